Context: an optimization exercise on an open-source flow, tuned for small area. The choices shown serve that exercise and are no tape-out recipe. Where RTL was checked, it was by simulation tests only, not by an equivalence proof against the original. The runs stand in the order in which they began. Some may have run side by side, so a run need not build on the results above it, and the first need not be the original design. Some runs may be left out. An edit can pass the tests and still lose a function that they never use. For runs 4 and 5, only the layout was checked, not whether the RTL still works. The clock cells of runs 15 to 17 come from the design's own scripts or RTL, not from TritonCTS. No driver is modelled on the clock port, so clock power and skew are understated where the tree is cut down; a real chip needs a root buffer or a tree. No activity file was given, so power comes from the tool's default toggle rates.

**flow/design.v**
```verilog
module top (
  input clk,
  input rst,
  input echo,
  input respSeguidorLinea1,
  input respSeguidorLinea2,
  output VCC_respSeguidorLinea1,
  output GND_respSeguidorLinea1,
  output VCC_respSeguidorLinea2,
  output GND_respSeguidorLinea2,
  output trig,
  output D8,
  output D7,
  output D6,
  output D5,
  output D4,
  output D3,
  output D2,
  output D1,
  output A,
  output B,
  output C,
  output D,
  output E,
  output F,
  output G,
  output H,
  output VCC,
  output GND,
  output GND_motor_iz,
  output GND_motor_de,
  output m_izquierdo,
  output m_derecho
);
  top_inicial top_inicial_i0 (
    .clk( clk ),
    .rst( rst ),
    .echo( echo ),
    .trig( trig ),
    .D8( D8 ),
    .D7( D7 ),
    .D6( D6 ),
    .D5( D5 ),
    .D4( D4 ),
    .D3( D3 ),
    .D2( D2 ),
    .D1( D1 ),
    .A( A ),
    .B( B ),
    .C( C ),
    .D( D ),
    .E( E ),
    .F( F ),
    .G( G ),
    .H( H ),
    .VCC( VCC ),
    .GND( GND ),
    .GND_motor_iz(GND_motor_iz),
    .GND_motor_de(GND_motor_de),
    .respSeguidorLinea1(respSeguidorLinea1),
    .respSeguidorLinea2(respSeguidorLinea2),
    .m_izquierdo(m_izquierdo),
    .m_derecho(m_derecho),
    .VCC_respSeguidorLinea1(VCC_respSeguidorLinea1),
    .GND_respSeguidorLinea1(GND_respSeguidorLinea1),
    .VCC_respSeguidorLinea2(VCC_respSeguidorLinea2),
    .GND_respSeguidorLinea2(GND_respSeguidorLinea2)
  );
endmodule
module top_inicial (
  input clk,
  input rst,
  input echo,
  input respSeguidorLinea1,
  input respSeguidorLinea2,
  output VCC_respSeguidorLinea1,
  output GND_respSeguidorLinea1,
  output VCC_respSeguidorLinea2,
  output GND_respSeguidorLinea2,
  output trig,
  output D8,
  output D7,
  output D6,
  output D5,
  output D4,
  output D3,
  output D2,
  output D1,
  output A,
  output B,
  output C,
  output D,
  output E,
  output F,
  output G,
  output H,
  output VCC,
  output GND,
  output GND_motor_iz,
  output GND_motor_de,
  output m_izquierdo,
  output m_derecho
);
  wire s6;
  wire [19:0] s7;
  wire [3:0] s8;
  wire s9;
  wire [3:0] s10;
  wire [3:0] s11;
  wire [3:0] s12;
  wire [15:0] s13;
  wire [15:0] s14;
  wire [15:0] s15;
  wire [3:0] s16;
  wire [3:0] s17;
  wire s18;
  wire [1:0] s19;
  wire centenas;
  wire decenas;
  wire unidades;
  wire decimal;
  wire [6:0] s25;
  wire [8:0] valorDistancia;
  wire s18_en;
  reg echo_q;
  wire echo_cae;
  always @(posedge clk) begin
    if (rst)
      echo_q <= 1'b0;
    else
      echo_q <= echo;
  end
  assign echo_cae = echo_q & ~echo;
  assign s13 = 16'b1010101111001101;
  assign VCC = 1'b1;
  assign GND = 1'b0;
  assign D8 = 1'b1;
  assign D7 = 1'b1;
  assign D6 = 1'b1;
  assign D5 = 1'b1;  
  assign GND_motor_iz = 1'b0;
  assign GND_motor_de = 1'b0;
  assign VCC_respSeguidorLinea1 = 1'b1;
  assign GND_respSeguidorLinea1 = 1'b0;
  assign VCC_respSeguidorLinea2 = 1'b1;
  assign GND_respSeguidorLinea2 = 1'b0;
  divFreq divFreq_i4 (
    .cl( clk ),
    .rst( rst ),
    .dvcl( s18 ),
    .dvcl_sube( s18_en )
  );
  senalTriger senalTriger_i6 (
    .clk( clk ),
    .rst( rst ),
    .pulso( trig  )
  );
  contadorSeleccionarDisplay contadorSD1 (
    .C( clk ),
    .rst( rst ),
    .en( s18_en ),
    .out( s19 )
  ); 
  obtener_D_U_D_C_Distancia obtener_D_U_D_C_Distancia_io(
    .echo( echo ),
    .clk( clk ),
    .rst( rst ),
    .distancia_calculada( s15 ),
    .distanciaEnElRango( s6 ),
    .distancia_temporal(valorDistancia)
  );
  controlMotor controlMotor_1(
	  .distancia(valorDistancia),
	  .clk( clk ),
	  .rst( rst ),
	  .respSeguidorLinea1(respSeguidorLinea1),
	  .respSeguidorLinea2(respSeguidorLinea2),
	  .m_izquierdo(m_izquierdo),
	  .m_derecho(m_derecho)
	);
  mostrarDisplay mostrarDisplay_io(
    .clk( clk ),
    .rst( rst ),
    .echo_cae( echo_cae ),
    .distancia_calculada( s15 ),
    .displaySeleccionado( s19 ),
    .centenas( centenas ),
    .decenas( decenas ),
    .unidades( unidades ),
    .decimal( decimal ),
    .valorNumericoDisplay( s25 )
  );
  assign D4 = ~ centenas;
  assign D3 = ~ decenas;
  assign D2 = ~ unidades;
  assign D1 = ~ decimal;
  assign A = s25[0];
  assign B = s25[1];
  assign C = s25[2];
  assign D = s25[3];
  assign E = s25[4];
  assign F = s25[5];
  assign G = s25[6];
  colocarPunto colocarPunto_1(
	  .clk(clk),
	  .rst(rst),
	  .echo_cae(echo_cae),
	  .transmitido(s6),
	  .centenas(centenas),
	  .unidades(unidades),
	  .H(H)
	); 
endmodule
module DIG_Counter_20bit
(
    output [(20-1):0] out,
    output ovf,
    input C,
    input en,
    input clr
);
    reg [(20-1):0] count;
    always @ (posedge C) begin
        if (clr)
          count <= 'h0;
        else if (en)
          count <= count + 1'b1;
    end
    assign out = count;
    assign ovf = en? &count : 1'b0;
endmodule
module contadorSeleccionarDisplay
(
    output [(2-1):0] out,
    output ovf,
    input C,
    input rst,
    input en
);
    reg [(2-1):0] count;
    always @ (posedge C) begin
        if (rst)
          count <= 'h0;
        else if (en)
          count <= count + 1'b1;
    end
    assign out = count;
    assign ovf = &count;
endmodule
module DIG_D_FF_1bit
(
   input D,
   input C,
   input rst,
   input en,
   output Q,
   output \~Q
);
    reg state;
    assign Q = state;
    assign \~Q = ~state;
    always @ (posedge C) begin
        if (rst)
          state <= 1'b0;
        else if (en)
          state <= D;
    end
endmodule
module divFreq(
  input cl,
  input rst,
  output reg dvcl,
  output dvcl_sube
);
parameter SIZE = 11; 
parameter LIMIT = 11'b11111111111; 
reg [SIZE-1:0] count;
assign dvcl_sube = (count == LIMIT) & ~dvcl;
always@(posedge cl)
begin
  if(rst)
  begin
    count <= 0;
    dvcl <= 1'b0;
  end
  else if(count == LIMIT)
  begin
    count <= 0;
    dvcl <= ~dvcl;
  end
  else
  begin
    count <= count + 1;
  end
end
endmodule
module senalTriger (
  input clk,
  input rst,
  output pulso
);  
  wire[19:0] ctd;
  DIG_Counter_20bit DIG_Counter_20bit_i0 (
    .en( 1'b1 ),
    .C( clk ),
    .clr( rst ),
    .out( ctd )
  );
  assign pulso =  ctd <= 20'b100010011;
endmodule
module colocarPunto(
  input clk,
  input rst,
  input echo_cae,
  input transmitido,
  input centenas,
  input unidades,
  output H
);  
  wire distanciaCorrecta;
  DIG_D_FF_1bit DIG_D_FF_1bit_i12 (
    .D( transmitido ),
    .C( clk ),
    .rst( rst ),
    .en( echo_cae ),
    .Q( distanciaCorrecta )
  );
  assign H = ((~ centenas & ~ distanciaCorrecta ) | (distanciaCorrecta  & ~ unidades));
endmodule
module controlMotor (
  input [8:0] distancia,
  input clk,
  input rst,
  input respSeguidorLinea1,
  input respSeguidorLinea2,
  output m_izquierdo,
  output m_derecho
);
  wire [8:0] s0;
  wire s1;
  DIG_D_FF_9bit DIG_D_FF_Nbit_i0 (
    .D( distancia ),
    .C( clk ),
    .rst( rst ),
    .Q( s0 )
  );
  assign s1 = s0 >= 9'b1111;
  assign m_izquierdo = s1 & respSeguidorLinea1;
  assign m_derecho = respSeguidorLinea2 | ~s1;
endmodule
module DIG_D_FF_9bit
(
   input [(9-1):0] D,
   input C,
   input rst,
   output [(9-1):0] Q,
   output [(9-1):0] \~Q
);
    reg [(9-1):0] state;
    assign Q = state;
    assign \~Q = ~state;
    always @ (posedge C) begin
        if (rst)
          state <= 0;
        else
          state <= D;
    end
endmodule
module obtener_D_U_D_C_Distancia (
  input echo,
  input clk,
  input rst,
  output [15:0] distancia_calculada,
  output distanciaEnElRango,
  output [8:0] distancia_temporal
);
  wire [19:0] s0;
  wire [3:0] s1;
  wire [3:0] s2;
  wire [3:0] s3;
  wire [3:0] s4;
  wire [3:0] s5;
  wire [15:0] s13;
  assign s13 = 16'b1010101111001101;   
  contadorTiempoEcho contadorTiempoEcho_i0 (
    .echo( echo ),
    .C( clk ),
    .rst( rst ),
    .out( s0 )
  );
  medicion_distancia medicion_distancia_i5 (
    .cn( s0 ),
    .l( distancia_temporal ),
    .ld( s1 )
  );
  bitsToBcd  bitsToBcd_i8 (
    .l( distancia_temporal ),
    .c( s2 ),
    .d( s3 ),
    .u( s4 )
  );
  assign s5 = (s1 < 4'b1010)? s1 : s1-4'b1010; 
  assign distanciaEnElRango = distancia_temporal <= 9'b10001100;  
  assign distancia_calculada = distanciaEnElRango ? {s2,s3,s4,s5} : s13;
endmodule
module medicion_distancia (
  input [19:0] cn,
  output [8:0] l,
  output [3:0] ld
);
  wire [28:0] s0;
  assign s0 = ( 9'b101100111 ) * cn;
  assign l = s0[28:20];
  assign ld = s0[19:16];
endmodule
module bitsToBcd  (
  input [8:0] l,
  output [3:0] c,
  output [3:0] d,
  output [3:0] u
);
assign c = (l <= 9'b111111111)? l/100 : 1'b0;  
assign d = (l <= 9'b111111111)? l/10-c*10 : 1'b0;
assign u = (l <= 9'b111111111)? l-c*100-d*10 : 1'b0;
endmodule
module contadorTiempoEcho
(
    output [(20-1):0] out,
    output ovf,
    input C,
    input rst,
    input echo
);
    reg [(20-1):0] count;
    always @ (posedge C) begin
        if (rst | ~ echo)
          count <= 'h0;
        else if (echo)
          count <= count + 1'b1;
    end
    assign out = count;
    assign ovf = echo? &count : 1'b0;
endmodule
module mostrarDisplay (
  input clk,
  input rst,
  input echo_cae,
  input [15:0] distancia_calculada,
  input [1:0] displaySeleccionado,
  output centenas,
  output decenas,
  output unidades,
  output decimal,
  output [6:0] valorNumericoDisplay
);
  wire [3:0] s8;
  wire [3:0] s10;
  wire [3:0] s11;
  wire [3:0] s12;
  wire [3:0] s16;
  wire [3:0] s17;
  wire [3:0] s22;
  wire [3:0] s23;
  wire [3:0] s24;
  wire [3:0] s26;
  wire s27;
  wire [3:0] s28;
  wire s30;
  wire s31;
  wire [3:0] s32;
  assign s11 = distancia_calculada[3:0];
  assign s8 = distancia_calculada[7:4];
  assign s16 = distancia_calculada[11:8];
  assign s17 = distancia_calculada[15:12];
  assign s32 = 4'b1110;
DIG_D_FF_Nbit DIG_D_FF_Nbit_i15 (
    .D( s8 ),
    .C( clk ),
    .rst( rst ),
    .en( echo_cae ),
    .Q( s10 )
  );
  DIG_D_FF_Nbit DIG_D_FF_Nbit_i16 (
    .D( s11 ),
    .C( clk ),
    .rst( rst ),
    .en( echo_cae ),
    .Q( s12 )
  );
  DIG_D_FF_Nbit DIG_D_FF_Nbit_i17 (
    .D( s17 ),
    .C( clk ),
    .rst( rst ),
    .en( echo_cae ),
    .Q( s28 )
  );
  DIG_D_FF_Nbit DIG_D_FF_Nbit_i18 (
    .D( s16 ),
    .C( clk ),
    .rst( rst ),
    .en( echo_cae ),
    .Q( s26 )
  );
  assign s31 = (s26 != 4'b0 || s28 != 4'b0);
  assign s30 = s28 != 4'b0;
  assign s22 = s30 ? s28 : s32;
  assign s23 = s31 ? s26 : s32;
  Mux_4x1_NBits Mux_4x1_NBits_i24 (
    .sel( displaySeleccionado ),
    .in_0( s22 ),
    .in_1( s23 ),
    .in_2( s10 ),
    .in_3( s12 ),
    .out( s24 )
  );
seg7 seg7_i25 (
.e( s24 ),
.s( valorNumericoDisplay )
);
visualizarDisplay visualizarDisplay_i11 (
    .sel( displaySeleccionado ),
    .in( 1'b1 ),
    .out_0( centenas ),
    .out_1( decenas ),
    .out_2( unidades ),
    .out_3( decimal )
  );
endmodule
module seg7 (
  input [3:0] e,
  output [6:0] s
);
  wire e_0;
  wire e_1;
  wire e_2;
  wire s0;
  wire s1;
  wire s2;
  wire e_3;
  wire s3;
  assign e_0 = e[0];
  assign e_1 = e[1];
  assign e_2 = e[2];
  assign e_3 = e[3];
  assign s2 = ~ e_3;
  assign s1 = ~ e_2;
  assign s0 = ~ e_1;
  assign s3 = ~ e_0;
  assign s[0] = ((e_0 & s0 & s1 & s2) | (s3 & s0 & e_2) | (s3 & e_2 & e_3));
  assign s[1] = ((e_0 & s0 & e_2) | (s3 & e_1 & e_2) | (s3 & e_1 & e_3) | (s3 & e_2 & e_3));
  assign s[2] = ((s3 & e_1 & s1) | (s3 & e_1 & e_3) | (s0 & e_2 & e_3));
  assign s[3] = ((e_0 & s0 & s1) | (s3 & s0 & e_2 & s2) | (e_0 & e_1 & e_2 & s2) | (s3 & e_1 & e_3) | (e_0 & s1 & e_3));
  assign s[4] = ((e_0 & s2) | (e_0 & s0 & s1) | (s3 & e_1 & e_2 & e_3) | (s0 & e_2 & s2));
  assign s[5] = ((e_0 & s1 & s2) | (e_0 & e_1 & s2) | (s3 & e_1 & e_2 & e_3) | (e_1 & s1 & s2));
  assign s[6] = ((e_0 & e_1 & e_2) | (s0 & s1 & s2) | (e_2 & e_3));
endmodule
module Mux_4x1_NBits 
(
    input [1:0] sel,
    input [(4 - 1):0] in_0,
    input [(4 - 1):0] in_1,
    input [(4 - 1):0] in_2,
    input [(4 - 1):0] in_3,
    output reg [(4 - 1):0] out
);
    always @ (*) begin
        case (sel)
            2'h0: out = in_0;
            2'h1: out = in_1;
            2'h2: out = in_2;
            2'h3: out = in_3;
            default:
                out = 'h0;
        endcase
    end
endmodule
module visualizarDisplay
(
    output out_0,
    output out_1,
    output out_2,
    output out_3,
    input [1:0] sel,
    input in
);
    assign out_0 = (sel == 2'h0)? in : 0;
    assign out_1 = (sel == 2'h1)? in : 0;
    assign out_2 = (sel == 2'h2)? in : 0;
    assign out_3 = (sel == 2'h3)? in : 0;
endmodule
module DIG_D_FF_Nbit
(
   input [(4-1):0] D,
   input C,
   input rst,
   input en,
   output [(4-1):0] Q
);
    reg [(4-1):0] state;
    assign Q = state;
    always @ (posedge C) begin
        if (rst)
          state <= 0;
        else if (en)
          state <= D;
    end
endmodule
```
**flow/run.sh**
```bash
#!/bin/bash
# synth_recipe.tcl (not shown) runs the flow's synth.tcl, then flattens the netlist and writes it again
# the make line also repeats each setting of config.mk as NAME=value (left out here)
make -C /OpenROAD-flow-scripts/flow DESIGN_CONFIG=/design/flow/config.mk WORK_HOME=/design/flow/orfs CLKGATE_MAP_FILE= SYNTH_SCRIPT=/design/flow/synth_recipe.tcl finish
```
**flow/config.mk**
```make
export PLATFORM = sky130hd
export DESIGN_NAME = top
export DESIGN_NICKNAME = top
export VERILOG_FILES = /design/flow/design.v
export SDC_FILE = /design/flow/constraint.sdc
export NUM_CORES = 4
export LEC_CHECK = 0
export CAP_MARGIN = 20
export CORE_MARGIN = 2
export CORE_UTILIZATION = 40
export SLEW_MARGIN = 20
```
**flow/constraint.sdc**
```tcl
create_clock -name core_clock -period 20.0 [get_ports {clk}]
set_input_delay 4.0000 -clock core_clock [delete_from_list [all_inputs] [get_ports {clk}]]
set_output_delay 4.0000 -clock core_clock [all_outputs]
set_load 0.01 [all_outputs]
```
==> metrics.cfg, run 1 <==
[timing]
final_period_minus_worst_setup_slack_ns=10.46
setup-tns-final_ns=0
slew_viol_final=0
slew_headroom_pct=33.7
worst_clock_skew_ns=0.0128
worstMarginPinSlew_ns=0.987
unrepaired_setup_endpoints_after_global_routing=false
peak_freq_ghz=0.0956
final_min_period_over_clock_period_pct=52.3
setup_slack_ns=9.54
final_setup_violation_count=0
final-hold-violation-count=0

[clock_network]
worst_setup_hold_path_clk_slew_ns=0.07
worst_skew_pair_latency_ns=0.35
cts_hold_buf=0
cts-buffers-inserted=9
cts_tree=yes
ctsRootBufferMaster=sky130_fd_sc_hd__clkbuf_16
post_cts_resize_count=0
h-tree-depth=3
cts_setup_buffers=0
clock_path_buffers=2
cts_sinks=81

[detailed_routing]
wl_mm=18.8
wire_per_inst_um=13.9
route.detailed.vias_per_inst=5.26
route.vias.total=7101
drt.antenna.violating_nets=0
drt_first_iter_violations=488
number_of_optimization_iterations_in_the_first_detailed_route_pass=5
residual_drc_count=0

[place]
placer_s_final_routability_congestion_estimate=0.863
dpl_worst_slack_ns=9.70
portBuffers=19
detailedPlacementHpwl_mm=14.5
detailed_place.area_um2=9270

[cells_and_area]
ff_latch_area_um2=1620
fin_nets=1255
fin_util_pct=44.0
post_route_cells_drive_above_1_share_pct=4.20
layout.cell_area.non_filler_um2=9600
fillCellCount=2164
multi_input_comb_area_um2=6550
area_growth_syn_to_layout_pct=7.84
diodes=0

[outcome]
run_status=finished clean

[critical_path]
timing.critical_path.slowest_stage_cell=sky130_fd_sc_hd__dfxtp_1
cp_data_required_time_ns=20.29
worst_setup_path_end_kind=flip-flop
worst_path_most_repeated_cell=sky130_fd_sc_hd__ha_1
cp_data_arrival_time_ns=10.75
r2r_slack_ns=9.54
worstSetupPathType=reg -> reg
r2r_cells=38
crit_path_start_kind=flip-flop
critical_path_peak_fanout=20
max_stage_delay_ns=0.63

[synthesis]
commonest_cells_post_synth=sky130_fd_sc_hd__inv_1 (136), sky130_fd_sc_hd__nor2_1 (124), sky130_fd_sc_hd__ha_1 (114)
synth.most_common_cell=sky130_fd_sc_hd__inv_1
synth.avg_cell_area_um2=8.34
synth_sequential_area_ratio_pct=18.2
syn-instance-count=1067
ys_types=78
ys_ff_latch=81
synth_enable_flop_cells=0
synth.top_cells.by_area=sky130_fd_sc_hd__dfxtp_1 (18%), sky130_fd_sc_hd__ha_1 (16%), sky130_fd_sc_hd__fa_1 (16%), sky130_fd_sc_hd__inv_1 (5.7%), sky130_fd_sc_hd__nor2_1 (5.2%)
synth.top_cell.area_share_pct=18.2
synth-main-ff-cell=sky130_fd_sc_hd__dfxtp_1
async_flop_share_pct=0
cell_type_with_the_highest_aggregate_area_in_the_netlist=sky130_fd_sc_hd__dfxtp_1
yosysWarningCount=9
mappedNetlistArea_um2=8900

[global_route]
first_global_vias=6826
grt_overflow=0
antenna_found_initial=0
grt_first_pass_wirelength_mm=33.2
groute.usage.overall_pct=16.8
grt_start_max_net_pins=54

[pwr]
power_density_nw_per_um2=39.3
cellLeakagePower_nw=4.66
ir_worst_vdd_uv=37.4

[min_path]
hp-class=reg -> reg

[die]
die_width_um=153
start_util_pct=40.8
floorplan.core_area_um2=21800
num_rows=54
floorplan.die_area_um2=23500
io-pin-count=32
dieHeight_um=153

[job]
max_cap_viol_count=0

-- layout by cell type (no fill, tap or decap), drive strengths merged, types with 4 or more instances in the layout --
master and count:
inv 142, nor2 124, ha 114, dfxtp 81, fa 70, nand2 66
a21oi 50, o21ai 47, xnor2 40, nand3 36, xor2 27, nor3 25
clkdlybuf4s50 18, nand4 15, nand2b 13, and3 12, conb 12, a31oi 11
a21o 10, and2 10, or3 10, a211oi 9, clkbuf 9, o211ai 8
a221oi 8, mux2i 7, nor2b 6, and4 6, buf 6, or4 5
o21a 5, o211a 5, nor4 5, a31o 4, o311ai 4
-- worst min path at each step --
stage               startpoint   endpoint  depth (start not counted)
floorplan            flip-flop  flip-flop                          1
global placement     flip-flop  flip-flop                          1
detailed placement   flip-flop  flip-flop                          1
CTS                  flip-flop  flip-flop                          1
global route         flip-flop  flip-flop                          1
finish               flip-flop  flip-flop                          1
-- where the power goes --
part	leakage [nW]	internal [W]	switching, W	total (W)
Clock	0.160	0.000112	0.0000767	0.000189
Combinational	3.84	0.00000974	0.0000129	0.0000226
Sequential	0.655	0.000164	0.00000229	0.000166
-- final cells by class --
cell class	count	area share, %
multi-input combinational	812	68.3
sequential	81	16.9
tap	280	3.65
clock buffer	9	2.35
clock inverter	7	1.12
timing repair buffer	24	2.32
inverter	138	5.40
-- cells by family (layout without fill, tap and decap cells) --
kind of cell,after synthesis,in the layout,share of synthesized area [%]
AOI/OAI and AO/OA,200,200,15.4
xor gates and xnor gates,67,67,6.59
adders and majority gates,184,184,31.8
buffers and inverters,184,178,8.58
DFF,81,81,18.2
muxes,9,9,1.04
other,2,12,0.0844
and+or+nand+nor,340,340,18.3
-- metrics by stage --
| step | hold slack [ns] | total power, W | cells |
|---|---|---|---|
| floorplan | 0.413 | 0.000186 | 1077 |
| global placement | 0.424 | 0.000192 | 1335 |
| detailed placement | 0.433 | 0.000192 | 1335 |
| CTS | 0.445 | 0.000382 | 1351 |
| global route | 0.474 | 0.000391 | 1351 |
| finish | 0.438 | 0.000377 | 1351 |
-- routing by layer --
metal  track usage [%]  wire length [um]
met1              24.2              9730
met2              26.6              8320
met3              2.35               563
met4              4.14               232
met5                 0                 0
-- critical path: cells and delay by family (launching register included) --
family          cells  cell delay (ns)
fa+ha+maj           9             3.54
simple gates       14             3.36
compound gates      8             1.72
flops               1             0.63
xor+xnor            3             0.56
buf+inv             3             0.41
mux                 1             0.14
==> run 2: changes to the inputs <==
==> flow/design.v (replaced) <==
module top (
  input clk,
  input rst,
  input echo,
  input respSeguidorLinea1,
  input respSeguidorLinea2,
  output VCC_respSeguidorLinea1,
  output GND_respSeguidorLinea1,
  output VCC_respSeguidorLinea2,
  output GND_respSeguidorLinea2,
  output trig,
  output D8,
  output D7,
  output D6,
  output D5,
  output D4,
  output D3,
  output D2,
  output D1,
  output A,
  output B,
  output C,
  output D,
  output E,
  output F,
  output G,
  output H,
  output VCC,
  output GND,
  output GND_motor_iz,
  output GND_motor_de,
  output m_izquierdo,
  output m_derecho
);
  assign VCC = 1'b1;
  assign GND = 1'b0;
  assign D8 = 1'b1;
  assign D7 = 1'b1;
  assign D6 = 1'b1;
  assign D5 = 1'b1;
  assign GND_motor_iz = 1'b0;
  assign GND_motor_de = 1'b0;
  assign VCC_respSeguidorLinea1 = 1'b1;
  assign GND_respSeguidorLinea1 = 1'b0;
  assign VCC_respSeguidorLinea2 = 1'b1;
  assign GND_respSeguidorLinea2 = 1'b0;
  reg [19:0] tc;
  always @(posedge clk) begin
    if (rst)
      tc <= 20'h00800;
    else
      tc <= tc + 1'b1;
  end
  wire [1:0] sel = tc[13:12];
  assign trig = (tc[19:11] == 9'b000000001) && (tc[10:0] <= 11'd275);
  reg echo_q;
  reg [19:0] acc;
  reg [1:0] lh;
  reg [3:0] lt, lu;
  wire [20:0] acc_n = {1'b0, acc} + 21'd359;
  wire inc = acc_n[20];
  wire lu9 = lu[3] & lu[0];
  wire lt9 = lt[3] & lt[0];
  wire l358 = lh[1] & lh[0] & lt[2] & lt[0] & lu[3];
  always @(posedge clk) begin
    if (rst)
      echo_q <= 1'b0;
    else
      echo_q <= echo;
  end
  always @(posedge clk) begin
    if (rst | ~echo) begin
      acc <= 20'd0;
      lh <= 2'd0;
      lt <= 4'd0;
      lu <= 4'd0;
    end else begin
      acc <= acc_n[19:0];
      if (inc) begin
        if (l358) begin
          lh <= 2'd0;
          lt <= 4'd0;
          lu <= 4'd0;
        end else if (lu9) begin
          lu <= 4'd0;
          if (lt9) begin
            lt <= 4'd0;
            lh <= lh + 1'b1;
          end else
            lt <= lt + 1'b1;
        end else
          lu <= lu + 1'b1;
      end
    end
  end
  wire in_range = ~lh[1] & (~lh[0] | ~(lt[3] | lt[2]) |
                  (lt[2] & ~lt[1] & ~lt[0] & ~lu[3] & ~lu[2] & ~lu[1] & ~lu[0]));
  wire far_n = lh[1] | lh[0] | lt[3] | lt[2] | lt[1] |
               (lt[0] & (lu[3] | (lu[2] & (lu[1] | lu[0]))));
  wire [3:0] fr = acc[19:16];
  wire [3:0] fd = (fr < 4'd10) ? fr : fr - 4'd10;
  reg far;
  always @(posedge clk) begin
    if (rst)
      far <= 1'b0;
    else
      far <= far_n;
  end
  assign m_izquierdo = far & respSeguidorLinea1;
  assign m_derecho = respSeguidorLinea2 | ~far;
  reg dp, wh;
  reg [3:0] wt, wu, wf;
  wire cap = echo_q & ~echo;
  always @(posedge clk) begin
    if (rst) begin
      dp <= 1'b0;
      wh <= 1'b0;
      wt <= 4'd0;
      wu <= 4'd0;
      wf <= 4'd0;
    end else if (cap) begin
      dp <= in_range;
      wh <= in_range ? lh[0] : 1'b1;
      wt <= in_range ? lt : 4'hB;
      wu <= in_range ? lu : 4'hC;
      wf <= in_range ? fd : 4'hD;
    end
  end
  wire [3:0] wc = {wh & ~dp, 1'b0, wh & ~dp, wh & dp};
  reg [3:0] v;
  always @(*) begin
    case (sel)
      2'd0: v = wh ? wc : 4'd14;
      2'd1: v = (wh | (wt != 4'd0)) ? wt : 4'd14;
      2'd2: v = wu;
      default: v = wf;
    endcase
  end
  reg [6:0] s;
  always @(*) begin
    case (v)
      4'd0: s = 7'h40;
      4'd1: s = 7'h79;
      4'd2: s = 7'h24;
      4'd3: s = 7'h30;
      4'd4: s = 7'h19;
      4'd5: s = 7'h12;
      4'd6: s = 7'h02;
      4'd7: s = 7'h78;
      4'd8: s = 7'h00;
      4'd9: s = 7'h18;
      4'd10: s = 7'h0e;
      4'd11: s = 7'h08;
      4'd12: s = 7'h47;
      4'd13: s = 7'h46;
      4'd14: s = 7'h7f;
      default: s = 7'h40;
    endcase
  end
  assign {G, F, E, D, C, B, A} = s;
  assign D4 = (sel != 2'd0);
  assign D3 = (sel != 2'd1);
  assign D2 = (sel != 2'd2);
  assign D1 = (sel != 2'd3);
  assign H = ((sel != 2'd0) & ~dp) | (dp & (sel != 2'd2));
endmodule
==> metrics.cfg, run 2 <==
[timing]
peak_freq_ghz=0.110  ; +15%
finalHoldWorstSlack_ns=0.478  ; +0.0403 ns
setup_slack_ns=10.89  ; +1.35 ns
final-hold-violation-count=0  ; unchanged
slew_headroom_pct=52.4  ; +19 points
unrepaired_setup_endpoints_after_global_routing=false
setup-tns-final_ns=0  ; unchanged
worstMarginPinSlew_ns=0.712  ; -0.275 ns
final_min_period_over_clock_period_pct=45.6  ; -6.8 points
slew_viol_final=0  ; unchanged
final_setup_violation_count=0  ; unchanged
final_period_minus_worst_setup_slack_ns=9.11  ; -1.35 ns
worst_clock_skew_ns=0.0118  ; -0.000980 ns

[detailed_routing]
drt.antenna.violating_nets=0  ; unchanged
route.detailed.vias_per_inst=5.15  ; -1.9%
residual_drc_count=0  ; unchanged
number_of_optimization_iterations_in_the_first_detailed_route_pass=6  ; +1
wire_per_inst_um=12.1  ; -13%
wl_mm=6.49  ; -66%
drt_first_iter_violations=109  ; -78%
route.vias.total=2773  ; -61%

[critical_path]
worstSetupPathType=in -> out
regToRegEndpoint=lu[2]$_SDFFE_PP0P_
path_cells=clkdlybuf4s50_1 > and2_1 > clkdlybuf4s50_1
crit_path_start_kind=input port
timing.rr.start=acc[0]$_SDFF_PP0_
worst_setup_path_end_kind=primary output
cp_data_required_time_ns=16.00  ; -4.29 ns
crit_family=buffers and inverters
max_stage_delay_ns=0.53  ; -0.10 ns
r2r_cells=7  ; -82%
cp_data_arrival_time_ns=5.11  ; -5.64 ns
timing.critical_path.slowest_stage_cell=sky130_fd_sc_hd__clkdlybuf4s50_1
worst_path_most_repeated_cell=sky130_fd_sc_hd__clkdlybuf4s50_1
critical_path_peak_fanout=1  ; -95%
r2r_slack_ns=17.99  ; +8.45 ns
crit_buf_inv=2  ; -1

[outcome]
run_status=finished clean

[pwr]
cellLeakagePower_nw=1.39  ; -70%
ir_worst_vdd_uv=35.1  ; -6.0%
power_density_nw_per_um2=68.5  ; +74%

[clock_network]
cts_setup_buffers=0  ; unchanged
clock_path_buffers=2  ; unchanged
cts_tree=yes
cts-buffers-inserted=9  ; unchanged
worst_setup_hold_path_clk_slew_ns=0.08  ; about the same
worst_skew_pair_latency_ns=0.33  ; -0.02 ns
cts_hold_buf=0  ; unchanged
h-tree-depth=3  ; unchanged
post_cts_resize_count=0  ; unchanged
cts_sinks=66  ; -19%
ctsRootBufferMaster=sky130_fd_sc_hd__clkbuf_8

[synthesis]
synth.avg_cell_area_um2=8.53  ; +2.2%
cell_type_with_the_highest_aggregate_area_in_the_netlist=sky130_fd_sc_hd__dfxtp_1
synth.top_cells.by_area=sky130_fd_sc_hd__dfxtp_1 (37%), sky130_fd_sc_hd__nor2_1 (6.2%), sky130_fd_sc_hd__ha_1 (5.3%), sky130_fd_sc_hd__xor2_1 (3.7%), sky130_fd_sc_hd__xnor2_1 (3.5%)
commonest_cells_post_synth=sky130_fd_sc_hd__dfxtp_1 (66), sky130_fd_sc_hd__nor2_1 (58), sky130_fd_sc_hd__inv_1 (21)
mappedNetlistArea_um2=3540  ; -60%
synth_enable_flop_cells=0  ; unchanged
yosysWarningCount=1  ; -8
syn-instance-count=415  ; -61%
async_flop_share_pct=0  ; unchanged
synth.most_common_cell=sky130_fd_sc_hd__dfxtp_1
ys_types=67  ; -14%
synth_sequential_area_ratio_pct=37.3  ; +19 points
ys_ff_latch=66  ; -19%
synth-main-ff-cell=sky130_fd_sc_hd__dfxtp_1
synth.top_cell.area_share_pct=37.3  ; +19 points

[global_route]
first_global_vias=2555  ; -63%
grt_overflow=0  ; unchanged
grt_first_pass_wirelength_mm=11.5  ; -65%
grt_start_max_net_pins=37  ; -31%
groute.usage.overall_pct=14.1  ; -2.7 points
antenna_found_initial=0  ; unchanged

[cells_and_area]
fin_nets=445  ; -65%
fin_util_pct=45.4  ; +1.4 points
registers_with_the_most_flip_flops=acc x20, tc x20
area_growth_syn_to_layout_pct=10.8
post_route_cells_drive_above_1_share_pct=8.14  ; +3.9 points
diodes=0  ; unchanged
most_common_cell_after_layout_fill_and_taps_aside=sky130_fd_sc_hd__dfxtp_1
filler_free_cell_count_of_the_finished_design=538  ; -60%
fillCellCount=873  ; -60%
layout.cells.most_common_list=sky130_fd_sc_hd__dfxtp_1 (66), sky130_fd_sc_hd__nor2_1 (58), sky130_fd_sc_hd__inv_1 (21), sky130_fd_sc_hd__clkdlybuf4s50_1 (19)

[place]
dp_cells=522  ; -61%
dpl_worst_slack_ns=10.87  ; +1.18 ns
portBuffers=19  ; unchanged
placer_s_final_routability_congestion_estimate=0.785  ; -9.0%
detailedPlacementHpwl_mm=4.56  ; -69%

[min_path]
capture_endpoint_of_the_worst_hold_path=acc[0]$_SDFF_PP0_
hp-class=reg -> reg
hp-start=acc[0]$_SDFF_PP0_
whs_path_cells=1  ; unchanged

[die]
die_width_um=98.1  ; -36%
floorplan.core_area_um2=8640  ; -60%
dieHeight_um=98.1  ; -36%
io-pin-count=32  ; unchanged
num_rows=34  ; -37%
floorplan.die_area_um2=9610  ; -59%
start_util_pct=41.0  ; +0.19 points

[job]
max_cap_viol_count=0  ; unchanged

-- run 2: how the worst max path moves through the flow --
stage | start | end | slack (ns) | depth (start not counted)
4_1_cts | respSeguidorLinea1 | m_izquierdo | 10.87 | 3
5_1_grt | respSeguidorLinea1 | m_izquierdo | 10.84 | 3
2_1_floorplan | respSeguidorLinea1 | m_izquierdo | 11.84 | 1
6_report | respSeguidorLinea1 | m_izquierdo | 10.89 | 3
3_3_place_gp | respSeguidorLinea1 | m_izquierdo | 10.88 | 3
3_5_place_dp | respSeguidorLinea1 | m_izquierdo | 10.87 | 3
-- run 2: per-stage QoR --
stage / power [W] / area [um2]
after floorplan: 0.000154 / 3580
after global placement: 0.000156 / 3710
after global routing: 0.000280 / 3920
after detailed placement: 0.000157 / 3720
after CTS: 0.000272 / 3920
final: 0.000269 / 3920
-- run 2: layout make-up --
class / instances / area [um2] / share of cell area [%]
clock inverters: 4 / 50.0 / 1.28
repair buffers: 21 / 205 / 5.23
multi-input cells: 306 / 1980 / 50.4
flip-flops and latches: 66 / 1320 / 33.7
well taps: 108 / 135 / 3.45
clock buffers: 12 / 155 / 3.96
inverters: 21 / 78.8 / 2.01
-- run 2: cells by family after synthesis --
group,after synthesis,share of synthesized area [%]
other cells,2,0.212
compound gates,74,14.0
simple gates,164,24.5
xor+xnor,29,7.18
buf+inv,53,8.03
fa+ha+maj,15,5.30
flops,66,37.3
mux,12,3.43
-- run 2: per-layer routing --
metal | up-vias | routed length [um] | track usage, %
met4 | 0 | 50 | 5.13
met5 | - | 0 | 0
met1 | 1288 | 3320 | 19.1
li1 | 1435 | - | -
met2 | 45 | 2890 | 22.4
met3 | 5 | 242 | 2.86
-- run 2: power by group --
part	leakage (nW)	switching (W)	internal (W)
clock	0.0986	0.0000508	0.0000643
sequential	0.535	0.00000303	0.000134
combinational	0.760	0.00000966	0.00000669
total	1.39	0.0000635	0.000205
==> run 3: changes to the inputs <==
--- a/flow/config.mk
+++ b/flow/config.mk
@@ -9,3 +9,6 @@
 export CORE_MARGIN = 2
-export CORE_UTILIZATION = 40
+export CORE_UTILIZATION = 60
+export CTS_BUF_LIST = sky130_fd_sc_hd__clkbuf_4
+export CTS_CLUSTER_DIAMETER = 200
+export CTS_CLUSTER_SIZE = 33
 export SLEW_MARGIN = 20
==> metrics.cfg, run 3 <==
[outcome]
run_status=finished clean

[timing]
setup-tns-final_ns=0  ; unchanged
final_period_minus_worst_setup_slack_ns=9.08  ; -0.0324 ns
final_min_period_over_clock_period_pct=45.4  ; -0.16 points
final_setup_violation_count=0  ; unchanged
peak_freq_ghz=0.110  ; +0.36%
final-hold-violation-count=0  ; unchanged
slew_viol_final=0  ; unchanged
unrepaired_setup_endpoints_after_global_routing=false
worst_clock_skew_ns=0.00932  ; -0.00249 ns
slew_headroom_pct=52.6  ; +0.20 points
worstMarginPinSlew_ns=0.709  ; -0.00304 ns

[clock_network]
cts_setup_buffers=0  ; unchanged
cts-buffers-inserted=9  ; unchanged
worst_setup_hold_path_clk_slew_ns=0.10  ; +0.02 ns
ctsRootBufferMaster=sky130_fd_sc_hd__clkbuf_4
worst_skew_pair_latency_ns=0.42  ; +0.09 ns
post_cts_resize_count=0  ; unchanged
h-tree-depth=3  ; unchanged
clock_path_buffers=2  ; unchanged
cts_sinks=66  ; unchanged
cts_tree=yes
cts_hold_buf=0  ; unchanged

[synthesis]
synth.top_cell.area_share_pct=37.3  ; unchanged
synth-adder-area-share_pct=5.30  ; unchanged
synth_compound_gate_area_share_pct=14.0  ; unchanged
yosys-mux-area-fraction_pct=3.43  ; unchanged
syn-instance-count=415  ; unchanged
synth-main-ff-cell=sky130_fd_sc_hd__dfxtp_1
yosysWarningCount=1  ; unchanged
synth.most_common_cell=sky130_fd_sc_hd__dfxtp_1
post_synth_and_or_nand_nor_area_fraction_pct=24.5  ; unchanged
mappedNetlistArea_um2=3540  ; unchanged
synth_sequential_area_ratio_pct=37.3  ; unchanged
synth.top_cells.by_area=sky130_fd_sc_hd__dfxtp_1 (37%), sky130_fd_sc_hd__nor2_1 (6.2%), sky130_fd_sc_hd__ha_1 (5.3%), sky130_fd_sc_hd__xor2_1 (3.7%), sky130_fd_sc_hd__xnor2_1 (3.5%)
async_flop_share_pct=0  ; unchanged
xor_and_xnor_area_share_after_synthesis_pct=7.18  ; unchanged
synth.avg_cell_area_um2=8.53  ; unchanged
cell_type_with_the_highest_aggregate_area_in_the_netlist=sky130_fd_sc_hd__dfxtp_1
synth_enable_flop_cells=0  ; unchanged
commonest_cells_post_synth=sky130_fd_sc_hd__dfxtp_1 (66), sky130_fd_sc_hd__nor2_1 (58), sky130_fd_sc_hd__inv_1 (21)
ys_ff_latch=66  ; unchanged
synth_top_family_by_area=simple AND/OR/NAND/NOR gates
ys_types=67  ; unchanged

[critical_path]
crit_path_start_kind=input port
worstSetupPathType=in -> out
max_stage_delay_ns=0.52  ; about the same
timing.critical_path.slowest_stage_cell=sky130_fd_sc_hd__clkdlybuf4s50_1
cp_data_required_time_ns=16.00  ; about the same
cp_data_arrival_time_ns=5.08  ; -0.03 ns
path_cells=clkdlybuf4s50_1 > and2_1 > clkdlybuf4s50_1
worst_path_most_repeated_cell=sky130_fd_sc_hd__clkdlybuf4s50_1
worst_setup_path_end_kind=primary output
critical_path_peak_fanout=1  ; unchanged

[pwr]
p_total_w=0.000253  ; -5.6%
power.switching_fraction_pct=24.6  ; +0.93 points
power_report.internal_total_w=0.000191  ; -6.8%
power_density_nw_per_um2=66.1  ; -3.4%
power_switching_w=0.0000623  ; -1.9%
share_comb_of_total_power_pct=6.5  ; +0.4 points
pwr-share-clk_pct=39.4  ; -3.4 points
ir_worst_vdd_uv=62.9  ; +79%
power.share.sequential_pct=54.2  ; +3.1 points
cellLeakagePower_nw=1.38  ; -1.2%

[cells_and_area]
fin_nets=445  ; unchanged
post_route_cells_drive_above_1_share_pct=8.37  ; +0.23 points
area_growth_syn_to_layout_pct=8.31
layout.cells.most_common_list=sky130_fd_sc_hd__dfxtp_1 (66), sky130_fd_sc_hd__nor2_1 (58), sky130_fd_sc_hd__inv_1 (21), sky130_fd_sc_hd__clkdlybuf4s50_1 (19)
most_common_cell_after_layout_fill_and_taps_aside=sky130_fd_sc_hd__dfxtp_1
multi_input_comb_area_um2=1980  ; unchanged
diodes=0  ; unchanged
ff_latch_area_um2=1320  ; unchanged
registers_with_the_most_flip_flops=acc x20, tc x20
fillCellCount=492  ; -44%
layout.cell_area.non_filler_um2=3830  ; -2.3%

[place]
portBuffers=19  ; unchanged
detailedPlacementHpwl_mm=4.69  ; +2.9%
placer_s_final_routability_congestion_estimate=0.777  ; -1.1%
detailed_place.area_um2=3670  ; -1.3%

[die]
num_rows=27  ; -21%
floorplan.core_area_um2=5610  ; -35%
start_util_pct=63.1  ; +22 points
floorplan.die_area_um2=6530  ; -32%
dieHeight_um=80.8  ; -18%
io-pin-count=32  ; unchanged
die_width_um=80.8  ; -18%

[detailed_routing]
route.detailed.vias_per_inst=5.56  ; +7.9%
wl_mm=6.58  ; +1.4%
route.vias.total=2793  ; +0.72%
number_of_optimization_iterations_in_the_first_detailed_route_pass=4  ; -2
drt_first_iter_violations=109  ; unchanged
residual_drc_count=0  ; unchanged
drt.antenna.violating_nets=0  ; unchanged
wire_per_inst_um=13.1  ; +8.6%

[global_route]
groute.usage.overall_pct=22.1  ; +8.0 points
grt_start_max_net_pins=37  ; unchanged
grt_first_pass_wirelength_mm=11.3  ; -2.0%
first_global_vias=2534  ; -0.82%
grt_overflow=0  ; unchanged
antenna_found_initial=0  ; unchanged

[min_path]
hp-class=reg -> reg

[job]
max_cap_viol_count=0  ; unchanged

[run 3: changes by cell type in the layout (fill, tap and decap cells not counted), sizes merged]
cell,before,now
clkbuf,12,9
clkinv,1,3
bufinv,1,2
[run 3: power groups by stage]
stage	sequential [W]	combinational, W	clock [W]
3_5_place_dp	0.000140	0.0000163	0
5_1_grt	0.000138	0.0000184	0.000108
6_report	0.000137	0.0000164	0.0000998
2_1_floorplan	0.000139	0.0000145	0
4_1_cts	0.000137	0.0000164	0.000102
3_3_place_gp	0.000140	0.0000160	0
[run 3: layer usage]
layer  share of wire [%]  GRT usage [%]  wire, um  up-vias
met5                   0              0         0        -
li1                    -              -         -     1437
met4                 1.5           8.31        99        0
met3                 3.4           5.00       222       10
met1                  50           29.6      3270     1305
met2                  45           34.9      2990       41
[run 3: cells by family (layout without fill, tap and decap cells)]
| kind of cell | Yosys count | count (layout) |
|---|---|---|
| xor gates and xnor gates | 29 | 29 |
| AOI/OAI and AO/OA | 74 | 74 |
| DFF | 66 | 66 |
| buffers and inverters | 53 | 58 |
| adders and majority gates | 15 | 15 |
| and+or+nand+nor | 164 | 164 |
| muxes | 12 | 12 |
| other | 2 | 12 |
[run 3: critical path, delay by kind of cell]
| kind | cells | cell delay, ns |
|---|---|---|
| AND/OR/NAND/NOR | 1 | 0.11 |
| buffers and inverters | 2 | 0.96 |
[run 3: worst paths after layout]
check,start,to,slack (ns),cells after the start
max,respSeguidorLinea1,m_izquierdo,10.92,3
min,acc[0]$_SDFF_PP0_,acc[0]$_SDFF_PP0_,0.49,1
max reg2reg,acc[0]$_SDFF_PP0_,lu[2]$_SDFFE_PP0P_,17.99,7
min reg2reg,acc[0]$_SDFF_PP0_,acc[0]$_SDFF_PP0_,0.49,1
[run 3: final cells by class]
type                    instances  area share [%]
clock buffers                   9            1.76
clock inverters                 7            2.45
inverters                      21            2.06
multi-input cells             306            51.6
flip-flops and latches         66            34.5
well taps                      72            2.35
repair buffers                 21            5.35
[run 3: stage by stage]
stage | hold WS, ns | utilization (%) | setup slack [ns] | std cells
3_3_place_gp | 0.449 | 65.4 | 10.92 | 486
4_1_cts | 0.494 | 68.3 | 10.92 | 502
5_1_grt | 0.518 | 68.3 | 10.88 | 502
6_report | 0.494 | 68.3 | 10.92 | 502
2_1_floorplan | 0.435 | - | 11.84 | 425
3_5_place_dp | 0.469 | 65.4 | 10.92 | 486
==> run 4: changes to the inputs <==
--- a/flow/design.v
+++ b/flow/design.v
@@ -47,8 +47,19 @@
   reg [19:0] tc;
-  always @(posedge clk) begin
-    if (rst)
-      tc <= 20'h00800;
-    else
-      tc <= tc + 1'b1;
-  end
+  wire [19:0] tc_d;
+  wire [20:0] tc_c;   
+  assign tc_d[0] = ~(rst | tc[0]);
+  assign tc_c[1] = tc[0];
+  genvar i;
+  generate
+    for (i = 1; i < 20; i = i + 1) begin : g_tc
+      if (i == 11)
+        cbit_p1 u (.q(tc[i]), .c(tc_c[i]), .r(rst), .d(tc_d[i]), .cn(tc_c[i+1]));
+      else if (i % 2 == 1)
+        cbit_p u (.q(tc[i]), .c(tc_c[i]), .r(rst), .d(tc_d[i]), .cn(tc_c[i+1]));
+      else
+        cbit_n u (.q(tc[i]), .cn(tc_c[i]), .r(rst), .d(tc_d[i]), .c(tc_c[i+1]));
+    end
+  endgenerate
+  always @(posedge clk)
+    tc <= tc_d;
   wire [1:0] sel = tc[13:12];
@@ -59,4 +70,23 @@
   reg [3:0] lt, lu;
-  wire [20:0] acc_n = {1'b0, acc} + 21'd359;
-  wire inc = acc_n[20];
+  wire clr = rst | ~echo;
+  wire [19:0] acc_d;
+  wire [20:0] acc_c;   
+  assign acc_d[0] = ~(clr | acc[0]);
+  assign acc_c[1] = acc[0];
+  generate
+    for (i = 1; i < 20; i = i + 1) begin : g_acc
+      if (i == 1 || i == 5 || i == 8 || i == 2 || i == 6) begin : k1
+        if (i % 2 == 1)
+          add1_p u (.q(acc[i]), .c(acc_c[i]), .r(clr), .d(acc_d[i]), .cn(acc_c[i+1]));
+        else
+          add1_n u (.q(acc[i]), .cn(acc_c[i]), .r(clr), .d(acc_d[i]), .c(acc_c[i+1]));
+      end else begin : k0
+        if (i % 2 == 1)
+          cbit_p u (.q(acc[i]), .c(acc_c[i]), .r(clr), .d(acc_d[i]), .cn(acc_c[i+1]));
+        else
+          cbit_n u (.q(acc[i]), .cn(acc_c[i]), .r(clr), .d(acc_d[i]), .c(acc_c[i+1]));
+      end
+    end
+  endgenerate
+  wire inc = ~acc_c[20];
   wire lu9 = lu[3] & lu[0];
@@ -70,5 +100,6 @@
   end
-  always @(posedge clk) begin
-    if (rst | ~echo) begin
-      acc <= 20'd0;
+  always @(posedge clk)
+    acc <= acc_d;
+  always @(posedge clk) begin
+    if (clr) begin
       lh <= 2'd0;
@@ -77,3 +108,2 @@
     end else begin
-      acc <= acc_n[19:0];
       if (inc) begin
@@ -166 +196,21 @@
 endmodule
+module cbit_p (input q, input c, input r, output d, output cn);
+  assign d = ~r & (q ^ c);
+  assign cn = ~(q & c);
+endmodule
+module cbit_n (input q, input cn, input r, output d, output c);
+  assign d = ~r & ~(q ^ cn);
+  assign c = q & ~cn;
+endmodule
+module cbit_p1 (input q, input c, input r, output d, output cn);
+  assign d = r | (q ^ c);
+  assign cn = ~(q & c);
+endmodule
+module add1_p (input q, input c, input r, output d, output cn);
+  assign d = ~r & ~(q ^ c);
+  assign cn = ~(q | c);
+endmodule
+module add1_n (input q, input cn, input r, output d, output c);
+  assign d = ~r & (q ^ cn);
+  assign c = q | ~cn;
+endmodule
==> flow/flow/run.sh (new file) <==
#!/bin/bash
# Layout flow: the standard ORFS flow (standard.sh, unchanged synthesis),
# with area-saving hooks:
#  - after floorplan, every logic cell is swapped to the smallest drive
#    strength of the same cell (downsize.tcl); timing repair later in the
#    flow may size them up again where needed
#  - tie cells are not duplicated per port
#  - ports are buffered with buf_1
#  - CTS with small clock buffers and no dummy loads
# Each tool's output stays in the ORFS logs under orfs/logs; make's output
# goes to flow.log.
set -euo pipefail
HERE=$(pwd)
export POST_FLOORPLAN_TCL=$HERE/flow/downsize.tcl
export SKIP_REPAIR_TIE_FANOUT=1
export BUFFER_PORTS_ARGS="-buffer_cell sky130_fd_sc_hd__buf_1"
export CTS_ARGS="-sink_clustering_enable -repair_clock_nets -dont_use_dummy_load -buf_list sky130_fd_sc_hd__clkbuf_4 -sink_clustering_size 24 -sink_clustering_max_diameter 120"
bash standard.sh > flow.log 2>&1
==> flow/flow/downsize.tcl (new file) <==
# Swap each instance to the smallest-area master of the same cell family
# (same name up to the drive-strength suffix), skipping DONT_USE cells.
set block [ord::get_db_block]
set db [ord::get_db]
set dont_use $::env(DONT_USE_CELLS)
proc is_dont_use { name } {
  foreach pat $::dont_use {
    if { [string match $pat $name] } { return 1 }
  }
  return 0
}
set best [dict create]
foreach lib [$db getLibs] {
  foreach m [$lib getMasters] {
    set n [$m getName]
    if { ![regexp {^sky130_fd_sc_hd__.*_[0-9]+$} $n] } { continue }
    set base [regsub {_[0-9]+$} $n ""]
    if { [is_dont_use $n] } { continue }
    set a [expr { [$m getWidth] * [$m getHeight] }]
    if { ![dict exists $best $base] || $a < [lindex [dict get $best $base] 1] } {
      dict set best $base [list $m $a]
    }
  }
}
set swapped 0
foreach inst [$block getInsts] {
  set m [$inst getMaster]
  set n [$m getName]
  if { ![regexp {^sky130_fd_sc_hd__.*_[0-9]+$} $n] } { continue }
  set base [regsub {_[0-9]+$} $n ""]
  if { ![dict exists $best $base] } { continue }
  set nm [lindex [dict get $best $base] 0]
  if { [$nm getName] eq $n } { continue }
  set a0 [expr { [$m getWidth] * [$m getHeight] }]
  if { [lindex [dict get $best $base] 1] >= $a0 } { continue }
  if { [$inst swapMaster $nm] } {
    puts "downsize: [$inst getName] $n -> [$nm getName]"
    incr swapped
  }
}
puts "downsize: swapped $swapped instances"
==> flow/standard.sh (new file) <==
#!/bin/bash
# synth_recipe.tcl (not shown) runs the flow's synth.tcl, then flattens the netlist and writes it again
# the make line also repeats each setting of config.mk as NAME=value (left out here)
make -C /OpenROAD-flow-scripts/flow DESIGN_CONFIG=/design/flow/config.mk WORK_HOME=/design/flow/orfs CLKGATE_MAP_FILE= SYNTH_SCRIPT=/design/flow/synth_recipe.tcl "${@:-finish}"
--- a/flow/config.mk
+++ b/flow/config.mk
@@ -9,6 +9,3 @@
 export CORE_MARGIN = 2
-export CORE_UTILIZATION = 60
-export CTS_BUF_LIST = sky130_fd_sc_hd__clkbuf_4
-export CTS_CLUSTER_DIAMETER = 200
-export CTS_CLUSTER_SIZE = 33
+export CORE_UTILIZATION = 40
 export SLEW_MARGIN = 20
removed: flow/run.sh
==> metrics.cfg, run 4 <==
[synthesis]
synth.top_cell.area_share_pct=39.6  ; +2.3 points
cell_type_with_the_highest_aggregate_area_in_the_netlist=sky130_fd_sc_hd__dfxtp_1
synth_enable_flop_cells=0  ; unchanged
synth_top_family_by_area=simple AND/OR/NAND/NOR gates
mappedNetlistArea_um2=3340  ; -5.7%
synth.avg_cell_area_um2=9.61  ; +13%
yosys-mux-area-fraction_pct=2.78  ; -0.65 points
synth_sequential_area_ratio_pct=39.6  ; +2.3 points
post_synth_and_or_nand_nor_area_fraction_pct=18.5  ; -6.0 points
ys_ff_latch=66  ; unchanged
async_flop_share_pct=0  ; unchanged
xor_and_xnor_area_share_after_synthesis_pct=1.31  ; -5.9 points
synth.top_cells.by_area=sky130_fd_sc_hd__dfxtp_1 (40%), sky130_fd_sc_hd__ha_1 (18%), sky130_fd_sc_hd__nor2_1 (3.7%), sky130_fd_sc_hd__nor2b_1 (3.6%), sky130_fd_sc_hd__inv_1 (3.4%)
synth_compound_gate_area_share_pct=11.2  ; -2.9 points
commonest_cells_post_synth=sky130_fd_sc_hd__dfxtp_1 (66), sky130_fd_sc_hd__ha_1 (49), sky130_fd_sc_hd__nor2_1 (33)
ys_types=51  ; -24%
synth.most_common_cell=sky130_fd_sc_hd__dfxtp_1
synth-adder-area-share_pct=18.4  ; +13 points
yosysWarningCount=1  ; unchanged
syn-instance-count=347  ; -16%
synth-main-ff-cell=sky130_fd_sc_hd__dfxtp_1

[outcome]
stop_stage=floorplan (2_1_floorplan)
run_status=stopped before the end
firstError=Error: floorplan.tcl, 161 can't read "::dont_use": no such variable

[die]
start_util_pct=41.0  ; -22 points
die_width_um=95.3  ; +18%
num_rows=33  ; +22%
dieHeight_um=95.3  ; +18%

run 4: cell types whose count changed after synthesis, moves of 9 or more:
cell                      before  now
sky130_fd_sc_hd__ha_1         15   49
sky130_fd_sc_hd__nor2_1       58   33
sky130_fd_sc_hd__nor2b_1       3   19
sky130_fd_sc_hd__xor2_1       15    1
sky130_fd_sc_hd__and2_1        4   15
sky130_fd_sc_hd__nor3_1       17    7
sky130_fd_sc_hd__xnor2_1      14    4
sky130_fd_sc_hd__inv_1        21   30
run 4: logic make-up after synthesis:
| family | count (synthesis) |
|---|---|
| other | 2 |
| adders and majority gates | 49 |
| and+or+nand+nor | 114 |
| buffers and inverters | 54 |
| xor gates and xnor gates | 5 |
| muxes | 7 |
| DFF | 66 |
| AOI/OAI and AO/OA | 50 |
==> run 5: changes to the inputs <==
--- a/flow/flow/downsize.tcl
+++ b/flow/flow/downsize.tcl
@@ -4,5 +4,5 @@
 set db [ord::get_db]
-set dont_use $::env(DONT_USE_CELLS)
+set ::ds_dont_use $::env(DONT_USE_CELLS)
 proc is_dont_use { name } {
-  foreach pat $::dont_use {
+  foreach pat $::ds_dont_use {
     if { [string match $pat $name] } { return 1 }
==> metrics.cfg, run 5 <==
[critical_path]
worst_setup_path_end_kind=primary output
timing.critical_path.slowest_stage_cell=sky130_fd_sc_hd__buf_1
crit_path_start=respSeguidorLinea1
critical_path_peak_fanout=1
path_cells=buf_1 > and2_1 > buf_1
crit_buf_inv=2
max_stage_delay_ns=0.14
worst_path_most_repeated_cell=sky130_fd_sc_hd__buf_1
cp_data_arrival_time_ns=4.31
crit_family=buffers and inverters
crit_path_start_kind=input port
timing.rr.start=acc[0]$_DFF_P_
worstSetupPathType=in -> out
cp_data_required_time_ns=16.00

[clock_network]
cts_setup_buffers=0
clock_path_buffers=2
worst_skew_pair_latency_ns=0.39
post_cts_resize_count=0
cts-buffers-inserted=9
ctsRootBufferMaster=sky130_fd_sc_hd__clkbuf_4
cts_hold_buf=0
cts_sinks=66
h-tree-depth=3
cts_tree=yes
worst_setup_hold_path_clk_slew_ns=0.08

[pwr]
ir_worst_vdd_uv=45.7
cellLeakagePower_nw=1.49
power_report.internal_total_w=0.000160
p_total_w=0.000209
power_switching_w=0.0000486
power.switching_fraction_pct=23.3
pwr-share-clk_pct=28.6
share_comb_of_total_power_pct=6.4
power.share.sequential_pct=65.0
power_density_nw_per_um2=61.3

[min_path]
hp-class=reg -> reg
hp-start=acc[0]$_DFF_P_

[die]
io-pin-count=32
die_width_um=95.3  ; unchanged
floorplan.die_area_um2=9090
dieHeight_um=95.3  ; unchanged
num_rows=33  ; unchanged
start_util_pct=41.0  ; unchanged
floorplan.core_area_um2=8130

[timing]
final_setup_violation_count=0
final_min_period_over_clock_period_pct=41.6
peak_freq_ghz=0.120
unrepaired_setup_endpoints_after_global_routing=false
finalHoldWorstSlack_ns=0.420
slew_headroom_pct=55.3
setup-tns-final_ns=0
slew_viol_final=0
setup_slack_ns=11.69
final_period_minus_worst_setup_slack_ns=8.31
worst_clock_skew_ns=0.0319
worstMarginPinSlew_ns=0.670
final-hold-violation-count=0

[synthesis]
yosysWarningCount=1  ; unchanged
syn-instance-count=347  ; unchanged
synth-main-ff-cell=sky130_fd_sc_hd__dfxtp_1
ys_ff_latch=66  ; unchanged
mappedNetlistArea_um2=3340  ; unchanged
synth_enable_flop_cells=0  ; unchanged
synth.most_common_cell=sky130_fd_sc_hd__dfxtp_1
ys_types=51  ; unchanged
synth_sequential_area_ratio_pct=39.6  ; unchanged
cell_type_with_the_highest_aggregate_area_in_the_netlist=sky130_fd_sc_hd__dfxtp_1
commonest_cells_post_synth=sky130_fd_sc_hd__dfxtp_1 (66), sky130_fd_sc_hd__ha_1 (49), sky130_fd_sc_hd__nor2_1 (33)
synth.top_cell.area_share_pct=39.6  ; unchanged
synth.avg_cell_area_um2=9.61  ; unchanged
synth.top_cells.by_area=sky130_fd_sc_hd__dfxtp_1 (40%), sky130_fd_sc_hd__ha_1 (18%), sky130_fd_sc_hd__nor2_1 (3.7%), sky130_fd_sc_hd__nor2b_1 (3.6%), sky130_fd_sc_hd__inv_1 (3.4%)
async_flop_share_pct=0  ; unchanged

[place]
placer_s_final_routability_congestion_estimate=0.754
detailed_place.area_um2=3340
portBuffers=19
detailedPlacementHpwl_mm=3.78
dpl_worst_slack_ns=11.68

[cells_and_area]
registers_with_the_most_flip_flops=acc x20, tc x20
layout.cells.most_common_list=sky130_fd_sc_hd__dfxtp_1 (66), sky130_fd_sc_hd__ha_1 (49), sky130_fd_sc_hd__nor2_1 (33), sky130_fd_sc_hd__inv_1 (30)
most_common_cell_after_layout_fill_and_taps_aside=sky130_fd_sc_hd__dfxtp_1
diodes=0
post_route_cells_drive_above_1_share_pct=3.97
fin_nets=409
layout.cell_area.non_filler_um2=3400
area_growth_syn_to_layout_pct=2.03
fillCellCount=830

[global_route]
antenna_found_initial=0
grt_first_pass_wirelength_mm=9.18
grt_overflow=0
groute.usage.overall_pct=12.8
grt_start_max_net_pins=37
first_global_vias=2175

[detailed_routing]
residual_drc_count=0
drt_first_iter_violations=75
drt.antenna.violating_nets=0
route.vias.total=2209
wire_per_inst_um=11.4
route.detailed.vias_per_inst=4.82
number_of_optimization_iterations_in_the_first_detailed_route_pass=4
wl_mm=5.23

[outcome]
run_status=finished clean

[job]
max_cap_viol_count=0

-- run 5: final timing paths --
kind,cells after the start,to,slack [ns]
max,3,m_izquierdo,11.69
min,1,acc[0]$_DFF_P_,0.42
max reg2reg,30,lh[0]$_SDFFE_PN0P_,15.25
min reg2reg,1,acc[0]$_DFF_P_,0.42
-- run 5: final cells by class --
cell class / instances / area [um2] / share of cell area (%)
repair buffers: 21 / 86.3 / 2.54
well taps: 105 / 131 / 3.86
multi-input cells: 227 / 1680 / 49.5
clock buffers: 9 / 67.6 / 1.99
flip-flops and latches: 66 / 1320 / 38.8
inverters: 30 / 113 / 3.31
-- run 5: metrics by stage --
stage	utilization, %	std cells
floorplan	-	347
global placement	41.0	449
detailed placement	41.0	449
CTS	41.8	458
global route	41.8	458
finish	41.8	458
-- run 5: cell families after synthesis --
| kind of cell | after synthesis | synth area share, % |
|---|---|---|
| flops | 66 | 39.6 |
| buf+inv | 54 | 8.06 |
| xor+xnor | 5 | 1.31 |
| other cells | 2 | 0.225 |
| fa+ha+maj | 49 | 18.4 |
| mux | 7 | 2.78 |
| compound gates | 50 | 11.2 |
| simple gates | 114 | 18.5 |
-- run 5: per-layer routing --
layer	share of wire [%]	GRT usage, %	vias to the layer above	routed length, um
met4	0.71	3.99	0	37
met2	45	21.2	34	2380
li1	-	-	1168	-
met1	49	15.3	1002	2580
met3	4.5	4.90	5	233
met5	0	0	-	0
-- run 5: power by group through the flow --
stage | sequential, W | clock, W | combinational, W
CTS | 0.000136 | 0.0000634 | 0.0000136
detailed placement | 0.000139 | 0 | 0.0000135
global placement | 0.000139 | 0 | 0.0000131
finish | 0.000136 | 0.0000596 | 0.0000134
global route | 0.000136 | 0.0000688 | 0.0000160
floorplan | 0.000138 | 0 | 0.0000128
==> run 6: changes to the inputs <==
==> flow/design.v (replaced) <==
module top (
  input clk,
  input rst,
  input echo,
  input respSeguidorLinea1,
  input respSeguidorLinea2,
  output VCC_respSeguidorLinea1,
  output GND_respSeguidorLinea1,
  output VCC_respSeguidorLinea2,
  output GND_respSeguidorLinea2,
  output trig,
  output D8,
  output D7,
  output D6,
  output D5,
  output D4,
  output D3,
  output D2,
  output D1,
  output A,
  output B,
  output C,
  output D,
  output E,
  output F,
  output G,
  output H,
  output VCC,
  output GND,
  output GND_motor_iz,
  output GND_motor_de,
  output m_izquierdo,
  output m_derecho
);
  assign VCC = 1'b1;
  assign GND = 1'b0;
  assign D8 = 1'b1;
  assign D7 = 1'b1;
  assign D6 = 1'b1;
  assign D5 = 1'b1;
  assign GND_motor_iz = 1'b0;
  assign GND_motor_de = 1'b0;
  assign VCC_respSeguidorLinea1 = 1'b1;
  assign GND_respSeguidorLinea1 = 1'b0;
  assign VCC_respSeguidorLinea2 = 1'b1;
  assign GND_respSeguidorLinea2 = 1'b0;
  genvar i;
  wire rst_n = ~rst;
  reg [19:0] tc_s;
  wire [19:0] tc_d;
  wire [20:0] tc_c;
  assign tc_d[0] = ~(rst | tc_s[0]);
  assign tc_c[1] = tc_s[0];
  generate
    for (i = 1; i < 20; i = i + 1) begin : g_tc
      if (i == 11)
        rbit_a1 u (.q(tc_s[i]), .c(tc_c[i]), .rn(rst_n), .d(tc_d[i]), .cn(tc_c[i+1]));
      else if (i % 2 == 1)
        rbit_a0 u (.q(tc_s[i]), .c(tc_c[i]), .r(rst), .d(tc_d[i]), .cn(tc_c[i+1]));
      else
        rbit_b0 u (.qn(tc_s[i]), .cn(tc_c[i]), .rn(rst_n), .d(tc_d[i]), .c(tc_c[i+1]));
    end
  endgenerate
  always @(posedge clk)
    tc_s <= tc_d;
  wire [19:0] tc = tc_s ^ 20'h55554;
  wire [1:0] sel = tc[13:12];
  assign trig = (tc[19:11] == 9'b000000001) && (tc[10:0] <= 11'd275);
  reg echo_q;
  always @(posedge clk) begin
    if (rst)
      echo_q <= 1'b0;
    else
      echo_q <= echo;
  end
  wire clr = rst | ~echo;
  wire clr_n = ~clr;
  reg [19:0] acc_s;
  wire [19:0] acc_d;
  wire [20:0] acc_c;
  assign acc_d[0] = ~(clr | acc_s[0]);
  assign acc_c[1] = acc_s[0];
  generate
    for (i = 1; i < 20; i = i + 1) begin : g_acc
      if (i == 1 || i == 5)
        rbit_a1k u (.q(acc_s[i]), .c(acc_c[i]), .r(clr), .d(acc_d[i]), .cn(acc_c[i+1]));
      else if (i == 2 || i == 6 || i == 8)
        rbit_b1k u (.qn(acc_s[i]), .cn(acc_c[i]), .rn(clr_n), .d(acc_d[i]), .c(acc_c[i+1]));
      else if (i % 2 == 1)
        rbit_a0 u (.q(acc_s[i]), .c(acc_c[i]), .r(clr), .d(acc_d[i]), .cn(acc_c[i+1]));
      else
        rbit_b0 u (.qn(acc_s[i]), .cn(acc_c[i]), .rn(clr_n), .d(acc_d[i]), .c(acc_c[i+1]));
    end
  endgenerate
  always @(posedge clk)
    acc_s <= acc_d;
  wire inc = ~acc_c[20];
  wire [3:0] fr = acc_s[19:16] ^ 4'b0101;
  reg [1:0] lh;
  reg [3:0] lt, lu;
  wire l358 = lh[1] & lh[0] & lt[2] & lt[0] & lu[3];
  wire kill = clr | (inc & l358);
  wire [3:0] lu_d, lt_d;
  wire cu, ct;
  bcd_digit u_lu (.q(lu), .e(inc), .k(kill), .d(lu_d), .co(cu));
  bcd_digit u_lt (.q(lt), .e(cu), .k(kill), .d(lt_d), .co(ct));
  wire [1:0] lh_d;
  tbit u_lh0 (.q(lh[0]), .t(ct), .k(kill), .d(lh_d[0]));
  tbit u_lh1 (.q(lh[1]), .t(ct & lh[0]), .k(kill), .d(lh_d[1]));
  always @(posedge clk) begin
    lu <= lu_d;
    lt <= lt_d;
    lh <= lh_d;
  end
  wire in_range = ~lh[1] & (~lh[0] | ~(lt[3] | lt[2]) |
                  (lt[2] & ~lt[1] & ~lt[0] & ~lu[3] & ~lu[2] & ~lu[1] & ~lu[0]));
  wire far_n = lh[1] | lh[0] | lt[3] | lt[2] | lt[1] |
               (lt[0] & (lu[3] | (lu[2] & (lu[1] | lu[0]))));
  wire [3:0] fd = (fr < 4'd10) ? fr : fr - 4'd10;
  reg far;
  always @(posedge clk) begin
    if (rst)
      far <= 1'b0;
    else
      far <= far_n;
  end
  assign m_izquierdo = far & respSeguidorLinea1;
  assign m_derecho = respSeguidorLinea2 | ~far;
  reg dp, wh;
  reg [3:0] wt, wu, wf;
  wire cap = echo_q & ~echo;
  always @(posedge clk) begin
    if (rst) begin
      dp <= 1'b0;
      wh <= 1'b0;
      wt <= 4'd0;
      wu <= 4'd0;
      wf <= 4'd0;
    end else if (cap) begin
      dp <= in_range;
      wh <= ~in_range | lh[0];
      wt <= lt;
      wu <= lu;
      wf <= fd;
    end
  end
  reg [3:0] q;
  always @(*) begin
    case (sel)
      2'd0: q = 4'd1;
      2'd1: q = wt;
      2'd2: q = wu;
      default: q = wf;
    endcase
  end
  wire [6:0] sg;
  assign sg[0] = ~(q[1] | (~q[2] & ~q[0]) | (q[2] & q[0]) | q[3]);
  assign sg[1] = ~((~q[1] & ~q[0]) | (q[1] & q[0]) | ~q[2]);
  assign sg[2] = ~q[2] & q[1] & ~q[0];
  assign sg[3] = (~q[2] & ~q[1] & q[0]) | (q[2] & ~q[1] & ~q[0]) | (q[2] & q[1] & q[0]);
  assign sg[4] = q[0] | (q[2] & ~q[1]);
  assign sg[5] = (q[1] & q[0]) | (~q[2] & q[1]) | (~q[3] & ~q[2] & q[0]);
  assign sg[6] = (q[2] & q[1] & q[0]) | (~q[3] & ~q[2] & ~q[1]);
  wire oor = wh & ~dp;
  wire blank = ~wh & (sel == 2'd0 || (sel == 2'd1 && wt == 4'd0));
  reg [6:0] letter;
  always @(*) begin
    case (sel)
      2'd0: letter = 7'h0e;   
      2'd1: letter = 7'h08;   
      2'd2: letter = 7'h47;   
      default: letter = 7'h46;   
    endcase
  end
  assign {G, F, E, D, C, B, A} = oor ? letter : blank ? 7'h7f : sg;
  assign D4 = (sel != 2'd0);
  assign D3 = (sel != 2'd1);
  assign D2 = (sel != 2'd2);
  assign D1 = (sel != 2'd3);
  assign H = ((sel != 2'd0) & ~dp) | (dp & (sel != 2'd2));
endmodule
module rbit_a0 (input q, input c, input r, output d, output cn);
  assign d = (q & ~c & ~r) | (~q & c & ~r);
  assign cn = ~(q & c);
endmodule
module rbit_a1 (input q, input c, input rn, output d, output cn);
  assign d = ~rn | (q & ~c) | (~q & c);
  assign cn = ~(q & c);
endmodule
module rbit_b0 (input qn, input cn, input rn, output d, output c);
  assign d = ~rn | (qn & cn) | (~qn & ~cn);
  assign c = ~(qn | cn);
endmodule
module rbit_a1k (input q, input c, input r, output d, output cn);
  assign d = (q & c & ~r) | (~q & ~c & ~r);
  assign cn = ~(q | c);
endmodule
module rbit_b1k (input qn, input cn, input rn, output d, output c);
  assign d = ~rn | (qn & ~cn) | (~qn & cn);
  assign c = ~(qn & cn);
endmodule
module bcd_digit (input [3:0] q, input e, input k, output [3:0] d, output co);
  wire n0 = ~(e & q[0]);
  wire [3:0] t;
  assign t[0] = e;
  assign t[1] = ~(n0 | q[3]);
  assign t[2] = ~(n0 | ~q[1]);
  assign t[3] = ~(n0 | ~(q[3] | (q[1] & q[2])));
  assign co = ~(n0 | ~q[3]);
  tbit u0 (.q(q[0]), .t(t[0]), .k(k), .d(d[0]));
  tbit u1 (.q(q[1]), .t(t[1]), .k(k), .d(d[1]));
  tbit u2 (.q(q[2]), .t(t[2]), .k(k), .d(d[2]));
  tbit u3 (.q(q[3]), .t(t[3]), .k(k), .d(d[3]));
endmodule
module tbit (input q, input t, input k, output d);
  assign d = (q & ~t & ~k) | (~q & t & ~k);
endmodule
--- a/flow/flow/run.sh
+++ b/flow/flow/run.sh
@@ -16,3 +16,3 @@
 export BUFFER_PORTS_ARGS="-buffer_cell sky130_fd_sc_hd__buf_1"
-export CTS_ARGS="-sink_clustering_enable -repair_clock_nets -dont_use_dummy_load -buf_list sky130_fd_sc_hd__clkbuf_4 -sink_clustering_size 24 -sink_clustering_max_diameter 120"
+export CTS_ARGS="-sink_clustering_enable -repair_clock_nets -dont_use_dummy_load -buf_list sky130_fd_sc_hd__clkbuf_8 -sink_clustering_size 33 -sink_clustering_max_diameter 250"
 bash standard.sh > flow.log 2>&1
--- a/flow/config.mk
+++ b/flow/config.mk
@@ -11 +11,3 @@
 export SLEW_MARGIN = 20
+export SYNTH_HIERARCHICAL = 1
+export SYNTH_MINIMUM_KEEP_SIZE = 0
==> metrics.cfg, run 6 <==
[outcome]
run_status=finished clean

[detailed_routing]
drt.antenna.violating_nets=0  ; unchanged
route.detailed.vias_per_inst=4.75  ; -1.6%
residual_drc_count=0  ; unchanged
wire_per_inst_um=11.2  ; -2.4%
route.vias.total=2212  ; +0.14%
number_of_optimization_iterations_in_the_first_detailed_route_pass=4  ; unchanged
drt_first_iter_violations=98  ; +31%
wl_mm=5.20  ; -0.65%

[critical_path]
worstSetupPathType=in -> out
cp_data_required_time_ns=16.00  ; about the same
critical_path_peak_fanout=1  ; unchanged
timing.critical_path.slowest_stage_cell=sky130_fd_sc_hd__buf_1
worst_path_most_repeated_cell=sky130_fd_sc_hd__buf_1
max_stage_delay_ns=0.15  ; about the same
path_cells=buf_1 > and2_1 > buf_1
crit_path_start_kind=input port
worst_setup_path_end_kind=primary output
cp_data_arrival_time_ns=4.31  ; about the same

[timing]
setup-tns-final_ns=0  ; unchanged
slew_viol_final=0  ; unchanged
unrepaired_setup_endpoints_after_global_routing=false
final_min_period_over_clock_period_pct=41.6  ; about the same
slew_headroom_pct=43.6  ; -12 points
final-hold-violation-count=0  ; unchanged
worst_clock_skew_ns=0.0235  ; -0.00839 ns
final_period_minus_worst_setup_slack_ns=8.31  ; +0.00130 ns
peak_freq_ghz=0.120  ; about the same
final_setup_violation_count=0  ; unchanged
worstMarginPinSlew_ns=0.844  ; +0.174 ns

[global_route]
grt_overflow=0  ; unchanged
groute.usage.overall_pct=13.7  ; +0.89 points
grt_first_pass_wirelength_mm=9.06  ; -1.3%
antenna_found_initial=0  ; unchanged
first_global_vias=2069  ; -4.9%
grt_start_max_net_pins=27  ; -27%

[synthesis]
synth.avg_cell_area_um2=8.39  ; -13%
syn-instance-count=357  ; +2.9%
mappedNetlistArea_um2=3000  ; -10%
yosysWarningCount=7  ; +6

[die]
floorplan.die_area_um2=8200  ; -9.7%
die_width_um=90.6  ; -5.0%
floorplan.core_area_um2=7250  ; -11%
start_util_pct=41.3  ; +0.31 points
dieHeight_um=90.6  ; -5.0%
io-pin-count=32  ; unchanged
num_rows=31  ; -6.1%

[pwr]
ir_worst_vdd_uv=35.1  ; -23%
power_density_nw_per_um2=71.7  ; +17%
cellLeakagePower_nw=1.09  ; -27%

[cells_and_area]
multi_input_comb_area_um2=1490  ; -11%
area_growth_syn_to_layout_pct=5.80
registers_with_the_most_flip_flops=acc_s x20, tc_s x20
diodes=0  ; unchanged
fillCellCount=755  ; -9.0%
fin_util_pct=43.7  ; +1.9 points
post_route_cells_drive_above_1_share_pct=3.54  ; -0.42 points
layout.cells.most_common_list=sky130_fd_sc_hd__nor2_1 (66), sky130_fd_sc_hd__dfxtp_1 (66), sky130_fd_sc_hd__nand2_1 (65), sky130_fd_sc_hd__xnor2_1 (34), sky130_fd_sc_hd__a21oi_1 (21)
fin_nets=376  ; -8.1%
ff_latch_area_um2=1320  ; unchanged

[place]
detailedPlacementHpwl_mm=3.52  ; -7.1%
portBuffers=19  ; unchanged
placer_s_final_routability_congestion_estimate=0.761  ; +0.90%

[min_path]
hp-class=reg -> reg

[clock_network]
cts_setup_buffers=0  ; unchanged
worst_setup_hold_path_clk_slew_ns=0.05  ; -0.03 ns
cts_hold_buf=0  ; unchanged
ctsRootBufferMaster=sky130_fd_sc_hd__clkbuf_8
cts_tree=yes
h-tree-depth=3  ; unchanged
cts_sinks=66  ; unchanged
clock_path_buffers=2  ; unchanged
worst_skew_pair_latency_ns=0.34  ; -0.05 ns
post_cts_resize_count=0  ; unchanged
cts-buffers-inserted=9  ; unchanged

[job]
max_cap_viol_count=0  ; unchanged

-- run 6: critical path, delay by kind of cell --
family	cells	cell delay, ns
buffers and inverters	2	0.21
and+or+nand+nor	1	0.10
-- run 6: metal layers --
metal	vias to the layer above	track usage, %	part of all wire [%]
li1	1171	-	-
met4	0	7.69	1.8
met1	1008	16.7	50
met3	6	4.26	3.8
met2	27	21.4	44
met5	-	0	0
-- run 6: worst paths after layout --
| kind | cells past startpoint | startpoint | end | slack (ns) |
|---|---|---|---|---|
| min | 2 | wu[3]$_SDFFE_PP0P_ | wu[3]$_SDFFE_PP0P_ | 0.45 |
| min reg2reg | 2 | wu[3]$_SDFFE_PP0P_ | wu[3]$_SDFFE_PP0P_ | 0.45 |
| max reg2reg | 23 | acc_s[0]$_DFF_P_ | lu[3]$_DFF_P_ | 16.26 |
| max | 3 | respSeguidorLinea1 | m_izquierdo | 11.69 |
-- run 6: through the flow --
stage / hold WS [ns] / cell area, um2 / power, W / worst slack (ns) / instances
finish: 0.454 / 3170 / 0.000227 / 11.69 / 466
detailed placement: 0.444 / 3050 / 0.000149 / 11.68 / 457
global route: 0.477 / 3170 / 0.000238 / 11.65 / 466
floorplan: 0.425 / 3000 / 0.000148 / 11.84 / 357
CTS: 0.455 / 3170 / 0.000232 / 11.68 / 466
global placement: 0.436 / 3050 / 0.000149 / 11.69 / 457
-- run 6: layout make-up --
type | instances | area share, %
inverters | 8 | 0.947
flip-flops and latches | 66 | 41.7
well taps | 99 | 3.91
repair buffers | 20 | 2.49
multi-input cells | 264 | 47.1
clock buffers | 9 | 3.91
-- run 6: power by group --
| part | internal, W | switching [W] |
|---|---|---|
| Combinational | 0.00000381 | 0.00000702 |
| Sequential | 0.000134 | 0.00000161 |
| Clock | 0.0000399 | 0.0000413 |
| Total | 0.000178 | 0.0000500 |
==> run 7: changes to the inputs <==
--- a/flow/flow/run.sh
+++ b/flow/flow/run.sh
@@ -16,3 +16,3 @@
 export BUFFER_PORTS_ARGS="-buffer_cell sky130_fd_sc_hd__buf_1"
-export CTS_ARGS="-sink_clustering_enable -repair_clock_nets -dont_use_dummy_load -buf_list sky130_fd_sc_hd__clkbuf_8 -sink_clustering_size 33 -sink_clustering_max_diameter 250"
+export CTS_ARGS="-sink_clustering_enable -repair_clock_nets -dont_use_dummy_load -buf_list sky130_fd_sc_hd__clkbuf_4 -sink_clustering_size 24 -sink_clustering_max_diameter 120"
 bash standard.sh > flow.log 2>&1
==> metrics.cfg, run 7 <==
[die]
floorplan.core_area_um2=7250  ; unchanged
die_width_um=90.6  ; unchanged
start_util_pct=41.3  ; unchanged
io-pin-count=32  ; unchanged
num_rows=31  ; unchanged
floorplan.die_area_um2=8200  ; unchanged
dieHeight_um=90.6  ; unchanged

[synthesis]
synth.avg_cell_area_um2=8.39  ; unchanged
syn-instance-count=357  ; unchanged
yosysWarningCount=7  ; unchanged
mappedNetlistArea_um2=3000  ; unchanged

[clock_network]
cts_setup_buffers=0  ; unchanged
worst_setup_hold_path_clk_slew_ns=0.07  ; +0.02 ns
clock_path_buffers=2  ; unchanged
cts_hold_buf=0  ; unchanged
cts_tree=yes
h-tree-depth=3  ; unchanged
cts_sinks=66  ; unchanged
ctsRootBufferMaster=sky130_fd_sc_hd__clkbuf_4
worst_skew_pair_latency_ns=0.40  ; +0.06 ns
post_cts_resize_count=0  ; unchanged
cts-buffers-inserted=9  ; unchanged

[cells_and_area]
fin_nets=376  ; unchanged
post_route_cells_drive_above_1_share_pct=3.54  ; unchanged
area_growth_syn_to_layout_pct=3.92
multi_input_comb_area_um2=1490  ; unchanged
fin_util_pct=42.9  ; -0.78 points
registers_with_the_most_flip_flops=acc_s x20, tc_s x20
ff_latch_area_um2=1320  ; unchanged
diodes=0  ; unchanged
filler_free_cell_count_of_the_finished_design=466  ; unchanged
fillCellCount=752  ; -0.40%
layout.cells.most_common_list=sky130_fd_sc_hd__nor2_1 (66), sky130_fd_sc_hd__dfxtp_1 (66), sky130_fd_sc_hd__nand2_1 (65), sky130_fd_sc_hd__xnor2_1 (34), sky130_fd_sc_hd__a21oi_1 (21)

[critical_path]
cp_data_arrival_time_ns=4.31  ; about the same
worst_setup_path_end_kind=primary output
path_cells=buf_1 > and2_1 > buf_1
worstSetupPathType=in -> out
crit_buf_inv=2  ; unchanged
timing.critical_path.slowest_stage_cell=sky130_fd_sc_hd__buf_1
worst_path_most_repeated_cell=sky130_fd_sc_hd__buf_1
crit_family=buffers and inverters
critical_path_peak_fanout=1  ; unchanged
cp_data_required_time_ns=16.00  ; about the same
crit_path_start_kind=input port
max_stage_delay_ns=0.15  ; about the same

[timing]
final_min_period_over_clock_period_pct=41.6  ; about the same
unrepaired_setup_endpoints_after_global_routing=false
final_period_minus_worst_setup_slack_ns=8.31  ; -0.00100 ns
worst_clock_skew_ns=0.0353  ; +0.0118 ns
slew_viol_final=0  ; unchanged
setup-tns-final_ns=0  ; unchanged
worstMarginPinSlew_ns=0.865  ; +0.0218 ns
final-hold-violation-count=0  ; unchanged
setup_slack_ns=11.69  ; +0.00100 ns
final_setup_violation_count=0  ; unchanged
peak_freq_ghz=0.120  ; about the same
slew_headroom_pct=42.2  ; -1.5 points

[global_route]
groute.usage.overall_pct=13.7  ; unchanged
grt_overflow=0  ; unchanged
antenna_found_initial=0  ; unchanged
first_global_vias=2081  ; +0.58%
grt_first_pass_wirelength_mm=9.08  ; +0.23%
grt_start_max_net_pins=27  ; unchanged

[detailed_routing]
route.detailed.vias_per_inst=4.74  ; about the same
drt.antenna.violating_nets=0  ; unchanged
wire_per_inst_um=11.1  ; -0.35%
drt_first_iter_violations=102  ; +4.1%
wl_mm=5.18  ; -0.35%
residual_drc_count=0  ; unchanged
route.vias.total=2211  ; -0.045%
number_of_optimization_iterations_in_the_first_detailed_route_pass=4  ; unchanged

[job]
max_cap_viol_count=0  ; unchanged

[place]
dpl_worst_slack_ns=11.68  ; unchanged
placer_s_final_routability_congestion_estimate=0.761  ; unchanged
dp_cells=457  ; unchanged
portBuffers=19  ; unchanged
detailedPlacementHpwl_mm=3.52  ; unchanged

[pwr]
ir_worst_vdd_uv=33.9  ; -3.3%
p_total_w=0.000206  ; -9.5%
cellLeakagePower_nw=1.06  ; -2.1%
power_density_nw_per_um2=66.1  ; -7.9%

[min_path]
hp-class=reg -> reg

[outcome]
run_status=finished clean

## run 7: report_power, final
group	switching, W	internal (W)
registers	0.00000160	0.000134
clock network	0.0000390	0.0000209
logic	0.00000705	0.00000381
total	0.0000476	0.000158
## run 7: stage by stage
stage | hold WS [ns] | instance area [um2]
3_3_place_gp | 0.436 | 3050
4_1_cts | 0.459 | 3110
6_report | 0.456 | 3110
3_5_place_dp | 0.444 | 3050
2_1_floorplan | 0.425 | 3000
5_1_grt | 0.485 | 3110
## run 7: routing by layer
metal,vias to the layer above,GRT usage [%],routed length [um]
met5,-,0,0
met4,0,5.77,97
met3,11,5.26,249
met2,30,21.6,2240
met1,1000,16.7,2600
li1,1170,-,-
## run 7: final timing paths
path,start,to,slack (ns),cells after the start
setup reg to reg,acc_s[0]$_DFF_P_,lu[3]$_DFF_P_,16.23,23
hold / removal,wu[3]$_SDFFE_PP0P_,wu[3]$_SDFFE_PP0P_,0.46,2
hold reg to reg,wu[3]$_SDFFE_PP0P_,wu[3]$_SDFFE_PP0P_,0.46,2
setup / recovery,respSeguidorLinea1,m_izquierdo,11.69,3
## run 7: worst register-to-register path: cells and delay by family (launching register included)
kind	cells	cell delay, ns
AOI/OAI and AO/OA	1	0.58
buffers and inverters	1	0.15
DFF	1	0.37
and+or+nand+nor	21	2.53
## run 7: layout make-up
cell class,count,area share [%]
clock buffers,9,2.17
inverters,8,0.964
multi-input cells,264,47.9
flip-flops and latches,66,42.4
well taps,99,3.98
repair buffers,20,2.53
==> run 8: changes to the inputs <==
==> flow/flow/run.sh (replaced) <==
#!/bin/bash
# Layout flow: the standard ORFS flow (standard.sh) with area-saving
# changes:
#  - synthesis: synth_recipe.tcl with an area-oriented abc script
#    (synth_area.tcl, area.abc); registers are the same as the standard
#    synthesis's
#  - after floorplan, every logic cell is swapped to the smallest drive
#    strength of the same cell (downsize.tcl); timing repair later in the
#    flow may size cells up again where needed
#  - tie cells are not duplicated per port
#  - ports are buffered with buf_1
#  - CTS with clkbuf_4 and no dummy loads; a leaf clock buffer with a
#    slow edge at its flip-flops is then swapped for clkbuf_8 (clkfix.tcl)
# Each ORFS step writes its full log under orfs/logs/; make's output goes
# to flow.log.
set -euo pipefail
HERE=$(pwd)
export FLOW_SYNTH_TCL=$HERE/synth_recipe.tcl
export AREA_ABC_SCRIPT=$HERE/flow/area.abc
export POST_FLOORPLAN_TCL=$HERE/flow/downsize.tcl
export POST_CTS_TCL=$HERE/flow/clkfix.tcl
export SKIP_REPAIR_TIE_FANOUT=1
export BUFFER_PORTS_ARGS="-buffer_cell sky130_fd_sc_hd__buf_1"
export CTS_ARGS="-sink_clustering_enable -repair_clock_nets -dont_use_dummy_load -buf_list sky130_fd_sc_hd__clkbuf_4 -sink_clustering_size 24 -sink_clustering_max_diameter 120"
sed "s#SYNTH_SCRIPT=[^ ]*#SYNTH_SCRIPT=$HERE/flow/synth_area.tcl#" standard.sh > standard_area.sh
grep -q "SYNTH_SCRIPT=$HERE/flow/synth_area.tcl" standard_area.sh
bash standard_area.sh > flow.log 2>&1
==> flow/flow/area.abc (new file) <==
&get -n
&st
&dch -f
&nf -R 1000 -p -E 50
&put
strash
&get -n
&st
&dch -f
&nf -R 1000 -p -E 50
&put
topo
==> flow/flow/clkfix.tcl (new file) <==
estimate_parasitics -placement
set ::cf_big [[ord::get_db] findMaster sky130_fd_sc_hd__clkbuf_8]
set ::cf_changed 0
foreach inst [[ord::get_db_block] getInsts] {
  set mname [[$inst getMaster] getName]
  if { ![string match "sky130_fd_sc_hd__clkbuf_*" $mname] } { continue }
  if { $mname eq "sky130_fd_sc_hd__clkbuf_8" || $mname eq "sky130_fd_sc_hd__clkbuf_16" } { continue }
  set out [$inst findITerm X]
  if { $out eq "NULL" || [$out getNet] eq "NULL" } { continue }
  if { [[$out getNet] getSigType] ne "CLOCK" } { continue }
  set drives_ff 0
  foreach it [[$out getNet] getITerms] {
    if { [string match "sky130_fd_sc_hd__df*" [[[$it getInst] getMaster] getName]] } { set drives_ff 1 }
  }
  if { !$drives_ff } { continue }
  set slew [get_property [get_pins [$inst getName]/X] slew_max]
  if { $slew > 0.110 } {
    puts "clkfix: [$inst getName] $mname slew $slew -> clkbuf_8"
    $inst swapMaster $::cf_big
    incr ::cf_changed
  }
}
if { $::cf_changed > 0 } {
  detailed_placement
  check_placement -verbose
  estimate_parasitics -placement
}
puts "clkfix: resized $::cf_changed clock buffers"
==> flow/flow/synth_area.tcl (new file) <==
# The standard flow's synthesis script (synth_recipe.tcl, which sources ORFS's
# synth.tcl), with one change: abc maps the logic with an area-oriented
# script (flow/area.abc) instead of ORFS's delay-oriented one. Registers,
# their names and cells are untouched: abc runs after dfflibmap and
# does not see the flip-flops.
proc abc {args} {
  set i [lsearch -exact $args -script]
  if { $i >= 0 } {
    lset args [expr { $i + 1 }] $::env(AREA_ABC_SCRIPT)
  }
  yosys abc {*}$args
}
source $::env(FLOW_SYNTH_TCL)
--- a/flow/config.mk
+++ b/flow/config.mk
@@ -11,3 +11 @@
 export SLEW_MARGIN = 20
-export SYNTH_HIERARCHICAL = 1
-export SYNTH_MINIMUM_KEEP_SIZE = 0
==> metrics.cfg, run 8 <==
[outcome]
run_status=finished clean

[timing]
final_setup_violation_count=0  ; unchanged
slew_headroom_pct=33.4  ; -8.8 points
worst_clock_skew_ns=0.0277  ; -0.00758 ns
unrepaired_setup_endpoints_after_global_routing=false
final-hold-violation-count=0  ; unchanged
slew_viol_final=0  ; unchanged
final_period_minus_worst_setup_slack_ns=8.31  ; +0.00230 ns
final_min_period_over_clock_period_pct=41.6  ; about the same
peak_freq_ghz=0.120  ; about the same
setup-tns-final_ns=0  ; unchanged
worstMarginPinSlew_ns=0.997  ; +0.131 ns

[critical_path]
critical_path_peak_fanout=1  ; unchanged
timing.rr.start=acc_s[0]$_DFF_P_
r2r_cells=23  ; unchanged
worst_path_most_repeated_cell=sky130_fd_sc_hd__buf_1
max_stage_delay_ns=0.15  ; about the same
path_cells=buf_1 > and2_0 > buf_1
timing.critical_path.slowest_stage_cell=sky130_fd_sc_hd__buf_1
crit_family=buffers and inverters
crit_buf_inv=2  ; unchanged
cp_data_arrival_time_ns=4.31  ; about the same
cp_data_required_time_ns=16.00  ; about the same
regToRegEndpoint=lh[1]$_DFF_P_
worst_setup_path_end_kind=primary output
worstSetupPathType=in -> out
crit_path_start_kind=input port
r2r_slack_ns=16.48  ; +0.25 ns

[die]
num_rows=30  ; -3.2%
floorplan.core_area_um2=6720  ; -7.4%
dieHeight_um=87.0  ; -3.9%
floorplan.die_area_um2=7570  ; -7.7%
die_width_um=87.0  ; -3.9%
io-pin-count=32  ; unchanged
start_util_pct=41.0  ; -0.31 points

[global_route]
grt_first_pass_wirelength_mm=8.37  ; -7.8%
grt_start_max_net_pins=37  ; +37%
grt_overflow=0  ; unchanged
groute.usage.overall_pct=14.0  ; +0.32 points
antenna_found_initial=0  ; unchanged
first_global_vias=1935  ; -7.0%

[detailed_routing]
residual_drc_count=0  ; unchanged
route.detailed.vias_per_inst=5.03  ; +6.1%
number_of_optimization_iterations_in_the_first_detailed_route_pass=4  ; unchanged
wl_mm=4.74  ; -8.5%
route.vias.total=2195  ; -0.72%
met3WireLength_um=176  ; -29%
drt.antenna.violating_nets=0  ; unchanged
wl_met2_mm=1.96  ; -12%
topRoutingLayerUsed=met4
drt_first_iter_violations=110  ; +7.8%
met1Wirelength_mm=2.50  ; -3.6%
wire_per_inst_um=10.9  ; -2.2%

[clock_network]
cts_tree=yes
worst_setup_hold_path_clk_slew_ns=0.06  ; about the same
cts_sinks=66  ; unchanged
worst_skew_pair_latency_ns=0.40  ; about the same

[synthesis]
ys_types=39
synth.top_cells.by_area=sky130_fd_sc_hd__dfxtp_1 (48%), sky130_fd_sc_hd__a21oi_1 (8.0%), sky130_fd_sc_hd__nor2_1 (6.9%), sky130_fd_sc_hd__nand2_1 (6.3%), sky130_fd_sc_hd__o21ai_0 (5.3%)
synth_enable_flop_cells=0
cell_type_with_the_highest_aggregate_area_in_the_netlist=sky130_fd_sc_hd__dfxtp_1
mappedNetlistArea_um2=2760  ; -8.1%
ys_ff_latch=66
yosysWarningCount=1  ; -6
syn-instance-count=339  ; -5.0%
synth.avg_cell_area_um2=8.13  ; -3.2%
synth-main-ff-cell=sky130_fd_sc_hd__dfxtp_1
async_flop_share_pct=0
synth.top_cell.area_share_pct=48.0
commonest_cells_post_synth=sky130_fd_sc_hd__dfxtp_1 (66), sky130_fd_sc_hd__nor2_1 (51), sky130_fd_sc_hd__nand2_1 (46)
synth_sequential_area_ratio_pct=48.0
synth.most_common_cell=sky130_fd_sc_hd__dfxtp_1

[job]
max_cap_viol_count=0  ; unchanged

[cells_and_area]
registers_with_the_most_flip_flops=acc_s x20, tc_s x20
fin_util_pct=43.4  ; +0.49 points
layout.cells.most_common_list=sky130_fd_sc_hd__dfxtp_1 (66), sky130_fd_sc_hd__nor2_1 (51), sky130_fd_sc_hd__nand2_1 (46), sky130_fd_sc_hd__a21oi_1 (44), sky130_fd_sc_hd__o21ai_0 (29)
fin_nets=365  ; -2.9%
diodes=0  ; unchanged
filler_free_cell_count_of_the_finished_design=436  ; -6.4%
fillCellCount=694  ; -7.7%
most_common_cell_after_layout_fill_and_taps_aside=sky130_fd_sc_hd__dfxtp_1
post_route_cells_drive_above_1_share_pct=2.81  ; -0.73 points
area_growth_syn_to_layout_pct=5.90

[place]
dp_cells=427  ; -6.6%
placer_s_final_routability_congestion_estimate=0.787  ; +3.4%
detailedPlacementHpwl_mm=3.34  ; -5.1%
portBuffers=19  ; unchanged

[min_path]
capture_endpoint_of_the_worst_hold_path=tc_s[0]$_DFF_P_
hp-start=tc_s[0]$_DFF_P_
whs_path_cells=1  ; -1
hp-class=reg -> reg

[pwr]
power_density_nw_per_um2=70.8  ; +7.1%
cellLeakagePower_nw=0.974  ; -8.4%
ir_worst_vdd_uv=40.8  ; +20%

## run 8: cell count changes in the layout (fill, tap and decap cells not counted), sizes merged, moves of 10 or more
cell	previous run	this run
a21oi	21	44
o21ai	1	29
nor2	66	51
xnor2	34	6
xor2	17	1
clkinv	0	10
nand2	65	46
## run 8: metal layers
layer | up-vias | track usage, %
met1 | 954 | 18.4
li1 | 1202 | -
met2 | 28 | 20.7
met5 | - | 0
met3 | 11 | 4.64
met4 | 0 | 6.53
## run 8: cell families (layout without fill, tap and decap cells)
group | Yosys count | count (layout) | synth area share, %
mux | 1 | 1 | 0.409
simple gates | 146 | 146 | 24.5
flops | 66 | 66 | 48.0
fa+ha+maj | 2 | 2 | 0.908
compound gates | 93 | 93 | 19.1
xor+xnor | 7 | 7 | 2.23
other cells | 2 | 2 | 0.273
buf+inv | 22 | 39 | 4.63
## run 8: cell type report
cell class / count / area (um2) / area share, %
multi-input combinational: 251 / 1310 / 44.8
clock buffer: 9 / 73.8 / 2.53
sequential: 66 / 1320 / 45.3
timing repair buffer: 20 / 78.8 / 2.70
inverter: 10 / 37.5 / 1.29
tap: 80 / 100 / 3.43
## run 8: report_power, final
group,internal (W),switching (W)
Sequential,0.000134,0.00000140
Combinational,0.00000304,0.00000697
Clock,0.0000230,0.0000385
## run 8: how the worst max path moves through the flow
stage	cells past startpoint	startpoint	to	slack (ns)
5_1_grt	3	respSeguidorLinea1	m_izquierdo	11.63
6_report	3	respSeguidorLinea1	m_izquierdo	11.69
3_3_place_gp	3	respSeguidorLinea1	m_izquierdo	11.69
2_1_floorplan	1	respSeguidorLinea1	m_izquierdo	11.83
3_5_place_dp	3	respSeguidorLinea1	m_izquierdo	11.68
## run 8: through the flow
step / power, W / hold slack [ns] / worst slack (ns) / cell area, um2
final: 0.000207 / 0.431 / 11.69 / 2920
after global placement: 0.000148 / 0.410 / 11.69 / 2840
after floorplan: 0.000146 / 0.398 / 11.83 / 2760
after detailed placement: 0.000148 / 0.420 / 11.68 / 2840
after global routing: 0.000216 / 0.449 / 11.63 / 2920
## run 8: worst reg2reg max path, cell delays in order (launching register included)
cell and delay [ns]:
sky130_fd_sc_hd__dfxtp_1 0.35, sky130_fd_sc_hd__nor2_1 0.09, sky130_fd_sc_hd__nand2_1 0.10, sky130_fd_sc_hd__nand2_1 0.08
sky130_fd_sc_hd__nor2_1 0.13, sky130_fd_sc_hd__nor2_1 0.09, sky130_fd_sc_hd__nand2_1 0.10, sky130_fd_sc_hd__nand2_1 0.09
sky130_fd_sc_hd__nand2_1 0.10, sky130_fd_sc_hd__nand2_1 0.09, sky130_fd_sc_hd__nor2_1 0.16, sky130_fd_sc_hd__nand2_1 0.11
sky130_fd_sc_hd__nor2_1 0.15, sky130_fd_sc_hd__nand2_1 0.10, sky130_fd_sc_hd__nor2_1 0.16, sky130_fd_sc_hd__nand2_1 0.10
sky130_fd_sc_hd__nor2_1 0.17, sky130_fd_sc_hd__nand2_1 0.10, sky130_fd_sc_hd__nor2_1 0.17, sky130_fd_sc_hd__and3_1 0.31
sky130_fd_sc_hd__and3_1 0.31, sky130_fd_sc_hd__nand3_1 0.14, sky130_fd_sc_hd__xor2_1 0.15, sky130_fd_sc_hd__nor2_1 0.05
==> run 9: changes to the inputs <==
--- a/flow/config.mk
+++ b/flow/config.mk
@@ -7,5 +7,6 @@
 export LEC_CHECK = 0
-export CAP_MARGIN = 20
+export CAP_MARGIN = 0
 export CORE_MARGIN = 2
 export CORE_UTILIZATION = 40
-export SLEW_MARGIN = 20
+export GPL_TIMING_DRIVEN = 0
+export SLEW_MARGIN = 0
==> metrics.cfg, run 9 <==
[cells_and_area]
layout.cell_area.non_filler_um2=2960  ; +1.5%
registers_with_the_most_flip_flops=acc_s x20, tc_s x20
layout.cells.most_common_list=sky130_fd_sc_hd__dfxtp_1 (66), sky130_fd_sc_hd__nor2_1 (51), sky130_fd_sc_hd__nand2_1 (46), sky130_fd_sc_hd__a21oi_1 (44), sky130_fd_sc_hd__buf_1 (30)
diodes=0  ; unchanged
post_route_cells_drive_above_1_share_pct=2.72  ; -0.084 points
area_growth_syn_to_layout_pct=7.54
fin_nets=376  ; +3.0%
most_common_cell_after_layout_fill_and_taps_aside=sky130_fd_sc_hd__dfxtp_1

[synthesis]
ys_types=39  ; unchanged
synth_enable_flop_cells=0  ; unchanged
synth.top_cells.by_area=sky130_fd_sc_hd__dfxtp_1 (48%), sky130_fd_sc_hd__a21oi_1 (8.0%), sky130_fd_sc_hd__nor2_1 (6.9%), sky130_fd_sc_hd__nand2_1 (6.3%), sky130_fd_sc_hd__o21ai_0 (5.3%)
yosysWarningCount=1  ; unchanged
syn-instance-count=339  ; unchanged
synth.most_common_cell=sky130_fd_sc_hd__dfxtp_1
async_flop_share_pct=0  ; unchanged
synth.top_cell.area_share_pct=48.0  ; unchanged
synth.avg_cell_area_um2=8.13  ; unchanged
synth_sequential_area_ratio_pct=48.0  ; unchanged
ys_ff_latch=66  ; unchanged
cell_type_with_the_highest_aggregate_area_in_the_netlist=sky130_fd_sc_hd__dfxtp_1
commonest_cells_post_synth=sky130_fd_sc_hd__dfxtp_1 (66), sky130_fd_sc_hd__nor2_1 (51), sky130_fd_sc_hd__nand2_1 (46)
synth-main-ff-cell=sky130_fd_sc_hd__dfxtp_1
mappedNetlistArea_um2=2760  ; unchanged

[critical_path]
cp_data_arrival_time_ns=4.31  ; about the same
critical_path_peak_fanout=1  ; unchanged
crit_family=buffers and inverters
worst_setup_path_end_kind=primary output
r2r_cells=23  ; unchanged
worstSetupPathType=in -> out
path_cells=buf_1 > and2_0 > buf_1
crit_path_start_kind=input port
cp.depth=3  ; unchanged
cp_data_required_time_ns=16.00  ; about the same
max_stage_delay_ns=0.14  ; about the same
timing.critical_path.slowest_stage_cell=sky130_fd_sc_hd__buf_1
worst_path_most_repeated_cell=sky130_fd_sc_hd__buf_1
crit_buf_inv=2  ; unchanged

[timing]
final-hold-violation-count=0  ; unchanged
setup-tns-final_ns=0  ; unchanged
final_setup_violation_count=0  ; unchanged
unrepaired_setup_endpoints_after_global_routing=false
peak_freq_ghz=0.120  ; about the same
slew_headroom_pct=36.3  ; +2.9 points
final_period_minus_worst_setup_slack_ns=8.31  ; -0.00430 ns
finalHoldWorstSlack_ns=0.432  ; +0.000179 ns
worstMarginPinSlew_ns=0.954  ; -0.0427 ns
final_min_period_over_clock_period_pct=41.5  ; about the same
worst_clock_skew_ns=0.0252  ; -0.00249 ns
slew_viol_final=0  ; unchanged

[place]
portBuffers=19  ; unchanged
detailedPlacementHpwl_mm=3.52  ; +5.4%
placer_s_final_routability_congestion_estimate=0.779  ; -0.90%
detailed_place.area_um2=2880  ; +1.4%

[die]
floorplan.die_area_um2=7570  ; unchanged
io-pin-count=32  ; unchanged
start_util_pct=41.0  ; unchanged
num_rows=30  ; unchanged
die_width_um=87.0  ; unchanged
dieHeight_um=87.0  ; unchanged
floorplan.core_area_um2=6720  ; unchanged

[global_route]
grt_first_pass_wirelength_mm=8.27  ; -1.1%
antenna_found_initial=0  ; unchanged
groute.usage.overall_pct=14.0  ; -0.046 points
grt_start_max_net_pins=37  ; unchanged
first_global_vias=1892  ; -2.2%
grt_overflow=0  ; unchanged

[detailed_routing]
drt.antenna.violating_nets=0  ; unchanged
topRoutingLayerUsed=met4
wl_mm=5.05  ; +6.5%
wire_per_inst_um=11.3  ; +3.9%
drt_first_iter_violations=127  ; +15%
route.vias.total=2277  ; +3.7%
route.detailed.vias_per_inst=5.09  ; +1.2%
number_of_optimization_iterations_in_the_first_detailed_route_pass=4  ; unchanged
met1Wirelength_mm=2.67  ; +6.5%
wl_met2_mm=2.07  ; +5.5%
residual_drc_count=0  ; unchanged
met3WireLength_um=220  ; +25%

[outcome]
run_status=finished clean

[clock_network]
cts_tree=yes
cts_sinks=66  ; unchanged
worst_setup_hold_path_clk_slew_ns=0.08  ; +0.02 ns
worst_skew_pair_latency_ns=0.41  ; about the same

[pwr]
ir_worst_vdd_uv=31.8  ; -22%
power_density_nw_per_um2=71.4  ; +0.85%
cellLeakagePower_nw=0.989  ; +1.5%

[min_path]
hp-class=reg -> reg
whs_path_cells=1  ; unchanged

[job]
max_cap_viol_count=0  ; unchanged

[run 9: cell families after synthesis]
kind of cell	count (synthesis)	share of synthesized area [%]
AOI/OAI and AO/OA	93	19.1
xor gates and xnor gates	7	2.23
adders and majority gates	2	0.908
buffers and inverters	22	4.63
DFF	66	48.0
muxes	1	0.409
other	2	0.273
and+or+nand+nor	146	24.5
[run 9: path summary, 6_finish.rpt]
path / slack (ns) / from / end
setup / recovery: 11.69 / respSeguidorLinea1 / m_izquierdo
hold / removal: 0.43 / tc_s[0]$_DFF_P_ / tc_s[0]$_DFF_P_
setup reg to reg: 16.44 / acc_s[0]$_DFF_P_ / lt[1]$_DFF_P_
hold reg to reg: 0.43 / tc_s[0]$_DFF_P_ / tc_s[0]$_DFF_P_
[run 9: power breakdown]
part | leakage [nW] | switching [W] | internal, W
Clock | 0.0466 | 0.0000407 | 0.0000251
Sequential | 0.536 | 0.00000143 | 0.000134
Combinational | 0.407 | 0.00000726 | 0.00000345
Total | 0.989 | 0.0000494 | 0.000162
[run 9: layout make-up]
cell class	count	area [um2]
fill	690	3760
sequential	66	1320
multi-input combinational	251	1310
tap	80	100
clock buffer	9	80.1
timing repair buffer	19	72.6
buffer	12	45.0
inverter	10	37.5
[run 9: routing by layer]
layer	GRT usage (%)	vias to the layer above
met5	0	-
met4	6.39	0
met3	4.93	10
met2	21.0	34
met1	17.9	1001
li1	-	1232
[run 9: stage by stage]
step / setup slack [ns] / util, % / power [W] / instances
2_1_floorplan: 11.83 / - / 0.000146 / 339
3_3_place_gp: 11.68 / 42.9 / 0.000149 / 438
3_5_place_dp: 11.68 / 42.9 / 0.000149 / 438
5_1_grt: 11.65 / 44.1 / 0.000221 / 447
6_report: 11.69 / 44.1 / 0.000212 / 447
==> run 10: changes to the inputs <==
--- a/flow/config.mk
+++ b/flow/config.mk
@@ -7,3 +7,3 @@
 export LEC_CHECK = 0
-export CAP_MARGIN = 0
+export CAP_MARGIN = 20
 export CORE_MARGIN = 2
@@ -11,2 +11,2 @@
 export GPL_TIMING_DRIVEN = 0
-export SLEW_MARGIN = 0
+export SLEW_MARGIN = 20
==> metrics.cfg, run 10 <==
[place]
portBuffers=19  ; unchanged
detailed_place.area_um2=2880  ; unchanged
placer_s_final_routability_congestion_estimate=0.779  ; unchanged
detailedPlacementHpwl_mm=3.52  ; unchanged

[global_route]
grt_overflow=0  ; unchanged
grt_first_pass_wirelength_mm=8.27  ; unchanged
first_global_vias=1892  ; unchanged
groute.usage.overall_pct=14.0  ; unchanged
antenna_found_initial=0  ; unchanged
grt_start_max_net_pins=37  ; unchanged

[outcome]
run_status=finished clean

[critical_path]
max_stage_delay_ns=0.14  ; about the same
worstSetupPathType=in -> out
path_cells=buf_1 > and2_0 > buf_1
timing.critical_path.slowest_stage_cell=sky130_fd_sc_hd__buf_1
worst_setup_path_end_kind=primary output
critical_path_peak_fanout=1  ; unchanged
cp_data_arrival_time_ns=4.31  ; about the same
crit_path_start_kind=input port
cp_data_required_time_ns=16.00  ; about the same
worst_path_most_repeated_cell=sky130_fd_sc_hd__buf_1

[pwr]
ir_worst_vdd_uv=31.8  ; unchanged
cellLeakagePower_nw=0.989  ; unchanged
p_total_w=0.000212  ; unchanged
power_density_nw_per_um2=71.4  ; unchanged

[cells_and_area]
diodes=0  ; unchanged
fin_nets=376  ; unchanged
post_route_cells_drive_above_1_share_pct=2.72  ; unchanged
fillCellCount=690  ; unchanged
ff_latch_area_um2=1320  ; unchanged
layout.cells.most_common_list=sky130_fd_sc_hd__dfxtp_1 (66), sky130_fd_sc_hd__nor2_1 (51), sky130_fd_sc_hd__nand2_1 (46), sky130_fd_sc_hd__a21oi_1 (44), sky130_fd_sc_hd__buf_1 (30)
area_growth_syn_to_layout_pct=7.54  ; unchanged
multi_input_comb_area_um2=1310  ; unchanged
most_common_cell_after_layout_fill_and_taps_aside=sky130_fd_sc_hd__dfxtp_1
registers_with_the_most_flip_flops=acc_s x20, tc_s x20
fin_util_pct=44.1  ; unchanged
layout.cell_area.non_filler_um2=2960  ; unchanged

[timing]
finalHoldWorstSlack_ns=0.432  ; unchanged
final-hold-violation-count=0  ; unchanged
unrepaired_setup_endpoints_after_global_routing=false
final_min_period_over_clock_period_pct=41.5  ; unchanged
setup-tns-final_ns=0  ; unchanged
final_period_minus_worst_setup_slack_ns=8.31  ; unchanged
slew_viol_final=0  ; unchanged
worstMarginPinSlew_ns=0.954  ; unchanged
final_setup_violation_count=0  ; unchanged
slew_headroom_pct=36.3  ; unchanged
peak_freq_ghz=0.120  ; unchanged
worst_clock_skew_ns=0.0252  ; unchanged

[die]
floorplan.core_area_um2=6720  ; unchanged
die_width_um=87.0  ; unchanged
io-pin-count=32  ; unchanged
start_util_pct=41.0  ; unchanged
num_rows=30  ; unchanged
dieHeight_um=87.0  ; unchanged
floorplan.die_area_um2=7570  ; unchanged

[synthesis]
synth_enable_flop_cells=0  ; unchanged
yosysWarningCount=1  ; unchanged
syn-instance-count=339  ; unchanged
mappedNetlistArea_um2=2760  ; unchanged
cell_type_with_the_highest_aggregate_area_in_the_netlist=sky130_fd_sc_hd__dfxtp_1
synth_sequential_area_ratio_pct=48.0  ; unchanged
synth-main-ff-cell=sky130_fd_sc_hd__dfxtp_1
synth.most_common_cell=sky130_fd_sc_hd__dfxtp_1
ys_types=39  ; unchanged
synth.top_cells.by_area=sky130_fd_sc_hd__dfxtp_1 (48%), sky130_fd_sc_hd__a21oi_1 (8.0%), sky130_fd_sc_hd__nor2_1 (6.9%), sky130_fd_sc_hd__nand2_1 (6.3%), sky130_fd_sc_hd__o21ai_0 (5.3%)
synth.top_cell.area_share_pct=48.0  ; unchanged
commonest_cells_post_synth=sky130_fd_sc_hd__dfxtp_1 (66), sky130_fd_sc_hd__nor2_1 (51), sky130_fd_sc_hd__nand2_1 (46)
ys_ff_latch=66  ; unchanged
async_flop_share_pct=0  ; unchanged
synth.avg_cell_area_um2=8.13  ; unchanged

[detailed_routing]
wire_per_inst_um=11.3  ; unchanged
route.detailed.vias_per_inst=5.09  ; unchanged
number_of_optimization_iterations_in_the_first_detailed_route_pass=4  ; unchanged
route.vias.total=2277  ; unchanged
drt_first_iter_violations=127  ; unchanged
residual_drc_count=0  ; unchanged
drt.antenna.violating_nets=0  ; unchanged
wl_mm=5.05  ; unchanged

[clock_network]
cts_tree=yes
worst_setup_hold_path_clk_slew_ns=0.08  ; about the same
cts_sinks=66  ; unchanged
worst_skew_pair_latency_ns=0.41  ; about the same

[min_path]
hp-class=reg -> reg

[job]
max_cap_viol_count=0  ; unchanged

run 10: power by group:
group	switching (W)	internal, W
Combinational	0.00000726	0.00000345
Sequential	0.00000143	0.000134
Clock	0.0000407	0.0000251
run 10: worst max-delay path, delay by kind of cell:
| kind | cells | cell delay (ns) |
|---|---|---|
| buffers and inverters | 2 | 0.20 |
| AND/OR/NAND/NOR | 1 | 0.11 |
run 10: logic make-up after synthesis:
logic type      share of synthesized area (%)
flops                                    48.0
fa+ha+maj                               0.908
other cells                             0.273
simple gates                             24.5
mux                                     0.409
xor+xnor                                 2.23
compound gates                           19.1
buf+inv                                  4.63
run 10: final cells by class:
cell class	count	area share, %
plain buffers	12	1.52
clock buffers	9	2.70
inverters	10	1.27
multi-input cells	251	44.1
flip-flops and latches	66	44.6
well taps	80	3.38
repair buffers	19	2.45
run 10: metrics by stage:
| stage | setup WS, ns | cells |
|---|---|---|
| 6_report | 11.69 | 447 |
| 5_1_grt | 11.65 | 447 |
| 3_5_place_dp | 11.68 | 438 |
| 3_3_place_gp | 11.68 | 438 |
| 2_1_floorplan | 11.83 | 339 |
run 10: routing by layer:
layer / up-vias / share of wire, % / track usage, %
met2: 34 / 41 / 21.0
met5: - / 0 / 0
li1: 1232 / - / -
met1: 1001 / 53 / 17.9
met4: 0 / 1.7 / 6.39
met3: 10 / 4.4 / 4.93
run 10: path summary, 6_finish.rpt:
path,start,endpoint,slack (ns),cells past startpoint
setup reg to reg,acc_s[0]$_DFF_P_,lt[1]$_DFF_P_,16.44,23
hold reg to reg,tc_s[0]$_DFF_P_,tc_s[0]$_DFF_P_,0.43,1
hold / removal,tc_s[0]$_DFF_P_,tc_s[0]$_DFF_P_,0.43,1
setup / recovery,respSeguidorLinea1,m_izquierdo,11.69,3
==> run 11: changes to the inputs <==
--- a/flow/config.mk
+++ b/flow/config.mk
@@ -9,4 +9,3 @@
 export CORE_MARGIN = 2
-export CORE_UTILIZATION = 40
-export GPL_TIMING_DRIVEN = 0
+export CORE_UTILIZATION = 60
 export SLEW_MARGIN = 20
==> metrics.cfg, run 11 <==
[clock_network]
cts_tree=yes
worst_skew_pair_latency_ns=0.39  ; -0.02 ns
worst_setup_hold_path_clk_slew_ns=0.09  ; about the same
cts_sinks=66  ; unchanged

[place]
portBuffers=19  ; unchanged
placer_s_final_routability_congestion_estimate=0.848  ; +8.8%
detailedPlacementHpwl_mm=3.33  ; -5.4%
dp_cells=399  ; -8.9%

[synthesis]
ys_ff_latch=66  ; unchanged
synth.most_common_cell=sky130_fd_sc_hd__dfxtp_1
synth-main-ff-cell=sky130_fd_sc_hd__dfxtp_1
ys_types=39  ; unchanged
synth.top_cell.area_share_pct=48.0  ; unchanged
mappedNetlistArea_um2=2760  ; unchanged
commonest_cells_post_synth=sky130_fd_sc_hd__dfxtp_1 (66), sky130_fd_sc_hd__nor2_1 (51), sky130_fd_sc_hd__nand2_1 (46)
synth.avg_cell_area_um2=8.13  ; unchanged
synth.top_cells.by_area=sky130_fd_sc_hd__dfxtp_1 (48%), sky130_fd_sc_hd__a21oi_1 (8.0%), sky130_fd_sc_hd__nor2_1 (6.9%), sky130_fd_sc_hd__nand2_1 (6.3%), sky130_fd_sc_hd__o21ai_0 (5.3%)
yosysWarningCount=1  ; unchanged
synth_sequential_area_ratio_pct=48.0  ; unchanged
async_flop_share_pct=0  ; unchanged
syn-instance-count=339  ; unchanged
cell_type_with_the_highest_aggregate_area_in_the_netlist=sky130_fd_sc_hd__dfxtp_1
synth_enable_flop_cells=0  ; unchanged

[global_route]
grt_first_pass_wirelength_mm=8.62  ; +4.2%
antenna_found_initial=0  ; unchanged
groute.usage.overall_pct=21.1  ; +7.2 points
grt_overflow=0  ; unchanged
grt_start_max_net_pins=37  ; unchanged
first_global_vias=2013  ; +6.4%

[cells_and_area]
layout.cells.most_common_list=sky130_fd_sc_hd__dfxtp_1 (66), sky130_fd_sc_hd__nor2_1 (51), sky130_fd_sc_hd__nand2_1 (46), sky130_fd_sc_hd__a21oi_1 (44), sky130_fd_sc_hd__o21ai_0 (29)
diodes=0  ; unchanged
filler_free_cell_count_of_the_finished_design=408  ; -8.7%
fin_nets=365  ; -2.9%
most_common_cell_after_layout_fill_and_taps_aside=sky130_fd_sc_hd__dfxtp_1
fin_util_pct=65.6  ; +22 points
area_growth_syn_to_layout_pct=4.41
registers_with_the_most_flip_flops=acc_s x20, tc_s x20
post_route_cells_drive_above_1_share_pct=2.81  ; +0.084 points

[detailed_routing]
wire_per_inst_um=11.6  ; +2.9%
wl_mm=4.74  ; -6.1%
drt_first_iter_violations=126  ; -0.79%
route.detailed.vias_per_inst=5.47  ; +7.3%
residual_drc_count=0  ; unchanged
route.vias.total=2230  ; -2.1%
drt.antenna.violating_nets=0  ; unchanged
number_of_optimization_iterations_in_the_first_detailed_route_pass=4  ; unchanged

[timing]
final_min_period_over_clock_period_pct=41.6  ; +0.044 points
peak_freq_ghz=0.120  ; -0.11%
unrepaired_setup_endpoints_after_global_routing=false
final_period_minus_worst_setup_slack_ns=8.32  ; +0.00880 ns
slew_headroom_pct=37.0  ; +0.75 points
final-hold-violation-count=0  ; unchanged
slew_viol_final=0  ; unchanged
worst_clock_skew_ns=0.0241  ; -0.00115 ns
final_setup_violation_count=0  ; unchanged
worstMarginPinSlew_ns=0.943  ; -0.0112 ns
setup-tns-final_ns=0  ; unchanged

[critical_path]
cp_data_arrival_time_ns=4.32  ; about the same
crit_path_start_kind=input port
cp_data_required_time_ns=16.00  ; about the same
critical_path_peak_fanout=1  ; unchanged
worst_setup_path_end_kind=primary output
worstSetupPathType=in -> out

[die]
die_width_um=71.8  ; -18%
io-pin-count=32  ; unchanged
start_util_pct=62.8  ; +22 points
floorplan.die_area_um2=5150  ; -32%
dieHeight_um=71.8  ; -18%
floorplan.core_area_um2=4380  ; -35%
num_rows=24  ; -20%

[pwr]
cellLeakagePower_nw=0.971  ; -1.7%
power_density_nw_per_um2=71.0  ; -0.53%
ir_worst_vdd_uv=43.5  ; +37%

[job]
max_cap_viol_count=0  ; unchanged

[min_path]
hp-class=reg -> reg

[outcome]
run_status=finished clean

## run 11: cell counts after synthesis
No cell type changed its count.
## run 11: path summary, 6_finish.rpt
kind	endpoint	cells past startpoint	startpoint	slack, ns
setup reg to reg	lt[1]$_DFF_P_	23	acc_s[0]$_DFF_P_	16.45
hold reg to reg	tc_s[0]$_DFF_P_	1	tc_s[0]$_DFF_P_	0.44
setup / recovery	m_izquierdo	3	respSeguidorLinea1	11.68
hold / removal	tc_s[0]$_DFF_P_	1	tc_s[0]$_DFF_P_	0.44
## run 11: logic make-up after synthesis
group	after synthesis	share of synthesized area (%)
and+or+nand+nor	146	24.5
AOI/OAI and AO/OA	93	19.1
DFF	66	48.0
buffers and inverters	22	4.63
xor gates and xnor gates	7	2.23
adders and majority gates	2	0.908
other	2	0.273
muxes	1	0.409
## run 11: final cells by class
| type | instances | area (um2) |
|---|---|---|
| multi-input cells | 251 | 1310 |
| well taps | 52 | 65.1 |
| fillers | 405 | 1510 |
| clock buffers | 9 | 67.6 |
| repair buffers | 20 | 78.8 |
| inverters | 10 | 37.5 |
| flip-flops and latches | 66 | 1320 |
## run 11: worst max-delay path, cell delays in order
cell and delay (ns):
sky130_fd_sc_hd__buf_1 0.07, sky130_fd_sc_hd__and2_0 0.11, sky130_fd_sc_hd__buf_1 0.14
## run 11: per-layer routing
| layer | share of wire (%) | GRT usage [%] | vias up |
|---|---|---|---|
| li1 | - | - | 1207 |
| met3 | 3.6 | 5.49 | 11 |
| met1 | 50 | 27.2 | 980 |
| met4 | 1.8 | 9.64 | 0 |
| met5 | 0 | 0 | - |
| met2 | 45 | 33.3 | 32 |
## run 11: through the flow
stage               total power, W  hold slack (ns)  cell area [um2]  setup WS (ns)
global placement          0.000148            0.411             2810          11.69
global route              0.000215            0.488             2880          11.63
floorplan                 0.000146            0.398             2760          11.83
finish                    0.000204            0.437             2880          11.68
detailed placement        0.000148            0.418             2810          11.67
## run 11: report_power, final
group	internal [W]	switching, W
combinational	0.00000303	0.00000684
sequential	0.000134	0.00000145
clock	0.0000209	0.0000384
total	0.000158	0.0000467
==> run 12: changes to the inputs <==
--- a/flow/flow/run.sh
+++ b/flow/flow/run.sh
@@ -9,3 +9,3 @@
 #    flow may size cells up again where needed
-#  - tie cells are not duplicated per port
+#  - one tie cell drives all constant outputs (tiemerge.tcl)
 #  - ports are buffered with buf_1
@@ -19,3 +19,4 @@
 export AREA_ABC_SCRIPT=$HERE/flow/area.abc
-export POST_FLOORPLAN_TCL=$HERE/flow/downsize.tcl
+export FLOW_DIR_OWN=$HERE/flow
+export POST_FLOORPLAN_TCL=$HERE/flow/post_floorplan.tcl
 export POST_CTS_TCL=$HERE/flow/clkfix.tcl
==> flow/flow/post_floorplan.tcl (new file) <==
# After floorplan: smallest drive strengths, then a single tie cell.
source [file join $::env(FLOW_DIR_OWN) downsize.tcl]
source [file join $::env(FLOW_DIR_OWN) tiemerge.tcl]
==> flow/flow/tiemerge.tcl (new file) <==
# One tie cell for all constant outputs: the HI and LO outputs of a single
# conb_1 drive every constant-1 and constant-0 net.
set ::tm_block [ord::get_db_block]
set ::tm_keep ""
foreach inst [$::tm_block getInsts] {
  if { [[$inst getMaster] getName] ne "sky130_fd_sc_hd__conb_1" } { continue }
  if { $::tm_keep eq "" } { set ::tm_keep $inst; continue }
  foreach pin {HI LO} {
    set it [$inst findITerm $pin]
    set net [$it getNet]
    if { $net eq "NULL" } { continue }
    $it disconnect
    set kit [$::tm_keep findITerm $pin]
    set knet [$kit getNet]
    if { $knet eq "NULL" } {
      $kit connect $net
    } else {
      foreach i2 [$net getITerms] { $i2 disconnect; $i2 connect $knet }
      foreach b2 [$net getBTerms] { $b2 connect $knet }
      odb::dbNet_destroy $net
    }
  }
  puts "tiemerge: removed [$inst getName]"
  odb::dbInst_destroy $inst
}
--- a/flow/config.mk
+++ b/flow/config.mk
@@ -9,3 +9,3 @@
 export CORE_MARGIN = 2
-export CORE_UTILIZATION = 60
+export CORE_UTILIZATION = 70
 export SLEW_MARGIN = 20
==> metrics.cfg, run 12 <==
[outcome]
run_status=finished clean

[timing]
final_min_period_over_clock_period_pct=41.6  ; about the same
slew_viol_final=0  ; unchanged
unrepaired_setup_endpoints_after_global_routing=false
finalHoldWorstSlack_ns=0.437  ; -0.000887 ns
peak_freq_ghz=0.120  ; about the same
worstMarginPinSlew_ns=0.892  ; -0.0511 ns
final_setup_violation_count=0  ; unchanged
final-hold-violation-count=0  ; unchanged
worst_clock_skew_ns=0.0222  ; -0.00187 ns
setup-tns-final_ns=0  ; unchanged
final_period_minus_worst_setup_slack_ns=8.31  ; -0.00630 ns
slew_headroom_pct=40.4  ; +3.4 points

[place]
detailedPlacementHpwl_mm=3.45  ; +3.6%
portBuffers=19  ; unchanged
placer_s_final_routability_congestion_estimate=0.867  ; +2.2%

[critical_path]
worstSetupPathType=in -> out
timing.rr.start=acc_s[0]$_DFF_P_
crit_path_start_kind=input port
cp_data_required_time_ns=16.00  ; about the same
worst_path_most_repeated_cell=sky130_fd_sc_hd__buf_1
r2r_cells=23  ; unchanged
r2r_slack_ns=16.38  ; -0.07 ns
critical_path_peak_fanout=1  ; unchanged
timing.critical_path.slowest_stage_cell=sky130_fd_sc_hd__nand2b_1
path_cells=buf_1 > nand2b_1 > buf_1
max_stage_delay_ns=0.13  ; about the same
crit_family=buffers and inverters
worst_setup_path_end_kind=primary output
crit_buf_inv=2  ; unchanged
cp_data_arrival_time_ns=4.31  ; about the same
regToRegEndpoint=lt[1]$_DFF_P_

[die]
die_width_um=66.7  ; -7.0%
start_util_pct=74.1  ; +11 points
dieHeight_um=66.7  ; -7.0%
floorplan.core_area_um2=3720  ; -15%
io-pin-count=32  ; unchanged
num_rows=22  ; -8.3%
floorplan.die_area_um2=4450  ; -14%

[cells_and_area]
fin_nets=365  ; unchanged
fillCellCount=307  ; -24%
area_growth_syn_to_layout_pct=4.09
most_common_cell_after_layout_fill_and_taps_aside=sky130_fd_sc_hd__dfxtp_1
post_route_cells_drive_above_1_share_pct=2.82  ; +0.0079 points
diodes=0  ; unchanged
registers_with_the_most_flip_flops=acc_s x20, tc_s x20
layout.cells.most_common_list=sky130_fd_sc_hd__dfxtp_1 (66), sky130_fd_sc_hd__nor2_1 (51), sky130_fd_sc_hd__nand2_1 (46), sky130_fd_sc_hd__a21oi_1 (44), sky130_fd_sc_hd__o21ai_0 (29)

[global_route]
grt_first_pass_wirelength_mm=8.66  ; +0.48%
first_global_vias=2071  ; +2.9%
busiest_layer=met2
grt_overflow=0  ; unchanged
antenna_found_initial=0  ; unchanged
grt_start_max_net_pins=37  ; unchanged
groute.usage.overall_pct=25.8  ; +4.7 points
met3_usage_pct=9.12  ; +3.6 points
grt_use_met2_pct=41.5  ; +8.2 points
groute.layer.met1.usage_pct=31.4  ; +4.2 points

[synthesis]
synth.top_cells.by_area=sky130_fd_sc_hd__dfxtp_1 (48%), sky130_fd_sc_hd__a21oi_1 (8.0%), sky130_fd_sc_hd__nor2_1 (6.9%), sky130_fd_sc_hd__nand2_1 (6.3%), sky130_fd_sc_hd__o21ai_0 (5.3%)
yosysWarningCount=1  ; unchanged
cell_type_with_the_highest_aggregate_area_in_the_netlist=sky130_fd_sc_hd__dfxtp_1
synth-main-ff-cell=sky130_fd_sc_hd__dfxtp_1
synth_enable_flop_cells=0  ; unchanged
commonest_cells_post_synth=sky130_fd_sc_hd__dfxtp_1 (66), sky130_fd_sc_hd__nor2_1 (51), sky130_fd_sc_hd__nand2_1 (46)
async_flop_share_pct=0  ; unchanged
synth.top_cell.area_share_pct=48.0  ; unchanged
syn-instance-count=339  ; unchanged
synth.avg_cell_area_um2=8.13  ; unchanged
synth_sequential_area_ratio_pct=48.0  ; unchanged
ys_types=39  ; unchanged
ys_ff_latch=66  ; unchanged
mappedNetlistArea_um2=2760  ; unchanged
synth.most_common_cell=sky130_fd_sc_hd__dfxtp_1

[pwr]
power_density_nw_per_um2=71.0  ; about the same
ir_worst_vdd_uv=50.1  ; +15%
cellLeakagePower_nw=0.968  ; -0.33%

[detailed_routing]
wl_mm=4.90  ; +3.4%
drt.antenna.violating_nets=0  ; unchanged
route.vias.total=2274  ; +2.0%
route.detailed.vias_per_inst=5.64  ; +3.2%
residual_drc_count=0  ; unchanged
drt_first_iter_violations=117  ; -7.1%
wire_per_inst_um=12.2  ; +4.7%
number_of_optimization_iterations_in_the_first_detailed_route_pass=4  ; unchanged

[clock_network]
worst_setup_hold_path_clk_slew_ns=0.08  ; about the same
cts_sinks=66  ; unchanged
cts_tree=yes
worst_skew_pair_latency_ns=0.39  ; about the same

[job]
max_cap_viol_count=0  ; unchanged

[min_path]
capture_endpoint_of_the_worst_hold_path=tc_s[0]$_DFF_P_
whs_path_cells=1  ; unchanged
hp-class=reg -> reg
hp-start=tc_s[0]$_DFF_P_

==> run 12: logic make-up after synthesis <==
group,after synthesis,synth area share [%]
simple gates,146,24.5
buf+inv,22,4.63
compound gates,93,19.1
other cells,2,0.273
xor+xnor,7,2.23
mux,1,0.409
fa+ha+maj,2,0.908
flops,66,48.0
==> run 12: worst max-delay path by stage <==
stage | to | start | cells past startpoint
2_1_floorplan | m_izquierdo | respSeguidorLinea1 | 1
3_3_place_gp | m_izquierdo | respSeguidorLinea1 | 3
3_5_place_dp | m_derecho | respSeguidorLinea2 | 3
5_1_grt | m_izquierdo | respSeguidorLinea1 | 3
6_report | m_derecho | respSeguidorLinea2 | 3
==> run 12: metal layers <==
layer	up-vias	part of all wire [%]
met4	0	1.5
met2	41	47
met3	10	3.6
li1	1204	-
met5	-	0
met1	1019	48
==> run 12: layout make-up <==
cell class,instances,area (um2),share of cell area [%]
Tap cell,48,60.1,2.09
Sequential cell,66,1320,46.1
Timing Repair Buffer,20,78.8,2.75
Inverter,10,37.5,1.31
Clock buffer,9,67.6,2.36
Multi-Input combinational cell,250,1300,45.4
==> run 12: power breakdown <==
group          switching [W]  internal [W]  leakage, nW   total [W]
clock              0.0000378     0.0000209       0.0414   0.0000587
combinational     0.00000693    0.00000303        0.391  0.00000996
sequential        0.00000147      0.000134        0.536    0.000135
==> run 12: per-stage QoR <==
stage	setup slack, ns	instance area, um2	cells	utilization, %	total power [W]
finish	11.69	2870	403	77.2	0.000204
global route	11.67	2870	403	77.2	0.000214
detailed placement	11.68	2800	394	75.4	0.000148
global placement	11.69	2800	394	75.4	0.000148
floorplan	11.83	2760	339	-	0.000146
==> run 13: changes to the inputs <==
--- a/flow/config.mk
+++ b/flow/config.mk
@@ -9,3 +9,3 @@
 export CORE_MARGIN = 2
-export CORE_UTILIZATION = 70
+export CORE_UTILIZATION = 60
 export SLEW_MARGIN = 20
==> metrics.cfg, run 13 <==
[synthesis]
yosysWarningCount=1  ; unchanged
synth.avg_cell_area_um2=8.13  ; unchanged
synth_enable_flop_cells=0  ; unchanged
synth_sequential_area_ratio_pct=48.0  ; unchanged
async_flop_share_pct=0  ; unchanged
commonest_cells_post_synth=sky130_fd_sc_hd__dfxtp_1 (66), sky130_fd_sc_hd__nor2_1 (51), sky130_fd_sc_hd__nand2_1 (46)
mappedNetlistArea_um2=2760  ; unchanged
synth.top_cells.by_area=sky130_fd_sc_hd__dfxtp_1 (48%), sky130_fd_sc_hd__a21oi_1 (8.0%), sky130_fd_sc_hd__nor2_1 (6.9%), sky130_fd_sc_hd__nand2_1 (6.3%), sky130_fd_sc_hd__o21ai_0 (5.3%)
synth.top_cell.area_share_pct=48.0  ; unchanged
syn-instance-count=339  ; unchanged
cell_type_with_the_highest_aggregate_area_in_the_netlist=sky130_fd_sc_hd__dfxtp_1
synth.most_common_cell=sky130_fd_sc_hd__dfxtp_1
ys_ff_latch=66  ; unchanged
ys_types=39  ; unchanged
synth-main-ff-cell=sky130_fd_sc_hd__dfxtp_1

[detailed_routing]
wl_mm=4.66  ; -5.0%
residual_drc_count=0  ; unchanged
number_of_optimization_iterations_in_the_first_detailed_route_pass=4  ; unchanged
route.detailed.vias_per_inst=5.44  ; -3.6%
drt_first_iter_violations=118  ; +0.85%
route.vias.total=2215  ; -2.6%
wire_per_inst_um=11.4  ; -6.0%
drt.antenna.violating_nets=0  ; unchanged

[cells_and_area]
diodes=0  ; unchanged
most_common_cell_after_layout_fill_and_taps_aside=sky130_fd_sc_hd__dfxtp_1
layout.cells.most_common_list=sky130_fd_sc_hd__dfxtp_1 (66), sky130_fd_sc_hd__nor2_1 (51), sky130_fd_sc_hd__nand2_1 (46), sky130_fd_sc_hd__a21oi_1 (44), sky130_fd_sc_hd__o21ai_0 (29)
fillCellCount=399  ; +30%
area_growth_syn_to_layout_pct=4.27
registers_with_the_most_flip_flops=acc_s x20, tc_s x20
fin_nets=365  ; unchanged
filler_free_cell_count_of_the_finished_design=407  ; +0.99%
fin_util_pct=65.5  ; -12 points
layout.cell_area.non_filler_um2=2870  ; +0.17%
post_route_cells_drive_above_1_share_pct=2.82  ; unchanged

[die]
floorplan.core_area_um2=4380  ; +18%
num_rows=24  ; +9.1%
floorplan.die_area_um2=5150  ; +16%
dieHeight_um=71.8  ; +7.5%
die_width_um=71.8  ; +7.5%
start_util_pct=62.8  ; -11 points
io-pin-count=32  ; unchanged

[timing]
peak_freq_ghz=0.120  ; about the same
slew_headroom_pct=41.0  ; +0.62 points
final_min_period_over_clock_period_pct=41.5  ; about the same
final_period_minus_worst_setup_slack_ns=8.31  ; -0.00190 ns
final-hold-violation-count=0  ; unchanged
final_setup_violation_count=0  ; unchanged
worstMarginPinSlew_ns=0.883  ; -0.00927 ns
setup-tns-final_ns=0  ; unchanged
finalHoldWorstSlack_ns=0.436  ; -0.000340 ns
unrepaired_setup_endpoints_after_global_routing=false
slew_viol_final=0  ; unchanged
worst_clock_skew_ns=0.0133  ; -0.00889 ns

[critical_path]
worst_setup_path_end_kind=primary output
crit_path_start_kind=input port
cp_data_required_time_ns=16.00  ; about the same
worstSetupPathType=in -> out
cp_data_arrival_time_ns=4.31  ; about the same
critical_path_peak_fanout=1  ; unchanged

[clock_network]
cts_sinks=66  ; unchanged
worst_skew_pair_latency_ns=0.38  ; about the same
worst_setup_hold_path_clk_slew_ns=0.09  ; about the same
cts_tree=yes

[global_route]
first_global_vias=2062  ; -0.43%
antenna_found_initial=0  ; unchanged
grt_start_max_net_pins=37  ; unchanged
groute.usage.overall_pct=21.6  ; -4.2 points
grt_first_pass_wirelength_mm=8.80  ; +1.6%
grt_overflow=0  ; unchanged

[place]
dp_cells=398  ; +1.0%
detailed_place.area_um2=2810  ; +0.18%
placer_s_final_routability_congestion_estimate=0.850  ; -2.0%
portBuffers=19  ; unchanged
detailedPlacementHpwl_mm=3.40  ; -1.5%

[pwr]
power_report.internal_total_w=0.000158  ; about the same
power.share.sequential_pct=66.7  ; +0.4 points
pwr-share-clk_pct=28.4  ; -0.4 points
power_switching_w=0.0000449  ; -2.7%
power.switching_fraction_pct=22.2  ; -0.47 points
cellLeakagePower_nw=0.968  ; unchanged
share_comb_of_total_power_pct=4.9  ; about the same
power_density_nw_per_um2=70.5  ; -0.77%
ir_worst_vdd_uv=45.9  ; -8.3%

[outcome]
run_status=finished clean

[job]
max_cap_viol_count=0  ; unchanged

[min_path]
hp-class=reg -> reg

## run 13: final cells by class
| type | instances | area [um2] | share of cell area [%] |
|---|---|---|---|
| flip-flops and latches | 66 | 1320 | 46.0 |
| multi-input cells | 250 | 1300 | 45.3 |
| repair buffers | 20 | 78.8 | 2.74 |
| inverters | 10 | 37.5 | 1.31 |
| clock buffers | 9 | 67.6 | 2.35 |
| well taps | 52 | 65.1 | 2.26 |
## run 13: final timing paths
check	startpoint	to	slack, ns	depth (start not counted)
setup / recovery	respSeguidorLinea2	m_derecho	11.69	3
hold / removal	tc_s[0]$_DFF_P_	tc_s[0]$_DFF_P_	0.44	1
setup reg to reg	acc_s[0]$_DFF_P_	lt[1]$_DFF_P_	16.45	23
hold reg to reg	tc_s[0]$_DFF_P_	tc_s[0]$_DFF_P_	0.44	1
## run 13: power by group through the flow
stage | sequential, W | clock (W) | combinational [W]
floorplan | 0.000138 | 0 | 0.00000866
global placement | 0.000138 | 0 | 0.00000982
detailed placement | 0.000138 | 0 | 0.0000100
global route | 0.000135 | 0.0000673 | 0.0000116
finish | 0.000135 | 0.0000574 | 0.00000998
## run 13: worst max-delay path, stage by stage
cell and delay (ns):
sky130_fd_sc_hd__buf_1 0.06, sky130_fd_sc_hd__nand2b_1 0.13, sky130_fd_sc_hd__buf_1 0.12
## run 13: metal layers
metal / vias to the layer above / GRT usage, % / wire, um
met2: 29 / 33.5 / 2080
met1: 976 / 28.1 / 2370
met4: 0 / 8.81 / 69
met5: - / 0 / 0
li1: 1204 / - / -
met3: 6 / 6.47 / 129
## run 13: per-stage QoR
stage                     setup slack [ns]  total power, W
after floorplan                      11.83        0.000146
after global placement               11.69        0.000148
after detailed placement             11.69        0.000148
after global routing                 11.65        0.000214
final                                11.69        0.000202
## run 13: logic make-up after synthesis
family	synth area share, %
XOR/XNOR	2.23
other	0.273
AO/OA/AOI/OAI	19.1
buffers and inverters	4.63
flip-flops	48.0
adder cells (fa/ha/maj)	0.908
AND/OR/NAND/NOR	24.5
multiplexers	0.409
==> run 14: changes to the inputs <==
--- a/flow/design.v
+++ b/flow/design.v
@@ -131,26 +131,17 @@
   wire cap = echo_q & ~echo;
-  always @(posedge clk) begin
-    if (rst) begin
-      dp <= 1'b0;
-      wh <= 1'b0;
-      wt <= 4'd0;
-      wu <= 4'd0;
-      wf <= 4'd0;
-    end else if (cap) begin
-      dp <= in_range;
-      wh <= ~in_range | lh[0];
-      wt <= lt;
-      wu <= lu;
-      wf <= fd;
+  wire [13:0] w_q = {dp, wh, wt, wu, wf};
+  wire [13:0] w_nv = {in_range, ~in_range | lh[0], lt, lu, fd};
+  wire [13:0] w_d;
+  generate
+    for (i = 0; i < 14; i = i + 1) begin : g_w
+      capbit u (.q(w_q[i]), .nv(w_nv[i]), .e(cap), .r(rst), .d(w_d[i]));
     end
-  end
-  reg [3:0] q;
-  always @(*) begin
-    case (sel)
-      2'd0: q = 4'd1;
-      2'd1: q = wt;
-      2'd2: q = wu;
-      default: q = wf;
-    endcase
-  end
+  endgenerate
+  always @(posedge clk)
+    {dp, wh, wt, wu, wf} <= w_d;
+  wire s0 = ~sel[1] & ~sel[0];
+  wire s1 = ~sel[1] & sel[0];
+  wire s2 = sel[1] & ~sel[0];
+  wire s3 = sel[1] & sel[0];
+  wire [3:0] q = ({4{s1}} & wt) | ({4{s2}} & wu) | ({4{s3}} & wf) | {3'b000, s0};
   wire [6:0] sg;
@@ -164,3 +155,3 @@
   wire oor = wh & ~dp;
-  wire blank = ~wh & (sel == 2'd0 || (sel == 2'd1 && wt == 4'd0));
+  wire blank = ~wh & (s0 | (s1 & (wt == 4'd0)));
   reg [6:0] letter;
@@ -175,7 +166,7 @@
   assign {G, F, E, D, C, B, A} = oor ? letter : blank ? 7'h7f : sg;
-  assign D4 = (sel != 2'd0);
-  assign D3 = (sel != 2'd1);
-  assign D2 = (sel != 2'd2);
-  assign D1 = (sel != 2'd3);
-  assign H = ((sel != 2'd0) & ~dp) | (dp & (sel != 2'd2));
+  assign D4 = ~s0;
+  assign D3 = ~s1;
+  assign D2 = ~s2;
+  assign D1 = ~s3;
+  assign H = dp ? ~s2 : ~s0;
 endmodule
@@ -217 +208,4 @@
 endmodule
+module capbit (input q, input nv, input e, input r, output d);
+  assign d = ~r & ((e & nv) | (~e & q));
+endmodule
==> metrics.cfg, run 14 <==
[die]
num_rows=24  ; unchanged
io-pin-count=32  ; unchanged
die_width_um=71.6  ; -0.28%
floorplan.core_area_um2=4380  ; unchanged
dieHeight_um=71.6  ; -0.28%
start_util_pct=62.5  ; -0.37 points
floorplan.die_area_um2=5120  ; -0.56%

[pwr]
power_density_nw_per_um2=71.3  ; +1.2%
ir_worst_vdd_uv=41.8  ; -8.9%
cellLeakagePower_nw=0.921  ; -4.9%

[timing]
slew_headroom_pct=43.1  ; +2.0 points
peak_freq_ghz=0.120  ; -0.18%
final_period_minus_worst_setup_slack_ns=8.32  ; +0.0150 ns
final_min_period_over_clock_period_pct=41.6  ; +0.075 points
final-hold-violation-count=0  ; unchanged
final_setup_violation_count=0  ; unchanged
unrepaired_setup_endpoints_after_global_routing=false
setup-tns-final_ns=0  ; unchanged
worst_clock_skew_ns=0.0190  ; +0.00566 ns
slew_viol_final=0  ; unchanged
worstMarginPinSlew_ns=0.854  ; -0.0289 ns

[min_path]
hp-class=reg -> reg

[cells_and_area]
post_route_cells_drive_above_1_share_pct=2.84  ; +0.024 points
diodes=0  ; unchanged
layout.cell_area.non_filler_um2=2860  ; -0.57%
fin_util_pct=65.2  ; -0.37 points
area_growth_syn_to_layout_pct=4.29  ; about the same
most_common_cell_after_layout_fill_and_taps_aside=sky130_fd_sc_hd__dfxtp_1
fillCellCount=409  ; +2.5%
registers_with_the_most_flip_flops=acc_s x20, tc_s x20
layout.cells.most_common_list=sky130_fd_sc_hd__dfxtp_1 (66), sky130_fd_sc_hd__a21oi_1 (52), sky130_fd_sc_hd__nand2_1 (43), sky130_fd_sc_hd__nor2_1 (42), sky130_fd_sc_hd__o21ai_0 (30)
fin_nets=362  ; -0.82%

[global_route]
grt_start_max_net_pins=37  ; unchanged
grt_overflow=0  ; unchanged
antenna_found_initial=0  ; unchanged
grt_first_pass_wirelength_mm=8.41  ; -4.4%
first_global_vias=1965  ; -4.7%
groute.usage.overall_pct=21.0  ; -0.62 points

[clock_network]
worst_setup_hold_path_clk_slew_ns=0.09  ; about the same
cts_sinks=66  ; unchanged
worst_skew_pair_latency_ns=0.40  ; +0.02 ns
cts_tree=yes

[synthesis]
synth-main-ff-cell=sky130_fd_sc_hd__dfxtp_1
synth.top_cells.by_area=sky130_fd_sc_hd__dfxtp_1 (48%), sky130_fd_sc_hd__a21oi_1 (9.5%), sky130_fd_sc_hd__nand2_1 (5.9%), sky130_fd_sc_hd__nor2_1 (5.8%), sky130_fd_sc_hd__o21ai_0 (5.5%)
synth_compound_gate_area_share_pct=21.6  ; +2.5 points
synth.most_common_cell=sky130_fd_sc_hd__dfxtp_1
ys_types=31  ; -21%
cell_type_with_the_highest_aggregate_area_in_the_netlist=sky130_fd_sc_hd__dfxtp_1
synth_top_family_by_area=simple AND/OR/NAND/NOR gates
ys_ff_latch=66  ; unchanged
syn-instance-count=336  ; -0.88%
post_synth_and_or_nand_nor_area_fraction_pct=22.6  ; -1.9 points
xor_and_xnor_area_share_after_synthesis_pct=1.60  ; -0.63 points
synth.avg_cell_area_um2=8.15  ; +0.30%
synth-adder-area-share_pct=0.914  ; +0.0054 points
mappedNetlistArea_um2=2740  ; -0.59%
synth_enable_flop_cells=0  ; unchanged
synth_sequential_area_ratio_pct=48.2  ; +0.28 points
yosysWarningCount=1  ; unchanged
commonest_cells_post_synth=sky130_fd_sc_hd__dfxtp_1 (66), sky130_fd_sc_hd__a21oi_1 (52), sky130_fd_sc_hd__nand2_1 (43)
async_flop_share_pct=0  ; unchanged
synth.top_cell.area_share_pct=48.2  ; +0.28 points
yosys-mux-area-fraction_pct=0  ; -0.41 points

[detailed_routing]
wire_per_inst_um=12.2  ; +6.7%
drt.antenna.violating_nets=0  ; unchanged
route.vias.total=2263  ; +2.2%
wl_mm=4.93  ; +5.9%
route.detailed.vias_per_inst=5.60  ; +2.9%
number_of_optimization_iterations_in_the_first_detailed_route_pass=4  ; unchanged
residual_drc_count=0  ; unchanged
drt_first_iter_violations=111  ; -5.9%

[place]
placer_s_final_routability_congestion_estimate=0.873  ; +2.8%
detailedPlacementHpwl_mm=3.40  ; about the same
portBuffers=19  ; unchanged
detailed_place.area_um2=2790  ; -0.58%

[outcome]
run_status=finished clean

[critical_path]
worst_setup_path_end_kind=primary output
cp_data_required_time_ns=16.00  ; about the same
crit_path_start_kind=input port
worstSetupPathType=in -> out
critical_path_peak_fanout=1  ; unchanged
cp_data_arrival_time_ns=4.32  ; about the same

[job]
max_cap_viol_count=0  ; unchanged

-- run 14: cell types whose count changed after synthesis, sizes merged, moves of 3 or more --
| cell | before | now |
|---|---|---|
| a211oi | 5 | 9 |
| a21oi | 44 | 52 |
| a31oi | 1 | 5 |
| nand2 | 46 | 43 |
| nor2 | 51 | 42 |
-- run 14: critical path, cell delays in order --
cell,delay (ns)
sky130_fd_sc_hd__buf_1,0.06
sky130_fd_sc_hd__and2_0,0.11
sky130_fd_sc_hd__buf_1,0.15
-- run 14: cell type report --
| type | instances | area [um2] | area share (%) |
|---|---|---|---|
| multi-input combinational | 246 | 1280 | 44.9 |
| tap | 52 | 65.1 | 2.28 |
| timing repair buffer | 20 | 78.8 | 2.76 |
| clock buffer | 9 | 67.6 | 2.37 |
| inverter | 11 | 41.3 | 1.45 |
| sequential | 66 | 1320 | 46.3 |
-- run 14: metrics by stage --
stage          hold slack (ns)  cells  setup slack [ns]  total power [W]
2_1_floorplan            0.398    336             11.83         0.000145
3_3_place_gp             0.416    395             11.69         0.000146
3_5_place_dp             0.428    395             11.68         0.000147
5_1_grt                  0.449    404             11.63         0.000214
6_report                 0.439    404             11.68         0.000204
-- run 14: final timing paths --
| check | cells past startpoint | slack, ns | startpoint | to |
|---|---|---|---|---|
| setup / recovery | 3 | 11.68 | respSeguidorLinea1 | m_izquierdo |
| hold / removal | 1 | 0.44 | tc_s[0]$_DFF_P_ | tc_s[0]$_DFF_P_ |
| setup reg to reg | 21 | 16.54 | acc_s[0]$_DFF_P_ | lh[1]$_DFF_P_ |
| hold reg to reg | 1 | 0.44 | tc_s[0]$_DFF_P_ | tc_s[0]$_DFF_P_ |
-- run 14: cells by family (layout without fill, tap and decap cells) --
logic type | Yosys count | in the layout
DFF | 66 | 66
AOI/OAI and AO/OA | 105 | 105
adders and majority gates | 2 | 2
buffers and inverters | 23 | 40
and+or+nand+nor | 133 | 133
xor gates and xnor gates | 5 | 5
other | 2 | 1
-- run 14: where the power goes --
part / total (W) / switching, W / internal [W]
logic: 0.00000854 / 0.00000600 / 0.00000253
clock network: 0.0000602 / 0.0000393 / 0.0000209
registers: 0.000135 / 0.00000148 / 0.000134
-- run 14: layer usage --
| layer | vias to the layer above | track usage, % | share of wire [%] |
|---|---|---|---|
| met5 | - | 0 | 0 |
| met4 | 0 | 9.43 | 1.0 |
| met3 | 5 | 6.61 | 3.9 |
| met2 | 32 | 33.0 | 45 |
| met1 | 1013 | 26.4 | 50 |
| li1 | 1213 | - | - |
==> run 15: changes to the inputs <==
--- a/flow/flow/run.sh
+++ b/flow/flow/run.sh
@@ -11,4 +11,7 @@
 #  - ports are buffered with buf_1
-#  - CTS with clkbuf_4 and no dummy loads; a leaf clock buffer with a
-#    slow edge at its flip-flops is then swapped for clkbuf_8 (clkfix.tcl)
+#  - clock tree: after CTS, its tree is replaced by a balanced two-level
+#    inverter tree (clktree.tcl): the clock port drives one inv_6, which
+#    drives four inverters (inv_6, sized up while their estimated slew is
+#    over 95 ps), each driving the flip-flops of one placement cluster
+#    (balanced k-means); every flip-flop is two inversions from the port
 # Each ORFS step writes its full log under orfs/logs/; make's output goes
@@ -21,3 +24,7 @@
 export POST_FLOORPLAN_TCL=$HERE/flow/post_floorplan.tcl
-export POST_CTS_TCL=$HERE/flow/clkfix.tcl
+export POST_CTS_TCL=$HERE/flow/clktree.tcl
+export CLKTREE_NBUF=4
+export CLKTREE_CELL=sky130_fd_sc_hd__inv_6
+export CLKTREE_ROOT=sky130_fd_sc_hd__inv_6
+export CLKTREE_MAX_SLEW=0.095
 export SKIP_REPAIR_TIE_FANOUT=1
==> flow/flow/clktree.tcl (new file) <==
set ::ct_db [ord::get_db]
set ::ct_block [ord::get_db_block]
set ::ct_nbuf [expr {[info exists ::env(CLKTREE_NBUF)] ? $::env(CLKTREE_NBUF) : 3}]
set ::ct_master [$::ct_db findMaster [expr {[info exists ::env(CLKTREE_CELL)] ? $::env(CLKTREE_CELL) : "sky130_fd_sc_hd__clkbuf_8"}]]
set ::ct_clk [$::ct_block findNet clk]
set ::ct_root [expr {[info exists ::env(CLKTREE_ROOT)] ? $::env(CLKTREE_ROOT) : ""}]

# collect the flip-flop clock pins under the clock port, through CTS's buffers
proc ct_collect { net } {
  set sinks {}
  foreach it [$net getITerms] {
    if { [$it isOutputSignal] } { continue }
    set inst [$it getInst]
    set m [[$inst getMaster] getName]
    if { [string match "sky130_fd_sc_hd__df*" $m] } {
      lappend sinks $it
    } else {
      set out [$inst findITerm X]
      if { $out eq "NULL" } { set out [$inst findITerm Y] }
      lappend ::ct_old $inst
      if { [$out getNet] ne "NULL" } {
        lappend ::ct_oldnets [$out getNet]
        set sinks [concat $sinks [ct_collect [$out getNet]]]
      }
    }
  }
  return $sinks
}
set ::ct_old {}
set ::ct_oldnets {}
set ::ct_sinks [ct_collect $::ct_clk]
foreach inst $::ct_old { odb::dbInst_destroy $inst }
foreach net $::ct_oldnets { odb::dbNet_destroy $net }

# optional root cell between the port and the leaves
set ::ct_src $::ct_clk
if { $::ct_root ne "" } {
  set rinst [odb::dbInst_create $::ct_block [$::ct_db findMaster $::ct_root] clkbuf_root]
  set rnet [odb::dbNet_create $::ct_block clknet_root]
  $rnet setSigType CLOCK
  set rin [$rinst findITerm A]
  set rout [$rinst findITerm X]
  if { $rout eq "NULL" } { set rout [$rinst findITerm Y] }
  $rin connect $::ct_clk
  $rout connect $rnet
  set ::ct_src $rnet
}
# k-means on the flip-flop locations
set pts {}
foreach it $::ct_sinks {
  set bb [[$it getInst] getBBox]
  lappend pts [list [expr {([$bb xMin] + [$bb xMax]) / 2.0}] [expr {([$bb yMin] + [$bb yMax]) / 2.0}]]
}
set n [llength $pts]
set k $::ct_nbuf
set sorted [lsort -real -index 0 $pts]
set cents {}
for {set c 0} {$c < $k} {incr c} {
  lappend cents [lindex $sorted [expr {int(($c + 0.5) * $n / $k)}]]
}
# balanced k-means: each cluster takes at most ceil(n / k) flip-flops
set cap [expr {($n + $k - 1) / $k}]
for {set iter 0} {$iter < 30} {incr iter} {
  set pairs {}
  set pi 0
  foreach p $pts {
    for {set c 0} {$c < $k} {incr c} {
      set q [lindex $cents $c]
      lappend pairs [list [expr {abs([lindex $p 0] - [lindex $q 0]) + abs([lindex $p 1] - [lindex $q 1])}] $pi $c]
    }
    incr pi
  }
  set pairs [lsort -real -index 0 $pairs]
  set assign [lrepeat $n -1]
  set fill [lrepeat $k 0]
  foreach pr $pairs {
    lassign $pr d pi c
    if { [lindex $assign $pi] >= 0 } { continue }
    if { [lindex $fill $c] >= $cap } { continue }
    lset assign $pi $c
    lset fill $c [expr {[lindex $fill $c] + 1}]
  }
  set newc {}
  for {set c 0} {$c < $k} {incr c} {
    set sx 0; set sy 0; set m 0
    foreach p $pts a $assign { if { $a == $c } { set sx [expr {$sx + [lindex $p 0]}]; set sy [expr {$sy + [lindex $p 1]}]; incr m } }
    if { $m > 0 } { lappend newc [list [expr {$sx / $m}] [expr {$sy / $m}]] } else { lappend newc [lindex $cents $c] }
  }
  set cents $newc
}
for {set c 0} {$c < $k} {incr c} {
  set buf [odb::dbInst_create $::ct_block $::ct_master "clkbuf_leaf_$c"]
  set net [odb::dbNet_create $::ct_block "clknet_leaf_$c"]
  $net setSigType CLOCK
  [$buf findITerm A] connect $::ct_src
  set bo [$buf findITerm X]
  if { $bo eq "NULL" } { set bo [$buf findITerm Y] }
  $bo connect $net
  set m 0
  foreach it $::ct_sinks a $assign {
    if { $a == $c } { $it disconnect; $it connect $net; incr m }
  }
  set q [lindex $cents $c]
  $buf setLocation [expr {int([lindex $q 0])}] [expr {int([lindex $q 1])}]
  $buf setPlacementStatus PLACED
  puts "clktree: clkbuf_leaf_$c [$::ct_master getName] drives $m flip-flops"
}
if { $::ct_root ne "" } {
  set sx 0; set sy 0
  foreach q $cents { set sx [expr {$sx + [lindex $q 0]}]; set sy [expr {$sy + [lindex $q 1]}] }
  $rinst setLocation [expr {int($sx / $k)}] [expr {int($sy / $k)}]
  $rinst setPlacementStatus PLACED
}
detailed_placement
check_placement -verbose
estimate_parasitics -placement
# a leaf whose estimated output slew is over CLKTREE_MAX_SLEW (ns) takes
# the next stronger cell of its kind
set ::ct_max [expr {[info exists ::env(CLKTREE_MAX_SLEW)] ? $::env(CLKTREE_MAX_SLEW) : 0.095}]
set ::ct_up {}
foreach c {inv_1 inv_2 inv_4 inv_6 inv_8 inv_12 inv_16 clkbuf_2 clkbuf_4 clkbuf_8 clkbuf_16} n {inv_2 inv_4 inv_6 inv_8 inv_12 inv_16 "" clkbuf_4 clkbuf_8 clkbuf_16 ""} {
  dict set ::ct_up sky130_fd_sc_hd__$c [expr {$n eq "" ? "" : "sky130_fd_sc_hd__$n"}]
}
for {set pass 0} {$pass < 4} {incr pass} {
  set changed 0
  for {set c 0} {$c < $k} {incr c} {
    set inst [$::ct_block findInst "clkbuf_leaf_$c"]
    set mn [[$inst getMaster] getName]
    set pin [expr {[$inst findITerm X] ne "NULL" ? "X" : "Y"}]
    set slew [get_property [get_pins clkbuf_leaf_$c/$pin] slew_max]
    if { $slew > $::ct_max && [dict exists $::ct_up $mn] && [dict get $::ct_up $mn] ne "" } {
      puts "clktree: clkbuf_leaf_$c slew $slew, $mn -> [dict get $::ct_up $mn]"
      $inst swapMaster [$::ct_db findMaster [dict get $::ct_up $mn]]
      incr changed
    }
  }
  if { $changed == 0 } { break }
  detailed_placement
  estimate_parasitics -placement
}
for {set c 0} {$c < $k} {incr c} {
  set pin [expr {[[$::ct_block findInst "clkbuf_leaf_$c"] findITerm X] ne "NULL" ? "X" : "Y"}]
  puts "clktree: clkbuf_leaf_$c [[[$::ct_block findInst clkbuf_leaf_$c] getMaster] getName] slew [get_property [get_pins clkbuf_leaf_$c/$pin] slew_max]"
}
check_placement -verbose
removed: flow/flow/clkfix.tcl
==> metrics.cfg, run 15 <==
[critical_path]
critical_path_peak_fanout=1  ; unchanged
timing.rr.start=acc_s[0]$_DFF_P_
crit_path_start=respSeguidorLinea1
worstSetupEndpoint=m_izquierdo
r2r_slack_ns=16.56  ; +0.02 ns
regToRegEndpoint=lh[1]$_DFF_P_
crit_path_start_kind=input port
r2r_cells=21  ; unchanged
cp_data_required_time_ns=16.00  ; about the same
worstSetupPathType=in -> out
cp_data_arrival_time_ns=4.33  ; about the same
worst_setup_path_end_kind=primary output

[global_route]
grt_first_pass_wirelength_mm=8.35  ; -0.74%
groute.layer.met1.usage_pct=26.0  ; -0.36 points
met3_usage_pct=2.95  ; -3.7 points
grt_overflow=0  ; unchanged
grt_use_met2_pct=33.5  ; +0.51 points
first_global_vias=1942  ; -1.2%
antenna_found_initial=0  ; unchanged
busiest_layer=met2
grt_start_max_net_pins=37  ; unchanged
groute.usage.overall_pct=19.5  ; -1.4 points

[timing]
unrepaired_setup_endpoints_after_global_routing=false
slew_headroom_pct=42.6  ; -0.52 points
worstMarginPinSlew_ns=0.861  ; +0.00774 ns
final_setup_violation_count=0  ; unchanged
setup-tns-final_ns=0  ; unchanged
peak_freq_ghz=0.120  ; about the same
worst_clock_skew_ns=0.0127  ; -0.00630 ns
final_min_period_over_clock_period_pct=41.6  ; about the same
final-hold-violation-count=0  ; unchanged
final_period_minus_worst_setup_slack_ns=8.33  ; +0.000200 ns
slew_viol_final=0  ; unchanged

[cells_and_area]
fillCellCount=406  ; -0.73%
post_route_cells_drive_above_1_share_pct=1.72  ; -1.1 points
registers_with_the_most_flip_flops=acc_s x20, tc_s x20
most_common_cell_after_layout_fill_and_taps_aside=sky130_fd_sc_hd__dfxtp_1
area_growth_syn_to_layout_pct=3.79
diodes=0  ; unchanged
filler_free_cell_count_of_the_finished_design=400  ; -0.99%
fin_nets=358  ; -1.1%
layout.cells.most_common_list=sky130_fd_sc_hd__dfxtp_1 (66), sky130_fd_sc_hd__a21oi_1 (52), sky130_fd_sc_hd__nand2_1 (43), sky130_fd_sc_hd__nor2_1 (42), sky130_fd_sc_hd__o21ai_0 (30)

[pwr]
power_report.internal_total_w=0.000145  ; -7.8%
p_total_w=0.000198  ; -2.6%
power_switching_w=0.0000537  ; +15%
power.switching_fraction_pct=27.1  ; +4.1 points
ir_worst_vdd_uv=56.4  ; +35%
power.share.sequential_pct=68.0  ; +1.7 points
cellLeakagePower_nw=0.909  ; -1.4%
power_density_nw_per_um2=69.8  ; -2.1%
share_comb_of_total_power_pct=4.3  ; about the same
pwr-share-clk_pct=27.7  ; -1.8 points

[detailed_routing]
drt_first_iter_violations=125  ; +13%
wl_mm=4.85  ; -1.6%
wire_per_inst_um=12.1  ; -0.58%
drt.antenna.violating_nets=0  ; unchanged
route.detailed.vias_per_inst=5.60  ; about the same
residual_drc_count=0  ; unchanged
number_of_optimization_iterations_in_the_first_detailed_route_pass=4  ; unchanged
route.vias.total=2240  ; -1.0%

[die]
floorplan.core_area_um2=4380  ; unchanged
die_width_um=71.6  ; unchanged
start_util_pct=62.5  ; unchanged
num_rows=24  ; unchanged
io-pin-count=32  ; unchanged
floorplan.die_area_um2=5120  ; unchanged
dieHeight_um=71.6  ; unchanged

[synthesis]
ys_types=31  ; unchanged
synth.top_cells.by_area=sky130_fd_sc_hd__dfxtp_1 (48%), sky130_fd_sc_hd__a21oi_1 (9.5%), sky130_fd_sc_hd__nand2_1 (5.9%), sky130_fd_sc_hd__nor2_1 (5.8%), sky130_fd_sc_hd__o21ai_0 (5.5%)
synth.most_common_cell=sky130_fd_sc_hd__dfxtp_1
mappedNetlistArea_um2=2740  ; unchanged
ys_ff_latch=66  ; unchanged
synth.avg_cell_area_um2=8.15  ; unchanged
commonest_cells_post_synth=sky130_fd_sc_hd__dfxtp_1 (66), sky130_fd_sc_hd__a21oi_1 (52), sky130_fd_sc_hd__nand2_1 (43)
yosysWarningCount=1  ; unchanged
synth.top_cell.area_share_pct=48.2  ; unchanged
synth_enable_flop_cells=0  ; unchanged
cell_type_with_the_highest_aggregate_area_in_the_netlist=sky130_fd_sc_hd__dfxtp_1
synth-main-ff-cell=sky130_fd_sc_hd__dfxtp_1
async_flop_share_pct=0  ; unchanged
synth_sequential_area_ratio_pct=48.2  ; unchanged
syn-instance-count=336  ; unchanged

[outcome]
run_status=finished clean

[place]
placer_s_final_routability_congestion_estimate=0.873  ; unchanged
portBuffers=19  ; unchanged
dp_cells=395  ; unchanged
detailedPlacementHpwl_mm=3.40  ; unchanged

[clock_network]
worst_skew_pair_latency_ns=0.16  ; -0.24 ns
cts_sinks=66  ; unchanged
worst_setup_hold_path_clk_slew_ns=0.07  ; -0.02 ns

[job]
max_cap_viol_count=0  ; unchanged

[min_path]
hp-class=reg -> reg

## run 15: cell counts after synthesis
Identical to the previous run, type by type.
## run 15: kinds of logic (layout without fill, tap and decap cells)
logic type               Yosys count  after routing  synth area share [%]
AO/OA/AOI/OAI                    105            105                  21.6
XOR/XNOR                           5              5                  1.60
adder cells (fa/ha/maj)            2              2                 0.914
buffers and inverters             23             36                  4.80
flip-flops                        66             66                  48.2
other                              2              1                 0.274
AND/OR/NAND/NOR                  133            133                  22.6
## run 15: how the worst min path moves through the flow
stage                       to             from  cells past startpoint
2_1_floorplan  tc_s[0]$_DFF_P_  tc_s[0]$_DFF_P_                      1
3_3_place_gp   tc_s[0]$_DFF_P_  tc_s[0]$_DFF_P_                      1
3_5_place_dp   tc_s[0]$_DFF_P_  tc_s[0]$_DFF_P_                      1
5_1_grt        tc_s[0]$_DFF_P_  tc_s[0]$_DFF_P_                      1
6_report       tc_s[0]$_DFF_P_  tc_s[0]$_DFF_P_                      1
## run 15: cell type report
cell class	count	area, um2	area share (%)
repair buffers	20	78.8	2.77
multi-input cells	246	1280	45.1
flip-flops and latches	66	1320	46.5
well taps	52	65.1	2.29
inverters	16	95.1	3.35
## run 15: metrics by stage
stage | setup WS (ns) | hold WS, ns | util, % | instance area, um2
final | 11.68 | 0.435 | 64.8 | 2840
after detailed placement | 11.68 | 0.428 | 63.6 | 2790
after global placement | 11.69 | 0.416 | 63.6 | 2790
after floorplan | 11.83 | 0.398 | - | 2740
after global routing | 11.63 | 0.447 | 64.8 | 2840
## run 15: worst max-delay path: stages
cell and delay (ns):
sky130_fd_sc_hd__buf_1 0.06, sky130_fd_sc_hd__and2_0 0.11, sky130_fd_sc_hd__buf_1 0.15
## run 15: metal layers
layer  wire [um]  share of wire, %
met5           0                 0
met4          69               1.4
met3         123               2.5
met2        2270                47
met1        2390                49
## run 15: power groups by stage
| stage | sequential (W) | combinational (W) | clock (W) |
|---|---|---|---|
| after floorplan | 0.000138 | 0.00000763 | 0 |
| after global placement | 0.000138 | 0.00000835 | 0 |
| after detailed placement | 0.000138 | 0.00000859 | 0 |
| after global routing | 0.000135 | 0.00000980 | 0.0000634 |
| final | 0.000135 | 0.00000855 | 0.0000549 |
==> run 16: changes to the inputs <==
--- a/flow/design.v
+++ b/flow/design.v
@@ -118,3 +118,2 @@
                (lt[0] & (lu[3] | (lu[2] & (lu[1] | lu[0]))));
-  wire [3:0] fd = (fr < 4'd10) ? fr : fr - 4'd10;
   reg far;
@@ -132,3 +131,3 @@
   wire [13:0] w_q = {dp, wh, wt, wu, wf};
-  wire [13:0] w_nv = {in_range, ~in_range | lh[0], lt, lu, fd};
+  wire [13:0] w_nv = {in_range, ~in_range | lh[0], lt, lu, fr};
   wire [13:0] w_d;
@@ -147,9 +146,9 @@
   wire [6:0] sg;
-  assign sg[0] = ~(q[1] | (~q[2] & ~q[0]) | (q[2] & q[0]) | q[3]);
-  assign sg[1] = ~((~q[1] & ~q[0]) | (q[1] & q[0]) | ~q[2]);
-  assign sg[2] = ~q[2] & q[1] & ~q[0];
-  assign sg[3] = (~q[2] & ~q[1] & q[0]) | (q[2] & ~q[1] & ~q[0]) | (q[2] & q[1] & q[0]);
-  assign sg[4] = q[0] | (q[2] & ~q[1]);
-  assign sg[5] = (q[1] & q[0]) | (~q[2] & q[1]) | (~q[3] & ~q[2] & q[0]);
-  assign sg[6] = (q[2] & q[1] & q[0]) | (~q[3] & ~q[2] & ~q[1]);
+  assign sg[0] = ~((~q[2] & ~q[0]) | (q[2] & q[0]) | (~q[3] & q[1]) | (q[3] & ~q[1]));
+  assign sg[1] = ~((~q[1] & ~q[0]) | (~q[2]) | (q[3] & ~q[0]) | (q[3] & ~q[1]) | (~q[3] & q[1] & q[0]));
+  assign sg[2] = ~((q[0]) | (~q[2] & ~q[1]) | (q[3] & q[1]) | (~q[3] & q[2]));
+  assign sg[3] = ~((~q[2] & ~q[0]) | (q[2] & ~q[1] & q[0]) | (~q[3] & q[1] & ~q[0]) | (q[3] & ~q[1] & ~q[0]) | (q[3] & q[2] & q[0]) | (~q[3] & ~q[2] & q[1]));
+  assign sg[4] = (q[0]) | (~q[3] & q[2] & ~q[1]) | (q[3] & q[2] & q[1]);
+  assign sg[5] = (~q[2] & q[1] & q[0]) | (~q[3] & q[1] & q[0]) | (~q[3] & ~q[2] & q[0]) | (~q[3] & ~q[2] & q[1]) | (q[3] & q[2] & ~q[1]);
+  assign sg[6] = (~q[3] & ~q[2] & ~q[1]) | (q[3] & ~q[2] & q[1]) | (~q[3] & q[2] & q[1] & q[0]);
   wire oor = wh & ~dp;
==> metrics.cfg, run 16 <==
[min_path]
hp-class=reg -> reg
hp-start=tc_s[0]$_DFF_P_

[synthesis]
synth_sequential_area_ratio_pct=48.6  ; +0.40 points
synth.top_cell.area_share_pct=48.6  ; +0.40 points
synth.top_cells.by_area=sky130_fd_sc_hd__dfxtp_1 (49%), sky130_fd_sc_hd__a21oi_1 (8.5%), sky130_fd_sc_hd__nand2_1 (6.5%), sky130_fd_sc_hd__nor2_1 (6.4%), sky130_fd_sc_hd__o21ai_0 (5.9%)
syn-instance-count=335  ; -0.30%
cell_type_with_the_highest_aggregate_area_in_the_netlist=sky130_fd_sc_hd__dfxtp_1
synth_enable_flop_cells=0  ; unchanged
ys_types=32  ; +3.2%
synth.most_common_cell=sky130_fd_sc_hd__dfxtp_1
mappedNetlistArea_um2=2720  ; -0.82%
synth.avg_cell_area_um2=8.11  ; -0.53%
commonest_cells_post_synth=sky130_fd_sc_hd__dfxtp_1 (66), sky130_fd_sc_hd__nand2_1 (47), sky130_fd_sc_hd__a21oi_1 (46), sky130_fd_sc_hd__nor2_1 (46), sky130_fd_sc_hd__o21ai_0 (32)
ys_ff_latch=66  ; unchanged
async_flop_share_pct=0  ; unchanged
synth-main-ff-cell=sky130_fd_sc_hd__dfxtp_1
yosysWarningCount=1  ; unchanged

[pwr]
ir_worst_vdd_uv=56.0  ; -0.58%
power_report.internal_total_w=0.000145  ; -0.12%
power_switching_w=0.0000528  ; -1.7%
pwr-share-clk_pct=27.5  ; -0.2 points
power_density_nw_per_um2=70.0  ; +0.26%
share_comb_of_total_power_pct=4.1  ; -0.2 points
power.share.sequential_pct=68.3  ; +0.3 points
cellLeakagePower_nw=0.924  ; +1.7%
power.switching_fraction_pct=26.8  ; -0.31 points

[detailed_routing]
wl_mm=4.68  ; -3.6%
route.vias.total=2195  ; -2.0%
number_of_optimization_iterations_in_the_first_detailed_route_pass=4  ; unchanged
drt_first_iter_violations=142  ; +14%
route.detailed.vias_per_inst=5.50  ; -1.8%
residual_drc_count=0  ; unchanged
drt.antenna.violating_nets=0  ; unchanged
wire_per_inst_um=11.7  ; -3.4%

[die]
floorplan.die_area_um2=5080  ; -0.78%
die_width_um=71.3  ; -0.39%
dieHeight_um=71.3  ; -0.39%
floorplan.core_area_um2=4350  ; -0.68%
io-pin-count=32  ; unchanged
num_rows=24  ; unchanged
start_util_pct=62.4  ; -0.086 points

[global_route]
grt_first_pass_wirelength_mm=8.34  ; about the same
antenna_found_initial=0  ; unchanged
first_global_vias=1895  ; -2.4%
grt_start_max_net_pins=37  ; unchanged
grt_overflow=0  ; unchanged
groute.usage.overall_pct=19.5  ; -0.032 points

[clock_network]
worst_setup_hold_path_clk_slew_ns=0.08  ; about the same
worst_skew_pair_latency_ns=0.16  ; about the same
cts_sinks=66  ; unchanged

[cells_and_area]
diodes=0  ; unchanged
fin_nets=355  ; -0.84%
registers_with_the_most_flip_flops=acc_s x20, tc_s x20
layout.cells.most_common_list=sky130_fd_sc_hd__dfxtp_1 (66), sky130_fd_sc_hd__nand2_1 (47), sky130_fd_sc_hd__nor2_1 (46), sky130_fd_sc_hd__a21oi_1 (46), sky130_fd_sc_hd__o21ai_0 (32)
filler_free_cell_count_of_the_finished_design=399  ; -0.25%
post_route_cells_drive_above_1_share_pct=1.73  ; +0.0050 points
area_growth_syn_to_layout_pct=3.82  ; about the same
most_common_cell_after_layout_fill_and_taps_aside=sky130_fd_sc_hd__dfxtp_1

[timing]
setup-tns-final_ns=0  ; unchanged
worstMarginPinSlew_ns=1.00  ; +0.138 ns
slew_viol_final=0  ; unchanged
unrepaired_setup_endpoints_after_global_routing=false
worst_clock_skew_ns=0.0107  ; -0.00197 ns
final-hold-violation-count=0  ; unchanged
peak_freq_ghz=0.120  ; +0.23%
slew_headroom_pct=33.2  ; -9.3 points
final_setup_violation_count=0  ; unchanged
final_period_minus_worst_setup_slack_ns=8.31  ; -0.0188 ns
final_min_period_over_clock_period_pct=41.5  ; -0.094 points

[job]
max_cap_viol_count=0  ; unchanged

[critical_path]
critical_path_peak_fanout=1  ; unchanged
worstSetupPathType=in -> out
cp_data_arrival_time_ns=4.31  ; -0.02 ns
crit_path_start_kind=input port
r2r_cells=23  ; +9.5%
worst_setup_path_end_kind=primary output
worstSetupEndpoint=m_derecho
regToRegEndpoint=lh[1]$_DFF_P_
r2r_slack_ns=16.25  ; -0.31 ns
crit_path_start=respSeguidorLinea2
timing.rr.start=acc_s[0]$_DFF_P_
cp_data_required_time_ns=16.00  ; about the same

[place]
detailedPlacementHpwl_mm=3.32  ; -2.3%
dp_cells=394  ; -0.25%
placer_s_final_routability_congestion_estimate=0.879  ; +0.63%
portBuffers=19  ; unchanged

[outcome]
run_status=finished clean

run 16: power by group through the flow:
stage	Clock (W)	Combinational, W	Sequential [W]
global placement	0	0.00000807	0.000138
detailed placement	0	0.00000826	0.000138
floorplan	0	0.00000746	0.000138
global route	0.0000616	0.00000948	0.000135
finish	0.0000543	0.00000818	0.000135
run 16: cell families (layout without fill, tap and decap cells):
| group | Yosys count | count (layout) | synth area share (%) |
|---|---|---|---|
| compound gates | 101 | 101 | 21.1 |
| flops | 66 | 66 | 48.6 |
| buf+inv | 19 | 32 | 4.28 |
| simple gates | 143 | 143 | 24.4 |
| xor+xnor | 4 | 4 | 1.29 |
| other cells | 2 | 1 | 0.276 |
run 16: layer usage:
| layer | routed length [um] | global-route usage (%) | part of all wire, % |
|---|---|---|---|
| met1 | 2400 | 29.5 | 51 |
| met2 | 2020 | 29.3 | 43 |
| met3 | 190 | 3.23 | 4.1 |
| met4 | 70 | 4.82 | 1.5 |
| met5 | 0 | 0 | 0 |
run 16: cell type report:
class	count	area, um2
repair buffers	20	78.8
flip-flops and latches	66	1320
multi-input cells	249	1270
well taps	52	65.1
fillers	399	1530
inverters	12	80.1
run 16: metrics by stage:
| step | setup WS (ns) | util (%) | total power, W | hold slack, ns | instance area [um2] |
|---|---|---|---|---|---|
| detailed placement | 11.69 | 63.5 | 0.000146 | 0.421 | 2770 |
| floorplan | 11.83 | - | 0.000145 | 0.398 | 2720 |
| finish | 11.69 | 64.8 | 0.000197 | 0.433 | 2820 |
| global route | 11.66 | 64.8 | 0.000206 | 0.467 | 2820 |
| global placement | 11.69 | 63.5 | 0.000146 | 0.409 | 2770 |
run 16: how the worst min path moves through the flow:
stage,end,slack (ns),cells after the start
global route,tc_s[0]$_DFF_P_,0.47,1
finish,tc_s[0]$_DFF_P_,0.43,1
global placement,tc_s[0]$_DFF_P_,0.41,1
detailed placement,tc_s[0]$_DFF_P_,0.42,1
floorplan,tc_s[0]$_DFF_P_,0.40,1
run 16: worst max-delay path, cell delays in order:
cell	delay, ns
sky130_fd_sc_hd__buf_1	0.06
sky130_fd_sc_hd__nand2b_1	0.12
sky130_fd_sc_hd__buf_1	0.12
==> run 17: changes to the inputs <==
--- a/flow/flow/area.abc
+++ b/flow/flow/area.abc
@@ -2,2 +2,3 @@
 &st
+&deepsyn -I 2 -J 100
 &dch -f
==> flow/flow/synth_area.tcl (replaced) <==
proc abc {args} {
  set i [lsearch -exact $args -script]
  if { $i >= 0 } {
    lset args [expr { $i + 1 }] $::env(AREA_ABC_SCRIPT)
  }
  yosys abc {*}$args
}
source $::env(FLOW_SYNTH_TCL)
==> metrics.cfg, run 17 <==
[synthesis]
synth.avg_cell_area_um2=8.58  ; +5.9%
synth.most_common_cell=sky130_fd_sc_hd__dfxtp_1
commonest_cells_post_synth=sky130_fd_sc_hd__dfxtp_1 (66), sky130_fd_sc_hd__nor2_1 (40), sky130_fd_sc_hd__o21ai_0 (35)
ys_ff_latch=66  ; unchanged
synth-main-ff-cell=sky130_fd_sc_hd__dfxtp_1
synth_sequential_area_ratio_pct=50.1  ; +1.5 points
synth.top_cells.by_area=sky130_fd_sc_hd__dfxtp_1 (50%), sky130_fd_sc_hd__o21ai_0 (6.6%), sky130_fd_sc_hd__a21oi_1 (6.5%), sky130_fd_sc_hd__nor2_1 (5.7%), sky130_fd_sc_hd__nand2_1 (4.6%)
mappedNetlistArea_um2=2640  ; -3.0%
synth.top_cell.area_share_pct=50.1  ; +1.5 points
async_flop_share_pct=0  ; unchanged
syn-instance-count=307  ; -8.4%
synth_enable_flop_cells=0  ; unchanged
cell_type_with_the_highest_aggregate_area_in_the_netlist=sky130_fd_sc_hd__dfxtp_1
yosysWarningCount=1  ; unchanged
ys_types=36  ; +13%

[place]
portBuffers=19  ; unchanged
placer_s_final_routability_congestion_estimate=0.739  ; -16%
detailed_place.area_um2=2680  ; -3.2%
detailedPlacementHpwl_mm=3.15  ; -5.1%

[global_route]
busiest_layer=met2
grt_use_met2_pct=30.7  ; +1.4 points
grt_start_max_net_pins=25  ; -32%
first_global_vias=1797  ; -5.2%
groute.layer.met1.usage_pct=26.0  ; -3.4 points
met3_usage_pct=2.74  ; -0.49 points
grt_first_pass_wirelength_mm=7.74  ; -7.2%
groute.usage.overall_pct=18.5  ; -0.96 points
grt_overflow=0  ; unchanged
antenna_found_initial=0  ; unchanged

[pwr]
pwr-share-clk_pct=26.8  ; -0.7 points
power_density_nw_per_um2=71.0  ; +1.4%
p_total_w=0.000194  ; -1.9%
power_report.internal_total_w=0.000143  ; -0.83%
power_switching_w=0.0000502  ; -4.9%
cellLeakagePower_nw=0.919  ; -0.58%
power.switching_fraction_pct=26.0  ; -0.82 points
ir_worst_vdd_uv=80.0  ; +43%
share_comb_of_total_power_pct=3.8  ; -0.3 points
power.share.sequential_pct=69.4  ; +1.1 points

[timing]
final_period_minus_worst_setup_slack_ns=8.31  ; +0.00490 ns
unrepaired_setup_endpoints_after_global_routing=false
final-hold-violation-count=0  ; unchanged
peak_freq_ghz=0.120  ; about the same
finalHoldWorstSlack_ns=0.432  ; -0.000318 ns
setup-tns-final_ns=0  ; unchanged
slew_headroom_pct=28.7  ; -4.5 points
final_min_period_over_clock_period_pct=41.6  ; about the same
slew_viol_final=0  ; unchanged
worstMarginPinSlew_ns=1.07  ; +0.0699 ns
worst_clock_skew_ns=0.0109  ; +0.000208 ns
final_setup_violation_count=0  ; unchanged

[detailed_routing]
wire_per_inst_um=11.9  ; +1.8%
route.vias.total=2024  ; -7.8%
wl_mm=4.42  ; -5.6%
number_of_optimization_iterations_in_the_first_detailed_route_pass=4  ; unchanged
residual_drc_count=0  ; unchanged
route.detailed.vias_per_inst=5.47  ; -0.56%
drt_first_iter_violations=103  ; -27%
drt.antenna.violating_nets=0  ; unchanged

[clock_network]
cts_sinks=66  ; unchanged
worst_setup_hold_path_clk_slew_ns=0.08  ; about the same
worst_skew_pair_latency_ns=0.16  ; about the same

[critical_path]
critical_path_peak_fanout=1  ; unchanged
crit_path_start_kind=input port
max_stage_delay_ns=0.13  ; about the same
worstSetupPathType=in -> out
worst_setup_path_end_kind=primary output
path_cells=buf_1 > nand2b_1 > buf_1
timing.critical_path.slowest_stage_cell=sky130_fd_sc_hd__nand2b_1
cp_data_required_time_ns=16.00  ; about the same
crit_family=buffers and inverters
cp_data_arrival_time_ns=4.31  ; about the same
crit_buf_inv=2  ; unchanged
worst_path_most_repeated_cell=sky130_fd_sc_hd__buf_1

[die]
dieHeight_um=70.3  ; -1.4%
io-pin-count=32  ; unchanged
floorplan.die_area_um2=4940  ; -2.8%
floorplan.core_area_um2=4290  ; -1.4%
start_util_pct=61.4  ; -1.0 points
die_width_um=70.3  ; -1.4%
num_rows=24  ; unchanged

[cells_and_area]
diodes=0  ; unchanged
area_growth_syn_to_layout_pct=3.56
registers_with_the_most_flip_flops=acc_s x20, tc_s x20
post_route_cells_drive_above_1_share_pct=1.57  ; -0.16 points
layout.cell_area.non_filler_um2=2730  ; -3.2%
layout.cells.most_common_list=sky130_fd_sc_hd__dfxtp_1 (66), sky130_fd_sc_hd__nor2_1 (40), sky130_fd_sc_hd__o21ai_0 (35), sky130_fd_sc_hd__a21oi_1 (34), sky130_fd_sc_hd__nand2_1 (32)
fin_nets=326  ; -8.2%
most_common_cell_after_layout_fill_and_taps_aside=sky130_fd_sc_hd__dfxtp_1

[outcome]
run_status=finished clean

[min_path]
hp-class=reg -> reg

[job]
max_cap_viol_count=0  ; unchanged

-- run 17: cell count changes after synthesis, moves of 2 or more --
cell / before / now
sky130_fd_sc_hd__and2_0: 2 / 5
sky130_fd_sc_hd__xor2_1: 0 / 2
sky130_fd_sc_hd__and3_1: 6 / 3
sky130_fd_sc_hd__o21ai_0: 32 / 35
sky130_fd_sc_hd__o31ai_1: 1 / 3
sky130_fd_sc_hd__nor2_1: 46 / 40
sky130_fd_sc_hd__a211oi_1: 7 / 3
sky130_fd_sc_hd__a22o_1: 0 / 10
sky130_fd_sc_hd__nand2b_1: 9 / 5
sky130_fd_sc_hd__nor3_1: 12 / 7
sky130_fd_sc_hd__a21oi_1: 46 / 34
sky130_fd_sc_hd__a22oi_1: 3 / 0
sky130_fd_sc_hd__nand2_1: 47 / 32
-- run 17: worst paths after layout --
path	startpoint	cells after the start	slack (ns)	end
hold reg to reg	tc_s[0]$_DFF_P_	1	0.43	tc_s[0]$_DFF_P_
setup / recovery	respSeguidorLinea2	3	11.69	m_derecho
hold / removal	tc_s[0]$_DFF_P_	1	0.43	tc_s[0]$_DFF_P_
setup reg to reg	acc_s[0]$_DFF_P_	23	16.03	lt[1]$_DFF_P_
-- run 17: per-layer routing --
metal / up-vias / part of all wire, % / routed length (um)
met5: - / 0 / 0
met4: 0 / 1.0 / 46
met2: 24 / 44 / 1940
met1: 890 / 52 / 2310
li1: 1106 / - / -
met3: 4 / 2.7 / 118
-- run 17: cell type report --
class / instances / area (um2)
inverters: 13 / 81.3
well taps: 52 / 65.1
multi-input cells: 220 / 1190
flip-flops and latches: 66 / 1320
fillers: 391 / 1570
repair buffers: 19 / 71.3
-- run 17: power groups by stage --
| stage | sequential [W] | clock, W | combinational, W |
|---|---|---|---|
| 3_3_place_gp | 0.000137 | 0 | 0.00000730 |
| 3_5_place_dp | 0.000137 | 0 | 0.00000737 |
| 5_1_grt | 0.000135 | 0.0000591 | 0.00000849 |
| 2_1_floorplan | 0.000137 | 0 | 0.00000707 |
| 6_report | 0.000134 | 0.0000520 | 0.00000731 |
-- run 17: logic make-up after synthesis --
| logic type | synth area share [%] |
|---|---|
| AND/OR/NAND/NOR | 19.9 |
| flip-flops | 50.1 |
| other | 0.285 |
| XOR/XNOR | 1.99 |
| AO/OA/AOI/OAI | 23.1 |
| buffers and inverters | 4.56 |
-- run 17: per-stage QoR --
step	cells	worst slack, ns	utilization [%]
finish	370	11.69	63.5
floorplan	307	11.83	-
global placement	365	11.69	62.4
detailed placement	365	11.68	62.4
global route	370	11.66	63.5

port drivers added, routing unchanged:
In the flow no input, the clock included, has a driving cell. The finished layouts below were timed again as built, in two steps.
Step 1: set_driving_cell puts a clkbuf_16 on clk and a buf_2 on each other input, an assumption about the parent block.
Step 2, shift: input delay + t, output delay - t, t = (earliest + latest rising clock arrival at the registers) / 2. This alone moves slack from input paths to output paths.
Slacks: ideal ports / drivers / drivers and shift; pairs: ideal ports / drivers.
run | t (ns) | slack for setup (ns) | worst setup path after step 2 | worst slew at a driven data input, ns | pins driven straight from the clock port
run 1 | 0.395 | 9.536 / 9.536 / 9.536 | register to register | 0.04 | 1
run 2 | 0.354 | 10.889 / 10.867 / 10.867 | input to output | 0.03 | 1
run 3 | 0.439 | 10.922 / 10.889 / 10.889 | input to output | 0.04 | 1
run 5 | 0.404 | 11.689 / 11.667 / 11.667 | input to output | 0.04 | 1
run 6 | 0.357 | 11.688 / 11.666 / 11.666 | input to output | 0.04 | 1
run 7 | 0.416 | 11.689 / 11.667 / 11.667 | input to output | 0.04 | 1
run 8 | 0.415 | 11.686 / 11.664 / 11.664 | input to output | 0.03 | 1
run 9 | 0.423 | 11.691 / 11.664 / 11.664 | input to output | 0.03 | 1
run 10 | 0.423 | 11.691 / 11.664 / 11.664 | input to output | 0.03 | 1
run 11 | 0.403 | 11.682 / 11.650 / 11.650 | input to output | 0.03 | 1
run 12 | 0.407 | 11.688 / 11.667 / 11.667 | input to output | 0.03 | 1
run 13 | 0.395 | 11.690 / 11.668 / 11.668 | input to output | 0.03 | 1
run 14 | 0.416 | 11.675 / 11.651 / 11.651 | input to output | 0.03 | 1
run 15 | 0.195 | 11.675 / 11.651 / 11.651 | input to output | 0.03 | 1
run 16 | 0.192 | 11.694 / 11.669 / 11.669 | input to output | 0.03 | 1
run 17 | 0.190 | 11.689 / 11.667 / 11.667 | input to output | 0.03 | 1
After both steps every run listed still meets setup and hold. The setup slack of run 3, which loses most, moves by -0.033 ns with the drivers and by -0.033 ns with both steps.
